What follows belongs to an exercise in optimizing a design on an open flow for small area and a short achievable clock period; a production flow would make more cautious choices.
RTL that was checked went through simulation tests only; none was proved equivalent to the original.
Order is by start time. A run may have started before the one above it ended, and the first run may already hold edits.
Not every run is shown, and edits may drop behaviour that the tests do not exercise.
Function not checked in runs 2 to 4, 7 and 8: the RTL went through the layout flow alone.

===== flow/config.mk =====
export PLATFORM = sky130hd
export DESIGN_NAME = DCT_Custom_Instruction
export DESIGN_NICKNAME = DCT_Custom_Instruction
export VERILOG_FILES = /design/flow/design.v
export SDC_FILE = /design/flow/constraint.sdc
export NUM_CORES = 4
export LEC_CHECK = 0
export CAP_MARGIN = 20
export CORE_MARGIN = 2
export CORE_UTILIZATION = 40
export SLEW_MARGIN = 20

===== flow/constraint.sdc =====
create_clock -name core_clock -period 16.0 [get_ports {clk}]
set_input_delay 3.2000 -clock core_clock [delete_from_list [all_inputs] [get_ports {clk}]]
set_output_delay 3.2000 -clock core_clock [all_outputs]
set_load 0.01 [all_outputs]

===== flow/design.v =====
module DCT_Component (
    input clk,
    input reset,
    input [3:0] address,
    input signed [31:0] writedata,
    input write,
    input read,
    input chipselect,
    output reg signed [31:0] readdata
);
    parameter signed [31:0] c1 = 1420;
    parameter signed [31:0] c2 = 1338;
    parameter signed [31:0] c3 = 1204;
    parameter signed [31:0] c5 = 805;
    parameter signed [31:0] c6 = 554;
    parameter signed [31:0] c7 = 283;
    parameter s1 = 3;
    parameter s2 = 10;
    parameter s3 = 13; 
    reg signed [31:0] data1, data2, data3, data4, data5, data6, data7, data8;
    wire signed [31:0] result1, result2, result3, result4, result5, result6, result7, result8;
    wire signed [31:0] result1_, result2_, result3_, result4_, result5_, result6_, result7_, result8_;
    wire signed [31:0] x0, x1, x2, x3, x4, x5, x6, x7, x8;
    wire signed [31:0] x5_out, x8_out, x7_out;
    DCT_Stage1 stage1(
        .data1(data1), .data2(data2), .data3(data3), .data4(data4),
        .data5(data5), .data6(data6), .data7(data7), .data8(data8),
        .x0(x0), .x1(x1), .x2(x2), .x3(x3), .x5(x5), .x6(x6), .x7(x7), .x8(x8)
    );
    DCT_Stage2 stage2(
        .x8(x8), .x5(x5), .x7(x7), .x6(x6),
        .x4(x4), .x5_out(x5_out), .x8_out(x8_out), .x7_out(x7_out)
    );
    DCT_Stage3 stage3(
        .x4(x4), .x5_out(x5_out),
        .result1(result1), .result5(result5)
    );
    DCT_Stage3Col stage3col(
        .x4(x4), .x5_out(x5_out),
        .result1_(result1_), .result5_(result5_)
    );
    DCT_Stage4 stage4(
        .x0(x0), .x1(x1), .x2(x2), .x3(x3), .x8_out(x8_out), .x7_out(x7_out),
        .result3(result3), .result7(result7), .result8(result8), .result6(result6), .result4(result4), .result2(result2)
    );
    DCT_Stage4Col stage4col(
        .x0(x0), .x1(x1), .x2(x2), .x3(x3), .x8_out(x8_out), .x7_out(x7_out),
        .result3_(result3_), .result7_(result7_), .result8_(result8_), .result6_(result6_), .result4_(result4_), .result2_(result2_)
    );
    always @(posedge clk or posedge reset) begin
        if (reset) begin
            data1 <= 0;
            data2 <= 0;
            data3 <= 0;
            data4 <= 0;
            data5 <= 0;
            data6 <= 0;
            data7 <= 0;
            data8 <= 0;
            readdata <= 0;
        end else begin
            if (write && chipselect) begin
                case (address)
                    4'b0000: data1 <= writedata;
                    4'b0001: data2 <= writedata;
                    4'b0010: data3 <= writedata;
                    4'b0011: data4 <= writedata;
                    4'b0100: data5 <= writedata;
                    4'b0101: data6 <= writedata;
                    4'b0110: data7 <= writedata;
                    4'b0111: data8 <= writedata;
                endcase
            end
            if (read && chipselect) begin
                case (address)
                    4'b0000: readdata <= result1;
                    4'b0001: readdata <= result2;
                    4'b0010: readdata <= result3;
                    4'b0011: readdata <= result4;
                    4'b0100: readdata <= result5;
                    4'b0101: readdata <= result6;
                    4'b0110: readdata <= result7;
                    4'b0111: readdata <= result8;
                    4'b1000: readdata <= result1_;
                    4'b1001: readdata <= result2_;
                    4'b1010: readdata <= result3_;
                    4'b1011: readdata <= result4_;
                    4'b1100: readdata <= result5_;
                    4'b1101: readdata <= result6_;
                    4'b1110: readdata <= result7_;
                    4'b1111: readdata <= result8_;
                endcase
            end
        end
    end
defparam stage4.c1 = c1;
defparam stage4.c2 = c2;
defparam stage4.c3 = c3;
defparam stage4.c5 = c5;
defparam stage4.c6 = c6;
defparam stage4.c7 = c7;
defparam stage4.s1 = s1;
defparam stage4.s2 = s2;
defparam stage4.s3 = s3;
defparam stage4col.c1 = c1;
defparam stage4col.c2 = c2;
defparam stage4col.c3 = c3;
defparam stage4col.c5 = c5;
defparam stage4col.c6 = c6;
defparam stage4col.c7 = c7;
defparam stage4col.s1 = s1;
defparam stage4col.s2 = s2;
defparam stage4col.s3 = s3;
defparam stage3col.s1 = s1;
defparam stage3col.s2 = s2;
defparam stage3col.s3 = s3;
endmodule
module DCT_Stage1(
    input signed [31:0] data1, data2, data3, data4, data5, data6, data7, data8,
    output reg signed [31:0] x0, x1, x2, x3, x5, x6, x7, x8
);
    always @(*) begin
        x8 = data1 + data8;
        x0 = data1 - data8;
        x7 = data2 + data7;
        x1 = data2 - data7;
        x6 = data3 + data6;
        x2 = data3 - data6;
        x5 = data4 + data5;
        x3 = data4 - data5;
    end
endmodule
module DCT_Stage2(
    input signed [31:0] x8, x5, x7, x6,
    output reg signed [31:0] x4, x5_out, x8_out, x7_out
);
    always @(*) begin
        x4 = x8 + x5;
        x8_out = x8 - x5;
        x5_out = x7 + x6;
        x7_out = x7 - x6;
    end
endmodule
module DCT_Stage3(
    input signed [31:0] x4, x5_out,
    output reg signed [31:0] result1, result5
);
    always @(*) begin
        result1 = x4 + x5_out;
        result5 = x4 - x5_out;
    end
endmodule
module DCT_Stage3Col(
    input signed [31:0] x4, x5_out,
    output reg signed [31:0] result1_, result5_
);
    parameter s1 = 3;
    parameter s2 = 10;
    parameter s3 = 13; 
    always @(*) begin
        result1_ = (x4 + x5_out) >>> s1;
        result5_ = (x4 - x5_out) >>> s1;
    end
endmodule
module DCT_Stage4(
    input signed [31:0] x0, x1, x2, x3, x8_out, x7_out,
    output reg signed [31:0] result3, result7, result8, result6, result4, result2
);
    parameter signed [31:0] c1 = 1420;
    parameter signed [31:0] c2 = 1338;
    parameter signed [31:0] c3 = 1204;
    parameter signed [31:0] c5 = 805;
    parameter signed [31:0] c6 = 554;
    parameter signed [31:0] c7 = 283;
    parameter s1 = 3;
    parameter s2 = 10;
    parameter s3 = 13; 
    always @(*) begin
        result3 = (x8_out * c2 + x7_out * c6) >>> s2;
        result7 = (x8_out * c6 - x7_out * c2) >>> s2;
        result8 = (x0 * c7 - x1 * c5 + x2 * c3 - x3 * c1) >>> s2;
        result6 = (x0 * c5 - x1 * c1 + x2 * c7 + x3 * c3) >>> s2;
        result4 = (x0 * c3 - x1 * c7 - x2 * c1 - x3 * c5) >>> s2;
        result2 = (x0 * c1 + x1 * c3 + x2 * c5 + x3 * c7) >>> s2;
    end
endmodule
module DCT_Stage4Col(
    input signed [31:0] x0, x1, x2, x3, x8_out, x7_out,
    output reg signed [31:0] result3_, result7_, result8_, result6_, result4_, result2_
);
    parameter signed [31:0] c1 = 1420;
    parameter signed [31:0] c2 = 1338;
    parameter signed [31:0] c3 = 1204;
    parameter signed [31:0] c5 = 805;
    parameter signed [31:0] c6 = 554;
    parameter signed [31:0] c7 = 283;
    parameter s1 = 3;
    parameter s2 = 10;
    parameter s3 = 13; 
    always @(*) begin
        result3_ = (x8_out * c2 + x7_out * c6) >>> s3;
        result7_ = (x8_out * c6 - x7_out * c2) >>> s3;
        result8_ = (x0 * c7 - x1 * c5 + x2 * c3 - x3 * c1) >>> s3;
        result6_ = (x0 * c5 - x1 * c1 + x2 * c7 + x3 * c3) >>> s3;
        result4_ = (x0 * c3 - x1 * c7 - x2 * c1 - x3 * c5) >>> s3;
        result2_ = (x0 * c1 + x1 * c3 + x2 * c5 + x3 * c7) >>> s3;
    end
endmodule
module DCT_Custom_Instruction(clk,
                              reset,
                              dataa,
                              n,
                              clk_en,
                              start,
							                done,
                              result);
parameter c1 = 1420;
parameter c2 = 1338;
parameter c3 = 1204;
parameter c5 = 805;
parameter c6 = 554;
parameter c7 = 283;
parameter s1 = 3;
parameter s2 = 10;
parameter s3 = 13;   
  input clk;
  input reset;
  input signed [31:0] dataa;  
  input [4:0] n;
  input clk_en;
  input start;
  output done;
  output signed [31:0] result;
  wire [3:0] address;
  wire write;
  wire read;
  reg done_delay;
  assign write = (n<8);
  assign read = (n>7);
 assign address = (n == 1) ? 4'b0001 :
                   (n == 2) ? 4'b0010 :
                   (n == 3) ? 4'b0011 :
                   (n == 4) ? 4'b0100 :
                   (n == 5) ? 4'b0101 :
                   (n == 6) ? 4'b0110 :
                   (n == 7) ? 4'b0111 :
                   (n == 8) ? 4'b0000 :
                   (n == 9) ? 4'b0001 :
                   (n == 10) ? 4'b0010 :
                   (n == 11) ? 4'b0011 :
                   (n == 12) ? 4'b0100 :
                   (n == 13) ? 4'b0101 :
                   (n == 14) ? 4'b0110 :
                   (n == 15) ? 4'b0111 :
                   (n == 16) ? 4'b1000 :
                   (n == 17) ? 4'b1001 :
                   (n == 18) ? 4'b1010 :
                   (n == 19) ? 4'b1011 :
                   (n == 20) ? 4'b1100 :
                   (n == 21) ? 4'b1101 :
                   (n == 22) ? 4'b1110 :
                   (n == 23) ? 4'b1111 : 4'b0000;
  assign done = (n>7)? done_delay : start;
  always @ (posedge clk or posedge reset)
  begin
  if (reset)
		done_delay <= 0;
  else
		done_delay <= start & read;
  end
  DCT_Component wrapper_wiring(.clk(clk),
                               .reset(reset),
                               .address(address),
                               .writedata(dataa),
                               .write(write & start),
                               .read(read),
                               .chipselect(clk_en),
                               .readdata(result));
defparam wrapper_wiring.c1 = c1;
defparam wrapper_wiring.c2 = c2;
defparam wrapper_wiring.c3 = c3;
defparam wrapper_wiring.c5 = c5;
defparam wrapper_wiring.c6 = c6;
defparam wrapper_wiring.c7 = c7;
defparam wrapper_wiring.s1 = s1;
defparam wrapper_wiring.s2 = s2;
defparam wrapper_wiring.s3 = s3;
endmodule

===== flow/run.sh =====
#!/bin/bash
# synth_recipe.tcl (not shown) runs the flow's synth.tcl, then flattens the netlist and writes it again
# the make line also repeats each setting of config.mk as NAME=value (left out here)
make -C /OpenROAD-flow-scripts/flow DESIGN_CONFIG=/design/flow/config.mk WORK_HOME=/design/flow/orfs CLKGATE_MAP_FILE= SYNTH_SCRIPT=/design/flow/synth_recipe.tcl finish

==> flow_metrics.py, run 1 <==
metrics = {
    "timing": {
        "slew_violations": 0,
        "fin_tns_setup_ps": 0,
        "rsz0062_at_grt": "false",
        "tightest_slew_ps": 1278,
        "slew_headroom_pct": 14.38,
        "finalCritPeriodShare_pct": 96.73,
        "finalSetupViolCount": 0,
        "hold_viol_final": 0,
        "skew_ps": 26.64,
        "fmax_mhz": 64.61,
        "post-route-min-period_ps": 15480,
    },
    "synth": {
        "netlist.area_leader.share_pct": 31.82,
        "synth_most_common_cell": "inv_1",
        "synthTopCellsByArea": "fa_1, ha_1, inv_1",
        "synth_seq_cells": 289,
        "syn_area_mm2": 0.1176,
        "synth_edf_count": 0,
        "synth_common_cells": "inv_1, ha_1, fa_1",
        "synth-main-ff-cell": "dfrtp_1",
        "yosysSeqAreaShare_pct": 6.147,
        "avgSynthCellArea_um2": 9.311,
        "yosys.area.top_type": "fa_1",
        "syn_inst": 12640,
        "synth.distinct_cells": 101,
        "synthArstFlopShare_pct": 100.0,
        "yosys_warnings": 8,
    },
    "min_path": {
        "hp-class": "reg2reg",
    },
    "placement": {
        "portBuffers": 73,
        "dp_cells": 16710,
        "hpwlAfterDp_mm": 379.7,
        "gp_congestion": 1.032,
    },
    "cells_and_area": {
        "area_delta_synth_final_pct": 7.595,
        "fill_cells": 29370,
        "fin_nets": 16950,
        "fin_cells": 16780,
        "multiInputGateArea_mm2": 0.09871,
        "fin_util_pct": 43.16,
        "seqCellArea_mm2": 0.007232,
        "drive_above_1_share_pct": 6.005,
    },
    "job": {
        "drv_cap": 0,
    },
    "drt": {
        "drt_iter0_drc": 7443,
        "drc": 0,
        "via_per_inst": 5.472,
        "detail-route-antenna-nets": 0,
        "wl_per_cell_um": 25.83,
        "wirelength_mm": 433.5,
        "vias": 91820,
        "drt_first_pass_iters": 7,
    },
    "worst_setup_path": {
        "critPathRequiredTime_ps": 16430,
        "path_class": "reg2reg",
        "rrSetupSlack_ps": 520,
        "worst_path_most_repeated_cell": "fa_1",
        "critPathMaxStageDelay_ps": 560,
        "cp-endpoint": "wrapper_wiring.readdata[23]",
        "critPathMaxFanout": 10,
        "start_kind": "flop",
        "crit_slowest_cell": "fa_1",
        "end_kind": "flop",
        "startpoint": "wrapper_wiring.data6[2]",
        "r2r_start": "wrapper_wiring.data6[2]",
        "reg2reg_depth": 56,
        "rr_endpoint": "wrapper_wiring.readdata[23]",
        "critPathArrivalTime_ps": 15910,
    },
    "floorplanning": {
        "die_y_um": 546.3,
        "fp.dieW_um": 546.3,
        "start_util_pct": 40.11,
        "fp.coreArea_mm2": 0.2933,
        "die-area_mm2": 0.2985,
        "boundaryPins": 74,
        "placementRows": 199,
    },
    "global_route": {
        "grt_pass1_wl_mm": 630.6,
        "grt_pass1_vias": 94960,
        "grt_max_degree": 132,
        "grt_overflow": 0,
        "track_usage_pct": 28.87,
        "grt_antenna_before_repair": 36,
    },
    "clock_network": {
        "clockBufferDepth": 3,
        "tritoncts": "yes",
        "clock_latency_ps": 610,
        "cts_root_buffer": "clkbuf_16",
        "htree_levels": 2,
        "clkTransAtPathRegs_ps": 70,
        "cts_buffers": 35,
        "cts.sinks": 289,
        "hold_buffers": 0,
    },
    "status": {
        "status": "complete, no violations",
    },
}
-- stage by stage --
| stage | hold slack [ps] | worst slack (ps) | cell area [um2] |
|---|---|---|---|
| after detailed placement | 465.5 | 721.0 | 125200 |
| after global placement | 469.1 | 713.6 | 125200 |
| after floorplan | 499.4 | 2793 | 117600 |
| after global routing | 520.0 | 56.38 | 126600 |
| final | 481.9 | 522.7 | 126600 |
| after CTS | 490.3 | 614.5 | 126500 |
-- placed cells by master, fill, tap and decap left out, types with 44 or more instances in the layout --
cell                n
a211oi_1           62
a21o_1            157
a21oi_1           594
a221oi_1           44
a31oi_1            59
and3_1             54
buf_4             271
clkdlybuf4s50_1    73
dfrtp_1           289
fa_1             1870
ha_1             2205
inv_1            3092
mux2_2            258
nand2_1           323
nand2b_1          121
nand3_1           135
nor2_1            663
nor2b_1           115
nor3_1            156
o211ai_1           47
o21a_1             86
o21ai_0           345
o21bai_1          142
or3_1              48
xnor2_1           646
xnor2_2            58
xor2_1            216
-- sequential cells by signal, indices dropped and copies added (netlist names) --
signal	flops
wrapper_wiring.data7	32
wrapper_wiring.readdata	32
wrapper_wiring.data3	32
wrapper_wiring.data8	32
wrapper_wiring.data2	32
wrapper_wiring.data6	32
wrapper_wiring.data5	32
done_delay	1
wrapper_wiring.data1	32
wrapper_wiring.data4	32
-- cell families after synthesis --
| group | synth area share (%) |
|---|---|
| AO/OA/AOI/OAI | 10.81 |
| AND/OR/NAND/NOR | 7.312 |
| buffers and inverters | 10.52 |
| adder cells (fa/ha/maj) | 55.27 |
| flip-flops | 6.147 |
| multiplexers | 2.522 |
| XOR/XNOR | 7.422 |
-- worst min path at each step --
| stage | to | cells after the start | slack [ps] | startpoint |
|---|---|---|---|---|
| final | wrapper_wiring.readdata[5] | 1 | 480 | wrapper_wiring.readdata[5] |
| after global routing | wrapper_wiring.readdata[3] | 2 | 520 | wrapper_wiring.readdata[3] |
| after CTS | wrapper_wiring.readdata[5] | 1 | 490 | wrapper_wiring.readdata[5] |
| after global placement | wrapper_wiring.readdata[25] | 1 | 470 | wrapper_wiring.readdata[25] |
| after detailed placement | wrapper_wiring.readdata[5] | 1 | 470 | wrapper_wiring.readdata[5] |
| after floorplan | wrapper_wiring.data2[31] | 1 | 500 | wrapper_wiring.data2[31] |
-- worst max-delay path, delay by kind of cell (launching register included) --
kind,cells,cell delay [ps]
adders and majority gates,14,6200
AOI/OAI and AO/OA,15,3890
DFF,1,360
and+or+nand+nor,6,1020
xor gates and xnor gates,11,2680
buffers and inverters,10,1130
-- repair_timing --
item                                    4_1_cts  5_1_grt
gates resized for setup                       0        2
endpoints found under the setup margin        0        5
setup buffers                                 0        0
-- layer usage --
layer  up-vias  wire length, um  GRT usage (%)
met3       946            35590          5.165
met2      3438           198900          47.29
li1      40880                -              -
met5         -              183              0
met4        26            21600          11.90
met1     46530           177200          37.48
-- area by class of cell --
type	count	share of cell area (%)
antenna	6	0.01186
clock buffer	42	0.7611
clock inverter	21	0.2560
inverter	3098	9.195
multi-input combinational	9059	77.98
sequential	289	5.713
tap	3919	3.874
timing repair buffer	346	2.212
Power of run 1 is not shown: default switching activity piles up to over one toggle a cycle in this logic, so the estimate is an artifact.
## Run 2: large edit since run 1, in outline
flow/design.v: 288 -> 1768 lines; modules unchanged: 0
  DCT_Tree: new, 1695 lines, shown in part
  DCT_Custom_Instruction: edited, 80 -> 73 lines
  removed: DCT_Component, DCT_Stage1, DCT_Stage2, DCT_Stage3, DCT_Stage3Col, DCT_Stage4, DCT_Stage4Col
==> module DCT_Tree as of run 2, first 27 of 1695 lines <==
module DCT_Tree (
    input  [31:0] x0, x1, x2, x3, x8, x7, x6, x5, e8, e7,
    input  t1, t2, t3, t4, t5, t6, t7, t8,
    output [31:0] sa, sb
);
  wire uA_2_4_6_8 = t2 | t4 | t6 | t8;
  wire uB_2_4_6_8 = t2 | t4 | t6 | t8;
  wire uC_2_3_4_6_7_8 = t2 | t3 | t4 | t6 | t7 | t8;
  wire uD_2_3_4_6_7_8 = t2 | t3 | t4 | t6 | t7 | t8;
  wire [31:0] mA;
  assign mA[0] = (t2 & x0[0]) | (t4 & ~x2[0]) | (t6 & ~x1[0]) | (t8 & ~x3[0]);
  assign mA[1] = (t2 & x0[1]) | (t4 & ~x2[1]) | (t6 & ~x1[1]) | (t8 & ~x3[1]);
  assign mA[2] = (t2 & x0[2]) | (t4 & ~x2[2]) | (t6 & ~x1[2]) | (t8 & ~x3[2]);
  assign mA[3] = (t2 & x0[3]) | (t4 & ~x2[3]) | (t6 & ~x1[3]) | (t8 & ~x3[3]);
  assign mA[4] = (t2 & x0[4]) | (t4 & ~x2[4]) | (t6 & ~x1[4]) | (t8 & ~x3[4]);
  assign mA[5] = (t2 & x0[5]) | (t4 & ~x2[5]) | (t6 & ~x1[5]) | (t8 & ~x3[5]);
  assign mA[6] = (t2 & x0[6]) | (t4 & ~x2[6]) | (t6 & ~x1[6]) | (t8 & ~x3[6]);
  assign mA[7] = (t2 & x0[7]) | (t4 & ~x2[7]) | (t6 & ~x1[7]) | (t8 & ~x3[7]);
  assign mA[8] = (t2 & x0[8]) | (t4 & ~x2[8]) | (t6 & ~x1[8]) | (t8 & ~x3[8]);
  assign mA[9] = (t2 & x0[9]) | (t4 & ~x2[9]) | (t6 & ~x1[9]) | (t8 & ~x3[9]);
  assign mA[10] = (t2 & x0[10]) | (t4 & ~x2[10]) | (t6 & ~x1[10]) | (t8 & ~x3[10]);
  assign mA[11] = (t2 & x0[11]) | (t4 & ~x2[11]) | (t6 & ~x1[11]) | (t8 & ~x3[11]);
  assign mA[12] = (t2 & x0[12]) | (t4 & ~x2[12]) | (t6 & ~x1[12]) | (t8 & ~x3[12]);
  assign mA[13] = (t2 & x0[13]) | (t4 & ~x2[13]) | (t6 & ~x1[13]) | (t8 & ~x3[13]);
  assign mA[14] = (t2 & x0[14]) | (t4 & ~x2[14]) | (t6 & ~x1[14]) | (t8 & ~x3[14]);
  assign mA[15] = (t2 & x0[15]) | (t4 & ~x2[15]) | (t6 & ~x1[15]) | (t8 & ~x3[15]);
  assign mA[16] = (t2 & x0[16]) | (t4 & ~x2[16]) | (t6 & ~x1[16]) | (t8 & ~x3[16]);
==> module DCT_Custom_Instruction as of run 2 <==
module DCT_Custom_Instruction(clk,
                              reset,
                              dataa,
                              n,
                              clk_en,
                              start,
                              done,
                              result);
  input clk;
  input reset;
  input signed [31:0] dataa;
  input [4:0] n;
  input clk_en;
  input start;
  output done;
  output signed [31:0] result;
  reg [31:0] d1, d2, d3, d4, d5, d6, d7, d8;
  reg done_delay;
  wire read = n[4] | n[3];
  assign done = read ? done_delay : start;
  always @(posedge clk or posedge reset) begin
    if (reset)
      done_delay <= 1'b0;
    else
      done_delay <= start & read;
  end
  wire we = start & clk_en & ~read;
  always @(posedge clk or posedge reset) begin
    if (reset) begin
      d1 <= 32'd0; d2 <= 32'd0; d3 <= 32'd0; d4 <= 32'd0;
      d5 <= 32'd0; d6 <= 32'd0; d7 <= 32'd0; d8 <= 32'd0;
    end else if (we) begin
      case (n[2:0])
        3'd0: d1 <= dataa;
        3'd1: d2 <= dataa;
        3'd2: d3 <= dataa;
        3'd3: d4 <= dataa;
        3'd4: d5 <= dataa;
        3'd5: d6 <= dataa;
        3'd6: d7 <= dataa;
        default: d8 <= dataa;
      endcase
    end
  end
  wire [31:0] x8 = d1 + d8, x0 = d1 - d8;
  wire [31:0] x7 = d2 + d7, x1 = d2 - d7;
  wire [31:0] x6 = d3 + d6, x2 = d3 - d6;
  wire [31:0] x5 = d4 + d5, x3 = d4 - d5;
  wire [31:0] e8 = x8 - x5, e7 = x7 - x6;
  wire hi = n[4] & n[3];
  wire t1 = hi | (n[2:0] == 3'd0);
  wire t2 = ~hi & (n[2:0] == 3'd1);
  wire t3 = ~hi & (n[2:0] == 3'd2);
  wire t4 = ~hi & (n[2:0] == 3'd3);
  wire t5 = ~hi & (n[2:0] == 3'd4);
  wire t6 = ~hi & (n[2:0] == 3'd5);
  wire t7 = ~hi & (n[2:0] == 3'd6);
  wire t8 = ~hi & (n[2:0] == 3'd7);
  wire [31:0] sa, sb;
  DCT_Tree tree(.x0(x0), .x1(x1), .x2(x2), .x3(x3), .x8(x8), .x7(x7), .x6(x6), .x5(x5),
                .e8(e8), .e7(e7), .t1(t1), .t2(t2), .t3(t3), .t4(t4), .t5(t5), .t6(t6),
                .t7(t7), .t8(t8), .sa(sa), .sb(sb));
  reg [31:0] pa, pb;
  reg col, even;
  always @(posedge clk) begin
    pa <= sa;
    pb <= sb;
    col <= n[4] & ~n[3];
    even <= t1 | t5;
  end
  wire signed [31:0] s = pa + pb;
  assign result = even ? (col ? (s >>> 3) : s) : (col ? (s >>> 13) : (s >>> 10));
endmodule
==> run 2 against run 1 <==
Compared with the run above: final area is 61% lower; via count is 57% lower; register-to-register slack better by 4100 ps; utilization is 0.33 points higher; count of clock-buffer cells in the layout rose by 16; sequential cell count is 34 higher; die area decreased by 61%; critical path type unchanged; largest cell class unchanged; highest routed layer unchanged.
==> flow_metrics.py, run 2 <==
metrics = {
    "status": {
        "status": "complete, no violations",
    },
    "cells_and_area": {
        "fin_nets": 5953,
        "fill_cells": 11310,
        "drive_above_1_share_pct": 9.814,
        "final_cell_mix": "inv_1, fa_1, nor2_1",
        "mostFrequentLayoutCell": "inv_1",
        "area_delta_synth_final_pct": 8.201,
    },
    "global_route": {
        "track_usage_pct": 27.82,
        "grt_pass1_wl_mm": 244.3,
        "grt_pass1_vias": 38090,
        "grt_max_degree": 88,
        "grt_overflow": 0,
        "grt_antenna_before_repair": 2,
    },
    "worst_setup_path": {
        "path_class": "reg2reg",
        "critPathArrivalTime_ps": 11910,
        "critPathRequiredTime_ps": 16540,
        "reg2reg_depth": 44,
        "rr_endpoint": "pa[31]",
        "startpoint": "d5[1]",
        "rrSetupSlack_ps": 4630,
        "crit_slowest_cell": "o41ai_1",
        "critPathMaxFanout": 6,
        "r2r_start": "d5[1]",
        "worst_path_most_repeated_cell": "xnor2_1",
        "end_kind": "flop",
        "start_kind": "flop",
        "critPathMaxStageDelay_ps": 720,
    },
    "clock_network": {
        "clock_latency_ps": 640,
        "cts_buffers": 39,
        "clockBufferDepth": 3,
        "tritoncts": "yes",
        "clkTransAtPathRegs_ps": 90,
        "hold_buffers": 0,
        "cts.sinks": 323,
        "ctsResizeCount": 0,
        "cts_setup_buffers": 0,
        "htree_levels": 2,
        "cts_root_buffer": "clkbuf_16",
    },
    "drt": {
        "vias": 39220,
        "drc": 0,
        "wl_met3_mm": 19.14,
        "detail-route-antenna-nets": 0,
        "wl_per_cell_um": 25.03,
        "wl_met1_mm": 73.71,
        "dr.max_layer_used": "met5",
        "met2WireLength_mm": 68.54,
        "drt_iter0_drc": 4835,
        "drt_first_pass_iters": 8,
        "wirelength_mm": 165.7,
        "via_per_inst": 5.924,
    },
    "min_path": {
        "whs_path_depth": 1,
        "hp-class": "reg2reg",
        "holdPathEnd": "d7[31]",
        "min-delay-start": "d7[31]",
    },
    "floorplanning": {
        "start_util_pct": 40.19,
        "die-area_mm2": 0.1171,
        "die_y_um": 342.3,
        "boundaryPins": 74,
        "fp.dieW_um": 342.3,
        "placementRows": 124,
        "fp.coreArea_mm2": 0.1139,
    },
    "synth": {
        "synth.distinct_cells": 114,
        "syn_inst": 5126,
        "synth-main-ff-cell": "dfrtp_1",
        "yosys.area.top_type": "fa_1",
        "yosys_warnings": 1,
        "synthArstFlopShare_pct": 79.57,
        "synth_edf_count": 0,
        "synth_most_common_cell": "inv_1",
        "syn_area_mm2": 0.04577,
        "netlist.area_leader.share_pct": 20.47,
        "avgSynthCellArea_um2": 8.929,
        "synth_seq_cells": 323,
        "synth_common_cells": "inv_1, fa_1, nor2_1",
        "yosysSeqAreaShare_pct": 16.94,
        "synthTopCellsByArea": "fa_1, dfrtp_1, ha_1",
    },
    "timing": {
        "fin_tns_setup_ps": 0,
        "slew_violations": 0,
        "hold_viol_final": 0,
        "skew_ps": 43.90,
        "post-route-min-period_ps": 11370,
        "finalCritPeriodShare_pct": 71.06,
        "fmax_mhz": 87.96,
        "slew_headroom_pct": 12.24,
        "rsz0062_at_grt": "false",
        "finalSetupViolCount": 0,
        "tightest_slew_ps": 1316,
    },
    "placement": {
        "portBuffers": 73,
        "gp_congestion": 1.053,
        "hpwlAfterDp_mm": 136.5,
    },
    "job": {
        "drv_cap": 0,
    },
}
## run 2: layout make-up
type / instances / area (um2) / share of cell area (%)
Antenna cell: 3 / 7.507 / 0.01516
Clock buffer: 58 / 1210 / 2.443
Clock inverter: 13 / 216.5 / 0.4371
Inverter: 630 / 2374 / 4.793
Multi-Input combinational cell: 3937 / 34790 / 70.26
Sequential cell: 323 / 7754 / 15.66
Tap cell: 1512 / 1892 / 3.820
Timing Repair Buffer: 144 / 1276 / 2.577
## run 2: metal layers
layer  vias to the layer above  track usage [%]
met5                         -                0
met4                         2            6.597
met3                       260            7.218
met2                      2074            40.92
met1                     19300            40.57
li1                      17580                -
## run 2: critical path, delay by kind of cell, from the launching register on
kind | cells | cell delay (ps)
AOI/OAI and AO/OA | 12 | 3560
xor gates and xnor gates | 13 | 2950
adders and majority gates | 8 | 3400
buffers and inverters | 4 | 290
DFF | 1 | 390
and+or+nand+nor | 7 | 700
## run 2: worst max-delay path by stage
stage                         to  slack (ps)  depth (start not counted)
final                     pa[31]        4630                         44
after global routing      pa[31]        3780                         42
after CTS                 pa[31]        4600                         44
after detailed placement  pa[31]        4370                         25
after global placement    pa[31]        4440                         25
after floorplan           pa[31]        5720                         25
## run 2: cells by family (layout without fill, tap and decap cells)
logic type                 after synthesis  in the layout  share of synthesized area, %
and+or+nand+nor                       1090           1090                         10.92
AOI/OAI and AO/OA                     1371           1371                         20.36
other                                    0              3                             0
adders and majority gates              837            837                         30.56
DFF                                    323            323                         16.94
buffers and inverters                  866            845                         7.288
xor gates and xnor gates               351            351                         6.927
muxes                                  288            288                         7.017
## run 2: through the flow
step	cells	cell area (um2)	hold WS [ps]	util [%]	setup WS, ps
2_1_floorplan	5126	45770	499.9	-	5718
3_5_place_dp	6544	48060	515.7	42.20	4374
3_3_place_gp	6543	48040	508.7	42.19	4445
4_1_cts	6615	49480	529.4	43.45	4596
6_report	6620	49520	530.8	43.49	4631
5_1_grt	6618	49520	544.8	43.48	3779
Power of run 2 is left out for the same reason.
## Run 3: large edit since run 2, in outline
flow/design.v: 1768 -> 1585 lines; modules unchanged: 0
  DCT_Tree: edited, 1695 -> 1470 lines, shown in part
  DCT_FA: new, 4 lines
  DCT_HA: new, 4 lines
  DCT_Final: new, 19 lines
  DCT_Custom_Instruction: edited, 73 -> 88 lines
==> module DCT_Tree as of run 3, first 26 of 1470 lines <==
module DCT_Tree (
    input  [31:0] x0, x1, x2, x3, x8, x7, x6, x5, e8, e7,
    input  t1, t2, t3, t4, t5, t6, t7, t8,
    output [4*32-1:0] rows
);
  wire [31:0] mA;
  assign mA[0] = (t2 & x0[0]) | (t4 & ~x2[0]) | (t6 & ~x1[0]) | (t8 & ~x3[0]);
  assign mA[1] = (t2 & x0[1]) | (t4 & ~x2[1]) | (t6 & ~x1[1]) | (t8 & ~x3[1]);
  assign mA[2] = (t2 & x0[2]) | (t4 & ~x2[2]) | (t6 & ~x1[2]) | (t8 & ~x3[2]);
  assign mA[3] = (t2 & x0[3]) | (t4 & ~x2[3]) | (t6 & ~x1[3]) | (t8 & ~x3[3]);
  assign mA[4] = (t2 & x0[4]) | (t4 & ~x2[4]) | (t6 & ~x1[4]) | (t8 & ~x3[4]);
  assign mA[5] = (t2 & x0[5]) | (t4 & ~x2[5]) | (t6 & ~x1[5]) | (t8 & ~x3[5]);
  assign mA[6] = (t2 & x0[6]) | (t4 & ~x2[6]) | (t6 & ~x1[6]) | (t8 & ~x3[6]);
  assign mA[7] = (t2 & x0[7]) | (t4 & ~x2[7]) | (t6 & ~x1[7]) | (t8 & ~x3[7]);
  assign mA[8] = (t2 & x0[8]) | (t4 & ~x2[8]) | (t6 & ~x1[8]) | (t8 & ~x3[8]);
  assign mA[9] = (t2 & x0[9]) | (t4 & ~x2[9]) | (t6 & ~x1[9]) | (t8 & ~x3[9]);
  assign mA[10] = (t2 & x0[10]) | (t4 & ~x2[10]) | (t6 & ~x1[10]) | (t8 & ~x3[10]);
  assign mA[11] = (t2 & x0[11]) | (t4 & ~x2[11]) | (t6 & ~x1[11]) | (t8 & ~x3[11]);
  assign mA[12] = (t2 & x0[12]) | (t4 & ~x2[12]) | (t6 & ~x1[12]) | (t8 & ~x3[12]);
  assign mA[13] = (t2 & x0[13]) | (t4 & ~x2[13]) | (t6 & ~x1[13]) | (t8 & ~x3[13]);
  assign mA[14] = (t2 & x0[14]) | (t4 & ~x2[14]) | (t6 & ~x1[14]) | (t8 & ~x3[14]);
  assign mA[15] = (t2 & x0[15]) | (t4 & ~x2[15]) | (t6 & ~x1[15]) | (t8 & ~x3[15]);
  assign mA[16] = (t2 & x0[16]) | (t4 & ~x2[16]) | (t6 & ~x1[16]) | (t8 & ~x3[16]);
  assign mA[17] = (t2 & x0[17]) | (t4 & ~x2[17]) | (t6 & ~x1[17]) | (t8 & ~x3[17]);
  assign mA[18] = (t2 & x0[18]) | (t4 & ~x2[18]) | (t6 & ~x1[18]) | (t8 & ~x3[18]);
  assign mA[19] = (t2 & x0[19]) | (t4 & ~x2[19]) | (t6 & ~x1[19]) | (t8 & ~x3[19]);
==> module DCT_FA as of run 3 <==
module DCT_FA (input a, b, c, output s, co);
  assign s = a ^ b ^ c;
  assign co = (a & b) | (a & c) | (b & c);
endmodule
==> module DCT_HA as of run 3 <==
module DCT_HA (input a, b, output s, co);
  assign s = a ^ b;
  assign co = a & b;
endmodule
==> module DCT_Final as of run 3 <==
module DCT_Final (
    input  [4*32-1:0] rows,
    output [31:0] a, b
);
  wire [31:0] fs1, fc1;
  genvar g1;
  generate for (g1 = 0; g1 < 32; g1 = g1 + 1) begin : l1
    wire [31:0] x = rows[31:0], y = rows[63:32], z = rows[95:64];
    DCT_FA u (.a(x[g1]), .b(y[g1]), .c(z[g1]), .s(fs1[g1]), .co(fc1[g1]));
  end endgenerate
  wire [31:0] fs2, fc2;
  genvar g2;
  generate for (g2 = 0; g2 < 32; g2 = g2 + 1) begin : l2
    wire [31:0] x = rows[127:96], y = fs1, z = {fc1[30:0], 1'b0};
    DCT_FA u (.a(x[g2]), .b(y[g2]), .c(z[g2]), .s(fs2[g2]), .co(fc2[g2]));
  end endgenerate
  assign a = fs2;
  assign b = {fc2[30:0], 1'b0};
endmodule
==> module DCT_Custom_Instruction as of run 3 <==
module DCT_Custom_Instruction(clk,
                              reset,
                              dataa,
                              n,
                              clk_en,
                              start,
                              done,
                              result);
  input clk;
  input reset;
  input signed [31:0] dataa;
  input [4:0] n;
  input clk_en;
  input start;
  output done;
  output signed [31:0] result;
  reg [32:0] y8, y7, y6, y5, x0, x1, x2, x3;
  reg done_delay;
  localparam NR = 4;
  wire read = n[4] | n[3];
  assign done = read ? done_delay : start;
  always @(posedge clk or posedge reset) begin
    if (reset)
      done_delay <= 1'b0;
    else
      done_delay <= start & read;
  end
  wire we = start & clk_en & ~read;
  wire first = ~n[2];
  wire [1:0] pair = n[2] ? ~n[1:0] : n[1:0];
  reg [32:0] ys, xs;
  always @(*) begin
    case (pair)
      2'd0: begin ys = y8; xs = x0; end
      2'd1: begin ys = y7; xs = x1; end
      2'd2: begin ys = y6; xs = x2; end
      default: begin ys = y5; xs = x3; end
    endcase
  end
  wire [33:0] v2 = {dataa[31], dataa, 1'b0};
  wire [33:0] ye = {ys[32], ys};
  wire [33:0] xe = {xs[32], xs};
  wire [33:0] fm = {34{first}};
  wire [33:0] ysum = v2 + ye + (xe ^ fm) + {33'd0, first};
  wire [33:0] xsum = xe + (ye ^ fm) + (v2 ^ ~fm) + 34'd1;
  wire [32:0] ynew = ysum[33:1];
  wire [32:0] xnew = xsum[33:1];
  always @(posedge clk or posedge reset) begin
    if (reset) begin
      y8 <= 33'd0; y7 <= 33'd0; y6 <= 33'd0; y5 <= 33'd0;
      x0 <= 33'd0; x1 <= 33'd0; x2 <= 33'd0; x3 <= 33'd0;
    end else if (we) begin
      case (pair)
        2'd0: begin y8 <= ynew; x0 <= xnew; end
        2'd1: begin y7 <= ynew; x1 <= xnew; end
        2'd2: begin y6 <= ynew; x2 <= xnew; end
        default: begin y5 <= ynew; x3 <= xnew; end
      endcase
    end
  end
  wire [31:0] e8 = y8[31:0] - y5[31:0];
  wire [31:0] e7 = y7[31:0] - y6[31:0];
  wire hi = n[4] & n[3];
  wire t1 = hi | (n[2:0] == 3'd0);
  wire t2 = ~hi & (n[2:0] == 3'd1);
  wire t3 = ~hi & (n[2:0] == 3'd2);
  wire t4 = ~hi & (n[2:0] == 3'd3);
  wire t5 = ~hi & (n[2:0] == 3'd4);
  wire t6 = ~hi & (n[2:0] == 3'd5);
  wire t7 = ~hi & (n[2:0] == 3'd6);
  wire t8 = ~hi & (n[2:0] == 3'd7);
  wire [NR*32-1:0] rows;
  DCT_Tree tree(.x0(x0[31:0]), .x1(x1[31:0]), .x2(x2[31:0]), .x3(x3[31:0]),
                .x8(y8[31:0]), .x7(y7[31:0]), .x6(y6[31:0]), .x5(y5[31:0]),
                .e8(e8), .e7(e7), .t1(t1), .t2(t2), .t3(t3), .t4(t4), .t5(t5), .t6(t6),
                .t7(t7), .t8(t8), .rows(rows));
  reg [NR*32-1:0] pr;
  reg col, even;
  always @(posedge clk) begin
    pr <= rows;
    col <= n[4] & ~n[3];
    even <= t1 | t5;
  end
  wire [31:0] fa_, fb_;
  DCT_Final fin(.rows(pr), .a(fa_), .b(fb_));
  wire signed [31:0] s = fa_ + fb_;
  assign result = even ? (col ? (s >>> 3) : s) : (col ? (s >>> 13) : (s >>> 10));
endmodule
==> run 3 against run 2 <==
Compared with the run above: first-iteration DRC count decreased by 10%; still clean on timing, DRC and antenna; sequential share of layout area increased by 4.5 points; final cell count decreased by 8.9%; die area decreased by 8.2%; fmax increased by 19%; hold slack got worse by 48 ps; utilization increased by 0.64 points; largest cell class unchanged; sequential cell count increased by 72; routed wire length decreased by 11%; synthesized area decreased by 8.3%.
==> flow_metrics.py, run 3 <==
metrics = {
    "synth": {
        "synth-main-ff-cell": "dfrtp_1",
        "netlist.area_leader.share_pct": 23.60,
        "synth_most_common_cell": "nand2_1",
        "yosys_warnings": 1,
        "synthTopCellsByArea": "fa_1, dfrtp_1, nand2_1",
        "syn_area_mm2": 0.04199,
        "synth_edf_count": 0,
        "synthArstFlopShare_pct": 67.09,
        "yosysSeqAreaShare_pct": 21.99,
        "synth_seq_cells": 395,
        "syn_inst": 4648,
        "avgSynthCellArea_um2": 9.033,
        "yosys.area.top_type": "fa_1",
        "synth.distinct_cells": 95,
        "synth_common_cells": "nand2_1, inv_1, fa_1",
    },
    "global_route": {
        "grt_antenna_before_repair": 2,
        "track_usage_pct": 27.24,
        "grt_max_degree": 167,
        "grt_overflow": 0,
        "grt_pass1_vias": 33780,
        "grt_pass1_wl_mm": 219.9,
    },
    "worst_setup_path": {
        "reg2reg_depth": 18,
        "critPathRequiredTime_ps": 16500,
        "worst_path_most_repeated_cell": "buf_4",
        "start_kind": "input pin",
        "critPathMaxFanout": 40,
        "end_kind": "flop",
        "critPathMaxStageDelay_ps": 700,
        "critPathArrivalTime_ps": 10070,
        "crit_slowest_cell": "buf_4",
        "path_class": "in2reg",
        "rrSetupSlack_ps": 9290,
        "crit_chain": "buf_4 -> buf_4 -> xnor2_2 -> buf_4 -> mux4_2 -> xnor2_1 -> fa_1 -> inv_1 -> ha_1 -> nor2b_1 -> o21ai_0 -> a21boi_1 -> o21ai_0 -> a21oi_1 -> a311o_1 -> a31o_2 -> a31oi_1 -> o21ai_1 -> a2111oi_4 -> or4_1 -> nand3_1",
        "rr_endpoint": "pr[28]",
        "r2r_start": "y6[3]",
        "critPathBufInv": 4,
        "cp_top_family": "compound AO/OA/AOI/OAI gates",
    },
    "timing": {
        "skew_ps": 20.80,
        "hold_viol_final": 0,
        "finalSetupViolCount": 0,
        "fin_tns_setup_ps": 0,
        "slew_headroom_pct": 15.59,
        "fmax_mhz": 104.5,
        "tightest_slew_ps": 1253,
        "post-route-min-period_ps": 9573,
        "slew_violations": 0,
        "rsz0062_at_grt": "false",
        "finalCritPeriodShare_pct": 59.83,
    },
    "floorplanning": {
        "die-area_mm2": 0.1076,
        "placementRows": 118,
        "fp.dieW_um": 328.0,
        "fp.coreArea_mm2": 0.1038,
        "start_util_pct": 40.45,
        "die_y_um": 328.0,
        "boundaryPins": 74,
    },
    "drt": {
        "drt_iter0_drc": 4328,
        "detail-route-antenna-nets": 0,
        "vias": 35050,
        "wl_per_cell_um": 24.52,
        "drc": 0,
        "via_per_inst": 5.813,
        "drt_first_pass_iters": 7,
        "wirelength_mm": 147.9,
    },
    "clock_network": {
        "hold_buffers": 0,
        "ctsResizeCount": 0,
        "cts_buffers": 47,
        "htree_levels": 2,
        "cts_setup_buffers": 0,
        "clock_latency_ps": 640,
        "clkTransAtPathRegs_ps": 60,
        "clockBufferDepth": 3,
        "cts_root_buffer": "clkbuf_16",
        "cts.sinks": 395,
        "tritoncts": "yes",
    },
    "cells_and_area": {
        "area_delta_synth_final_pct": 9.074,
        "fin_nets": 5322,
        "mostFrequentLayoutCell": "nand2_1",
        "drive_above_1_share_pct": 7.141,
        "top_register": "pr",
        "largest_reg_flops": 128,
        "final_cell_mix": "nand2_1, inv_1, fa_1",
        "diodes": 0,
    },
    "min_path": {
        "whs_path_depth": 2,
        "holdPathEnd": "x3[32]",
        "min-delay-start": "x3[32]",
        "hp-class": "reg2reg",
    },
    "placement": {
        "gp_congestion": 0.9859,
        "portBuffers": 73,
        "hpwlAfterDp_mm": 117.0,
    },
    "job": {
        "drv_cap": 0,
    },
    "status": {
        "status": "complete, no violations",
    },
}
-- run 3: cell types whose count changed after synthesis, sizes merged, moves of 32 or more --
cell / before / now
mux2: 253 / 44
nand2: 311 / 725
o21bai: 83 / 18
o21ai: 215 / 249
buf: 82 / 45
mux4: 1 / 73
xnor2: 278 / 187
a21oi: 399 / 235
dfxtp: 66 / 130
o21a: 58 / 26
nor2: 419 / 273
ha: 369 / 173
-- run 3: how the worst max path moves through the flow --
stage	from	end	slack [ps]	cells after the start
after global routing	n[0]	y7[32]	6040	21
after detailed placement	n[0]	y7[32]	5860	21
after floorplan	reset	done_delay	5500	1
final	n[0]	y7[32]	6430	21
after CTS	n[0]	y7[32]	6490	20
after global placement	n[0]	y7[32]	5990	21
-- run 3: worst min-delay path, delay by kind of cell, from the launching register on --
kind	cells	cell delay, ps
compound gates	1	60
simple gates	1	50
flops	1	340
-- run 3: metal layers --
layer | global-route usage [%] | wire (um) | up-vias
li1 | - | - | 15570
met1 | 40.75 | 65360 | 17490
met2 | 39.02 | 60810 | 1823
met3 | 7.252 | 18230 | 165
met4 | 6.372 | 3424 | 4
met5 | 0 | 32 | -
-- run 3: final cells by class --
class | instances | area, um2
fill | 10110 | 58000
multi-input combinational | 3396 | 29640
sequential | 395 | 9235
inverter | 651 | 2451
tap | 1380 | 1727
clock buffer | 60 | 1285
timing repair buffer | 122 | 1110
clock inverter | 25 | 346.6
-- run 3: stage by stage --
| step | hold WS [ps] | area, um2 | std cells | setup slack (ps) | utilization, % |
|---|---|---|---|---|---|
| after global routing | 509.8 | 45800 | 6029 | 6037 | 44.12 |
| after global placement | 460.1 | 44160 | 5944 | 5986 | 42.55 |
| after detailed placement | 470.3 | 44160 | 5944 | 5859 | 42.55 |
| final | 482.8 | 45800 | 6029 | 6427 | 44.12 |
| after CTS | 483.0 | 45800 | 6029 | 6492 | 44.12 |
| after floorplan | 444.6 | 41990 | 4648 | 5503 | - |
-- run 3: cells by family (layout without fill, tap and decap cells) --
kind of cell	Yosys count	after routing	share of synthesized area (%)
adder cells (fa/ha/maj)	668	668	28.76
AND/OR/NAND/NOR	1237	1237	12.41
AO/OA/AOI/OAI	1069	1069	17.40
XOR/XNOR	274	274	5.817
multiplexers	148	148	5.874
buffers and inverters	857	858	7.748
flip-flops	395	395	21.99
Power of run 3 is left out for the same reason.
==> run 4, diff against run 3 <==
--- a/flow/config.mk
+++ b/flow/config.mk
@@ -9,3 +9,5 @@
 export CORE_MARGIN = 2
 export CORE_UTILIZATION = 40
 export SLEW_MARGIN = 20
+export SYNTH_HIERARCHICAL = 1
+export SYNTH_MINIMUM_KEEP_SIZE = 0
==> run 4 against run 3 <==
Compared with the run above: critical endpoint is now x0[30]; clock skew is 11 ps higher; synthesized area is 0.84% higher; critical path type unchanged; setup slack worse by 70 ps; fmax is 0.73% lower; highest routed layer unchanged; non-clock buffer count is 20 lower.
==> flow_metrics.py, run 4 <==
metrics = {
    "timing": {
        "slew_violations": 0,
        "rsz0062_at_grt": "false",
        "finalCritPeriodShare_pct": 60.27,
        "tightest_slew_ps": 968.6,
        "fmax_mhz": 103.7,
        "hold_viol_final": 0,
        "skew_ps": 31.53,
        "fin_tns_setup_ps": 0,
        "slew_headroom_pct": 35.42,
        "post-route-min-period_ps": 9643,
        "finalSetupViolCount": 0,
    },
    "worst_setup_path": {
        "worst_path_most_repeated_cell": "buf_4",
        "critPathMaxStageDelay_ps": 730,
        "crit_chain": "buf_6 -> buf_4 -> xnor2_2 -> buf_4 -> buf_4 -> mux4_2 -> xnor2_1 -> fa_1 -> ha_1 -> a21oi_1 -> a21oi_1 -> or4_1 -> nor3_2 -> nor3_1 -> nor2_1 -> o21ai_1 -> a311oi_1 -> nor2_1 -> mux2_2",
        "critPathRequiredTime_ps": 16500,
        "crit_slowest_cell": "buf_4",
        "cp_top_family": "buffers and inverters",
        "start_kind": "input pin",
        "path_class": "in2reg",
        "end_kind": "flop",
        "critPathArrivalTime_ps": 10140,
        "critPathMaxFanout": 57,
        "critPathBufInv": 4,
    },
    "clock_network": {
        "clkTransAtPathRegs_ps": 60,
        "cts_setup_buffers": 0,
        "clockBufferDepth": 3,
        "cts_root_buffer": "clkbuf_16",
        "hold_buffers": 0,
        "cts.sinks": 395,
        "htree_levels": 2,
        "clock_latency_ps": 620,
        "tritoncts": "yes",
        "cts_buffers": 42,
        "ctsResizeCount": 0,
    },
    "cells_and_area": {
        "top_register": "pr",
        "final_cell_mix": "fa_1, nand2_1, inv_1",
        "mostFrequentLayoutCell": "fa_1",
        "fill_cells": 10160,
        "area_delta_synth_final_pct": 5.503,
        "largest_reg_flops": 128,
        "fin_nets": 4591,
        "drive_above_1_share_pct": 12.04,
        "diodes": 0,
    },
    "floorplanning": {
        "die-area_mm2": 0.1085,
        "boundaryPins": 74,
        "placementRows": 119,
        "fp.coreArea_mm2": 0.1051,
        "die_y_um": 329.3,
        "start_util_pct": 40.28,
        "fp.dieW_um": 329.3,
    },
    "drt": {
        "wl_per_cell_um": 24.67,
        "detail-route-antenna-nets": 0,
        "drt_iter0_drc": 3195,
        "wirelength_mm": 130.4,
        "drt_first_pass_iters": 9,
        "vias": 31080,
        "drc": 0,
        "via_per_inst": 5.880,
    },
    "synth": {
        "syn_area_mm2": 0.04234,
        "avgSynthCellArea_um2": 10.40,
        "syn_inst": 4071,
        "yosys_warnings": 7,
    },
    "global_route": {
        "track_usage_pct": 23.96,
        "grt_antenna_before_repair": 3,
        "grt_max_degree": 116,
        "grt_pass1_vias": 31300,
        "grt_overflow": 0,
        "grt_pass1_wl_mm": 197.0,
    },
    "placement": {
        "gp_congestion": 0.9376,
        "portBuffers": 73,
        "hpwlAfterDp_mm": 104.3,
    },
    "job": {
        "drv_cap": 0,
    },
    "status": {
        "status": "complete, no violations",
    },
    "min_path": {
        "hp-class": "reg2reg",
    },
}
[run 4: metrics by stage]
| stage | std cells | util, % | hold WS, ps | worst slack [ps] | area [um2] |
|---|---|---|---|---|---|
| global route | 5285 | 42.49 | 512.0 | 5963 | 44670 |
| finish | 5285 | 42.49 | 486.8 | 6357 | 44670 |
| floorplan | 4072 | - | 444.6 | 5503 | 42340 |
| global placement | 5206 | 40.98 | 461.4 | 5815 | 43080 |
| detailed placement | 5206 | 40.98 | 474.5 | 5742 | 43080 |
| CTS | 5284 | 42.47 | 488.7 | 6386 | 44640 |
[run 4: final cells by class]
cell class | count | area (um2) | share of cell area, %
Clock buffer | 51 | 1145 | 2.563
Timing Repair Buffer | 102 | 969.7 | 2.171
Clock inverter | 27 | 412.9 | 0.9244
Inverter | 344 | 1299 | 2.908
Sequential cell | 395 | 9236 | 20.68
Multi-Input combinational cell | 2975 | 29860 | 66.86
Tap cell | 1391 | 1740 | 3.896
[run 4: worst min-delay path, cell delays in order, from the launching register on]
cell and delay [ps]:
dfrtp_1 340, nand2_1 50, o21ai_1 60
[run 4: worst paths after layout]
| path | from | slack [ps] | endpoint | depth (start not counted) |
|---|---|---|---|---|
| setup / recovery | n[2] | 6360 | x0[30] | 19 |
| hold / removal | x1[32] | 490 | x1[32] | 2 |
| setup reg to reg | y5[2] | 9170 | pr[29] | 18 |
| hold reg to reg | x1[32] | 490 | x1[32] | 2 |
| max in group asynchronous | reset | 10690 | x2[25] | 5 |
| min in group asynchronous | reset | 3140 | y7[1] | 2 |
[run 4: layer usage]
layer | part of all wire [%] | up-vias | track usage [%]
li1 | - | 13670 | -
met1 | 46 | 15800 | 36.42
met2 | 41 | 1455 | 34.30
met3 | 11 | 147 | 5.901
met4 | 2.0 | 4 | 5.059
met5 | 0.018 | - | 0
Power of run 4 is left out for the same reason.
==> run 5, diff against run 4 <==
--- a/flow/design.v
+++ b/flow/design.v
@@ -1,140 +1,218 @@
-module DCT_Tree (
-    input  [31:0] x0, x1, x2, x3, x8, x7, x6, x5, e8, e7,
-    input  t1, t2, t3, t4, t5, t6, t7, t8,
-    output [4*32-1:0] rows
-);
+module DCT_FA (input a, b, c, output s, co);
+  assign s = a ^ b ^ c;
+  assign co = (a & b) | (a & c) | (b & c);
+endmodule
+module DCT_HA (input a, b, output s, co);
+  assign s = a ^ b;
+  assign co = a & b;
+endmodule
+module DCT_Custom_Instruction(clk,
+                              reset,
+                              dataa,
+                              n,
+                              clk_en,
+                              start,
+                              done,
+                              result);
+  input clk;
+  input reset;
+  input signed [31:0] dataa;
+  input [4:0] n;
+  input clk_en;
+  input start;
+  output done;
+  output signed [31:0] result;
+  reg [32:0] y8, y7, y6, y5, x0, x1, x2, x3;
+  reg done_delay;
+  localparam NR = 4;
+  wire read = n[4] | n[3];
+  assign done = read ? done_delay : start;
+  always @(posedge clk or posedge reset) begin
+    if (reset)
+      done_delay <= 1'b0;
+    else
+      done_delay <= start & read;
+  end
+  wire we = start & clk_en & ~read;
+  wire first = ~n[2];
+  wire [1:0] pair = n[2] ? ~n[1:0] : n[1:0];
+  reg [32:0] ys, xs;
+  always @(*) begin
+    case (pair)
+      2'd0: begin ys = y8; xs = x0; end
+      2'd1: begin ys = y7; xs = x1; end
+      2'd2: begin ys = y6; xs = x2; end
+      default: begin ys = y5; xs = x3; end
+    endcase
+  end
+  wire [33:0] v2 = {dataa[31], dataa, 1'b0};
+  wire [33:0] ye = {ys[32], ys};
+  wire [33:0] xe = {xs[32], xs};
+  wire [33:0] fm = {34{first}};
+  wire [33:0] ysum = v2 + ye + (xe ^ fm) + {33'd0, first};
+  wire [33:0] xsum = xe + (ye ^ fm) + (v2 ^ ~fm) + 34'd1;
+  wire [32:0] ynew = ysum[33:1];
+  wire [32:0] xnew = xsum[33:1];
+  always @(posedge clk or posedge reset) begin
+    if (reset) begin
+      y8 <= 33'd0; y7 <= 33'd0; y6 <= 33'd0; y5 <= 33'd0;
+      x0 <= 33'd0; x1 <= 33'd0; x2 <= 33'd0; x3 <= 33'd0;
+    end else if (we) begin
+      case (pair)
+        2'd0: begin y8 <= ynew; x0 <= xnew; end
+        2'd1: begin y7 <= ynew; x1 <= xnew; end
+        2'd2: begin y6 <= ynew; x2 <= xnew; end
+        default: begin y5 <= ynew; x3 <= xnew; end
+      endcase
+    end
+  end
+  wire [31:0] e8 = y8[31:0] - y5[31:0];
+  wire [31:0] e7 = y7[31:0] - y6[31:0];
+  wire hi = n[4] & n[3];
+  wire t1 = hi | (n[2:0] == 3'd0);
+  wire t2 = ~hi & (n[2:0] == 3'd1);
+  wire t3 = ~hi & (n[2:0] == 3'd2);
+  wire t4 = ~hi & (n[2:0] == 3'd3);
+  wire t5 = ~hi & (n[2:0] == 3'd4);
+  wire t6 = ~hi & (n[2:0] == 3'd5);
+  wire t7 = ~hi & (n[2:0] == 3'd6);
+  wire t8 = ~hi & (n[2:0] == 3'd7);
+  wire [31:0] qx0 = x0[31:0], qx1 = x1[31:0], qx2 = x2[31:0], qx3 = x3[31:0];
+  wire [31:0] qx8 = y8[31:0], qx7 = y7[31:0], qx6 = y6[31:0], qx5 = y5[31:0];
+  wire [31:0] qe8 = e8, qe7 = e7;
+  wire [NR*32-1:0] rows;
   wire [31:0] mA;
-  assign mA[0] = (t2 & x0[0]) | (t4 & ~x2[0]) | (t6 & ~x1[0]) | (t8 & ~x3[0]);
-  assign mA[1] = (t2 & x0[1]) | (t4 & ~x2[1]) | (t6 & ~x1[1]) | (t8 & ~x3[1]);
-  assign mA[2] = (t2 & x0[2]) | (t4 & ~x2[2]) | (t6 & ~x1[2]) | (t8 & ~x3[2]);
-  assign mA[3] = (t2 & x0[3]) | (t4 & ~x2[3]) | (t6 & ~x1[3]) | (t8 & ~x3[3]);
-  assign mA[4] = (t2 & x0[4]) | (t4 & ~x2[4]) | (t6 & ~x1[4]) | (t8 & ~x3[4]);
-  assign mA[5] = (t2 & x0[5]) | (t4 & ~x2[5]) | (t6 & ~x1[5]) | (t8 & ~x3[5]);
-  assign mA[6] = (t2 & x0[6]) | (t4 & ~x2[6]) | (t6 & ~x1[6]) | (t8 & ~x3[6]);
-  assign mA[7] = (t2 & x0[7]) | (t4 & ~x2[7]) | (t6 & ~x1[7]) | (t8 & ~x3[7]);
-  assign mA[8] = (t2 & x0[8]) | (t4 & ~x2[8]) | (t6 & ~x1[8]) | (t8 & ~x3[8]);
-  assign mA[9] = (t2 & x0[9]) | (t4 & ~x2[9]) | (t6 & ~x1[9]) | (t8 & ~x3[9]);
-  assign mA[10] = (t2 & x0[10]) | (t4 & ~x2[10]) | (t6 & ~x1[10]) | (t8 & ~x3[10]);
-  assign mA[11] = (t2 & x0[11]) | (t4 & ~x2[11]) | (t6 & ~x1[11]) | (t8 & ~x3[11]);
-  assign mA[12] = (t2 & x0[12]) | (t4 & ~x2[12]) | (t6 & ~x1[12]) | (t8 & ~x3[12]);
-  assign mA[13] = (t2 & x0[13]) | (t4 & ~x2[13]) | (t6 & ~x1[13]) | (t8 & ~x3[13]);
-  assign mA[14] = (t2 & x0[14]) | (t4 & ~x2[14]) | (t6 & ~x1[14]) | (t8 & ~x3[14]);
-  assign mA[15] = (t2 & x0[15]) | (t4 & ~x2[15]) | (t6 & ~x1[15]) | (t8 & ~x3[15]);
-  assign mA[16] = (t2 & x0[16]) | (t4 & ~x2[16]) | (t6 & ~x1[16]) | (t8 & ~x3[16]);
-  assign mA[17] = (t2 & x0[17]) | (t4 & ~x2[17]) | (t6 & ~x1[17]) | (t8 & ~x3[17]);
-  assign mA[18] = (t2 & x0[18]) | (t4 & ~x2[18]) | (t6 & ~x1[18]) | (t8 & ~x3[18]);
-  assign mA[19] = (t2 & x0[19]) | (t4 & ~x2[19]) | (t6 & ~x1[19]) | (t8 & ~x3[19]);
-  assign mA[20] = (t2 & x0[20]) | (t4 & ~x2[20]) | (t6 & ~x1[20]) | (t8 & ~x3[20]);
-  assign mA[21] = (t2 & x0[21]) | (t4 & ~x2[21]) | (t6 & ~x1[21]) | (t8 & ~x3[21]);
-  assign mA[22] = (t2 & x0[22]) | (t4 & ~x2[22]) | (t6 & ~x1[22]) | (t8 & ~x3[22]);
-  assign mA[23] = (t2 & x0[23]) | (t4 & ~x2[23]) | (t6 & ~x1[23]) | (t8 & ~x3[23]);
-  assign mA[24] = (t2 & x0[24]) | (t4 & ~x2[24]) | (t6 & ~x1[24]) | (t8 & ~x3[24]);
-  assign mA[25] = (t2 & x0[25]) | (t4 & ~x2[25]) | (t6 & ~x1[25]) | (t8 & ~x3[25]);
-  assign mA[26] = (t2 & x0[26]) | (t4 & ~x2[26]) | (t6 & ~x1[26]) | (t8 & ~x3[26]);
-  assign mA[27] = (t2 & x0[27]) | (t4 & ~x2[27]) | (t6 & ~x1[27]) | (t8 & ~x3[27]);
-  assign mA[28] = (t2 & x0[28]) | (t4 & ~x2[28]) | (t6 & ~x1[28]) | (t8 & ~x3[28]);
-  assign mA[29] = (t2 & x0[29]) | (t4 & ~x2[29]) | (t6 & ~x1[29]) | (t8 & ~x3[29]);
-  assign mA[30] = (t2 & x0[30]) | (t4 & ~x2[30]) | (t6 & ~x1[30]) | (t8 & ~x3[30]);
-  assign mA[31] = (t2 & x0[31]) | (t4 & ~x2[31]) | (t6 & ~x1[31]) | (t8 & ~x3[31]);
+  assign mA[0] = (t2 & qx0[0]) | (t4 & ~qx2[0]) | (t6 & ~qx1[0]) | (t8 & ~qx3[0]);
+  assign mA[1] = (t2 & qx0[1]) | (t4 & ~qx2[1]) | (t6 & ~qx1[1]) | (t8 & ~qx3[1]);
+  assign mA[2] = (t2 & qx0[2]) | (t4 & ~qx2[2]) | (t6 & ~qx1[2]) | (t8 & ~qx3[2]);
+  assign mA[3] = (t2 & qx0[3]) | (t4 & ~qx2[3]) | (t6 & ~qx1[3]) | (t8 & ~qx3[3]);
+  assign mA[4] = (t2 & qx0[4]) | (t4 & ~qx2[4]) | (t6 & ~qx1[4]) | (t8 & ~qx3[4]);
+  assign mA[5] = (t2 & qx0[5]) | (t4 & ~qx2[5]) | (t6 & ~qx1[5]) | (t8 & ~qx3[5]);
+  assign mA[6] = (t2 & qx0[6]) | (t4 & ~qx2[6]) | (t6 & ~qx1[6]) | (t8 & ~qx3[6]);
+  assign mA[7] = (t2 & qx0[7]) | (t4 & ~qx2[7]) | (t6 & ~qx1[7]) | (t8 & ~qx3[7]);
+  assign mA[8] = (t2 & qx0[8]) | (t4 & ~qx2[8]) | (t6 & ~qx1[8]) | (t8 & ~qx3[8]);
+  assign mA[9] = (t2 & qx0[9]) | (t4 & ~qx2[9]) | (t6 & ~qx1[9]) | (t8 & ~qx3[9]);
+  assign mA[10] = (t2 & qx0[10]) | (t4 & ~qx2[10]) | (t6 & ~qx1[10]) | (t8 & ~qx3[10]);
+  assign mA[11] = (t2 & qx0[11]) | (t4 & ~qx2[11]) | (t6 & ~qx1[11]) | (t8 & ~qx3[11]);
+  assign mA[12] = (t2 & qx0[12]) | (t4 & ~qx2[12]) | (t6 & ~qx1[12]) | (t8 & ~qx3[12]);
+  assign mA[13] = (t2 & qx0[13]) | (t4 & ~qx2[13]) | (t6 & ~qx1[13]) | (t8 & ~qx3[13]);
+  assign mA[14] = (t2 & qx0[14]) | (t4 & ~qx2[14]) | (t6 & ~qx1[14]) | (t8 & ~qx3[14]);
+  assign mA[15] = (t2 & qx0[15]) | (t4 & ~qx2[15]) | (t6 & ~qx1[15]) | (t8 & ~qx3[15]);
+  assign mA[16] = (t2 & qx0[16]) | (t4 & ~qx2[16]) | (t6 & ~qx1[16]) | (t8 & ~qx3[16]);
+  assign mA[17] = (t2 & qx0[17]) | (t4 & ~qx2[17]) | (t6 & ~qx1[17]) | (t8 & ~qx3[17]);
+  assign mA[18] = (t2 & qx0[18]) | (t4 & ~qx2[18]) | (t6 & ~qx1[18]) | (t8 & ~qx3[18]);
+  assign mA[19] = (t2 & qx0[19]) | (t4 & ~qx2[19]) | (t6 & ~qx1[19]) | (t8 & ~qx3[19]);
+  assign mA[20] = (t2 & qx0[20]) | (t4 & ~qx2[20]) | (t6 & ~qx1[20]) | (t8 & ~qx3[20]);
+  assign mA[21] = (t2 & qx0[21]) | (t4 & ~qx2[21]) | (t6 & ~qx1[21]) | (t8 & ~qx3[21]);
+  assign mA[22] = (t2 & qx0[22]) | (t4 & ~qx2[22]) | (t6 & ~qx1[22]) | (t8 & ~qx3[22]);
+  assign mA[23] = (t2 & qx0[23]) | (t4 & ~qx2[23]) | (t6 & ~qx1[23]) | (t8 & ~qx3[23]);
+  assign mA[24] = (t2 & qx0[24]) | (t4 & ~qx2[24]) | (t6 & ~qx1[24]) | (t8 & ~qx3[24]);
+  assign mA[25] = (t2 & qx0[25]) | (t4 & ~qx2[25]) | (t6 & ~qx1[25]) | (t8 & ~qx3[25]);
+  assign mA[26] = (t2 & qx0[26]) | (t4 & ~qx2[26]) | (t6 & ~qx1[26]) | (t8 & ~qx3[26]);
+  assign mA[27] = (t2 & qx0[27]) | (t4 & ~qx2[27]) | (t6 & ~qx1[27]) | (t8 & ~qx3[27]);
+  assign mA[28] = (t2 & qx0[28]) | (t4 & ~qx2[28]) | (t6 & ~qx1[28]) | (t8 & ~qx3[28]);
+  assign mA[29] = (t2 & qx0[29]) | (t4 & ~qx2[29]) | (t6 & ~qx1[29]) | (t8 & ~qx3[29]);
+  assign mA[30] = (t2 & qx0[30]) | (t4 & ~qx2[30]) | (t6 & ~qx1[30]) | (t8 & ~qx3[30]);
+  assign mA[31] = (t2 & qx0[31]) | (t4 & ~qx2[31]) | (t6 & ~qx1[31]) | (t8 & ~qx3[31]);
   wire [31:0] mB;
-  assign mB[0] = (t2 & x1[0]) | (t4 & x0[0]) | (t6 & x3[0]) | (t8 & x2[0]);
-  assign mB[1] = (t2 & x1[1]) | (t4 & x0[1]) | (t6 & x3[1]) | (t8 & x2[1]);
-  assign mB[2] = (t2 & x1[2]) | (t4 & x0[2]) | (t6 & x3[2]) | (t8 & x2[2]);
-  assign mB[3] = (t2 & x1[3]) | (t4 & x0[3]) | (t6 & x3[3]) | (t8 & x2[3]);
-  assign mB[4] = (t2 & x1[4]) | (t4 & x0[4]) | (t6 & x3[4]) | (t8 & x2[4]);
-  assign mB[5] = (t2 & x1[5]) | (t4 & x0[5]) | (t6 & x3[5]) | (t8 & x2[5]);
-  assign mB[6] = (t2 & x1[6]) | (t4 & x0[6]) | (t6 & x3[6]) | (t8 & x2[6]);
-  assign mB[7] = (t2 & x1[7]) | (t4 & x0[7]) | (t6 & x3[7]) | (t8 & x2[7]);
-  assign mB[8] = (t2 & x1[8]) | (t4 & x0[8]) | (t6 & x3[8]) | (t8 & x2[8]);
-  assign mB[9] = (t2 & x1[9]) | (t4 & x0[9]) | (t6 & x3[9]) | (t8 & x2[9]);
-  assign mB[10] = (t2 & x1[10]) | (t4 & x0[10]) | (t6 & x3[10]) | (t8 & x2[10]);
-  assign mB[11] = (t2 & x1[11]) | (t4 & x0[11]) | (t6 & x3[11]) | (t8 & x2[11]);
-  assign mB[12] = (t2 & x1[12]) | (t4 & x0[12]) | (t6 & x3[12]) | (t8 & x2[12]);
-  assign mB[13] = (t2 & x1[13]) | (t4 & x0[13]) | (t6 & x3[13]) | (t8 & x2[13]);
-  assign mB[14] = (t2 & x1[14]) | (t4 & x0[14]) | (t6 & x3[14]) | (t8 & x2[14]);
-  assign mB[15] = (t2 & x1[15]) | (t4 & x0[15]) | (t6 & x3[15]) | (t8 & x2[15]);
-  assign mB[16] = (t2 & x1[16]) | (t4 & x0[16]) | (t6 & x3[16]) | (t8 & x2[16]);
-  assign mB[17] = (t2 & x1[17]) | (t4 & x0[17]) | (t6 & x3[17]) | (t8 & x2[17]);
-  assign mB[18] = (t2 & x1[18]) | (t4 & x0[18]) | (t6 & x3[18]) | (t8 & x2[18]);
-  assign mB[19] = (t2 & x1[19]) | (t4 & x0[19]) | (t6 & x3[19]) | (t8 & x2[19]);
-  assign mB[20] = (t2 & x1[20]) | (t4 & x0[20]) | (t6 & x3[20]) | (t8 & x2[20]);
-  assign mB[21] = (t2 & x1[21]) | (t4 & x0[21]) | (t6 & x3[21]) | (t8 & x2[21]);
-  assign mB[22] = (t2 & x1[22]) | (t4 & x0[22]) | (t6 & x3[22]) | (t8 & x2[22]);
-  assign mB[23] = (t2 & x1[23]) | (t4 & x0[23]) | (t6 & x3[23]) | (t8 & x2[23]);
-  assign mB[24] = (t2 & x1[24]) | (t4 & x0[24]) | (t6 & x3[24]) | (t8 & x2[24]);
-  assign mB[25] = (t2 & x1[25]) | (t4 & x0[25]) | (t6 & x3[25]) | (t8 & x2[25]);
-  assign mB[26] = (t2 & x1[26]) | (t4 & x0[26]) | (t6 & x3[26]) | (t8 & x2[26]);
-  assign mB[27] = (t2 & x1[27]) | (t4 & x0[27]) | (t6 & x3[27]) | (t8 & x2[27]);
-  assign mB[28] = (t2 & x1[28]) | (t4 & x0[28]) | (t6 & x3[28]) | (t8 & x2[28]);
-  assign mB[29] = (t2 & x1[29]) | (t4 & x0[29]) | (t6 & x3[29]) | (t8 & x2[29]);
-  assign mB[30] = (t2 & x1[30]) | (t4 & x0[30]) | (t6 & x3[30]) | (t8 & x2[30]);
-  assign mB[31] = (t2 & x1[31]) | (t4 & x0[31]) | (t6 & x3[31]) | (t8 & x2[31]);
+  assign mB[0] = (t2 & qx1[0]) | (t4 & qx0[0]) | (t6 & qx3[0]) | (t8 & qx2[0]);
+  assign mB[1] = (t2 & qx1[1]) | (t4 & qx0[1]) | (t6 & qx3[1]) | (t8 & qx2[1]);
+  assign mB[2] = (t2 & qx1[2]) | (t4 & qx0[2]) | (t6 & qx3[2]) | (t8 & qx2[2]);
+  assign mB[3] = (t2 & qx1[3]) | (t4 & qx0[3]) | (t6 & qx3[3]) | (t8 & qx2[3]);
+  assign mB[4] = (t2 & qx1[4]) | (t4 & qx0[4]) | (t6 & qx3[4]) | (t8 & qx2[4]);
+  assign mB[5] = (t2 & qx1[5]) | (t4 & qx0[5]) | (t6 & qx3[5]) | (t8 & qx2[5]);
+  assign mB[6] = (t2 & qx1[6]) | (t4 & qx0[6]) | (t6 & qx3[6]) | (t8 & qx2[6]);
+  assign mB[7] = (t2 & qx1[7]) | (t4 & qx0[7]) | (t6 & qx3[7]) | (t8 & qx2[7]);
+  assign mB[8] = (t2 & qx1[8]) | (t4 & qx0[8]) | (t6 & qx3[8]) | (t8 & qx2[8]);
+  assign mB[9] = (t2 & qx1[9]) | (t4 & qx0[9]) | (t6 & qx3[9]) | (t8 & qx2[9]);
+  assign mB[10] = (t2 & qx1[10]) | (t4 & qx0[10]) | (t6 & qx3[10]) | (t8 & qx2[10]);
+  assign mB[11] = (t2 & qx1[11]) | (t4 & qx0[11]) | (t6 & qx3[11]) | (t8 & qx2[11]);
+  assign mB[12] = (t2 & qx1[12]) | (t4 & qx0[12]) | (t6 & qx3[12]) | (t8 & qx2[12]);
+  assign mB[13] = (t2 & qx1[13]) | (t4 & qx0[13]) | (t6 & qx3[13]) | (t8 & qx2[13]);
+  assign mB[14] = (t2 & qx1[14]) | (t4 & qx0[14]) | (t6 & qx3[14]) | (t8 & qx2[14]);
+  assign mB[15] = (t2 & qx1[15]) | (t4 & qx0[15]) | (t6 & qx3[15]) | (t8 & qx2[15]);
+  assign mB[16] = (t2 & qx1[16]) | (t4 & qx0[16]) | (t6 & qx3[16]) | (t8 & qx2[16]);
+  assign mB[17] = (t2 & qx1[17]) | (t4 & qx0[17]) | (t6 & qx3[17]) | (t8 & qx2[17]);
+  assign mB[18] = (t2 & qx1[18]) | (t4 & qx0[18]) | (t6 & qx3[18]) | (t8 & qx2[18]);
+  assign mB[19] = (t2 & qx1[19]) | (t4 & qx0[19]) | (t6 & qx3[19]) | (t8 & qx2[19]);
+  assign mB[20] = (t2 & qx1[20]) | (t4 & qx0[20]) | (t6 & qx3[20]) | (t8 & qx2[20]);
+  assign mB[21] = (t2 & qx1[21]) | (t4 & qx0[21]) | (t6 & qx3[21]) | (t8 & qx2[21]);
+  assign mB[22] = (t2 & qx1[22]) | (t4 & qx0[22]) | (t6 & qx3[22]) | (t8 & qx2[22]);
+  assign mB[23] = (t2 & qx1[23]) | (t4 & qx0[23]) | (t6 & qx3[23]) | (t8 & qx2[23]);
+  assign mB[24] = (t2 & qx1[24]) | (t4 & qx0[24]) | (t6 & qx3[24]) | (t8 & qx2[24]);
+  assign mB[25] = (t2 & qx1[25]) | (t4 & qx0[25]) | (t6 & qx3[25]) | (t8 & qx2[25]);
+  assign mB[26] = (t2 & qx1[26]) | (t4 & qx0[26]) | (t6 & qx3[26]) | (t8 & qx2[26]);
+  assign mB[27] = (t2 & qx1[27]) | (t4 & qx0[27]) | (t6 & qx3[27]) | (t8 & qx2[27]);
+  assign mB[28] = (t2 & qx1[28]) | (t4 & qx0[28]) | (t6 & qx3[28]) | (t8 & qx2[28]);
+  assign mB[29] = (t2 & qx1[29]) | (t4 & qx0[29]) | (t6 & qx3[29]) | (t8 & qx2[29]);
+  assign mB[30] = (t2 & qx1[30]) | (t4 & qx0[30]) | (t6 & qx3[30]) | (t8 & qx2[30]);
+  assign mB[31] = (t2 & qx1[31]) | (t4 & qx0[31]) | (t6 & qx3[31]) | (t8 & qx2[31]);
   wire [31:0] mC;
-  assign mC[0] = (t2 & x2[0]) | (t4 & ~x3[0]) | (t6 & x0[0]) | (t7 & 1'b1) | (t8 & ~x1[0]);
-  assign mC[1] = (t2 & x2[1]) | (t3 & e8[0]) | (t4 & ~x3[1]) | (t6 & x0[1]) | (t7 & ~e7[0]) | (t8 & ~x1[1]);
-  assign mC[2] = (t2 & x2[2]) | (t3 & e8[1]) | (t4 & ~x3[2]) | (t6 & x0[2]) | (t7 & ~e7[1]) | (t8 & ~x1[2]);
-  assign mC[3] = (t2 & x2[3]) | (t3 & e8[2]) | (t4 & ~x3[3]) | (t6 & x0[3]) | (t7 & ~e7[2]) | (t8 & ~x1[3]);
-  assign mC[4] = (t2 & x2[4]) | (t3 & e8[3]) | (t4 & ~x3[4]) | (t6 & x0[4]) | (t7 & ~e7[3]) | (t8 & ~x1[4]);
-  assign mC[5] = (t2 & x2[5]) | (t3 & e8[4]) | (t4 & ~x3[5]) | (t6 & x0[5]) | (t7 & ~e7[4]) | (t8 & ~x1[5]);
-  assign mC[6] = (t2 & x2[6]) | (t3 & e8[5]) | (t4 & ~x3[6]) | (t6 & x0[6]) | (t7 & ~e7[5]) | (t8 & ~x1[6]);
-  assign mC[7] = (t2 & x2[7]) | (t3 & e8[6]) | (t4 & ~x3[7]) | (t6 & x0[7]) | (t7 & ~e7[6]) | (t8 & ~x1[7]);
-  assign mC[8] = (t2 & x2[8]) | (t3 & e8[7]) | (t4 & ~x3[8]) | (t6 & x0[8]) | (t7 & ~e7[7]) | (t8 & ~x1[8]);
-  assign mC[9] = (t2 & x2[9]) | (t3 & e8[8]) | (t4 & ~x3[9]) | (t6 & x0[9]) | (t7 & ~e7[8]) | (t8 & ~x1[9]);
-  assign mC[10] = (t2 & x2[10]) | (t3 & e8[9]) | (t4 & ~x3[10]) | (t6 & x0[10]) | (t7 & ~e7[9]) | (t8 & ~x1[10]);
-  assign mC[11] = (t2 & x2[11]) | (t3 & e8[10]) | (t4 & ~x3[11]) | (t6 & x0[11]) | (t7 & ~e7[10]) | (t8 & ~x1[11]);
-  assign mC[12] = (t2 & x2[12]) | (t3 & e8[11]) | (t4 & ~x3[12]) | (t6 & x0[12]) | (t7 & ~e7[11]) | (t8 & ~x1[12]);
-  assign mC[13] = (t2 & x2[13]) | (t3 & e8[12]) | (t4 & ~x3[13]) | (t6 & x0[13]) | (t7 & ~e7[12]) | (t8 & ~x1[13]);
-  assign mC[14] = (t2 & x2[14]) | (t3 & e8[13]) | (t4 & ~x3[14]) | (t6 & x0[14]) | (t7 & ~e7[13]) | (t8 & ~x1[14]);
-  assign mC[15] = (t2 & x2[15]) | (t3 & e8[14]) | (t4 & ~x3[15]) | (t6 & x0[15]) | (t7 & ~e7[14]) | (t8 & ~x1[15]);
-  assign mC[16] = (t2 & x2[16]) | (t3 & e8[15]) | (t4 & ~x3[16]) | (t6 & x0[16]) | (t7 & ~e7[15]) | (t8 & ~x1[16]);
-  assign mC[17] = (t2 & x2[17]) | (t3 & e8[16]) | (t4 & ~x3[17]) | (t6 & x0[17]) | (t7 & ~e7[16]) | (t8 & ~x1[17]);
-  assign mC[18] = (t2 & x2[18]) | (t3 & e8[17]) | (t4 & ~x3[18]) | (t6 & x0[18]) | (t7 & ~e7[17]) | (t8 & ~x1[18]);
-  assign mC[19] = (t2 & x2[19]) | (t3 & e8[18]) | (t4 & ~x3[19]) | (t6 & x0[19]) | (t7 & ~e7[18]) | (t8 & ~x1[19]);
-  assign mC[20] = (t2 & x2[20]) | (t3 & e8[19]) | (t4 & ~x3[20]) | (t6 & x0[20]) | (t7 & ~e7[19]) | (t8 & ~x1[20]);
-  assign mC[21] = (t2 & x2[21]) | (t3 & e8[20]) | (t4 & ~x3[21]) | (t6 & x0[21]) | (t7 & ~e7[20]) | (t8 & ~x1[21]);
-  assign mC[22] = (t2 & x2[22]) | (t3 & e8[21]) | (t4 & ~x3[22]) | (t6 & x0[22]) | (t7 & ~e7[21]) | (t8 & ~x1[22]);
-  assign mC[23] = (t2 & x2[23]) | (t3 & e8[22]) | (t4 & ~x3[23]) | (t6 & x0[23]) | (t7 & ~e7[22]) | (t8 & ~x1[23]);
-  assign mC[24] = (t2 & x2[24]) | (t3 & e8[23]) | (t4 & ~x3[24]) | (t6 & x0[24]) | (t7 & ~e7[23]) | (t8 & ~x1[24]);
-  assign mC[25] = (t2 & x2[25]) | (t3 & e8[24]) | (t4 & ~x3[25]) | (t6 & x0[25]) | (t7 & ~e7[24]) | (t8 & ~x1[25]);
-  assign mC[26] = (t2 & x2[26]) | (t3 & e8[25]) | (t4 & ~x3[26]) | (t6 & x0[26]) | (t7 & ~e7[25]) | (t8 & ~x1[26]);
-  assign mC[27] = (t2 & x2[27]) | (t3 & e8[26]) | (t4 & ~x3[27]) | (t6 & x0[27]) | (t7 & ~e7[26]) | (t8 & ~x1[27]);
-  assign mC[28] = (t2 & x2[28]) | (t3 & e8[27]) | (t4 & ~x3[28]) | (t6 & x0[28]) | (t7 & ~e7[27]) | (t8 & ~x1[28]);
-  assign mC[29] = (t2 & x2[29]) | (t3 & e8[28]) | (t4 & ~x3[29]) | (t6 & x0[29]) | (t7 & ~e7[28]) | (t8 & ~x1[29]);
-  assign mC[30] = (t2 & x2[30]) | (t3 & e8[29]) | (t4 & ~x3[30]) | (t6 & x0[30]) | (t7 & ~e7[29]) | (t8 & ~x1[30]);
-  assign mC[31] = (t2 & x2[31]) | (t3 & e8[30]) | (t4 & ~x3[31]) | (t6 & x0[31]) | (t7 & ~e7[30]) | (t8 & ~x1[31]);
+  assign mC[0] = (t2 & qx2[0]) | (t4 & ~qx3[0]) | (t6 & qx0[0]) | (t7 & 1'b1) | (t8 & ~qx1[0]);
+  assign mC[1] = (t2 & qx2[1]) | (t3 & qe8[0]) | (t4 & ~qx3[1]) | (t6 & qx0[1]) | (t7 & ~qe7[0]) | (t8 & ~qx1[1]);
+  assign mC[2] = (t2 & qx2[2]) | (t3 & qe8[1]) | (t4 & ~qx3[2]) | (t6 & qx0[2]) | (t7 & ~qe7[1]) | (t8 & ~qx1[2]);
+  assign mC[3] = (t2 & qx2[3]) | (t3 & qe8[2]) | (t4 & ~qx3[3]) | (t6 & qx0[3]) | (t7 & ~qe7[2]) | (t8 & ~qx1[3]);
+  assign mC[4] = (t2 & qx2[4]) | (t3 & qe8[3]) | (t4 & ~qx3[4]) | (t6 & qx0[4]) | (t7 & ~qe7[3]) | (t8 & ~qx1[4]);
+  assign mC[5] = (t2 & qx2[5]) | (t3 & qe8[4]) | (t4 & ~qx3[5]) | (t6 & qx0[5]) | (t7 & ~qe7[4]) | (t8 & ~qx1[5]);
+  assign mC[6] = (t2 & qx2[6]) | (t3 & qe8[5]) | (t4 & ~qx3[6]) | (t6 & qx0[6]) | (t7 & ~qe7[5]) | (t8 & ~qx1[6]);
+  assign mC[7] = (t2 & qx2[7]) | (t3 & qe8[6]) | (t4 & ~qx3[7]) | (t6 & qx0[7]) | (t7 & ~qe7[6]) | (t8 & ~qx1[7]);
+  assign mC[8] = (t2 & qx2[8]) | (t3 & qe8[7]) | (t4 & ~qx3[8]) | (t6 & qx0[8]) | (t7 & ~qe7[7]) | (t8 & ~qx1[8]);
+  assign mC[9] = (t2 & qx2[9]) | (t3 & qe8[8]) | (t4 & ~qx3[9]) | (t6 & qx0[9]) | (t7 & ~qe7[8]) | (t8 & ~qx1[9]);
+  assign mC[10] = (t2 & qx2[10]) | (t3 & qe8[9]) | (t4 & ~qx3[10]) | (t6 & qx0[10]) | (t7 & ~qe7[9]) | (t8 & ~qx1[10]);
+  assign mC[11] = (t2 & qx2[11]) | (t3 & qe8[10]) | (t4 & ~qx3[11]) | (t6 & qx0[11]) | (t7 & ~qe7[10]) | (t8 & ~qx1[11]);
+  assign mC[12] = (t2 & qx2[12]) | (t3 & qe8[11]) | (t4 & ~qx3[12]) | (t6 & qx0[12]) | (t7 & ~qe7[11]) | (t8 & ~qx1[12]);
+  assign mC[13] = (t2 & qx2[13]) | (t3 & qe8[12]) | (t4 & ~qx3[13]) | (t6 & qx0[13]) | (t7 & ~qe7[12]) | (t8 & ~qx1[13]);
+  assign mC[14] = (t2 & qx2[14]) | (t3 & qe8[13]) | (t4 & ~qx3[14]) | (t6 & qx0[14]) | (t7 & ~qe7[13]) | (t8 & ~qx1[14]);
+  assign mC[15] = (t2 & qx2[15]) | (t3 & qe8[14]) | (t4 & ~qx3[15]) | (t6 & qx0[15]) | (t7 & ~qe7[14]) | (t8 & ~qx1[15]);
+  assign mC[16] = (t2 & qx2[16]) | (t3 & qe8[15]) | (t4 & ~qx3[16]) | (t6 & qx0[16]) | (t7 & ~qe7[15]) | (t8 & ~qx1[16]);
+  assign mC[17] = (t2 & qx2[17]) | (t3 & qe8[16]) | (t4 & ~qx3[17]) | (t6 & qx0[17]) | (t7 & ~qe7[16]) | (t8 & ~qx1[17]);
+  assign mC[18] = (t2 & qx2[18]) | (t3 & qe8[17]) | (t4 & ~qx3[18]) | (t6 & qx0[18]) | (t7 & ~qe7[17]) | (t8 & ~qx1[18]);
+  assign mC[19] = (t2 & qx2[19]) | (t3 & qe8[18]) | (t4 & ~qx3[19]) | (t6 & qx0[19]) | (t7 & ~qe7[18]) | (t8 & ~qx1[19]);
+  assign mC[20] = (t2 & qx2[20]) | (t3 & qe8[19]) | (t4 & ~qx3[20]) | (t6 & qx0[20]) | (t7 & ~qe7[19]) | (t8 & ~qx1[20]);
+  assign mC[21] = (t2 & qx2[21]) | (t3 & qe8[20]) | (t4 & ~qx3[21]) | (t6 & qx0[21]) | (t7 & ~qe7[20]) | (t8 & ~qx1[21]);
+  assign mC[22] = (t2 & qx2[22]) | (t3 & qe8[21]) | (t4 & ~qx3[22]) | (t6 & qx0[22]) | (t7 & ~qe7[21]) | (t8 & ~qx1[22]);
+  assign mC[23] = (t2 & qx2[23]) | (t3 & qe8[22]) | (t4 & ~qx3[23]) | (t6 & qx0[23]) | (t7 & ~qe7[22]) | (t8 & ~qx1[23]);
+  assign mC[24] = (t2 & qx2[24]) | (t3 & qe8[23]) | (t4 & ~qx3[24]) | (t6 & qx0[24]) | (t7 & ~qe7[23]) | (t8 & ~qx1[24]);
+  assign mC[25] = (t2 & qx2[25]) | (t3 & qe8[24]) | (t4 & ~qx3[25]) | (t6 & qx0[25]) | (t7 & ~qe7[24]) | (t8 & ~qx1[25]);
+  assign mC[26] = (t2 & qx2[26]) | (t3 & qe8[25]) | (t4 & ~qx3[26]) | (t6 & qx0[26]) | (t7 & ~qe7[25]) | (t8 & ~qx1[26]);
+  assign mC[27] = (t2 & qx2[27]) | (t3 & qe8[26]) | (t4 & ~qx3[27]) | (t6 & qx0[27]) | (t7 & ~qe7[26]) | (t8 & ~qx1[27]);
+  assign mC[28] = (t2 & qx2[28]) | (t3 & qe8[27]) | (t4 & ~qx3[28]) | (t6 & qx0[28]) | (t7 & ~qe7[27]) | (t8 & ~qx1[28]);
+  assign mC[29] = (t2 & qx2[29]) | (t3 & qe8[28]) | (t4 & ~qx3[29]) | (t6 & qx0[29]) | (t7 & ~qe7[28]) | (t8 & ~qx1[29]);
+  assign mC[30] = (t2 & qx2[30]) | (t3 & qe8[29]) | (t4 & ~qx3[30]) | (t6 & qx0[30]) | (t7 & ~qe7[29]) | (t8 & ~qx1[30]);
+  assign mC[31] = (t2 & qx2[31]) | (t3 & qe8[30]) | (t4 & ~qx3[31]) | (t6 & qx0[31]) | (t7 & ~qe7[30]) | (t8 & ~qx1[31]);
   wire [31:0] mD;
-  assign mD[0] = (t2 & x3[0]) | (t4 & ~x1[0]) | (t6 & x2[0]) | (t8 & x0[0]);
-  assign mD[1] = (t2 & x3[1]) | (t3 & e7[0]) | (t4 & ~x1[1]) | (t6 & x2[1]) | (t7 & e8[0]) | (t8 & x0[1]);
-  assign mD[2] = (t2 & x3[2]) | (t3 & e7[1]) | (t4 & ~x1[2]) | (t6 & x2[2]) | (t7 & e8[1]) | (t8 & x0[2]);
-  assign mD[3] = (t2 & x3[3]) | (t3 & e7[2]) | (t4 & ~x1[3]) | (t6 & x2[3]) | (t7 & e8[2]) | (t8 & x0[3]);
-  assign mD[4] = (t2 & x3[4]) | (t3 & e7[3]) | (t4 & ~x1[4]) | (t6 & x2[4]) | (t7 & e8[3]) | (t8 & x0[4]);
-  assign mD[5] = (t2 & x3[5]) | (t3 & e7[4]) | (t4 & ~x1[5]) | (t6 & x2[5]) | (t7 & e8[4]) | (t8 & x0[5]);
-  assign mD[6] = (t2 & x3[6]) | (t3 & e7[5]) | (t4 & ~x1[6]) | (t6 & x2[6]) | (t7 & e8[5]) | (t8 & x0[6]);
-  assign mD[7] = (t2 & x3[7]) | (t3 & e7[6]) | (t4 & ~x1[7]) | (t6 & x2[7]) | (t7 & e8[6]) | (t8 & x0[7]);
-  assign mD[8] = (t2 & x3[8]) | (t3 & e7[7]) | (t4 & ~x1[8]) | (t6 & x2[8]) | (t7 & e8[7]) | (t8 & x0[8]);
-  assign mD[9] = (t2 & x3[9]) | (t3 & e7[8]) | (t4 & ~x1[9]) | (t6 & x2[9]) | (t7 & e8[8]) | (t8 & x0[9]);
-  assign mD[10] = (t2 & x3[10]) | (t3 & e7[9]) | (t4 & ~x1[10]) | (t6 & x2[10]) | (t7 & e8[9]) | (t8 & x0[10]);
-  assign mD[11] = (t2 & x3[11]) | (t3 & e7[10]) | (t4 & ~x1[11]) | (t6 & x2[11]) | (t7 & e8[10]) | (t8 & x0[11]);
-  assign mD[12] = (t2 & x3[12]) | (t3 & e7[11]) | (t4 & ~x1[12]) | (t6 & x2[12]) | (t7 & e8[11]) | (t8 & x0[12]);
-  assign mD[13] = (t2 & x3[13]) | (t3 & e7[12]) | (t4 & ~x1[13]) | (t6 & x2[13]) | (t7 & e8[12]) | (t8 & x0[13]);
-  assign mD[14] = (t2 & x3[14]) | (t3 & e7[13]) | (t4 & ~x1[14]) | (t6 & x2[14]) | (t7 & e8[13]) | (t8 & x0[14]);
-  assign mD[15] = (t2 & x3[15]) | (t3 & e7[14]) | (t4 & ~x1[15]) | (t6 & x2[15]) | (t7 & e8[14]) | (t8 & x0[15]);
-  assign mD[16] = (t2 & x3[16]) | (t3 & e7[15]) | (t4 & ~x1[16]) | (t6 & x2[16]) | (t7 & e8[15]) | (t8 & x0[16]);
-  assign mD[17] = (t2 & x3[17]) | (t3 & e7[16]) | (t4 & ~x1[17]) | (t6 & x2[17]) | (t7 & e8[16]) | (t8 & x0[17]);
-  assign mD[18] = (t2 & x3[18]) | (t3 & e7[17]) | (t4 & ~x1[18]) | (t6 & x2[18]) | (t7 & e8[17]) | (t8 & x0[18]);
-  assign mD[19] = (t2 & x3[19]) | (t3 & e7[18]) | (t4 & ~x1[19]) | (t6 & x2[19]) | (t7 & e8[18]) | (t8 & x0[19]);
-  assign mD[20] = (t2 & x3[20]) | (t3 & e7[19]) | (t4 & ~x1[20]) | (t6 & x2[20]) | (t7 & e8[19]) | (t8 & x0[20]);
-  assign mD[21] = (t2 & x3[21]) | (t3 & e7[20]) | (t4 & ~x1[21]) | (t6 & x2[21]) | (t7 & e8[20]) | (t8 & x0[21]);
-  assign mD[22] = (t2 & x3[22]) | (t3 & e7[21]) | (t4 & ~x1[22]) | (t6 & x2[22]) | (t7 & e8[21]) | (t8 & x0[22]);
-  assign mD[23] = (t2 & x3[23]) | (t3 & e7[22]) | (t4 & ~x1[23]) | (t6 & x2[23]) | (t7 & e8[22]) | (t8 & x0[23]);
-  assign mD[24] = (t2 & x3[24]) | (t3 & e7[23]) | (t4 & ~x1[24]) | (t6 & x2[24]) | (t7 & e8[23]) | (t8 & x0[24]);
-  assign mD[25] = (t2 & x3[25]) | (t3 & e7[24]) | (t4 & ~x1[25]) | (t6 & x2[25]) | (t7 & e8[24]) | (t8 & x0[25]);
-  assign mD[26] = (t2 & x3[26]) | (t3 & e7[25]) | (t4 & ~x1[26]) | (t6 & x2[26]) | (t7 & e8[25]) | (t8 & x0[26]);
-  assign mD[27] = (t2 & x3[27]) | (t3 & e7[26]) | (t4 & ~x1[27]) | (t6 & x2[27]) | (t7 & e8[26]) | (t8 & x0[27]);
-  assign mD[28] = (t2 & x3[28]) | (t3 & e7[27]) | (t4 & ~x1[28]) | (t6 & x2[28]) | (t7 & e8[27]) | (t8 & x0[28]);
-  assign mD[29] = (t2 & x3[29]) | (t3 & e7[28]) | (t4 & ~x1[29]) | (t6 & x2[29]) | (t7 & e8[28]) | (t8 & x0[29]);
-  assign mD[30] = (t2 & x3[30]) | (t3 & e7[29]) | (t4 & ~x1[30]) | (t6 & x2[30]) | (t7 & e8[29]) | (t8 & x0[30]);
-  assign mD[31] = (t2 & x3[31]) | (t3 & e7[30]) | (t4 & ~x1[31]) | (t6 & x2[31]) | (t7 & e8[30]) | (t8 & x0[31]);
+  assign mD[0] = (t2 & qx3[0]) | (t4 & ~qx1[0]) | (t6 & qx2[0]) | (t8 & qx0[0]);
+  assign mD[1] = (t2 & qx3[1]) | (t3 & qe7[0]) | (t4 & ~qx1[1]) | (t6 & qx2[1]) | (t7 & qe8[0]) | (t8 & qx0[1]);
+  assign mD[2] = (t2 & qx3[2]) | (t3 & qe7[1]) | (t4 & ~qx1[2]) | (t6 & qx2[2]) | (t7 & qe8[1]) | (t8 & qx0[2]);
+  assign mD[3] = (t2 & qx3[3]) | (t3 & qe7[2]) | (t4 & ~qx1[3]) | (t6 & qx2[3]) | (t7 & qe8[2]) | (t8 & qx0[3]);
+  assign mD[4] = (t2 & qx3[4]) | (t3 & qe7[3]) | (t4 & ~qx1[4]) | (t6 & qx2[4]) | (t7 & qe8[3]) | (t8 & qx0[4]);
+  assign mD[5] = (t2 & qx3[5]) | (t3 & qe7[4]) | (t4 & ~qx1[5]) | (t6 & qx2[5]) | (t7 & qe8[4]) | (t8 & qx0[5]);
+  assign mD[6] = (t2 & qx3[6]) | (t3 & qe7[5]) | (t4 & ~qx1[6]) | (t6 & qx2[6]) | (t7 & qe8[5]) | (t8 & qx0[6]);
+  assign mD[7] = (t2 & qx3[7]) | (t3 & qe7[6]) | (t4 & ~qx1[7]) | (t6 & qx2[7]) | (t7 & qe8[6]) | (t8 & qx0[7]);
+  assign mD[8] = (t2 & qx3[8]) | (t3 & qe7[7]) | (t4 & ~qx1[8]) | (t6 & qx2[8]) | (t7 & qe8[7]) | (t8 & qx0[8]);
+  assign mD[9] = (t2 & qx3[9]) | (t3 & qe7[8]) | (t4 & ~qx1[9]) | (t6 & qx2[9]) | (t7 & qe8[8]) | (t8 & qx0[9]);
+  assign mD[10] = (t2 & qx3[10]) | (t3 & qe7[9]) | (t4 & ~qx1[10]) | (t6 & qx2[10]) | (t7 & qe8[9]) | (t8 & qx0[10]);
+  assign mD[11] = (t2 & qx3[11]) | (t3 & qe7[10]) | (t4 & ~qx1[11]) | (t6 & qx2[11]) | (t7 & qe8[10]) | (t8 & qx0[11]);
+  assign mD[12] = (t2 & qx3[12]) | (t3 & qe7[11]) | (t4 & ~qx1[12]) | (t6 & qx2[12]) | (t7 & qe8[11]) | (t8 & qx0[12]);
+  assign mD[13] = (t2 & qx3[13]) | (t3 & qe7[12]) | (t4 & ~qx1[13]) | (t6 & qx2[13]) | (t7 & qe8[12]) | (t8 & qx0[13]);
+  assign mD[14] = (t2 & qx3[14]) | (t3 & qe7[13]) | (t4 & ~qx1[14]) | (t6 & qx2[14]) | (t7 & qe8[13]) | (t8 & qx0[14]);
+  assign mD[15] = (t2 & qx3[15]) | (t3 & qe7[14]) | (t4 & ~qx1[15]) | (t6 & qx2[15]) | (t7 & qe8[14]) | (t8 & qx0[15]);
+  assign mD[16] = (t2 & qx3[16]) | (t3 & qe7[15]) | (t4 & ~qx1[16]) | (t6 & qx2[16]) | (t7 & qe8[15]) | (t8 & qx0[16]);
+  assign mD[17] = (t2 & qx3[17]) | (t3 & qe7[16]) | (t4 & ~qx1[17]) | (t6 & qx2[17]) | (t7 & qe8[16]) | (t8 & qx0[17]);
+  assign mD[18] = (t2 & qx3[18]) | (t3 & qe7[17]) | (t4 & ~qx1[18]) | (t6 & qx2[18]) | (t7 & qe8[17]) | (t8 & qx0[18]);
+  assign mD[19] = (t2 & qx3[19]) | (t3 & qe7[18]) | (t4 & ~qx1[19]) | (t6 & qx2[19]) | (t7 & qe8[18]) | (t8 & qx0[19]);
+  assign mD[20] = (t2 & qx3[20]) | (t3 & qe7[19]) | (t4 & ~qx1[20]) | (t6 & qx2[20]) | (t7 & qe8[19]) | (t8 & qx0[20]);
+  assign mD[21] = (t2 & qx3[21]) | (t3 & qe7[20]) | (t4 & ~qx1[21]) | (t6 & qx2[21]) | (t7 & qe8[20]) | (t8 & qx0[21]);
+  assign mD[22] = (t2 & qx3[22]) | (t3 & qe7[21]) | (t4 & ~qx1[22]) | (t6 & qx2[22]) | (t7 & qe8[21]) | (t8 & qx0[22]);
+  assign mD[23] = (t2 & qx3[23]) | (t3 & qe7[22]) | (t4 & ~qx1[23]) | (t6 & qx2[23]) | (t7 & qe8[22]) | (t8 & qx0[23]);
+  assign mD[24] = (t2 & qx3[24]) | (t3 & qe7[23]) | (t4 & ~qx1[24]) | (t6 & qx2[24]) | (t7 & qe8[23]) | (t8 & qx0[24]);
+  assign mD[25] = (t2 & qx3[25]) | (t3 & qe7[24]) | (t4 & ~qx1[25]) | (t6 & qx2[25]) | (t7 & qe8[24]) | (t8 & qx0[25]);
+  assign mD[26] = (t2 & qx3[26]) | (t3 & qe7[25]) | (t4 & ~qx1[26]) | (t6 & qx2[26]) | (t7 & qe8[25]) | (t8 & qx0[26]);
+  assign mD[27] = (t2 & qx3[27]) | (t3 & qe7[26]) | (t4 & ~qx1[27]) | (t6 & qx2[27]) | (t7 & qe8[26]) | (t8 & qx0[27]);
+  assign mD[28] = (t2 & qx3[28]) | (t3 & qe7[27]) | (t4 & ~qx1[28]) | (t6 & qx2[28]) | (t7 & qe8[27]) | (t8 & qx0[28]);
+  assign mD[29] = (t2 & qx3[29]) | (t3 & qe7[28]) | (t4 & ~qx1[29]) | (t6 & qx2[29]) | (t7 & qe8[28]) | (t8 & qx0[29]);
+  assign mD[30] = (t2 & qx3[30]) | (t3 & qe7[29]) | (t4 & ~qx1[30]) | (t6 & qx2[30]) | (t7 & qe8[29]) | (t8 & qx0[30]);
+  assign mD[31] = (t2 & qx3[31]) | (t3 & qe7[30]) | (t4 & ~qx1[31]) | (t6 & qx2[31]) | (t7 & qe8[30]) | (t8 & qx0[31]);
   wire r_A10_10 = mA[0];
   wire r_A10_11 = mA[1];
   wire r_A10_12 = mA[2];
@@ -157,30 +235,30 @@
   wire r_A10_29 = mA[19];
   wire r_A10_30 = mA[20];
   wire r_A10_31 = mA[21];
-  wire r_A8_8 = (t3 & ~e8[0]) | (t7 & e7[0]) | mA[0];
-  wire r_A8_9 = (t3 & ~e8[1]) | (t7 & e7[1]) | mA[1];
-  wire r_A8_10 = (t3 & ~e8[2]) | (t7 & e7[2]) | mA[2];
-  wire r_A8_11 = (t3 & ~e8[3]) | (t7 & e7[3]) | mA[3];
-  wire r_A8_12 = (t3 & ~e8[4]) | (t7 & e7[4]) | mA[4];
-  wire r_A8_13 = (t3 & ~e8[5]) | (t7 & e7[5]) | mA[5];
-  wire r_A8_14 = (t3 & ~e8[6]) | (t7 & e7[6]) | mA[6];
-  wire r_A8_15 = (t3 & ~e8[7]) | (t7 & e7[7]) | mA[7];
-  wire r_A8_16 = (t3 & ~e8[8]) | (t7 & e7[8]) | mA[8];
-  wire r_A8_17 = (t3 & ~e8[9]) | (t7 & e7[9]) | mA[9];
-  wire r_A8_18 = (t3 & ~e8[10]) | (t7 & e7[10]) | mA[10];
-  wire r_A8_19 = (t3 & ~e8[11]) | (t7 & e7[11]) | mA[11];
-  wire r_A8_20 = (t3 & ~e8[12]) | (t7 & e7[12]) | mA[12];
-  wire r_A8_21 = (t3 & ~e8[13]) | (t7 & e7[13]) | mA[13];
-  wire r_A8_22 = (t3 & ~e8[14]) | (t7 & e7[14]) | mA[14];
-  wire r_A8_23 = (t3 & ~e8[15]) | (t7 & e7[15]) | mA[15];
-  wire r_A8_24 = (t3 & ~e8[16]) | (t7 & e7[16]) | mA[16];
-  wire r_A8_25 = (t3 & ~e8[17]) | (t7 & e7[17]) | mA[17];
-  wire r_A8_26 = (t3 & ~e8[18]) | (t7 & e7[18]) | mA[18];
-  wire r_A8_27 = (t3 & ~e8[19]) | (t7 & e7[19]) | mA[19];
-  wire r_A8_28 = (t3 & ~e8[20]) | (t7 & e7[20]) | mA[20];
-  wire r_A8_29 = (t3 & ~e8[21]) | (t7 & e7[21]) | mA[21];
-  wire r_A8_30 = (t3 & ~e8[22]) | (t7 & e7[22]) | mA[22];
-  wire r_A8_31 = (t3 & ~e8[23]) | (t7 & e7[23]) | mA[23];
+  wire r_A8_8 = (t3 & ~qe8[0]) | (t7 & qe7[0]) | mA[0];
+  wire r_A8_9 = (t3 & ~qe8[1]) | (t7 & qe7[1]) | mA[1];
+  wire r_A8_10 = (t3 & ~qe8[2]) | (t7 & qe7[2]) | mA[2];
+  wire r_A8_11 = (t3 & ~qe8[3]) | (t7 & qe7[3]) | mA[3];
+  wire r_A8_12 = (t3 & ~qe8[4]) | (t7 & qe7[4]) | mA[4];
+  wire r_A8_13 = (t3 & ~qe8[5]) | (t7 & qe7[5]) | mA[5];
+  wire r_A8_14 = (t3 & ~qe8[6]) | (t7 & qe7[6]) | mA[6];
+  wire r_A8_15 = (t3 & ~qe8[7]) | (t7 & qe7[7]) | mA[7];
+  wire r_A8_16 = (t3 & ~qe8[8]) | (t7 & qe7[8]) | mA[8];
+  wire r_A8_17 = (t3 & ~qe8[9]) | (t7 & qe7[9]) | mA[9];
+  wire r_A8_18 = (t3 & ~qe8[10]) | (t7 & qe7[10]) | mA[10];
+  wire r_A8_19 = (t3 & ~qe8[11]) | (t7 & qe7[11]) | mA[11];
+  wire r_A8_20 = (t3 & ~qe8[12]) | (t7 & qe7[12]) | mA[12];
+  wire r_A8_21 = (t3 & ~qe8[13]) | (t7 & qe7[13]) | mA[13];
+  wire r_A8_22 = (t3 & ~qe8[14]) | (t7 & qe7[14]) | mA[14];
+  wire r_A8_23 = (t3 & ~qe8[15]) | (t7 & qe7[15]) | mA[15];
+  wire r_A8_24 = (t3 & ~qe8[16]) | (t7 & qe7[16]) | mA[16];
+  wire r_A8_25 = (t3 & ~qe8[17]) | (t7 & qe7[17]) | mA[17];
+  wire r_A8_26 = (t3 & ~qe8[18]) | (t7 & qe7[18]) | mA[18];
+  wire r_A8_27 = (t3 & ~qe8[19]) | (t7 & qe7[19]) | mA[19];
+  wire r_A8_28 = (t3 & ~qe8[20]) | (t7 & qe7[20]) | mA[20];
+  wire r_A8_29 = (t3 & ~qe8[21]) | (t7 & qe7[21]) | mA[21];
+  wire r_A8_30 = (t3 & ~qe8[22]) | (t7 & qe7[22]) | mA[22];
+  wire r_A8_31 = (t3 & ~qe8[23]) | (t7 & qe7[23]) | mA[23];
   wire r_A7_7 = mA[0];
   wire r_A7_8 = mA[1];
   wire r_A7_9 = mA[2];
@@ -206,67 +284,67 @@
   wire r_A7_29 = mA[22];
   wire r_A7_30 = mA[23];
   wire r_A7_31 = mA[24];
-  wire r_A3_3 = (t3 & ~e7[0]) | (t7 & ~e8[0]) | mA[0];
-  wire r_A3_4 = (t3 & ~e7[1]) | (t7 & ~e8[1]) | mA[1];
-  wire r_A3_5 = (t3 & ~e7[2]) | (t7 & ~e8[2]) | mA[2];
-  wire r_A3_6 = (t3 & ~e7[3]) | (t7 & ~e8[3]) | mA[3];
-  wire r_A3_7 = (t3 & ~e7[4]) | (t7 & ~e8[4]) | mA[4];
-  wire r_A3_8 = (t3 & ~e7[5]) | (t7 & ~e8[5]) | mA[5];
-  wire r_A3_9 = (t3 & ~e7[6]) | (t7 & ~e8[6]) | mA[6];
-  wire r_A3_10 = (t3 & ~e7[7]) | (t7 & ~e8[7]) | mA[7];
-  wire r_A3_11 = (t3 & ~e7[8]) | (t7 & ~e8[8]) | mA[8];
-  wire r_A3_12 = (t3 & ~e7[9]) | (t7 & ~e8[9]) | mA[9];
-  wire r_A3_13 = (t3 & ~e7[10]) | (t7 & ~e8[10]) | mA[10];
-  wire r_A3_14 = (t3 & ~e7[11]) | (t7 & ~e8[11]) | mA[11];
-  wire r_A3_15 = (t3 & ~e7[12]) | (t7 & ~e8[12]) | mA[12];
-  wire r_A3_16 = (t3 & ~e7[13]) | (t7 & ~e8[13]) | mA[13];
-  wire r_A3_17 = (t3 & ~e7[14]) | (t7 & ~e8[14]) | mA[14];
-  wire r_A3_18 = (t3 & ~e7[15]) | (t7 & ~e8[15]) | mA[15];
-  wire r_A3_19 = (t3 & ~e7[16]) | (t7 & ~e8[16]) | mA[16];
-  wire r_A3_20 = (t3 & ~e7[17]) | (t7 & ~e8[17]) | mA[17];
-  wire r_A3_21 = (t3 & ~e7[18]) | (t7 & ~e8[18]) | mA[18];
-  wire r_A3_22 = (t3 & ~e7[19]) | (t7 & ~e8[19]) | mA[19];
-  wire r_A3_23 = (t3 & ~e7[20]) | (t7 & ~e8[20]) | mA[20];
-  wire r_A3_24 = (t3 & ~e7[21]) | (t7 & ~e8[21]) | mA[21];
-  wire r_A3_25 = (t3 & ~e7[22]) | (t7 & ~e8[22]) | mA[22];
-  wire r_A3_26 = (t3 & ~e7[23]) | (t7 & ~e8[23]) | mA[23];
-  wire r_A3_27 = (t3 & ~e7[24]) | (t7 & ~e8[24]) | mA[24];
-  wire r_A3_28 = (t3 & ~e7[25]) | (t7 & ~e8[25]) | mA[25];
-  wire r_A3_29 = (t3 & ~e7[26]) | (t7 & ~e8[26]) | mA[26];
-  wire r_A3_30 = (t3 & ~e7[27]) | (t7 & ~e8[27]) | mA[27];
-  wire r_A3_31 = (t3 & ~e7[28]) | (t7 & ~e8[28]) | mA[28];
-  wire r_A2_0 = (t1 & x5[0]) | (t5 & x5[0]);
-  wire r_A2_1 = (t1 & x5[1]) | (t5 & x5[1]);
-  wire r_A2_2 = (t1 & x5[2]) | (t3 & ~e7[0]) | (t5 & x5[2]) | (t7 & ~e8[0]) | mA[0];
-  wire r_A2_3 = (t1 & x5[3]) | (t3 & ~e7[1]) | (t5 & x5[3]) | (t7 & ~e8[1]) | mA[1];
-  wire r_A2_4 = (t1 & x5[4]) | (t3 & ~e7[2]) | (t5 & x5[4]) | (t7 & ~e8[2]) | mA[2];
-  wire r_A2_5 = (t1 & x5[5]) | (t3 & ~e7[3]) | (t5 & x5[5]) | (t7 & ~e8[3]) | mA[3];
-  wire r_A2_6 = (t1 & x5[6]) | (t3 & ~e7[4]) | (t5 & x5[6]) | (t7 & ~e8[4]) | mA[4];
-  wire r_A2_7 = (t1 & x5[7]) | (t3 & ~e7[5]) | (t5 & x5[7]) | (t7 & ~e8[5]) | mA[5];
-  wire r_A2_8 = (t1 & x5[8]) | (t3 & ~e7[6]) | (t5 & x5[8]) | (t7 & ~e8[6]) | mA[6];
-  wire r_A2_9 = (t1 & x5[9]) | (t3 & ~e7[7]) | (t5 & x5[9]) | (t7 & ~e8[7]) | mA[7];
-  wire r_A2_10 = (t1 & x5[10]) | (t3 & ~e7[8]) | (t5 & x5[10]) | (t7 & ~e8[8]) | mA[8];
-  wire r_A2_11 = (t1 & x5[11]) | (t3 & ~e7[9]) | (t5 & x5[11]) | (t7 & ~e8[9]) | mA[9];
-  wire r_A2_12 = (t1 & x5[12]) | (t3 & ~e7[10]) | (t5 & x5[12]) | (t7 & ~e8[10]) | mA[10];
-  wire r_A2_13 = (t1 & x5[13]) | (t3 & ~e7[11]) | (t5 & x5[13]) | (t7 & ~e8[11]) | mA[11];
-  wire r_A2_14 = (t1 & x5[14]) | (t3 & ~e7[12]) | (t5 & x5[14]) | (t7 & ~e8[12]) | mA[12];
-  wire r_A2_15 = (t1 & x5[15]) | (t3 & ~e7[13]) | (t5 & x5[15]) | (t7 & ~e8[13]) | mA[13];
-  wire r_A2_16 = (t1 & x5[16]) | (t3 & ~e7[14]) | (t5 & x5[16]) | (t7 & ~e8[14]) | mA[14];
-  wire r_A2_17 = (t1 & x5[17]) | (t3 & ~e7[15]) | (t5 & x5[17]) | (t7 & ~e8[15]) | mA[15];
-  wire r_A2_18 = (t1 & x5[18]) | (t3 & ~e7[16]) | (t5 & x5[18]) | (t7 & ~e8[16]) | mA[16];
-  wire r_A2_19 = (t1 & x5[19]) | (t3 & ~e7[17]) | (t5 & x5[19]) | (t7 & ~e8[17]) | mA[17];
-  wire r_A2_20 = (t1 & x5[20]) | (t3 & ~e7[18]) | (t5 & x5[20]) | (t7 & ~e8[18]) | mA[18];
-  wire r_A2_21 = (t1 & x5[21]) | (t3 & ~e7[19]) | (t5 & x5[21]) | (t7 & ~e8[19]) | mA[19];
-  wire r_A2_22 = (t1 & x5[22]) | (t3 & ~e7[20]) | (t5 & x5[22]) | (t7 & ~e8[20]) | mA[20];
-  wire r_A2_23 = (t1 & x5[23]) | (t3 & ~e7[21]) | (t5 & x5[23]) | (t7 & ~e8[21]) | mA[21];
-  wire r_A2_24 = (t1 & x5[24]) | (t3 & ~e7[22]) | (t5 & x5[24]) | (t7 & ~e8[22]) | mA[22];
-  wire r_A2_25 = (t1 & x5[25]) | (t3 & ~e7[23]) | (t5 & x5[25]) | (t7 & ~e8[23]) | mA[23];
-  wire r_A2_26 = (t1 & x5[26]) | (t3 & ~e7[24]) | (t5 & x5[26]) | (t7 & ~e8[24]) | mA[24];
-  wire r_A2_27 = (t1 & x5[27]) | (t3 & ~e7[25]) | (t5 & x5[27]) | (t7 & ~e8[25]) | mA[25];
-  wire r_A2_28 = (t1 & x5[28]) | (t3 & ~e7[26]) | (t5 & x5[28]) | (t7 & ~e8[26]) | mA[26];
-  wire r_A2_29 = (t1 & x5[29]) | (t3 & ~e7[27]) | (t5 & x5[29]) | (t7 & ~e8[27]) | mA[27];
-  wire r_A2_30 = (t1 & x5[30]) | (t3 & ~e7[28]) | (t5 & x5[30]) | (t7 & ~e8[28]) | mA[28];
-  wire r_A2_31 = (t1 & x5[31]) | (t3 & ~e7[29]) | (t5 & x5[31]) | (t7 & ~e8[29]) | mA[29];
+  wire r_A3_3 = (t3 & ~qe7[0]) | (t7 & ~qe8[0]) | mA[0];
+  wire r_A3_4 = (t3 & ~qe7[1]) | (t7 & ~qe8[1]) | mA[1];
+  wire r_A3_5 = (t3 & ~qe7[2]) | (t7 & ~qe8[2]) | mA[2];
+  wire r_A3_6 = (t3 & ~qe7[3]) | (t7 & ~qe8[3]) | mA[3];
+  wire r_A3_7 = (t3 & ~qe7[4]) | (t7 & ~qe8[4]) | mA[4];
+  wire r_A3_8 = (t3 & ~qe7[5]) | (t7 & ~qe8[5]) | mA[5];
+  wire r_A3_9 = (t3 & ~qe7[6]) | (t7 & ~qe8[6]) | mA[6];
+  wire r_A3_10 = (t3 & ~qe7[7]) | (t7 & ~qe8[7]) | mA[7];
+  wire r_A3_11 = (t3 & ~qe7[8]) | (t7 & ~qe8[8]) | mA[8];
+  wire r_A3_12 = (t3 & ~qe7[9]) | (t7 & ~qe8[9]) | mA[9];
+  wire r_A3_13 = (t3 & ~qe7[10]) | (t7 & ~qe8[10]) | mA[10];
+  wire r_A3_14 = (t3 & ~qe7[11]) | (t7 & ~qe8[11]) | mA[11];
+  wire r_A3_15 = (t3 & ~qe7[12]) | (t7 & ~qe8[12]) | mA[12];
+  wire r_A3_16 = (t3 & ~qe7[13]) | (t7 & ~qe8[13]) | mA[13];
+  wire r_A3_17 = (t3 & ~qe7[14]) | (t7 & ~qe8[14]) | mA[14];
+  wire r_A3_18 = (t3 & ~qe7[15]) | (t7 & ~qe8[15]) | mA[15];
+  wire r_A3_19 = (t3 & ~qe7[16]) | (t7 & ~qe8[16]) | mA[16];
+  wire r_A3_20 = (t3 & ~qe7[17]) | (t7 & ~qe8[17]) | mA[17];
+  wire r_A3_21 = (t3 & ~qe7[18]) | (t7 & ~qe8[18]) | mA[18];
+  wire r_A3_22 = (t3 & ~qe7[19]) | (t7 & ~qe8[19]) | mA[19];
+  wire r_A3_23 = (t3 & ~qe7[20]) | (t7 & ~qe8[20]) | mA[20];
+  wire r_A3_24 = (t3 & ~qe7[21]) | (t7 & ~qe8[21]) | mA[21];
+  wire r_A3_25 = (t3 & ~qe7[22]) | (t7 & ~qe8[22]) | mA[22];
+  wire r_A3_26 = (t3 & ~qe7[23]) | (t7 & ~qe8[23]) | mA[23];
+  wire r_A3_27 = (t3 & ~qe7[24]) | (t7 & ~qe8[24]) | mA[24];
+  wire r_A3_28 = (t3 & ~qe7[25]) | (t7 & ~qe8[25]) | mA[25];
+  wire r_A3_29 = (t3 & ~qe7[26]) | (t7 & ~qe8[26]) | mA[26];
+  wire r_A3_30 = (t3 & ~qe7[27]) | (t7 & ~qe8[27]) | mA[27];
+  wire r_A3_31 = (t3 & ~qe7[28]) | (t7 & ~qe8[28]) | mA[28];
+  wire r_A2_0 = (t1 & qx5[0]) | (t5 & qx5[0]);
+  wire r_A2_1 = (t1 & qx5[1]) | (t5 & qx5[1]);
+  wire r_A2_2 = (t1 & qx5[2]) | (t3 & ~qe7[0]) | (t5 & qx5[2]) | (t7 & ~qe8[0]) | mA[0];
+  wire r_A2_3 = (t1 & qx5[3]) | (t3 & ~qe7[1]) | (t5 & qx5[3]) | (t7 & ~qe8[1]) | mA[1];
+  wire r_A2_4 = (t1 & qx5[4]) | (t3 & ~qe7[2]) | (t5 & qx5[4]) | (t7 & ~qe8[2]) | mA[2];
+  wire r_A2_5 = (t1 & qx5[5]) | (t3 & ~qe7[3]) | (t5 & qx5[5]) | (t7 & ~qe8[3]) | mA[3];
+  wire r_A2_6 = (t1 & qx5[6]) | (t3 & ~qe7[4]) | (t5 & qx5[6]) | (t7 & ~qe8[4]) | mA[4];
+  wire r_A2_7 = (t1 & qx5[7]) | (t3 & ~qe7[5]) | (t5 & qx5[7]) | (t7 & ~qe8[5]) | mA[5];
+  wire r_A2_8 = (t1 & qx5[8]) | (t3 & ~qe7[6]) | (t5 & qx5[8]) | (t7 & ~qe8[6]) | mA[6];
+  wire r_A2_9 = (t1 & qx5[9]) | (t3 & ~qe7[7]) | (t5 & qx5[9]) | (t7 & ~qe8[7]) | mA[7];
+  wire r_A2_10 = (t1 & qx5[10]) | (t3 & ~qe7[8]) | (t5 & qx5[10]) | (t7 & ~qe8[8]) | mA[8];
+  wire r_A2_11 = (t1 & qx5[11]) | (t3 & ~qe7[9]) | (t5 & qx5[11]) | (t7 & ~qe8[9]) | mA[9];
+  wire r_A2_12 = (t1 & qx5[12]) | (t3 & ~qe7[10]) | (t5 & qx5[12]) | (t7 & ~qe8[10]) | mA[10];
+  wire r_A2_13 = (t1 & qx5[13]) | (t3 & ~qe7[11]) | (t5 & qx5[13]) | (t7 & ~qe8[11]) | mA[11];
+  wire r_A2_14 = (t1 & qx5[14]) | (t3 & ~qe7[12]) | (t5 & qx5[14]) | (t7 & ~qe8[12]) | mA[12];
+  wire r_A2_15 = (t1 & qx5[15]) | (t3 & ~qe7[13]) | (t5 & qx5[15]) | (t7 & ~qe8[13]) | mA[13];
+  wire r_A2_16 = (t1 & qx5[16]) | (t3 & ~qe7[14]) | (t5 & qx5[16]) | (t7 & ~qe8[14]) | mA[14];
+  wire r_A2_17 = (t1 & qx5[17]) | (t3 & ~qe7[15]) | (t5 & qx5[17]) | (t7 & ~qe8[15]) | mA[15];
+  wire r_A2_18 = (t1 & qx5[18]) | (t3 & ~qe7[16]) | (t5 & qx5[18]) | (t7 & ~qe8[16]) | mA[16];
+  wire r_A2_19 = (t1 & qx5[19]) | (t3 & ~qe7[17]) | (t5 & qx5[19]) | (t7 & ~qe8[17]) | mA[17];
+  wire r_A2_20 = (t1 & qx5[20]) | (t3 & ~qe7[18]) | (t5 & qx5[20]) | (t7 & ~qe8[18]) | mA[18];
+  wire r_A2_21 = (t1 & qx5[21]) | (t3 & ~qe7[19]) | (t5 & qx5[21]) | (t7 & ~qe8[19]) | mA[19];
+  wire r_A2_22 = (t1 & qx5[22]) | (t3 & ~qe7[20]) | (t5 & qx5[22]) | (t7 & ~qe8[20]) | mA[20];
+  wire r_A2_23 = (t1 & qx5[23]) | (t3 & ~qe7[21]) | (t5 & qx5[23]) | (t7 & ~qe8[21]) | mA[21];
+  wire r_A2_24 = (t1 & qx5[24]) | (t3 & ~qe7[22]) | (t5 & qx5[24]) | (t7 & ~qe8[22]) | mA[22];
+  wire r_A2_25 = (t1 & qx5[25]) | (t3 & ~qe7[23]) | (t5 & qx5[25]) | (t7 & ~qe8[23]) | mA[23];
+  wire r_A2_26 = (t1 & qx5[26]) | (t3 & ~qe7[24]) | (t5 & qx5[26]) | (t7 & ~qe8[24]) | mA[24];
+  wire r_A2_27 = (t1 & qx5[27]) | (t3 & ~qe7[25]) | (t5 & qx5[27]) | (t7 & ~qe8[25]) | mA[25];
+  wire r_A2_28 = (t1 & qx5[28]) | (t3 & ~qe7[26]) | (t5 & qx5[28]) | (t7 & ~qe8[26]) | mA[26];
+  wire r_A2_29 = (t1 & qx5[29]) | (t3 & ~qe7[27]) | (t5 & qx5[29]) | (t7 & ~qe8[27]) | mA[27];
+  wire r_A2_30 = (t1 & qx5[30]) | (t3 & ~qe7[28]) | (t5 & qx5[30]) | (t7 & ~qe8[28]) | mA[28];
+  wire r_A2_31 = (t1 & qx5[31]) | (t3 & ~qe7[29]) | (t5 & qx5[31]) | (t7 & ~qe8[29]) | mA[29];
   wire r_B10_10 = mB[0];
   wire r_B10_11 = mB[1];
   wire r_B10_12 = mB[2];
@@ -341,66 +419,66 @@
   wire r_B5_29 = mB[24];
   wire r_B5_30 = mB[25];
   wire r_B5_31 = mB[26];
-  wire r_B4_4 = (t3 & ~e8[0]) | (t7 & e7[0]) | mB[0];
-  wire r_B4_5 = (t3 & ~e8[1]) | (t7 & e7[1]) | mB[1];
-  wire r_B4_6 = (t3 & ~e8[2]) | (t7 & e7[2]) | mB[2];
-  wire r_B4_7 = (t3 & ~e8[3]) | (t7 & e7[3]) | mB[3];
-  wire r_B4_8 = (t3 & ~e8[4]) | (t7 & e7[4]) | mB[4];
-  wire r_B4_9 = (t3 & ~e8[5]) | (t7 & e7[5]) | mB[5];
-  wire r_B4_10 = (t3 & ~e8[6]) | (t7 & e7[6]) | mB[6];
-  wire r_B4_11 = (t3 & ~e8[7]) | (t7 & e7[7]) | mB[7];
-  wire r_B4_12 = (t3 & ~e8[8]) | (t7 & e7[8]) | mB[8];
-  wire r_B4_13 = (t3 & ~e8[9]) | (t7 & e7[9]) | mB[9];
-  wire r_B4_14 = (t3 & ~e8[10]) | (t7 & e7[10]) | mB[10];
-  wire r_B4_15 = (t3 & ~e8[11]) | (t7 & e7[11]) | mB[11];
-  wire r_B4_16 = (t3 & ~e8[12]) | (t7 & e7[12]) | mB[12];
-  wire r_B4_17 = (t3 & ~e8[13]) | (t7 & e7[13]) | mB[13];
-  wire r_B4_18 = (t3 & ~e8[14]) | (t7 & e7[14]) | mB[14];
-  wire r_B4_19 = (t3 & ~e8[15]) | (t7 & e7[15]) | mB[15];
-  wire r_B4_20 = (t3 & ~e8[16]) | (t7 & e7[16]) | mB[16];
-  wire r_B4_21 = (t3 & ~e8[17]) | (t7 & e7[17]) | mB[17];
-  wire r_B4_22 = (t3 & ~e8[18]) | (t7 & e7[18]) | mB[18];
-  wire r_B4_23 = (t3 & ~e8[19]) | (t7 & e7[19]) | mB[19];
-  wire r_B4_24 = (t3 & ~e8[20]) | (t7 & e7[20]) | mB[20];
-  wire r_B4_25 = (t3 & ~e8[21]) | (t7 & e7[21]) | mB[21];
-  wire r_B4_26 = (t3 & ~e8[22]) | (t7 & e7[22]) | mB[22];
-  wire r_B4_27 = (t3 & ~e8[23]) | (t7 & e7[23]) | mB[23];
-  wire r_B4_28 = (t3 & ~e8[24]) | (t7 & e7[24]) | mB[24];
-  wire r_B4_29 = (t3 & ~e8[25]) | (t7 & e7[25]) | mB[25];
-  wire r_B4_30 = (t3 & ~e8[26]) | (t7 & e7[26]) | mB[26];
-  wire r_B4_31 = (t3 & ~e8[27]) | (t7 & e7[27]) | mB[27];
-  wire r_B2_0 = (t1 & x7[0]) | (t5 & ~x7[0]);
-  wire r_B2_1 = (t1 & x7[1]) | (t5 & ~x7[1]);
-  wire r_B2_2 = (t1 & x7[2]) | (t5 & ~x7[2]) | mB[0];
-  wire r_B2_3 = (t1 & x7[3]) | (t5 & ~x7[3]) | mB[1];
-  wire r_B2_4 = (t1 & x7[4]) | (t5 & ~x7[4]) | mB[2];
-  wire r_B2_5 = (t1 & x7[5]) | (t5 & ~x7[5]) | mB[3];
-  wire r_B2_6 = (t1 & x7[6]) | (t5 & ~x7[6]) | mB[4];
-  wire r_B2_7 = (t1 & x7[7]) | (t5 & ~x7[7]) | mB[5];
-  wire r_B2_8 = (t1 & x7[8]) | (t5 & ~x7[8]) | mB[6];
-  wire r_B2_9 = (t1 & x7[9]) | (t5 & ~x7[9]) | mB[7];
-  wire r_B2_10 = (t1 & x7[10]) | (t5 & ~x7[10]) | mB[8];
-  wire r_B2_11 = (t1 & x7[11]) | (t5 & ~x7[11]) | mB[9];
-  wire r_B2_12 = (t1 & x7[12]) | (t5 & ~x7[12]) | mB[10];
-  wire r_B2_13 = (t1 & x7[13]) | (t5 & ~x7[13]) | mB[11];
-  wire r_B2_14 = (t1 & x7[14]) | (t5 & ~x7[14]) | mB[12];
-  wire r_B2_15 = (t1 & x7[15]) | (t5 & ~x7[15]) | mB[13];
-  wire r_B2_16 = (t1 & x7[16]) | (t5 & ~x7[16]) | mB[14];
-  wire r_B2_17 = (t1 & x7[17]) | (t5 & ~x7[17]) | mB[15];
-  wire r_B2_18 = (t1 & x7[18]) | (t5 & ~x7[18]) | mB[16];
-  wire r_B2_19 = (t1 & x7[19]) | (t5 & ~x7[19]) | mB[17];
-  wire r_B2_20 = (t1 & x7[20]) | (t5 & ~x7[20]) | mB[18];
-  wire r_B2_21 = (t1 & x7[21]) | (t5 & ~x7[21]) | mB[19];
-  wire r_B2_22 = (t1 & x7[22]) | (t5 & ~x7[22]) | mB[20];
-  wire r_B2_23 = (t1 & x7[23]) | (t5 & ~x7[23]) | mB[21];
-  wire r_B2_24 = (t1 & x7[24]) | (t5 & ~x7[24]) | mB[22];
-  wire r_B2_25 = (t1 & x7[25]) | (t5 & ~x7[25]) | mB[23];
-  wire r_B2_26 = (t1 & x7[26]) | (t5 & ~x7[26]) | mB[24];
-  wire r_B2_27 = (t1 & x7[27]) | (t5 & ~x7[27]) | mB[25];
-  wire r_B2_28 = (t1 & x7[28]) | (t5 & ~x7[28]) | mB[26];
-  wire r_B2_29 = (t1 & x7[29]) | (t5 & ~x7[29]) | mB[27];
-  wire r_B2_30 = (t1 & x7[30]) | (t5 & ~x7[30]) | mB[28];
-  wire r_B2_31 = (t1 & x7[31]) | (t5 & ~x7[31]) | mB[29];
+  wire r_B4_4 = (t3 & ~qe8[0]) | (t7 & qe7[0]) | mB[0];
+  wire r_B4_5 = (t3 & ~qe8[1]) | (t7 & qe7[1]) | mB[1];
+  wire r_B4_6 = (t3 & ~qe8[2]) | (t7 & qe7[2]) | mB[2];
+  wire r_B4_7 = (t3 & ~qe8[3]) | (t7 & qe7[3]) | mB[3];
+  wire r_B4_8 = (t3 & ~qe8[4]) | (t7 & qe7[4]) | mB[4];
+  wire r_B4_9 = (t3 & ~qe8[5]) | (t7 & qe7[5]) | mB[5];
+  wire r_B4_10 = (t3 & ~qe8[6]) | (t7 & qe7[6]) | mB[6];
+  wire r_B4_11 = (t3 & ~qe8[7]) | (t7 & qe7[7]) | mB[7];
+  wire r_B4_12 = (t3 & ~qe8[8]) | (t7 & qe7[8]) | mB[8];
+  wire r_B4_13 = (t3 & ~qe8[9]) | (t7 & qe7[9]) | mB[9];
+  wire r_B4_14 = (t3 & ~qe8[10]) | (t7 & qe7[10]) | mB[10];
+  wire r_B4_15 = (t3 & ~qe8[11]) | (t7 & qe7[11]) | mB[11];
+  wire r_B4_16 = (t3 & ~qe8[12]) | (t7 & qe7[12]) | mB[12];
+  wire r_B4_17 = (t3 & ~qe8[13]) | (t7 & qe7[13]) | mB[13];
+  wire r_B4_18 = (t3 & ~qe8[14]) | (t7 & qe7[14]) | mB[14];
+  wire r_B4_19 = (t3 & ~qe8[15]) | (t7 & qe7[15]) | mB[15];
+  wire r_B4_20 = (t3 & ~qe8[16]) | (t7 & qe7[16]) | mB[16];
+  wire r_B4_21 = (t3 & ~qe8[17]) | (t7 & qe7[17]) | mB[17];
+  wire r_B4_22 = (t3 & ~qe8[18]) | (t7 & qe7[18]) | mB[18];
+  wire r_B4_23 = (t3 & ~qe8[19]) | (t7 & qe7[19]) | mB[19];
+  wire r_B4_24 = (t3 & ~qe8[20]) | (t7 & qe7[20]) | mB[20];
+  wire r_B4_25 = (t3 & ~qe8[21]) | (t7 & qe7[21]) | mB[21];
+  wire r_B4_26 = (t3 & ~qe8[22]) | (t7 & qe7[22]) | mB[22];
+  wire r_B4_27 = (t3 & ~qe8[23]) | (t7 & qe7[23]) | mB[23];
+  wire r_B4_28 = (t3 & ~qe8[24]) | (t7 & qe7[24]) | mB[24];
+  wire r_B4_29 = (t3 & ~qe8[25]) | (t7 & qe7[25]) | mB[25];
+  wire r_B4_30 = (t3 & ~qe8[26]) | (t7 & qe7[26]) | mB[26];
+  wire r_B4_31 = (t3 & ~qe8[27]) | (t7 & qe7[27]) | mB[27];
+  wire r_B2_0 = (t1 & qx7[0]) | (t5 & ~qx7[0]);
+  wire r_B2_1 = (t1 & qx7[1]) | (t5 & ~qx7[1]);
+  wire r_B2_2 = (t1 & qx7[2]) | (t5 & ~qx7[2]) | mB[0];
+  wire r_B2_3 = (t1 & qx7[3]) | (t5 & ~qx7[3]) | mB[1];
+  wire r_B2_4 = (t1 & qx7[4]) | (t5 & ~qx7[4]) | mB[2];
+  wire r_B2_5 = (t1 & qx7[5]) | (t5 & ~qx7[5]) | mB[3];
+  wire r_B2_6 = (t1 & qx7[6]) | (t5 & ~qx7[6]) | mB[4];
+  wire r_B2_7 = (t1 & qx7[7]) | (t5 & ~qx7[7]) | mB[5];
+  wire r_B2_8 = (t1 & qx7[8]) | (t5 & ~qx7[8]) | mB[6];
+  wire r_B2_9 = (t1 & qx7[9]) | (t5 & ~qx7[9]) | mB[7];
+  wire r_B2_10 = (t1 & qx7[10]) | (t5 & ~qx7[10]) | mB[8];
+  wire r_B2_11 = (t1 & qx7[11]) | (t5 & ~qx7[11]) | mB[9];
+  wire r_B2_12 = (t1 & qx7[12]) | (t5 & ~qx7[12]) | mB[10];
+  wire r_B2_13 = (t1 & qx7[13]) | (t5 & ~qx7[13]) | mB[11];
+  wire r_B2_14 = (t1 & qx7[14]) | (t5 & ~qx7[14]) | mB[12];
+  wire r_B2_15 = (t1 & qx7[15]) | (t5 & ~qx7[15]) | mB[13];
+  wire r_B2_16 = (t1 & qx7[16]) | (t5 & ~qx7[16]) | mB[14];
+  wire r_B2_17 = (t1 & qx7[17]) | (t5 & ~qx7[17]) | mB[15];
+  wire r_B2_18 = (t1 & qx7[18]) | (t5 & ~qx7[18]) | mB[16];
+  wire r_B2_19 = (t1 & qx7[19]) | (t5 & ~qx7[19]) | mB[17];
+  wire r_B2_20 = (t1 & qx7[20]) | (t5 & ~qx7[20]) | mB[18];
+  wire r_B2_21 = (t1 & qx7[21]) | (t5 & ~qx7[21]) | mB[19];
+  wire r_B2_22 = (t1 & qx7[22]) | (t5 & ~qx7[22]) | mB[20];
+  wire r_B2_23 = (t1 & qx7[23]) | (t5 & ~qx7[23]) | mB[21];
+  wire r_B2_24 = (t1 & qx7[24]) | (t5 & ~qx7[24]) | mB[22];
+  wire r_B2_25 = (t1 & qx7[25]) | (t5 & ~qx7[25]) | mB[23];
+  wire r_B2_26 = (t1 & qx7[26]) | (t5 & ~qx7[26]) | mB[24];
+  wire r_B2_27 = (t1 & qx7[27]) | (t5 & ~qx7[27]) | mB[25];
+  wire r_B2_28 = (t1 & qx7[28]) | (t5 & ~qx7[28]) | mB[26];
+  wire r_B2_29 = (t1 & qx7[29]) | (t5 & ~qx7[29]) | mB[27];
+  wire r_B2_30 = (t1 & qx7[30]) | (t5 & ~qx7[30]) | mB[28];
+  wire r_B2_31 = (t1 & qx7[31]) | (t5 & ~qx7[31]) | mB[29];
   wire r_C9_9 = mC[0];
   wire r_C9_10 = mC[1];
   wire r_C9_11 = mC[2];
@@ -475,70 +553,70 @@
   wire r_C5_29 = mC[24];
   wire r_C5_30 = mC[25];
   wire r_C5_31 = mC[26];
-  wire r_C2_0 = (t1 & x6[0]) | (t5 & ~x6[0]);
-  wire r_C2_1 = (t1 & x6[1]) | (t5 & ~x6[1]);
-  wire r_C2_2 = (t1 & x6[2]) | (t5 & ~x6[2]) | mC[0];
-  wire r_C2_3 = (t1 & x6[3]) | (t5 & ~x6[3]) | mC[1];
-  wire r_C2_4 = (t1 & x6[4]) | (t5 & ~x6[4]) | mC[2];
-  wire r_C2_5 = (t1 & x6[5]) | (t5 & ~x6[5]) | mC[3];
-  wire r_C2_6 = (t1 & x6[6]) | (t5 & ~x6[6]) | mC[4];
-  wire r_C2_7 = (t1 & x6[7]) | (t5 & ~x6[7]) | mC[5];
-  wire r_C2_8 = (t1 & x6[8]) | (t5 & ~x6[8]) | mC[6];
-  wire r_C2_9 = (t1 & x6[9]) | (t5 & ~x6[9]) | mC[7];
-  wire r_C2_10 = (t1 & x6[10]) | (t5 & ~x6[10]) | mC[8];
-  wire r_C2_11 = (t1 & x6[11]) | (t5 & ~x6[11]) | mC[9];
-  wire r_C2_12 = (t1 & x6[12]) | (t5 & ~x6[12]) | mC[10];
-  wire r_C2_13 = (t1 & x6[13]) | (t5 & ~x6[13]) | mC[11];
-  wire r_C2_14 = (t1 & x6[14]) | (t5 & ~x6[14]) | mC[12];
-  wire r_C2_15 = (t1 & x6[15]) | (t5 & ~x6[15]) | mC[13];
-  wire r_C2_16 = (t1 & x6[16]) | (t5 & ~x6[16]) | mC[14];
-  wire r_C2_17 = (t1 & x6[17]) | (t5 & ~x6[17]) | mC[15];
-  wire r_C2_18 = (t1 & x6[18]) | (t5 & ~x6[18]) | mC[16];
-  wire r_C2_19 = (t1 & x6[19]) | (t5 & ~x6[19]) | mC[17];
-  wire r_C2_20 = (t1 & x6[20]) | (t5 & ~x6[20]) | mC[18];
-  wire r_C2_21 = (t1 & x6[21]) | (t5 & ~x6[21]) | mC[19];
-  wire r_C2_22 = (t1 & x6[22]) | (t5 & ~x6[22]) | mC[20];
-  wire r_C2_23 = (t1 & x6[23]) | (t5 & ~x6[23]) | mC[21];
-  wire r_C2_24 = (t1 & x6[24]) | (t5 & ~x6[24]) | mC[22];
-  wire r_C2_25 = (t1 & x6[25]) | (t5 & ~x6[25]) | mC[23];
-  wire r_C2_26 = (t1 & x6[26]) | (t5 & ~x6[26]) | mC[24];
-  wire r_C2_27 = (t1 & x6[27]) | (t5 & ~x6[27]) | mC[25];
-  wire r_C2_28 = (t1 & x6[28]) | (t5 & ~x6[28]) | mC[26];
-  wire r_C2_29 = (t1 & x6[29]) | (t5 & ~x6[29]) | mC[27];
-  wire r_C2_30 = (t1 & x6[30]) | (t5 & ~x6[30]) | mC[28];
-  wire r_C2_31 = (t1 & x6[31]) | (t5 & ~x6[31]) | mC[29];
-  wire r_C0_0 = (t1 & x8[0]) | (t5 & x8[0]) | mC[0];
-  wire r_C0_1 = (t1 & x8[1]) | (t5 & x8[1]) | mC[1];
-  wire r_C0_2 = (t1 & x8[2]) | (t5 & x8[2]) | mC[2];
-  wire r_C0_3 = (t1 & x8[3]) | (t5 & x8[3]) | mC[3];
-  wire r_C0_4 = (t1 & x8[4]) | (t5 & x8[4]) | mC[4];
-  wire r_C0_5 = (t1 & x8[5]) | (t5 & x8[5]) | mC[5];
-  wire r_C0_6 = (t1 & x8[6]) | (t5 & x8[6]) | mC[6];
-  wire r_C0_7 = (t1 & x8[7]) | (t5 & x8[7]) | mC[7];
-  wire r_C0_8 = (t1 & x8[8]) | (t5 & x8[8]) | mC[8];
-  wire r_C0_9 = (t1 & x8[9]) | (t5 & x8[9]) | mC[9];
-  wire r_C0_10 = (t1 & x8[10]) | (t5 & x8[10]) | mC[10];
-  wire r_C0_11 = (t1 & x8[11]) | (t5 & x8[11]) | mC[11];
-  wire r_C0_12 = (t1 & x8[12]) | (t5 & x8[12]) | mC[12];
-  wire r_C0_13 = (t1 & x8[13]) | (t5 & x8[13]) | mC[13];
-  wire r_C0_14 = (t1 & x8[14]) | (t5 & x8[14]) | mC[14];
-  wire r_C0_15 = (t1 & x8[15]) | (t5 & x8[15]) | mC[15];
-  wire r_C0_16 = (t1 & x8[16]) | (t5 & x8[16]) | mC[16];
-  wire r_C0_17 = (t1 & x8[17]) | (t5 & x8[17]) | mC[17];
-  wire r_C0_18 = (t1 & x8[18]) | (t5 & x8[18]) | mC[18];
-  wire r_C0_19 = (t1 & x8[19]) | (t5 & x8[19]) | mC[19];
-  wire r_C0_20 = (t1 & x8[20]) | (t5 & x8[20]) | mC[20];
-  wire r_C0_21 = (t1 & x8[21]) | (t5 & x8[21]) | mC[21];
-  wire r_C0_22 = (t1 & x8[22]) | (t5 & x8[22]) | mC[22];
-  wire r_C0_23 = (t1 & x8[23]) | (t5 & x8[23]) | mC[23];
-  wire r_C0_24 = (t1 & x8[24]) | (t5 & x8[24]) | mC[24];
-  wire r_C0_25 = (t1 & x8[25]) | (t5 & x8[25]) | mC[25];
-  wire r_C0_26 = (t1 & x8[26]) | (t5 & x8[26]) | mC[26];
-  wire r_C0_27 = (t1 & x8[27]) | (t5 & x8[27]) | mC[27];
-  wire r_C0_28 = (t1 & x8[28]) | (t5 & x8[28]) | mC[28];
-  wire r_C0_29 = (t1 & x8[29]) | (t5 & x8[29]) | mC[29];
-  wire r_C0_30 = (t1 & x8[30]) | (t5 & x8[30]) | mC[30];
-  wire r_C0_31 = (t1 & x8[31]) | (t5 & x8[31]) | mC[31];
+  wire r_C2_0 = (t1 & qx6[0]) | (t5 & ~qx6[0]);
+  wire r_C2_1 = (t1 & qx6[1]) | (t5 & ~qx6[1]);
+  wire r_C2_2 = (t1 & qx6[2]) | (t5 & ~qx6[2]) | mC[0];
+  wire r_C2_3 = (t1 & qx6[3]) | (t5 & ~qx6[3]) | mC[1];
+  wire r_C2_4 = (t1 & qx6[4]) | (t5 & ~qx6[4]) | mC[2];
+  wire r_C2_5 = (t1 & qx6[5]) | (t5 & ~qx6[5]) | mC[3];
+  wire r_C2_6 = (t1 & qx6[6]) | (t5 & ~qx6[6]) | mC[4];
+  wire r_C2_7 = (t1 & qx6[7]) | (t5 & ~qx6[7]) | mC[5];
+  wire r_C2_8 = (t1 & qx6[8]) | (t5 & ~qx6[8]) | mC[6];
+  wire r_C2_9 = (t1 & qx6[9]) | (t5 & ~qx6[9]) | mC[7];
+  wire r_C2_10 = (t1 & qx6[10]) | (t5 & ~qx6[10]) | mC[8];
+  wire r_C2_11 = (t1 & qx6[11]) | (t5 & ~qx6[11]) | mC[9];
+  wire r_C2_12 = (t1 & qx6[12]) | (t5 & ~qx6[12]) | mC[10];
+  wire r_C2_13 = (t1 & qx6[13]) | (t5 & ~qx6[13]) | mC[11];
+  wire r_C2_14 = (t1 & qx6[14]) | (t5 & ~qx6[14]) | mC[12];
+  wire r_C2_15 = (t1 & qx6[15]) | (t5 & ~qx6[15]) | mC[13];
+  wire r_C2_16 = (t1 & qx6[16]) | (t5 & ~qx6[16]) | mC[14];
+  wire r_C2_17 = (t1 & qx6[17]) | (t5 & ~qx6[17]) | mC[15];
+  wire r_C2_18 = (t1 & qx6[18]) | (t5 & ~qx6[18]) | mC[16];
+  wire r_C2_19 = (t1 & qx6[19]) | (t5 & ~qx6[19]) | mC[17];
+  wire r_C2_20 = (t1 & qx6[20]) | (t5 & ~qx6[20]) | mC[18];
+  wire r_C2_21 = (t1 & qx6[21]) | (t5 & ~qx6[21]) | mC[19];
+  wire r_C2_22 = (t1 & qx6[22]) | (t5 & ~qx6[22]) | mC[20];
+  wire r_C2_23 = (t1 & qx6[23]) | (t5 & ~qx6[23]) | mC[21];
+  wire r_C2_24 = (t1 & qx6[24]) | (t5 & ~qx6[24]) | mC[22];
+  wire r_C2_25 = (t1 & qx6[25]) | (t5 & ~qx6[25]) | mC[23];
+  wire r_C2_26 = (t1 & qx6[26]) | (t5 & ~qx6[26]) | mC[24];
+  wire r_C2_27 = (t1 & qx6[27]) | (t5 & ~qx6[27]) | mC[25];
+  wire r_C2_28 = (t1 & qx6[28]) | (t5 & ~qx6[28]) | mC[26];
+  wire r_C2_29 = (t1 & qx6[29]) | (t5 & ~qx6[29]) | mC[27];
+  wire r_C2_30 = (t1 & qx6[30]) | (t5 & ~qx6[30]) | mC[28];
+  wire r_C2_31 = (t1 & qx6[31]) | (t5 & ~qx6[31]) | mC[29];
+  wire r_C0_0 = (t1 & qx8[0]) | (t5 & qx8[0]) | mC[0];
+  wire r_C0_1 = (t1 & qx8[1]) | (t5 & qx8[1]) | mC[1];
+  wire r_C0_2 = (t1 & qx8[2]) | (t5 & qx8[2]) | mC[2];
+  wire r_C0_3 = (t1 & qx8[3]) | (t5 & qx8[3]) | mC[3];
+  wire r_C0_4 = (t1 & qx8[4]) | (t5 & qx8[4]) | mC[4];
+  wire r_C0_5 = (t1 & qx8[5]) | (t5 & qx8[5]) | mC[5];
+  wire r_C0_6 = (t1 & qx8[6]) | (t5 & qx8[6]) | mC[6];
+  wire r_C0_7 = (t1 & qx8[7]) | (t5 & qx8[7]) | mC[7];
+  wire r_C0_8 = (t1 & qx8[8]) | (t5 & qx8[8]) | mC[8];
+  wire r_C0_9 = (t1 & qx8[9]) | (t5 & qx8[9]) | mC[9];
+  wire r_C0_10 = (t1 & qx8[10]) | (t5 & qx8[10]) | mC[10];
+  wire r_C0_11 = (t1 & qx8[11]) | (t5 & qx8[11]) | mC[11];
+  wire r_C0_12 = (t1 & qx8[12]) | (t5 & qx8[12]) | mC[12];
+  wire r_C0_13 = (t1 & qx8[13]) | (t5 & qx8[13]) | mC[13];
+  wire r_C0_14 = (t1 & qx8[14]) | (t5 & qx8[14]) | mC[14];
+  wire r_C0_15 = (t1 & qx8[15]) | (t5 & qx8[15]) | mC[15];
+  wire r_C0_16 = (t1 & qx8[16]) | (t5 & qx8[16]) | mC[16];
+  wire r_C0_17 = (t1 & qx8[17]) | (t5 & qx8[17]) | mC[17];
+  wire r_C0_18 = (t1 & qx8[18]) | (t5 & qx8[18]) | mC[18];
+  wire r_C0_19 = (t1 & qx8[19]) | (t5 & qx8[19]) | mC[19];
+  wire r_C0_20 = (t1 & qx8[20]) | (t5 & qx8[20]) | mC[20];
+  wire r_C0_21 = (t1 & qx8[21]) | (t5 & qx8[21]) | mC[21];
+  wire r_C0_22 = (t1 & qx8[22]) | (t5 & qx8[22]) | mC[22];
+  wire r_C0_23 = (t1 & qx8[23]) | (t5 & qx8[23]) | mC[23];
+  wire r_C0_24 = (t1 & qx8[24]) | (t5 & qx8[24]) | mC[24];
+  wire r_C0_25 = (t1 & qx8[25]) | (t5 & qx8[25]) | mC[25];
+  wire r_C0_26 = (t1 & qx8[26]) | (t5 & qx8[26]) | mC[26];
+  wire r_C0_27 = (t1 & qx8[27]) | (t5 & qx8[27]) | mC[27];
+  wire r_C0_28 = (t1 & qx8[28]) | (t5 & qx8[28]) | mC[28];
+  wire r_C0_29 = (t1 & qx8[29]) | (t5 & qx8[29]) | mC[29];
+  wire r_C0_30 = (t1 & qx8[30]) | (t5 & qx8[30]) | mC[30];
+  wire r_C0_31 = (t1 & qx8[31]) | (t5 & qx8[31]) | mC[31];
   wire r_D8_8 = mD[0];
   wire r_D8_9 = mD[1];
   wire r_D8_10 = mD[2];
@@ -1467,119 +1545,28 @@
   wire s797, c798;
   DCT_FA f399 (.a(c662), .b(c664), .c(c666), .s(s797), .co(c798));
   assign rows = {c794, c790, c786, c782, c778, c774, c770, c766, c762, c758, c754, c750, c746, c742, c738, c734, c730, c726, c722, c718, c714, c710, c706, c702, s701, c694, s693, c686, c682, s681, c674, s673, c792, c788, c784, c780, c776, c772, c768, c764, c760, c756, c752, c748, c744, c740, c736, c732, c728, c724, c720, c716, c712, c708, s709, s705, c698, s697, c690, s689, s685, c678, s677, k_0_0, s797, s793, s789, s785, s781, s777, s773, s769, s765, s761, s757, s753, s749, s745, s741, s737, s733, s729, s725, s721, s717, s713, s707, c700, s699, c692, s691, c684, c680, c676, s675, r_D0_0, s795, s791, s787, s783, s779, s775, s771, s767, s763, s759, s755, s751, s747, s743, s739, s735, s731, s727, s723, s719, s715, s711, c704, s703, c696, s695, c688, s687, s683, s679, k_1_0, r_C0_0};
-endmodule
-module DCT_FA (input a, b, c, output s, co);
-  assign s = a ^ b ^ c;
-  assign co = (a & b) | (a & c) | (b & c);
-endmodule
-module DCT_HA (input a, b, output s, co);
-  assign s = a ^ b;
-  assign co = a & b;
-endmodule
-module DCT_Final (
-    input  [4*32-1:0] rows,
-    output [31:0] a, b
-);
+  reg [NR*32-1:0] pr;
+  reg col, even;
+  always @(posedge clk) begin
+    pr <= rows;
+    col <= n[4] & ~n[3];
+    even <= t1 | t5;
+  end
+  wire [31:0] fa_, fb_;
   wire [31:0] fs1, fc1;
   genvar g1;
   generate for (g1 = 0; g1 < 32; g1 = g1 + 1) begin : l1
-    wire [31:0] x = rows[31:0], y = rows[63:32], z = rows[95:64];
+    wire [31:0] x = pr[31:0], y = pr[63:32], z = pr[95:64];
     DCT_FA u (.a(x[g1]), .b(y[g1]), .c(z[g1]), .s(fs1[g1]), .co(fc1[g1]));
   end endgenerate
   wire [31:0] fs2, fc2;
   genvar g2;
   generate for (g2 = 0; g2 < 32; g2 = g2 + 1) begin : l2
-    wire [31:0] x = rows[127:96], y = fs1, z = {fc1[30:0], 1'b0};
+    wire [31:0] x = pr[127:96], y = fs1, z = {fc1[30:0], 1'b0};
     DCT_FA u (.a(x[g2]), .b(y[g2]), .c(z[g2]), .s(fs2[g2]), .co(fc2[g2]));
   end endgenerate
-  assign a = fs2;
-  assign b = {fc2[30:0], 1'b0};
-endmodule
-module DCT_Custom_Instruction(clk,
-                              reset,
-                              dataa,
-                              n,
-                              clk_en,
-                              start,
-                              done,
-                              result);
-  input clk;
-  input reset;
-  input signed [31:0] dataa;
-  input [4:0] n;
-  input clk_en;
-  input start;
-  output done;
-  output signed [31:0] result;
-  reg [32:0] y8, y7, y6, y5, x0, x1, x2, x3;
-  reg done_delay;
-  localparam NR = 4;
-  wire read = n[4] | n[3];
-  assign done = read ? done_delay : start;
-  always @(posedge clk or posedge reset) begin
-    if (reset)
-      done_delay <= 1'b0;
-    else
-      done_delay <= start & read;
-  end
-  wire we = start & clk_en & ~read;
-  wire first = ~n[2];
-  wire [1:0] pair = n[2] ? ~n[1:0] : n[1:0];
-  reg [32:0] ys, xs;
-  always @(*) begin
-    case (pair)
-      2'd0: begin ys = y8; xs = x0; end
-      2'd1: begin ys = y7; xs = x1; end
-      2'd2: begin ys = y6; xs = x2; end
-      default: begin ys = y5; xs = x3; end
-    endcase
-  end
-  wire [33:0] v2 = {dataa[31], dataa, 1'b0};
-  wire [33:0] ye = {ys[32], ys};
-  wire [33:0] xe = {xs[32], xs};
-  wire [33:0] fm = {34{first}};
-  wire [33:0] ysum = v2 + ye + (xe ^ fm) + {33'd0, first};
-  wire [33:0] xsum = xe + (ye ^ fm) + (v2 ^ ~fm) + 34'd1;
-  wire [32:0] ynew = ysum[33:1];
-  wire [32:0] xnew = xsum[33:1];
-  always @(posedge clk or posedge reset) begin
-    if (reset) begin
-      y8 <= 33'd0; y7 <= 33'd0; y6 <= 33'd0; y5 <= 33'd0;
-      x0 <= 33'd0; x1 <= 33'd0; x2 <= 33'd0; x3 <= 33'd0;
-    end else if (we) begin
-      case (pair)
-        2'd0: begin y8 <= ynew; x0 <= xnew; end
-        2'd1: begin y7 <= ynew; x1 <= xnew; end
-        2'd2: begin y6 <= ynew; x2 <= xnew; end
-        default: begin y5 <= ynew; x3 <= xnew; end
-      endcase
-    end
-  end
-  wire [31:0] e8 = y8[31:0] - y5[31:0];
-  wire [31:0] e7 = y7[31:0] - y6[31:0];
-  wire hi = n[4] & n[3];
-  wire t1 = hi | (n[2:0] == 3'd0);
-  wire t2 = ~hi & (n[2:0] == 3'd1);
-  wire t3 = ~hi & (n[2:0] == 3'd2);
-  wire t4 = ~hi & (n[2:0] == 3'd3);
-  wire t5 = ~hi & (n[2:0] == 3'd4);
-  wire t6 = ~hi & (n[2:0] == 3'd5);
-  wire t7 = ~hi & (n[2:0] == 3'd6);
-  wire t8 = ~hi & (n[2:0] == 3'd7);
-  wire [NR*32-1:0] rows;
-  DCT_Tree tree(.x0(x0[31:0]), .x1(x1[31:0]), .x2(x2[31:0]), .x3(x3[31:0]),
-                .x8(y8[31:0]), .x7(y7[31:0]), .x6(y6[31:0]), .x5(y5[31:0]),
-                .e8(e8), .e7(e7), .t1(t1), .t2(t2), .t3(t3), .t4(t4), .t5(t5), .t6(t6),
-                .t7(t7), .t8(t8), .rows(rows));
-  reg [NR*32-1:0] pr;
-  reg col, even;
-  always @(posedge clk) begin
-    pr <= rows;
-    col <= n[4] & ~n[3];
-    even <= t1 | t5;
-  end
-  wire [31:0] fa_, fb_;
-  DCT_Final fin(.rows(pr), .a(fa_), .b(fb_));
+  assign fa_ = fs2;
+  assign fb_ = {fc2[30:0], 1'b0};
   wire signed [31:0] s = fa_ + fb_;
   assign result = even ? (col ? (s >>> 3) : s) : (col ? (s >>> 13) : (s >>> 10));
 endmodule
==> flow/flow/run.sh (new file) <==
#!/bin/bash
set -o pipefail
export SETUP_SLACK_MARGIN=8
bash standard.sh finish > standard.log 2>&1
==> flow/standard.sh (new file) <==
#!/bin/bash
# synth_recipe.tcl (not shown) runs the flow's synth.tcl, then flattens the netlist and writes it again
# the make line also repeats each setting of config.mk as NAME=value (left out here)
make -C /OpenROAD-flow-scripts/flow DESIGN_CONFIG=/design/flow/config.mk WORK_HOME=/design/flow/orfs CLKGATE_MAP_FILE= SYNTH_SCRIPT=/design/flow/synth_recipe.tcl "${@:-finish}"
removed: flow/run.sh
==> run 5 against run 4 <==
Compared with the run above: still clean on timing, DRC and antenna; critical path depth fell by 2; final cell count increased by 4.3%; hold slack better by 28 ps; fmax is 16% higher; global-route usage increased by 3.1 points.
==> flow_metrics.py, run 5 <==
metrics = {
    "status": {
        "status": "complete, no violations",
    },
    "cells_and_area": {
        "drive_above_1_share_pct": 10.79,
        "mostFrequentLayoutCell": "fa_1",
        "fin_nets": 4909,
        "top_register": "pr",
        "largest_reg_flops": 128,
        "final_cell_mix": "fa_1, nand2_1, o21ai_0",
        "diodes": 0,
        "area_delta_synth_final_pct": 12.20,
    },
    "floorplanning": {
        "placementRows": 116,
        "start_util_pct": 40.22,
        "fp.dieW_um": 320.6,
        "die-area_mm2": 0.1028,
        "die_y_um": 320.6,
        "boundaryPins": 74,
        "fp.coreArea_mm2": 0.09971,
    },
    "timing": {
        "finalSetupViolCount": 0,
        "finalCritPeriodShare_pct": 52.05,
        "fmax_mhz": 120.1,
        "rsz0062_at_grt": "true",
        "post-route-min-period_ps": 8328,
        "hold_viol_final": 0,
        "skew_ps": 34.60,
        "fin_tns_setup_ps": 0,
        "tightest_slew_ps": 1245,
        "slew_violations": 0,
        "slew_headroom_pct": 16.67,
    },
    "clock_network": {
        "clkTransAtPathRegs_ps": 70,
        "tritoncts": "yes",
        "cts_root_buffer": "clkbuf_16",
        "clockBufferDepth": 3,
        "hold_buffers": 0,
        "clock_latency_ps": 630,
        "htree_levels": 2,
        "cts.sinks": 395,
        "cts_buffers": 44,
    },
    "worst_setup_path": {
        "end_kind": "primary output",
        "path_class": "reg2out",
        "critPathMaxFanout": 4,
        "critPathMaxStageDelay_ps": 590,
        "crit_chain": "fa_1 -> fa_1 -> ha_2 -> inv_2 -> fa_2 -> nor2b_2 -> o31a_1 -> o211ai_1 -> a311oi_2 -> o211ai_1 -> a21oi_2 -> a31oi_2 -> xnor2_2 -> buf_6 -> buf_6 -> mux4_2 -> buf_6",
        "critPathRequiredTime_ps": 12800,
        "crit_slowest_cell": "fa_1",
        "critPathArrivalTime_ps": 5130,
        "worst_path_most_repeated_cell": "buf_6",
        "start_kind": "flop",
    },
    "global_route": {
        "grt_max_degree": 102,
        "grt_antenna_before_repair": 1,
        "grt_pass1_vias": 32330,
        "grt_overflow": 0,
        "track_usage_pct": 27.08,
        "grt_pass1_wl_mm": 209.3,
    },
    "synth": {
        "muxShareOfSynthArea_pct": 4.836,
        "yosys_warnings": 7,
        "synth_compound_area_share_pct": 20.53,
        "avgSynthCellArea_um2": 9.600,
        "synth_most_common_cell": "fa_1",
        "syn_area_mm2": 0.04010,
        "yosysSeqAreaShare_pct": 23.03,
        "synthArstFlopShare_pct": 67.09,
        "synth-xor-area-share_pct": 5.239,
        "synthTopCellsByArea": "fa_1, dfrtp_1, dfxtp_1",
        "synth_top_family_by_area": "adder cells",
        "synth_edf_count": 0,
        "synthSimpleGateAreaFrac_pct": 10.19,
        "synth_common_cells": "fa_1, nand2_1, o21ai_0",
        "synth.distinct_cells": 80,
        "synthAdderAreaFrac_pct": 31.23,
        "netlist.area_leader.share_pct": 26.11,
        "syn_inst": 4177,
        "yosys.area.top_type": "fa_1",
        "synth-main-ff-cell": "dfrtp_1",
        "synth_seq_cells": 395,
    },
    "job": {
        "drv_cap": 0,
    },
    "drt": {
        "vias": 33140,
        "wl_per_cell_um": 25.66,
        "detail-route-antenna-nets": 0,
        "drt_iter0_drc": 3667,
        "drc": 0,
        "via_per_inst": 6.011,
        "drt_first_pass_iters": 6,
        "wirelength_mm": 141.4,
    },
    "placement": {
        "hpwlAfterDp_mm": 110.9,
        "gp_congestion": 0.9678,
        "portBuffers": 73,
    },
    "min_path": {
        "hp-class": "reg2reg",
    },
}
[run 5: logic make-up (layout without fill, tap and decap cells)]
| group | after synthesis | count (layout) |
|---|---|---|
| AO/OA/AOI/OAI | 1258 | 1258 |
| XOR/XNOR | 239 | 239 |
| adder cells (fa/ha/maj) | 687 | 687 |
| buffers and inverters | 525 | 563 |
| flip-flops | 395 | 395 |
| multiplexers | 111 | 111 |
| other | 1 | 1 |
| AND/OR/NAND/NOR | 961 | 961 |
[run 5: per-module statistics from Yosys, one instance, submodules excluded]
module                  times used  cells inside  flip-flops and latches  cell area, um2
DCT_Custom_Instruction           1          3714                     395           30900
DCT_FA                         454             1                       0           20.02
DCT_HA                           9             1                       0           12.51
[run 5: layout make-up]
type	count	area, um2
well taps	1298	1624
inverters	316	1195
clock inverters	26	319.1
fillers	9358	54720
clock buffers	54	1200
repair buffers	167	1620
flip-flops and latches	395	9238
multi-input cells	3257	29800
[run 5: repair_timing]
action,4_1_cts,5_1_grt
resized for setup,236,109
cloned,2,3
setup endpoints to repair,331,189
buffers inserted,28,21
pin swaps,29,34
[run 5: per-stage QoR]
| step | std cells | cell area (um2) | hold slack [ps] | util [%] | setup slack [ps] |
|---|---|---|---|---|---|
| global route | 5513 | 44990 | 545.4 | 45.12 | 7550 |
| floorplan | 4177 | 40110 | 460.8 | - | 8021 |
| CTS | 5489 | 44390 | 513.2 | 44.52 | 7641 |
| detailed placement | 5379 | 42070 | 505.8 | 42.19 | 5867 |
| finish | 5513 | 44990 | 514.9 | 45.12 | 7672 |
| global placement | 5379 | 42070 | 499.8 | 42.19 | 5954 |
[run 5: worst max-delay path, delay by kind of cell (launching register included)]
kind | cells | cell delay (ps)
adders and majority gates | 4 | 1640
AOI/OAI and AO/OA | 6 | 1290
muxes | 1 | 490
buffers and inverters | 4 | 440
DFF | 1 | 320
and+or+nand+nor | 1 | 160
xor gates and xnor gates | 1 | 160
[run 5: per-layer routing]
layer  wire [um]  track usage (%)  vias up
met5          18                0        -
met4        3829            7.084        2
met3       16040            6.415      227
met2       59670            39.64     1757
met1       61890            40.01    16540
li1            -                -    14610
[run 5: path summary, 6_finish.rpt]
path	start	depth (start not counted)	to	slack [ps]
max	pr[1]	17	result[20]	7670
min	x2[32]	2	x2[32]	510
max reg2reg	y6[3]	14	pr[30]	9370
min reg2reg	x2[32]	2	x2[32]	510
max in group asynchronous	reset	4	y8[27]	11330
min in group asynchronous	reset	3	x1[2]	3190
Power of run 5 is left out for the same reason.
==> run 6, diff against run 5 <==
==> flow/run.sh (new file) <==
#!/bin/bash
# synth_recipe.tcl (not shown) runs the flow's synth.tcl, then flattens the netlist and writes it again
# the make line also repeats each setting of config.mk as NAME=value (left out here)
make -C /OpenROAD-flow-scripts/flow DESIGN_CONFIG=/design/flow/config.mk WORK_HOME=/design/flow/orfs CLKGATE_MAP_FILE= SYNTH_SCRIPT=/design/flow/synth_recipe.tcl finish
removed: flow/flow/run.sh
removed: flow/standard.sh
==> run 6 against run 5 <==
Compared with the run above: synthesized area unchanged; clock skew fell by 6.8 ps; non-clock buffer count is 56 lower; sequential cell count is the same; critical path type is now in2reg; largest cell class unchanged.
==> flow_metrics.py, run 6 <==
metrics = {
    "clock_network": {
        "clkTransAtPathRegs_ps": 60,
        "cts_setup_buffers": 0,
        "ctsResizeCount": 0,
        "cts_root_buffer": "clkbuf_16",
        "tritoncts": "yes",
        "cts_buffers": 44,
        "htree_levels": 2,
        "clock_latency_ps": 630,
        "cts.sinks": 395,
        "clockBufferDepth": 3,
        "hold_buffers": 0,
    },
    "min_path": {
        "min-delay-start": "y5[31]",
        "hp-class": "reg2reg",
    },
    "drt": {
        "via_per_inst": 6.002,
        "drt_iter0_drc": 3509,
        "vias": 32740,
        "drc": 0,
        "drt_first_pass_iters": 8,
        "wirelength_mm": 139.5,
        "met2WireLength_mm": 58.64,
        "wl_met1_mm": 62.49,
        "wl_per_cell_um": 25.58,
        "dr.max_layer_used": "met5",
        "wl_met3_mm": 15.36,
        "detail-route-antenna-nets": 0,
    },
    "timing": {
        "slew_violations": 0,
        "slew_headroom_pct": 20.45,
        "finalSetupViolCount": 0,
        "hold_viol_final": 0,
        "tightest_slew_ps": 1163,
        "setup_slack_ps": 6219,
        "post-route-min-period_ps": 9781,
        "rsz0062_at_grt": "false",
        "holdWs_ps": 520.9,
        "skew_ps": 27.84,
        "finalCritPeriodShare_pct": 61.13,
        "fin_tns_setup_ps": 0,
        "fmax_mhz": 102.2,
    },
    "floorplanning": {
        "die-area_mm2": 0.1028,
        "placementRows": 116,
        "start_util_pct": 40.22,
        "die_y_um": 320.6,
        "boundaryPins": 74,
        "fp.coreArea_mm2": 0.09971,
        "fp.dieW_um": 320.6,
    },
    "cells_and_area": {
        "multiInputGateArea_mm2": 0.02899,
        "area_delta_synth_final_pct": 8.546,
        "top_register": "pr",
        "drive_above_1_share_pct": 5.942,
        "seqCellArea_mm2": 0.009235,
        "fill_cells": 9563,
        "final_cell_mix": "fa_1, nand2_1, o21ai_0",
        "fin_util_pct": 43.65,
        "diodes": 0,
        "mostFrequentLayoutCell": "fa_1",
        "fin_nets": 4853,
        "largest_reg_flops": 128,
    },
    "worst_setup_path": {
        "end_kind": "flop",
        "critPathMaxFanout": 68,
        "critPathRequiredTime_ps": 16510,
        "crit_slowest_cell": "buf_4",
        "start_kind": "input pin",
        "crit_chain": "buf_6 -> buf_4 -> xor2_4 -> buf_4 -> buf_4 -> mux4_2 -> xor2_1 -> fa_1 -> inv_1 -> ha_1 -> and3_1 -> a221oi_1 -> nor2b_1 -> a311oi_1 -> o21a_1 -> o21ai_1 -> a221oi_1 -> mux2i_1 -> nand2_1",
        "startpoint": "n[2]",
        "cp_top_family": "buffers and inverters",
        "worst_path_most_repeated_cell": "buf_4",
        "path_class": "in2reg",
        "critPathArrivalTime_ps": 10290,
        "critPathMaxStageDelay_ps": 830,
        "critPathBufInv": 5,
        "r2r_start": "y6[1]",
    },
    "synth": {
        "syn_area_mm2": 0.04010,
        "netlist.area_leader.share_pct": 26.11,
        "syn_inst": 4177,
        "yosys_warnings": 7,
        "synthTopCellsByArea": "fa_1, dfrtp_1, dfxtp_1",
        "yosysSeqAreaShare_pct": 23.03,
        "synth_common_cells": "fa_1, nand2_1, o21ai_0",
        "synthArstFlopShare_pct": 67.09,
        "yosys.area.top_type": "fa_1",
        "synth.distinct_cells": 80,
        "synth_most_common_cell": "fa_1",
        "synth_seq_cells": 395,
        "synth-main-ff-cell": "dfrtp_1",
        "avgSynthCellArea_um2": 9.600,
        "synth_edf_count": 0,
    },
    "placement": {
        "gp_congestion": 0.9453,
        "portBuffers": 73,
        "hpwlAfterDp_mm": 111.6,
        "pre_cts_ws_ps": 5463,
    },
    "job": {
        "drv_cap": 0,
    },
    "global_route": {
        "track_usage_pct": 27.16,
        "grt_pass1_wl_mm": 209.7,
        "grt_antenna_before_repair": 2,
        "grt_pass1_vias": 31860,
        "grt_max_degree": 120,
        "grt_overflow": 0,
    },
    "status": {
        "status": "complete, no violations",
    },
}
==> run 6: cell counts after synthesis <==
Identical to the previous run, type by type.
==> run 6: through the flow <==
| step | std cells | cell area [um2] |
|---|---|---|
| floorplan | 4177 | 40100 |
| global placement | 5377 | 42050 |
| detailed placement | 5377 | 42050 |
| CTS | 5455 | 43520 |
| global route | 5455 | 43530 |
| finish | 5455 | 43530 |
==> run 6: layout make-up <==
type,instances,area share [%]
clock buffer,58,2.886
clock inverter,20,0.4829
inverter,316,2.742
multi-input combinational,3257,66.60
sequential,395,21.22
tap,1298,3.731
timing repair buffer,111,2.346
==> run 6: per-layer routing <==
metal / GRT usage, % / vias to the layer above
met5: 0 / -
met2: 39.49 / 1641
met4: 6.082 / 2
met3: 6.131 / 174
met1: 40.95 / 16440
li1: - / 14480
==> run 6: kinds of logic after synthesis <==
logic type	Yosys count	synth area share, %
xor+xnor	239	5.239
compound gates	1258	20.53
mux	111	4.836
other cells	1	0.009351
simple gates	961	10.19
buf+inv	525	4.942
fa+ha+maj	687	31.23
flops	395	23.03
==> run 6: path summary, 6_finish.rpt <==
kind,depth (start not counted),end,slack (ps)
max,19,x3[32],6220
min,2,y5[31],520
max reg2reg,16,pr[28],9270
min reg2reg,2,y5[31],520
max in group asynchronous,3,y8[28],11410
min in group asynchronous,2,x0[4],3170
==> run 6: modules after synthesis, one instance, submodules excluded <==
module | flops+latches | cells inside | times used
DCT_Custom_Instruction | 395 | 3714 | 1
DCT_FA | 0 | 1 | 454
DCT_HA | 0 | 1 | 9
==> run 6: worst register-to-register path, cell delays in order, from the launching register on <==
cell	delay, ps
dfrtp_1	430
inv_1	200
ha_1	260
nor2b_1	140
o31ai_1	490
a21oi_1	310
a211oi_1	560
o31a_1	360
o21ai_0	210
a211oi_1	360
xor2_1	440
nor2_1	110
a211oi_1	690
fa_1	570
fa_1	510
fa_1	570
fa_1	410
Power of run 6 is left out for the same reason.
==> run 7: too many edits to list; what changed since run 6 <==
flow/design.v: 1572 -> 1862 lines; modules unchanged: 2
  DCT_Custom_Instruction: edited, 1564 -> 1854 lines, shown in part
==> module DCT_Custom_Instruction, changes in run 7, first 48 of 1874 lines <==
@@ -14,7 +14,9 @@
   input start;
   output done;
   output signed [31:0] result;
-  reg [32:0] y8, y7, y6, y5, x0, x1, x2, x3;
+  reg [32:0] y8, y7, y6, y5;
+  reg [32:1] xh0, xh1, xh2, xh3;
+  wire [32:0] x0 = {xh0, y8[0]}, x1 = {xh1, y7[0]}, x2 = {xh2, y6[0]}, x3 = {xh3, y5[0]};
   reg done_delay;
   localparam NR = 4;
   wire read = n[4] | n[3];
@@ -26,40 +28,339 @@
       done_delay <= start & read;
   end
   wire we = start & clk_en & ~read;
-  wire first = ~n[2];
-  wire [1:0] pair = n[2] ? ~n[1:0] : n[1:0];
-  reg [32:0] ys, xs;
-  always @(*) begin
-    case (pair)
-      2'd0: begin ys = y8; xs = x0; end
-      2'd1: begin ys = y7; xs = x1; end
-      2'd2: begin ys = y6; xs = x2; end
-      default: begin ys = y5; xs = x3; end
-    endcase
-  end
-  wire [33:0] v2 = {dataa[31], dataa, 1'b0};
-  wire [33:0] ye = {ys[32], ys};
-  wire [33:0] xe = {xs[32], xs};
-  wire [33:0] fm = {34{first}};
-  wire [33:0] ysum = v2 + ye + (xe ^ fm) + {33'd0, first};
-  wire [33:0] xsum = xe + (ye ^ fm) + (v2 ^ ~fm) + 34'd1;
-  wire [32:0] ynew = ysum[33:1];
+  wire first = ~n[0];
+  wire p0 = (n[2:0] == 3'd0) | (n[2:0] == 3'd7);
+  wire p1 = (n[2:0] == 3'd1) | (n[2:0] == 3'd6);
+  wire p2 = (n[2:0] == 3'd2) | (n[2:0] == 3'd5);
+  wire p3 = (n[2:0] == 3'd3) | (n[2:0] == 3'd4);
+  wire [32:0] ys = ({33{p0}} & y8) | ({33{p1}} & y7) | ({33{p2}} & y6) | ({33{p3}} & y5);
+  wire [32:0] xs = ({33{p0}} & x0) | ({33{p1}} & x1) | ({33{p2}} & x2) | ({33{p3}} & x3);
+  wire second = n[0];
+  wire [32:0] fm = {33{first}};
+  wire [32:0] vx = {dataa[31], dataa};
+  wire [32:0] yh = {ys[32], ys[32:1]};
+  wire [32:0] xh = {xs[32], xs[32:1]};
+  wire par = ys[0];
+  wire [32:0] ya = vx, yb = yh, yc = xh ^ fm;
+  wire [32:0] xa = vx ^ ~fm, xb = yh ^ fm, xc = xh;
removed: flow/run.sh
==> flow/flow/run.sh (new file) <==
#!/bin/bash
set -o pipefail
export SETUP_SLACK_MARGIN=8
bash standard.sh finish > standard.log 2>&1
==> flow/standard.sh (new file) <==
#!/bin/bash
# synth_recipe.tcl (not shown) runs the flow's synth.tcl, then flattens the netlist and writes it again
# the make line also repeats each setting of config.mk as NAME=value (left out here)
make -C /OpenROAD-flow-scripts/flow DESIGN_CONFIG=/design/flow/config.mk WORK_HOME=/design/flow/orfs CLKGATE_MAP_FILE= SYNTH_SCRIPT=/design/flow/synth_recipe.tcl "${@:-finish}"
--- a/flow/config.mk
+++ b/flow/config.mk
@@ -7,7 +7,8 @@
 export LEC_CHECK = 0
 export CAP_MARGIN = 20
 export CORE_MARGIN = 2
-export CORE_UTILIZATION = 40
+export CORE_UTILIZATION = 55
+export PLACE_DENSITY = 0.65
 export SLEW_MARGIN = 20
 export SYNTH_HIERARCHICAL = 1
 export SYNTH_MINIMUM_KEEP_SIZE = 0
==> run 7 against run 6 <==
Compared with the run above: hold slack got worse by 41 ps; final area decreased by 5.2%; utilization increased by 17 points.
==> flow_metrics.py, run 7 <==
metrics = {
    "timing": {
        "finalCritPeriodShare_pct": 49.73,
        "holdWs_ps": 480.3,
        "hold_viol_final": 0,
        "finalSetupViolCount": 0,
        "slew_violations": 0,
        "fmax_mhz": 125.7,
        "skew_ps": 37.05,
        "fin_tns_setup_ps": 0,
        "tightest_slew_ps": 1090,
        "slew_headroom_pct": 27.36,
        "post-route-min-period_ps": 7956,
        "rsz0062_at_grt": "true",
    },
    "floorplanning": {
        "die-area_mm2": 0.07116,
        "placementRows": 96,
        "fp.dieW_um": 266.8,
        "start_util_pct": 55.46,
        "fp.coreArea_mm2": 0.06847,
        "die_y_um": 266.8,
        "boundaryPins": 74,
    },
    "cells_and_area": {
        "largest_reg_flops": 128,
        "diodes": 0,
        "area_delta_synth_final_pct": 8.725,
        "postLayoutCellArea_mm2": 0.04129,
        "seqCellArea_mm2": 0.009136,
        "mostFrequentLayoutCell": "nand2_1",
        "fill_cells": 5895,
        "drive_above_1_share_pct": 6.303,
        "multiInputGateArea_mm2": 0.02773,
        "top_register": "pr",
        "fin_nets": 4605,
        "final_cell_mix": "nand2_1, fa_1, o21ai_0",
    },
    "drt": {
        "drc": 0,
        "drt_first_pass_iters": 6,
        "wirelength_mm": 120.7,
        "via_per_inst": 6.407,
        "vias": 30560,
        "drt_iter0_drc": 3898,
        "detail-route-antenna-nets": 0,
        "wl_per_cell_um": 25.31,
    },
    "synth": {
        "avgSynthCellArea_um2": 9.722,
        "synthTopCellsByArea": "fa_1, dfrtp_1, dfxtp_1",
        "yosys_warnings": 7,
        "synth_most_common_cell": "nand2_1",
        "yosysSeqAreaShare_pct": 24.05,
        "yosys.area.top_type": "fa_1",
        "synthArstFlopShare_pct": 66.75,
        "synth.distinct_cells": 84,
        "syn_area_mm2": 0.03797,
        "synth_common_cells": "nand2_1, fa_1, o21ai_0",
        "synth_edf_count": 0,
        "synth_seq_cells": 391,
        "syn_inst": 3906,
        "netlist.area_leader.share_pct": 28.84,
        "synth-main-ff-cell": "dfrtp_1",
    },
    "status": {
        "status": "complete, no violations",
    },
    "clock_network": {
        "clockBufferDepth": 3,
        "cts_buffers": 42,
        "cts_root_buffer": "clkbuf_16",
        "htree_levels": 2,
        "tritoncts": "yes",
        "clkTransAtPathRegs_ps": 60,
        "clock_latency_ps": 600,
        "hold_buffers": 0,
        "cts.sinks": 391,
    },
    "min_path": {
        "hp-class": "reg2reg",
        "holdPathEnd": "xh3[32]",
        "whs_path_depth": 2,
        "min-delay-start": "xh3[32]",
    },
    "placement": {
        "portBuffers": 73,
        "gp_congestion": 0.9871,
        "hpwlAfterDp_mm": 94.38,
        "post_dp_cell_area_mm2": 0.03933,
    },
    "worst_setup_path": {
        "end_kind": "primary output",
        "rrSetupSlack_ps": 8730,
        "r2r_start": "y8[0]",
        "start_kind": "flop",
        "critPathArrivalTime_ps": 4760,
        "path_class": "reg2out",
        "reg2reg_depth": 23,
        "rr_endpoint": "pr[29]",
        "critPathMaxFanout": 3,
        "critPathRequiredTime_ps": 12800,
    },
    "job": {
        "drv_cap": 0,
    },
    "global_route": {
        "grt_pass1_vias": 29650,
        "grt_antenna_before_repair": 0,
        "grt_pass1_wl_mm": 184.0,
        "track_usage_pct": 34.44,
        "grt_overflow": 0,
        "grt_max_degree": 175,
    },
}
==> run 7: cell count changes after synthesis, sizes merged, moves of 62 or more <==
cell,change
mux4,-62
a21oi,-74
nand2,+115
a22oi,+127
inv,-127
nor2,-93
==> run 7: cell type report <==
type                    count  area share, %
multi-input cells        3114          67.16
clock inverters            14         0.5061
flip-flops and latches    391          22.13
well taps                 882          2.673
clock buffers              62          3.097
repair buffers            116          2.682
inverters                 190          1.752
==> run 7: through the flow <==
| stage | cells | utilization, % | setup WS [ps] |
|---|---|---|---|
| after global routing | 4769 | 60.30 | 7892 |
| after global placement | 4676 | 57.45 | 6823 |
| after floorplan | 3906 | - | 8150 |
| after detailed placement | 4676 | 57.45 | 6778 |
| after CTS | 4759 | 59.91 | 7799 |
| final | 4769 | 60.30 | 8044 |
==> run 7: Yosys stat by module (local to each module, per instance) <==
module	cell area, um2	cells	copies in the design	flops+latches
DCT_FA	20.02	1	515	0
DCT_Custom_Instruction	27530	3380	1	391
DCT_HA	12.51	1	11	0
==> run 7: worst max-delay path by stage <==
stage | startpoint | end | slack, ps | cells past startpoint
2_1_floorplan | n[2] | y5[18] | 8150 | 22
3_3_place_gp | n[1] | y7[32] | 6820 | 20
3_5_place_dp | n[1] | y7[32] | 6780 | 20
4_1_cts | pr[65] | result[15] | 7800 | 16
5_1_grt | pr[65] | result[26] | 7890 | 20
6_report | pr[66] | result[27] | 8040 | 14
==> run 7: timing repair <==
action,CTS,global route
endpoints found under the hold margin,0,0
setup endpoints to repair,255,207
cloned,0,2
gates resized for setup,79,84
setup buffers,7,8
pin swaps,16,28
==> run 7: cell families after synthesis <==
kind of cell	count (synthesis)	synth area share, %
other	1	0.009876
AO/OA/AOI/OAI	1205	21.04
flip-flops	391	24.05
XOR/XNOR	204	4.705
AND/OR/NAND/NOR	934	10.24
buffers and inverters	401	3.997
adder cells (fa/ha/maj)	709	34.18
multiplexers	61	1.783
==> run 7: worst max-delay path, stage by stage (launching register included) <==
cell and delay (ps):
dfxtp_2 330, fa_1 510, fa_2 620, ha_4 210
a211oi_2 200, nor2_2 80, o31a_1 280, a311o_2 490
o2111ai_4 260, a21boi_2 100, o311a_1 370, o21ai_2 190
nand2_4 90, a221oi_1 260, buf_2 180
==> run 7: per-layer routing <==
layer	up-vias	track usage, %	routed length (um)
met1	15160	54.96	55250
met3	137	10.24	15390
met2	1772	45.84	47570
met5	-	0.6237	64
met4	2	6.726	2442
li1	13490	-	-
Power of run 7 is left out for the same reason.
==> run 8, diff against run 7 <==
--- a/flow/config.mk
+++ b/flow/config.mk
@@ -7,8 +7,7 @@
 export LEC_CHECK = 0
 export CAP_MARGIN = 20
 export CORE_MARGIN = 2
-export CORE_UTILIZATION = 55
-export PLACE_DENSITY = 0.65
+export CORE_UTILIZATION = 40
 export SLEW_MARGIN = 20
 export SYNTH_HIERARCHICAL = 1
 export SYNTH_MINIMUM_KEEP_SIZE = 0
==> run 8 against run 7 <==
Compared with the run above: sequential share of layout area shrank 0.42 points; count of clock-buffer cells in the layout did not move; setup slack worse by 100 ps; routed wire length rose by 1.9%; global-route usage is 9.4 points lower.
==> flow_metrics.py, run 8 <==
metrics = {
    "timing": {
        "slew_headroom_pct": 27.56,
        "tightest_slew_ps": 1087,
        "slew_violations": 0,
        "finalSetupViolCount": 0,
        "skew_ps": 35.03,
        "finalCritPeriodShare_pct": 50.36,
        "fin_tns_setup_ps": 0,
        "rsz0062_at_grt": "true",
        "hold_viol_final": 0,
        "fmax_mhz": 124.1,
        "post-route-min-period_ps": 8057,
    },
    "clock_network": {
        "cts.sinks": 391,
        "hold_buffers": 0,
        "clkTransAtPathRegs_ps": 70,
        "cts_root_buffer": "clkbuf_16",
        "tritoncts": "yes",
        "cts_buffers": 43,
        "htree_levels": 2,
        "clockBufferDepth": 3,
        "clock_latency_ps": 620,
    },
    "cells_and_area": {
        "mostFrequentLayoutCell": "nand2_1",
        "diodes": 0,
        "area_delta_synth_final_pct": 10.82,
        "postLayoutCellArea_mm2": 0.04208,
        "largest_reg_flops": 128,
        "fin_cells": 5169,
        "top_register": "pr",
        "drive_above_1_share_pct": 7.403,
        "fin_nets": 4620,
        "final_cell_mix": "nand2_1, fa_1, o21ai_0",
    },
    "worst_setup_path": {
        "crit_slowest_cell": "fa_2",
        "critPathMaxFanout": 3,
        "rrSetupSlack_ps": 8720,
        "crit_chain": "fa_1 -> fa_2 -> ha_4 -> a211oi_2 -> nor2_2 -> o31a_1 -> a311o_2 -> o2111ai_4 -> a21boi_2 -> o311a_1 -> o21ai_2 -> nand2_4 -> buf_6 -> o31ai_4 -> buf_2",
        "critPathMaxStageDelay_ps": 650,
        "critPathArrivalTime_ps": 4860,
        "end_kind": "primary output",
        "critPathRequiredTime_ps": 12800,
        "path_class": "reg2out",
        "start_kind": "flop",
    },
    "placement": {
        "hpwlAfterDp_mm": 95.87,
        "dp_cells": 5062,
        "gp_congestion": 0.9379,
        "portBuffers": 73,
        "post_dp_cell_area_mm2": 0.03983,
    },
    "synth": {
        "synth.distinct_cells": 84,
        "synthArstFlopShare_pct": 66.75,
        "synth_edf_count": 0,
        "netlist.area_leader.share_pct": 28.84,
        "synth_common_cells": "nand2_1, fa_1, o21ai_0",
        "avgSynthCellArea_um2": 9.722,
        "yosysSeqAreaShare_pct": 24.05,
        "syn_inst": 3906,
        "syn_area_mm2": 0.03797,
        "yosys.area.top_type": "fa_1",
        "synthTopCellsByArea": "fa_1, dfrtp_1, dfxtp_1",
        "synth_seq_cells": 391,
        "synth_most_common_cell": "nand2_1",
        "synth-main-ff-cell": "dfrtp_1",
        "yosys_warnings": 7,
    },
    "global_route": {
        "grt_antenna_before_repair": 0,
        "grt_pass1_wl_mm": 186.7,
        "grt_overflow": 0,
        "track_usage_pct": 25.04,
        "grt_max_degree": 157,
        "grt_pass1_vias": 29680,
    },
    "drt": {
        "vias": 29920,
        "detail-route-antenna-nets": 0,
        "drc": 0,
        "drt_iter0_drc": 3482,
        "via_per_inst": 5.789,
        "wl_per_cell_um": 23.81,
        "wirelength_mm": 123.1,
        "drt_first_pass_iters": 6,
    },
    "floorplanning": {
        "die-area_mm2": 0.09741,
        "boundaryPins": 74,
        "fp.coreArea_mm2": 0.09459,
        "die_y_um": 312.1,
        "fp.dieW_um": 312.1,
        "placementRows": 113,
        "start_util_pct": 40.15,
    },
    "min_path": {
        "hp-class": "reg2reg",
    },
    "job": {
        "drv_cap": 0,
    },
    "status": {
        "status": "complete, no violations",
    },
}
-- run 8: cell count changes in the layout (fill, tap and decap cells not counted), moves of 3 or more --
cell	change
a21oi_1	-3
a221oi_1	-5
a221oi_2	+4
buf_2	+4
buf_4	+9
buf_6	+5
clkbuf_8	+3
clkdlybuf4s15_2	+3
clkinv_4	+3
dlygate4sd2_1	-3
xnor2_1	-3
xnor2_2	+3
-- run 8: area by class of cell --
class                      instances  area (um2)
fill                            9002       52500
multi-input combinational       3114       27880
sequential                       391        9136
tap                             1265        1583
clock buffer                      62        1287
timing repair buffer             130        1211
inverter                         190       723.2
clock inverter                    17       257.7
-- run 8: worst paths after layout --
kind | start | endpoint | depth (start not counted)
max | pr[66] | result[20] | 15
min | y5[32] | y5[32] | 2
max reg2reg | y8[0] | pr[29] | 23
min reg2reg | y5[32] | y5[32] | 2
max in group asynchronous | reset | xh1[32] | 4
min in group asynchronous | reset | y5[3] | 2
-- run 8: kinds of logic after synthesis --
group / after synthesis / share of synthesized area, %
compound gates: 1205 / 21.04
fa+ha+maj: 709 / 34.18
xor+xnor: 204 / 4.705
mux: 61 / 1.783
buf+inv: 401 / 3.997
flops: 391 / 24.05
simple gates: 934 / 10.24
other cells: 1 / 0.009876
-- run 8: repair_timing --
| item | in CTS | in global routing |
|---|---|---|
| cloned | 0 | 2 |
| setup buffers | 16 | 10 |
| setup endpoints to repair | 238 | 113 |
| gates resized for setup | 145 | 68 |
| pin swaps | 29 | 23 |
-- run 8: per-stage QoR --
stage	hold slack, ps	utilization [%]	setup slack (ps)
floorplan	450.2	-	8150
global placement	469.0	42.11	6722
detailed placement	471.3	42.11	6645
CTS	484.3	44.19	7845
global route	533.8	44.49	7829
finish	478.7	44.49	7943
-- run 8: critical path: cells and delay by family, from the launching register on --
| kind | cells | cell delay (ps) |
|---|---|---|
| adder cells (fa/ha/maj) | 3 | 1380 |
| buffers and inverters | 2 | 310 |
| AND/OR/NAND/NOR | 2 | 180 |
| AO/OA/AOI/OAI | 8 | 2090 |
| flip-flops | 1 | 320 |
-- run 8: routing by layer --
layer,GRT usage [%],share of wire (%),vias to the layer above
li1,-,-,13530
met1,38.53,47,14890
met2,34.94,41,1373
met3,7.147,11,132
met4,4.666,1.7,0
met5,0,0,-
-- run 8: per-module statistics from Yosys, one instance, submodules excluded --
module | flops+latches | area (um2)
DCT_Custom_Instruction | 391 | 27530
DCT_FA | 0 | 20.02
DCT_HA | 0 | 12.51
Power of run 8 is left out for the same reason.
==> run 9, diff against run 8 <==
--- a/flow/design.v
+++ b/flow/design.v
@@ -1836,11 +1836,15 @@
   DCT_FA f396 (.a(c656), .b(c658), .c(c660), .s(s791), .co(c792));
   assign rows = {c788, c784, c780, c776, c772, c768, c764, c760, c756, c752, c748, c744, c740, c736, c732, c728, c724, c720, c716, c712, c708, c704, c700, s699, c692, c688, s687, c680, c676, s675, c668, s667, c786, c782, c778, c774, c770, c766, c762, c758, c754, c750, c746, c742, c738, c734, c730, c726, c722, c718, c714, c710, c706, s707, s703, c696, s695, s691, c684, s683, s679, c672, s671, k_0_0, s791, s787, s783, s779, s775, s771, s767, s763, s759, s755, s751, s747, s743, s739, s735, s731, s727, s723, s719, s715, s711, s705, c698, c694, s693, c686, c682, s681, c674, c670, s669, r_D0_0, s789, s785, s781, s777, s773, s769, s765, s761, s757, s753, s749, s745, s741, s737, s733, s729, s725, s721, s717, s713, s709, c702, s701, s697, c690, s689, s685, c678, s677, s673, k_1_0, r_C0_0};
   reg [NR*32-1:0] pr;
-  reg col, even;
+  reg sh0, sh3, sh10, sh13;
+  wire col = n[4] & ~n[3];
+  wire even = t1 | t5;
   always @(posedge clk) begin
     pr <= rows;
-    col <= n[4] & ~n[3];
-    even <= t1 | t5;
+    sh0 <= even & ~col;
+    sh3 <= even & col;
+    sh10 <= ~even & ~col;
+    sh13 <= ~even & col;
   end
   wire [31:0] fa_, fb_;
   wire [31:0] fs1, fc1;
@@ -1858,5 +1862,6 @@
   assign fa_ = fs2;
   assign fb_ = {fc2[30:0], 1'b0};
   wire signed [31:0] s = fa_ + fb_;
-  assign result = even ? (col ? (s >>> 3) : s) : (col ? (s >>> 13) : (s >>> 10));
+  wire [31:0] q3 = s >>> 3, q10 = s >>> 10, q13 = s >>> 13;
+  assign result = ({32{sh0}} & s) | ({32{sh3}} & q3) | ({32{sh10}} & q10) | ({32{sh13}} & q13);
 endmodule
==> flow/flow/run.sh (replaced) <==
#!/bin/bash
set -o pipefail
export SETUP_SLACK_MARGIN=8
bash standard.sh REMOVE_ABC_BUFFERS=1 finish > standard.log 2>&1
--- a/flow/config.mk
+++ b/flow/config.mk
@@ -7,7 +7,8 @@
 export LEC_CHECK = 0
 export CAP_MARGIN = 20
 export CORE_MARGIN = 2
-export CORE_UTILIZATION = 40
+export CORE_UTILIZATION = 55
+export PLACE_DENSITY = 0.65
 export SLEW_MARGIN = 20
 export SYNTH_HIERARCHICAL = 1
 export SYNTH_MINIMUM_KEEP_SIZE = 0
==> run 9 against run 8 <==
Compared with the run above: still clean on timing, DRC and antenna; die area shrank 28%; sequential cell count grew 2; final area down 0.75%; largest cell class unchanged; highest routed layer unchanged.
==> flow_metrics.py, run 9 <==
metrics = {
    "status": {
        "status": "complete, no violations",
    },
    "timing": {
        "tightest_slew_ps": 1234,
        "slew_headroom_pct": 17.64,
        "fmax_mhz": 123.8,
        "slew_violations": 0,
        "finalCritPeriodShare_pct": 50.47,
        "skew_ps": 28.84,
        "hold_viol_final": 0,
        "finalSetupViolCount": 0,
        "fin_tns_setup_ps": 0,
        "rsz0062_at_grt": "true",
        "post-route-min-period_ps": 8075,
    },
    "drt": {
        "wl_met3_mm": 16.22,
        "via_per_inst": 6.782,
        "detail-route-antenna-nets": 0,
        "dr.max_layer_used": "met4",
        "wirelength_mm": 143.8,
        "vias": 31880,
        "met2WireLength_mm": 64.35,
        "wl_met1_mm": 54.15,
        "drt_iter0_drc": 4415,
        "drt_first_pass_iters": 7,
        "drc": 0,
        "wl_per_cell_um": 30.58,
    },
    "worst_setup_path": {
        "critPathMaxStageDelay_ps": 590,
        "critPathArrivalTime_ps": 4880,
        "start_kind": "flop",
        "path_class": "reg2out",
        "cp_top_family": "compound AO/OA/AOI/OAI gates",
        "crit_slowest_cell": "fa_1",
        "critPathMaxFanout": 4,
        "crit_chain": "fa_1 -> fa_1 -> ha_2 -> fa_2 -> a21o_1 -> a21oi_2 -> o21ai_2 -> a31oi_4 -> o21ai_4 -> a311o_1 -> a21oi_2 -> xnor2_2 -> buf_4 -> a22o_1 -> a221o_1 -> buf_2",
        "critPathRequiredTime_ps": 12800,
        "end_kind": "primary output",
        "critPathBufInv": 2,
    },
    "cells_and_area": {
        "top_register": "pr",
        "seqCellArea_mm2": 0.009176,
        "multiInputGateArea_mm2": 0.02782,
        "postLayoutCellArea_mm2": 0.04177,
        "largest_reg_flops": 128,
        "fin_nets": 4540,
        "mostFrequentLayoutCell": "nand2_1",
        "final_cell_mix": "nand2_1, fa_1, o21ai_0",
        "fill_cells": 5553,
        "diodes": 0,
        "drive_above_1_share_pct": 8.255,
        "area_delta_synth_final_pct": 10.94,
    },
    "synth": {
        "syn_inst": 3799,
        "synthTopCellsByArea": "fa_1, dfrtp_1, dfxtp_1",
        "avgSynthCellArea_um2": 9.910,
        "synth.distinct_cells": 70,
        "yosys_warnings": 7,
        "synthArstFlopShare_pct": 66.41,
        "synth_common_cells": "nand2_1, fa_1, o21ai_0",
        "synth_seq_cells": 393,
        "yosys.area.top_type": "fa_1",
        "yosysSeqAreaShare_pct": 24.37,
        "syn_area_mm2": 0.03765,
        "synth_edf_count": 0,
        "synth-main-ff-cell": "dfrtp_1",
        "netlist.area_leader.share_pct": 29.09,
        "synth_most_common_cell": "nand2_1",
    },
    "floorplanning": {
        "die-area_mm2": 0.07056,
        "boundaryPins": 74,
        "placementRows": 95,
        "start_util_pct": 55.77,
        "die_y_um": 265.6,
        "fp.dieW_um": 265.6,
        "fp.coreArea_mm2": 0.06751,
    },
    "clock_network": {
        "htree_levels": 2,
        "cts_root_buffer": "clkbuf_16",
        "clkTransAtPathRegs_ps": 60,
        "tritoncts": "yes",
        "cts.sinks": 393,
        "clock_latency_ps": 620,
        "clockBufferDepth": 3,
        "cts_buffers": 48,
    },
    "placement": {
        "gp_congestion": 0.9982,
        "portBuffers": 73,
        "post_dp_cell_area_mm2": 0.03913,
        "hpwlAfterDp_mm": 109.4,
    },
    "global_route": {
        "grt_overflow": 0,
        "grt_antenna_before_repair": 0,
        "grt_pass1_wl_mm": 212.2,
        "grt_max_degree": 132,
        "grt_pass1_vias": 33000,
        "track_usage_pct": 40.99,
    },
    "min_path": {
        "hp-class": "reg2reg",
    },
    "job": {
        "drv_cap": 0,
    },
}
-- run 9: worst register-to-register path, cell delays in order (launching register included) --
cell	delay [ps]
dfrtp_1	560
ha_1	230
inv_1	60
fa_1	440
a211oi_1	240
o21bai_1	200
or4_1	550
a31oi_1	340
o31a_1	430
inv_1	140
a21o_1	200
a21o_1	250
fa_1	470
o21ai_0	530
o21ai_0	180
a221oi_2	490
o211ai_1	440
fa_1	660
fa_1	460
fa_1	490
fa_1	490
-- run 9: worst paths after layout --
kind / from / to / slack, ps / cells after the start
worst max-delay path: pr[1] / result[15] / 7920 / 16
worst min-delay path: y7[32] / y7[32] / 490 / 2
worst max register to register: y5[0] / pr[23] / 8040 / 20
worst min register to register: y7[32] / y7[32] / 490 / 2
max in group asynchronous: reset / y5[30] / 11210 / 3
min in group asynchronous: reset / xh3[31] / 3220 / 2
-- run 9: Yosys stat by module (local to each module, per instance) --
module                  flops+latches  cells  cell area, um2
DCT_Custom_Instruction            393   3273           27200
DCT_FA                              0      1           20.02
DCT_HA                              0      1           12.51
-- run 9: per-layer routing --
layer  track usage [%]  vias to the layer above
met1             52.19                    15900
li1                  -                    13340
met2             64.52                     2143
met5                 0                        -
met3             11.43                      494
met4             20.57                        0
-- run 9: final cells by class --
type	instances	area share, %
flip-flops and latches	393	21.97
clock buffers	67	3.238
inverters	184	1.696
clock inverters	21	0.5332
well taps	873	2.615
multi-input cells	3017	66.60
repair buffers	146	3.343
-- run 9: per-stage QoR --
step | std cells | setup slack (ps) | util, % | hold slack, ps
after global placement | 4575 | 6066 | 57.93 | 469.7
after detailed placement | 4576 | 6064 | 57.95 | 471.8
after CTS | 4683 | 7817 | 61.11 | 485.0
after floorplan | 3593 | 4631 | - | 448.9
final | 4701 | 7925 | 61.86 | 488.1
after global routing | 4701 | 7826 | 61.86 | 515.8
-- run 9: kinds of logic after synthesis --
logic type                 count (synthesis)  synth area share (%)
xor gates and xnor gates                 213                 4.975
DFF                                      393                 24.37
muxes                                     39                 1.087
adders and majority gates                709                 34.47
and+or+nand+nor                          887                 9.810
AOI/OAI and AO/OA                       1167                 21.37
buffers and inverters                    390                 3.911
other                                      1              0.009960
-- run 9: what timing repair did --
action                     CTS  global route
cloned                       1             2
hold buffers                 0             0
buffers inserted            18            16
setup endpoints to repair  345           244
pin swaps                   33            57
gates resized for setup    125           111
Power of run 9 is left out for the same reason.
==> run 10, diff against run 9 <==
==> flow/flow/run.sh (replaced) <==
#!/bin/bash
set -o pipefail
export SETUP_SLACK_MARGIN=8
bash standard.sh "BUFFER_PORTS_ARGS=-buffer_cell sky130_fd_sc_hd__buf_4" finish > standard.log 2>&1
==> run 10 against run 9 <==
Compared with the run above: die area is the same; hold slack lost 11 ps; synthesized area is the same; register-to-register slack gained 410 ps; critical path type unchanged.
==> flow_metrics.py, run 10 <==
metrics = {
    "floorplanning": {
        "boundaryPins": 74,
        "start_util_pct": 55.77,
        "fp.coreArea_mm2": 0.06751,
        "die-area_mm2": 0.07056,
        "die_y_um": 265.6,
        "fp.dieW_um": 265.6,
        "placementRows": 95,
    },
    "synth": {
        "synthTopCellsByArea": "fa_1, dfrtp_1, dfxtp_1",
        "yosysSeqAreaShare_pct": 24.37,
        "syn_inst": 3799,
        "netlist.area_leader.share_pct": 29.09,
        "yosys_warnings": 7,
        "synth.distinct_cells": 70,
        "synth_seq_cells": 393,
        "synth-main-ff-cell": "dfrtp_1",
        "avgSynthCellArea_um2": 9.910,
        "synth_most_common_cell": "nand2_1",
        "synth_edf_count": 0,
        "yosys.area.top_type": "fa_1",
        "synth_common_cells": "nand2_1, fa_1, o21ai_0",
        "syn_area_mm2": 0.03765,
        "synthArstFlopShare_pct": 66.41,
    },
    "clock_network": {
        "clockBufferDepth": 3,
        "tritoncts": "yes",
        "htree_levels": 2,
        "hold_buffers": 0,
        "clock_latency_ps": 610,
        "cts.sinks": 393,
        "cts_root_buffer": "clkbuf_16",
        "cts_buffers": 42,
        "clkTransAtPathRegs_ps": 60,
    },
    "placement": {
        "gp_congestion": 0.9868,
        "hpwlAfterDp_mm": 105.0,
        "portBuffers": 73,
    },
    "worst_setup_path": {
        "crit_chain": "fa_1 -> fa_1 -> ha_1 -> fa_2 -> a21o_1 -> a21oi_2 -> o21ai_2 -> a31oi_4 -> o21ai_4 -> a311o_1 -> a21oi_2 -> xnor2_2 -> a22o_1 -> a221o_1 -> buf_4",
        "crit_slowest_cell": "fa_1",
        "critPathMaxStageDelay_ps": 600,
        "r2r_start": "y7[0]",
        "path_class": "reg2out",
        "rrSetupSlack_ps": 8450,
        "critPathRequiredTime_ps": 12800,
        "cp_top_family": "compound AO/OA/AOI/OAI gates",
        "critPathArrivalTime_ps": 4720,
        "start_kind": "flop",
        "reg2reg_depth": 23,
        "rr_endpoint": "pr[29]",
        "critPathBufInv": 1,
        "end_kind": "primary output",
        "critPathMaxFanout": 3,
    },
    "min_path": {
        "holdPathEnd": "y8[32]",
        "whs_path_depth": 2,
        "hp-class": "reg2reg",
        "min-delay-start": "y8[32]",
    },
    "cells_and_area": {
        "top_register": "pr",
        "multiInputGateArea_mm2": 0.02740,
        "area_delta_synth_final_pct": 8.421,
        "fin_nets": 4513,
        "mostFrequentLayoutCell": "nand2_1",
        "largest_reg_flops": 128,
        "diodes": 0,
        "drive_above_1_share_pct": 7.536,
        "final_cell_mix": "nand2_1, fa_1, o21ai_0",
        "fill_cells": 5609,
        "seqCellArea_mm2": 0.009174,
    },
    "drt": {
        "drc": 0,
        "via_per_inst": 6.720,
        "drt_iter0_drc": 4022,
        "wirelength_mm": 133.0,
        "wl_per_cell_um": 28.50,
        "vias": 31370,
        "drt_first_pass_iters": 8,
        "detail-route-antenna-nets": 0,
    },
    "timing": {
        "fin_tns_setup_ps": 0,
        "slew_headroom_pct": 20.37,
        "tightest_slew_ps": 1194,
        "finalCritPeriodShare_pct": 49.51,
        "rsz0062_at_grt": "true",
        "hold_viol_final": 0,
        "fmax_mhz": 126.2,
        "skew_ps": 41.16,
        "finalSetupViolCount": 0,
        "slew_violations": 0,
        "post-route-min-period_ps": 7921,
    },
    "global_route": {
        "grt_overflow": 0,
        "track_usage_pct": 38.12,
        "grt_antenna_before_repair": 3,
        "grt_max_degree": 179,
        "grt_pass1_vias": 31050,
        "grt_pass1_wl_mm": 199.2,
    },
    "job": {
        "drv_cap": 0,
    },
    "status": {
        "status": "complete, no violations",
    },
}
==> run 10: routing by layer <==
layer | GRT usage [%] | vias up | wire length (um)
li1 | - | 13280 | -
met1 | 58.70 | 15840 | 58700
met2 | 51.70 | 2038 | 52770
met3 | 12.91 | 213 | 18770
met4 | 8.305 | 6 | 2727
met5 | 0 | - | 41
==> run 10: cells by family (layout without fill, tap and decap cells) <==
| kind of cell | after synthesis | in the layout | share of synthesized area, % |
|---|---|---|---|
| AO/OA/AOI/OAI | 1167 | 1167 | 21.37 |
| AND/OR/NAND/NOR | 887 | 888 | 9.810 |
| adder cells (fa/ha/maj) | 709 | 709 | 34.47 |
| flip-flops | 393 | 393 | 24.37 |
| buffers and inverters | 390 | 385 | 3.911 |
| XOR/XNOR | 213 | 213 | 4.975 |
| multiplexers | 39 | 39 | 1.087 |
| other | 1 | 1 | 0.009960 |
==> run 10: Yosys stat by module, one instance, submodules excluded <==
module                  cell area, um2  cells  flip-flops and latches
DCT_Custom_Instruction           27200   3273                     393
DCT_FA                           20.02      1                       0
DCT_HA                           12.51      1                       0
==> run 10: worst max path at each step <==
stage | to | startpoint | cells past startpoint
finish | result[15] | pr[65] | 15
global route | xh0[32] | n[0] | 20
CTS | result[16] | pr[2] | 13
detailed placement | xh0[32] | n[2] | 20
global placement | xh1[32] | n[2] | 20
floorplan | y7[32] | n[0] | 22
==> run 10: worst reg2reg max path: stages (launching register included) <==
cell	delay, ps
dfrtp_1	530
inv_1	270
ha_1	190
inv_1	50
fa_1	410
a21o_1	170
a21oi_1	430
nor4_1	190
o311ai_1	570
and2_1	360
o21bai_1	150
a21o_1	190
a21o_1	180
fa_1	370
xor2_1	160
o21ai_0	400
nor2_1	130
a2111oi_2	400
buf_4	230
inv_1	60
fa_1	480
fa_1	510
fa_1	570
fa_1	410
==> run 10: final cells by class <==
class	instances	area share [%]
Clock buffer	61	3.071
Clock inverter	15	0.4291
Tap cell	873	2.676
Multi-Input combinational cell	3017	67.11
Inverter	184	1.720
Timing Repair Buffer	125	2.516
Sequential cell	393	22.47
==> run 10: timing repair <==
action | CTS | global route
cloned | 1 | 0
pin swaps | 8 | 13
setup buffers | 7 | 10
endpoints found under the setup margin | 242 | 152
gates resized for setup | 38 | 36
==> run 10: stage by stage <==
| step | area, um2 | utilization [%] | instances | setup WS [ps] | hold slack, ps |
|---|---|---|---|---|---|
| 2_1_floorplan | 37650 | - | 3799 | 8091 | 448.9 |
| 3_3_place_gp | 38920 | 57.65 | 4573 | 6531 | 462.3 |
| 3_5_place_dp | 38930 | 57.66 | 4574 | 6506 | 469.8 |
| 4_1_cts | 40580 | 60.11 | 4658 | 8001 | 482.8 |
| 5_1_grt | 40820 | 60.46 | 4668 | 7943 | 525.4 |
| 6_report | 40820 | 60.46 | 4668 | 8079 | 477.5 |
Power of run 10 is left out for the same reason.
==> run 11, diff against run 10 <==
==> flow/flow/run.sh (replaced) <==
#!/bin/bash
set -o pipefail
export SETUP_SLACK_MARGIN=8.5
bash standard.sh "BUFFER_PORTS_ARGS=-buffer_cell sky130_fd_sc_hd__buf_4" finish > standard.log 2>&1
==> run 11 against run 10 <==
Compared with the run above: sequential share of layout area shrank 0.77 points; register-to-register slack gained 250 ps; largest cell class unchanged; synthesized cell count is the same; global-route usage grew 0.056 points; utilization grew 2.2 points; synthesized area is the same; critical path type unchanged; critical path depth is the same; still clean on timing, DRC and antenna; setup slack gained 130 ps; clock skew grew 25 ps; final cell count grew 1.1%; critical endpoint unchanged; sequential cell count is the same; fmax grew 1.7%.
==> flow_metrics.py, run 11 <==
metrics = {
    "timing": {
        "skew_ps": 66.17,
        "holdWs_ps": 485.0,
        "hold_viol_final": 0,
        "post-route-min-period_ps": 7789,
        "rsz0062_at_grt": "true",
        "finalCritPeriodShare_pct": 48.68,
        "tightest_slew_ps": 1157,
        "slew_violations": 0,
        "slew_headroom_pct": 22.85,
        "fin_tns_setup_ps": 0,
        "finalSetupViolCount": 0,
        "fmax_mhz": 128.4,
    },
    "synth": {
        "yosys.area.top_type": "fa_1",
        "synthArstFlopShare_pct": 66.41,
        "synth_seq_cells": 393,
        "syn_area_mm2": 0.03765,
        "syn_inst": 3799,
        "synth_edf_count": 0,
        "synth-main-ff-cell": "dfrtp_1",
        "avgSynthCellArea_um2": 9.910,
        "netlist.area_leader.share_pct": 29.09,
        "synth.distinct_cells": 70,
        "synth_most_common_cell": "nand2_1",
        "synthTopCellsByArea": "fa_1, dfrtp_1, dfxtp_1",
        "synth_common_cells": "nand2_1, fa_1, o21ai_0",
        "yosysSeqAreaShare_pct": 24.37,
        "yosys_warnings": 7,
    },
    "drt": {
        "detail-route-antenna-nets": 0,
        "vias": 31970,
        "drt_first_pass_iters": 8,
        "via_per_inst": 6.772,
        "drt_iter0_drc": 4040,
        "wirelength_mm": 138.0,
        "wl_per_cell_um": 29.23,
        "drc": 0,
    },
    "worst_setup_path": {
        "crit_chain": "fa_1 -> fa_1 -> ha_2 -> fa_2 -> a21o_1 -> a21oi_2 -> o21ai_2 -> a31oi_4 -> o21ai_4 -> a311o_1 -> a21oi_2 -> xnor2_2 -> a22o_1 -> a221o_1 -> buf_6",
        "critPathArrivalTime_ps": 4590,
        "cp_top_family": "compound AO/OA/AOI/OAI gates",
        "crit_slowest_cell": "fa_1",
        "start_kind": "flop",
        "critPathRequiredTime_ps": 12800,
        "critPathBufInv": 1,
        "critPathMaxFanout": 3,
        "path_class": "reg2out",
        "critPathMaxStageDelay_ps": 580,
        "end_kind": "primary output",
    },
    "cells_and_area": {
        "postLayoutCellArea_mm2": 0.04229,
        "final_cell_mix": "nand2_1, fa_1, o21ai_0",
        "drive_above_1_share_pct": 11.54,
        "area_delta_synth_final_pct": 12.33,
        "top_register": "pr",
        "fin_nets": 4564,
        "mostFrequentLayoutCell": "nand2_1",
        "largest_reg_flops": 128,
        "fin_cells": 4720,
        "diodes": 0,
    },
    "clock_network": {
        "cts_buffers": 44,
        "clkTransAtPathRegs_ps": 60,
        "clock_latency_ps": 630,
        "cts.sinks": 393,
        "cts_root_buffer": "clkbuf_16",
        "htree_levels": 2,
        "tritoncts": "yes",
        "hold_buffers": 0,
        "clockBufferDepth": 3,
    },
    "placement": {
        "gp_congestion": 1.008,
        "post_dp_cell_area_mm2": 0.03893,
        "hpwlAfterDp_mm": 104.3,
        "dp_cells": 4573,
        "portBuffers": 73,
    },
    "global_route": {
        "track_usage_pct": 38.17,
        "grt_max_degree": 178,
        "grt_overflow": 0,
        "grt_antenna_before_repair": 4,
        "grt_pass1_wl_mm": 199.9,
        "grt_pass1_vias": 31330,
    },
    "min_path": {
        "hp-class": "reg2reg",
    },
    "floorplanning": {
        "boundaryPins": 74,
        "die_y_um": 265.6,
        "start_util_pct": 55.77,
        "die-area_mm2": 0.07056,
        "fp.dieW_um": 265.6,
        "fp.coreArea_mm2": 0.06751,
        "placementRows": 95,
    },
    "status": {
        "status": "complete, no violations",
    },
    "job": {
        "drv_cap": 0,
    },
}
run 11: cell counts after synthesis:
Identical to the previous run, type by type.
run 11: worst paths after layout:
check                            start          to  slack, ps  cells past startpoint
max in group asynchronous        reset      y5[21]      12090                      3
worst min register to register  y5[32]      y5[32]        480                      2
min in group asynchronous        reset  done_delay       2590                      2
worst max register to register   y7[0]      pr[30]       8700                     21
worst min-delay path            y5[32]      y5[32]        480                      2
worst max-delay path            pr[65]  result[15]       8210                     15
run 11: per-layer routing:
metal | part of all wire, % | track usage (%) | vias up | routed length [um]
met1 | 43 | 58.55 | 16170 | 59130
met5 | 0.067 | 0.8316 | - | 92
met2 | 40 | 52.07 | 2182 | 55110
li1 | - | - | 13350 | -
met4 | 2.4 | 7.911 | 4 | 3245
met3 | 15 | 13.09 | 261 | 20390
run 11: worst min-delay path: cells and delay by family, from the launching register on:
| kind | cells | cell delay (ps) |
|---|---|---|
| simple gates | 1 | 50 |
| compound gates | 1 | 50 |
| flops | 1 | 340 |
run 11: metrics by stage:
step           setup slack, ps  utilization [%]
2_1_floorplan             8506                -
3_3_place_gp              6666            57.66
3_5_place_dp              6481            57.66
4_1_cts                   8216            61.24
5_1_grt                   8100            62.64
6_report                  8211            62.64
run 11: layout make-up:
cell class | count | area (um2)
Clock buffer | 55 | 1192
Clock inverter | 24 | 270.3
Fill cell | 5508 | 25220
Inverter | 184 | 705.7
Multi-Input combinational cell | 3016 | 28130
Sequential cell | 393 | 9179
Tap cell | 873 | 1092
Timing Repair Buffer | 175 | 1724
run 11: cell families after synthesis:
group / share of synthesized area (%)
adder cells (fa/ha/maj): 34.47
AO/OA/AOI/OAI: 21.37
AND/OR/NAND/NOR: 9.810
other: 0.009960
buffers and inverters: 3.911
XOR/XNOR: 4.975
multiplexers: 1.087
flip-flops: 24.37
run 11: what timing repair did:
action / CTS / global route
buffers inserted: 31 / 26
endpoints found under the setup margin: 349 / 242
cloned: 3 / 8
pin swaps: 61 / 43
resized for setup: 131 / 119
run 11: per-module statistics from Yosys, one instance, submodules excluded:
module	area, um2	flip-flops and latches	cells
DCT_HA	12.51	0	1
DCT_FA	20.02	0	1
DCT_Custom_Instruction	27200	393	3273
Power of run 11 is left out for the same reason.
==> run 12, diff against run 11 <==
==> flow/flow/run.sh (replaced) <==
#!/bin/bash
set -o pipefail
export SETUP_SLACK_MARGIN=8
bash standard.sh "BUFFER_PORTS_ARGS=-buffer_cell sky130_fd_sc_hd__buf_4" finish > standard.log 2>&1
--- a/flow/config.mk
+++ b/flow/config.mk
@@ -5,6 +5,7 @@
 export SDC_FILE = /design/flow/constraint.sdc
 export NUM_CORES = 4
 export LEC_CHECK = 0
+export ABC_AREA = 1
 export CAP_MARGIN = 20
 export CORE_MARGIN = 2
 export CORE_UTILIZATION = 55
==> run 12 against run 11 <==
Compared with the run above: final cell count grew 18%; synthesized area grew 5.3%; via count grew 11%; critical path depth shrank 2; critical endpoint is now pr[15]; largest cell class unchanged; hold slack lost 1.3 ps; count of clock-buffer cells in the layout grew 6; synthesized cell count grew 21%.
==> flow_metrics.py, run 12 <==
metrics = {
    "min_path": {
        "hp-class": "reg2reg",
        "whs_path_depth": 2,
        "holdPathEnd": "xh1[31]",
        "min-delay-start": "xh1[31]",
    },
    "timing": {
        "slew_headroom_pct": 20.42,
        "hold_viol_final": 0,
        "fin_tns_setup_ps": 0,
        "tightest_slew_ps": 1183,
        "rsz0062_at_grt": "true",
        "skew_ps": 42.11,
        "post-route-min-period_ps": 8020,
        "slew_violations": 0,
        "finalCritPeriodShare_pct": 50.13,
        "fmax_mhz": 124.7,
        "finalSetupViolCount": 0,
    },
    "worst_setup_path": {
        "critPathMaxFanout": 57,
        "r2r_start": "y8[0]",
        "rr_endpoint": "pr[16]",
        "reg2reg_depth": 24,
        "start_kind": "input pin",
        "path_class": "in2reg",
        "end_kind": "flop",
        "rrSetupSlack_ps": 8900,
        "critPathArrivalTime_ps": 8490,
        "critPathRequiredTime_ps": 16470,
    },
    "cells_and_area": {
        "mostFrequentLayoutCell": "nand2_1",
        "diodes": 0,
        "area_delta_synth_final_pct": 9.367,
        "drive_above_1_share_pct": 7.443,
        "final_cell_mix": "nand2_1, fa_1, inv_1",
        "largest_reg_flops": 128,
        "fin_nets": 5350,
        "fill_cells": 6435,
        "fin_cells": 5585,
        "top_register": "pr",
    },
    "global_route": {
        "grt_pass1_wl_mm": 225.5,
        "grt_antenna_before_repair": 1,
        "track_usage_pct": 41.15,
        "grt_pass1_vias": 34520,
        "grt_max_degree": 95,
        "grt_overflow": 0,
    },
    "job": {
        "drv_cap": 0,
    },
    "floorplanning": {
        "start_util_pct": 55.54,
        "fp.dieW_um": 272.4,
        "die_y_um": 272.4,
        "die-area_mm2": 0.07422,
        "boundaryPins": 74,
        "placementRows": 98,
        "fp.coreArea_mm2": 0.07136,
    },
    "drt": {
        "via_per_inst": 6.382,
        "drt_iter0_drc": 4955,
        "wl_per_cell_um": 27.36,
        "detail-route-antenna-nets": 0,
        "wirelength_mm": 152.8,
        "vias": 35640,
        "drt_first_pass_iters": 6,
        "drc": 0,
    },
    "clock_network": {
        "cts.sinks": 393,
        "hold_buffers": 0,
        "cts_root_buffer": "clkbuf_16",
        "clock_latency_ps": 630,
        "clockBufferDepth": 3,
        "tritoncts": "yes",
        "cts_buffers": 46,
        "htree_levels": 2,
        "clkTransAtPathRegs_ps": 70,
    },
    "placement": {
        "dp_cells": 5494,
        "portBuffers": 73,
        "gp_congestion": 1.006,
        "hpwlAfterDp_mm": 118.0,
    },
    "synth": {
        "synth_edf_count": 0,
        "yosysSeqAreaShare_pct": 23.15,
        "netlist.area_leader.share_pct": 27.63,
        "synth_seq_cells": 393,
        "synth-main-ff-cell": "dfrtp_1",
        "syn_inst": 4612,
        "yosys.area.top_type": "fa_1",
        "synthArstFlopShare_pct": 66.41,
        "synth_most_common_cell": "nand2_1",
        "synthTopCellsByArea": "fa_1, dfrtp_1, dfxtp_1",
        "avgSynthCellArea_um2": 8.593,
        "synth_common_cells": "nand2_1, fa_1, inv_1",
        "syn_area_mm2": 0.03963,
        "synth.distinct_cells": 59,
        "yosys_warnings": 7,
    },
    "status": {
        "status": "complete, no violations",
    },
}
run 12: cell count changes after synthesis, sizes merged, moves of 49 or more:
cell	before	now
a21oi	123	196
a221o	119	10
nand3	22	208
inv	184	549
nor4	3	66
o22ai	14	216
a22oi	50	1
a22o	82	0
xnor2	120	49
nand2	608	716
a21o	124	25
nor2	122	396
run 12: per-layer routing:
layer  track usage, %  part of all wire, %  vias up
met2            57.27                   40     2536
li1                 -                    -    15410
met1            59.85                   41    17410
met3            15.92                   16      277
met5           0.9628                0.079        -
met4            10.53                  2.9        4
run 12: cell families after synthesis:
| group | count (synthesis) | synth area share (%) |
|---|---|---|
| muxes | 1 | 0.02841 |
| xor gates and xnor gates | 185 | 4.107 |
| and+or+nand+nor | 1497 | 16.27 |
| buffers and inverters | 746 | 7.264 |
| other | 1 | 0.009462 |
| AOI/OAI and AO/OA | 1080 | 16.43 |
| DFF | 393 | 23.15 |
| adders and majority gates | 709 | 32.75 |
run 12: worst max path at each step:
stage,from,to,slack (ps),cells past startpoint
floorplan,n[0],pr[16],8880,14
global placement,n[0],xh1[24],6170,23
detailed placement,n[0],xh0[24],6060,23
CTS,n[0],xh0[28],8000,24
global route,n[0],pr[12],8000,18
finish,n[4],pr[15],7980,13
run 12: critical path, stage by stage:
cell and delay [ps]:
buf_4 100, nand2_1 340, clkinv_4 290, nor3_4 60
inv_4 440, buf_6 520, nor2_1 90, nor4_1 910
inv_1 380, fa_1 630, fa_1 460, fa_1 520
fa_1 490
run 12: what timing repair did:
item / 4_1_cts / 5_1_grt
setup buffers: 0 / 4
setup endpoints to repair: 340 / 257
gates cloned: 0 / 4
gates resized for setup: 74 / 58
pin swaps: 0 / 4
run 12: stage by stage:
stage | hold WS, ps | setup WS, ps | area (um2) | utilization, %
detailed placement | 465.6 | 6059 | 41070 | 57.54
CTS | 481.5 | 8003 | 43010 | 60.27
floorplan | 448.9 | 8878 | 39640 | -
global placement | 464.2 | 6170 | 41060 | 57.54
finish | 483.7 | 7980 | 43340 | 60.74
global route | 503.6 | 7997 | 43340 | 60.74
run 12: final cells by class:
class	instances	area, um2	share of cell area [%]
multi-input combinational	3474	28050	64.72
sequential	393	9174	21.17
inverter	551	2135	4.925
clock buffer	61	1350	3.115
timing repair buffer	134	1199	2.765
tap	950	1189	2.742
clock inverter	22	244.0	0.5629
run 12: Yosys stat by module, one instance, submodules excluded:
module | area [um2] | cells inside | flip-flops and latches
DCT_FA | 20.02 | 1 | 0
DCT_HA | 12.51 | 1 | 0
DCT_Custom_Instruction | 29180 | 4086 | 393
Power of run 12 is left out for the same reason.
==> run 13, diff against run 12 <==
--- a/flow/config.mk
+++ b/flow/config.mk
@@ -5,11 +5,10 @@
 export SDC_FILE = /design/flow/constraint.sdc
 export NUM_CORES = 4
 export LEC_CHECK = 0
-export ABC_AREA = 1
 export CAP_MARGIN = 20
 export CORE_MARGIN = 2
-export CORE_UTILIZATION = 55
-export PLACE_DENSITY = 0.65
+export CORE_UTILIZATION = 65
+export PLACE_DENSITY = 0.75
 export SLEW_MARGIN = 20
 export SYNTH_HIERARCHICAL = 1
 export SYNTH_MINIMUM_KEEP_SIZE = 0
==> run 13 against run 12 <==
Compared with the run above: still clean on timing, DRC and antenna; first-iteration DRC count down 6.3%; sequential cell count did not move; routed wire length down 9.6%; non-clock buffer count fell by 13; sequential share of layout area is 1.4 points higher; synthesized area shrank 5.0%; clock skew decreased by 0.59 ps; setup slack got worse by 83 ps; critical endpoint is now result[25]; highest routed layer unchanged.
==> flow_metrics.py, run 13 <==
metrics = {
    "cells_and_area": {
        "drive_above_1_share_pct": 7.499,
        "top_register": "pr",
        "fin_nets": 4508,
        "largest_reg_flops": 128,
        "postLayoutCellArea_mm2": 0.04071,
        "final_cell_mix": "nand2_1, fa_1, o21ai_0",
        "fin_util_pct": 70.83,
        "area_delta_synth_final_pct": 8.129,
        "mostFrequentLayoutCell": "nand2_1",
    },
    "floorplanning": {
        "boundaryPins": 74,
        "die-area_mm2": 0.05986,
        "placementRows": 88,
        "start_util_pct": 65.51,
        "fp.dieW_um": 244.7,
        "fp.coreArea_mm2": 0.05748,
        "die_y_um": 244.7,
    },
    "worst_setup_path": {
        "reg2reg_depth": 23,
        "crit_slowest_cell": "fa_1",
        "cp_top_family": "compound AO/OA/AOI/OAI gates",
        "path_class": "reg2out",
        "end_kind": "primary output",
        "critPathMaxFanout": 5,
        "critPathRequiredTime_ps": 12800,
        "critPathMaxStageDelay_ps": 580,
        "critical_path_cell_count": 14,
        "critPathArrivalTime_ps": 4900,
        "crit_chain": "fa_1 -> fa_1 -> ha_1 -> a21o_1 -> a21oi_2 -> o21ai_1 -> a41oi_4 -> a211oi_2 -> and3b_2 -> o21bai_1 -> a21oi_2 -> xnor2_2 -> a221o_1 -> buf_4",
        "start_kind": "flop",
        "critPathBufInv": 1,
    },
    "timing": {
        "slew_violations": 0,
        "skew_ps": 41.52,
        "fin_tns_setup_ps": 0,
        "post-route-min-period_ps": 8103,
        "slew_headroom_pct": 15.92,
        "fmax_mhz": 123.4,
        "finalCritPeriodShare_pct": 50.64,
        "rsz0062_at_grt": "true",
        "finalSetupViolCount": 0,
        "tightest_slew_ps": 1261,
        "hold_viol_final": 0,
    },
    "drt": {
        "detail-route-antenna-nets": 0,
        "vias": 32740,
        "via_per_inst": 7.188,
        "drc": 0,
        "drt_iter0_drc": 4644,
        "wl_per_cell_um": 30.35,
        "drt_first_pass_iters": 13,
        "wirelength_mm": 138.2,
    },
    "status": {
        "status": "complete, no violations",
    },
    "synth": {
        "synthTopCellsByArea": "fa_1, dfrtp_1, dfxtp_1",
        "netlist.area_leader.share_pct": 29.09,
        "synth-main-ff-cell": "dfrtp_1",
        "avgSynthCellArea_um2": 9.910,
        "syn_area_mm2": 0.03765,
        "yosysSeqAreaShare_pct": 24.37,
        "synth_seq_cells": 393,
        "synth_common_cells": "nand2_1, fa_1, o21ai_0",
        "syn_inst": 3799,
        "yosys.area.top_type": "fa_1",
        "synth.distinct_cells": 70,
        "synth_most_common_cell": "nand2_1",
        "synth_edf_count": 0,
        "yosys_warnings": 7,
        "synthArstFlopShare_pct": 66.41,
    },
    "clock_network": {
        "htree_levels": 2,
        "clockBufferDepth": 3,
        "cts_buffers": 42,
        "cts.sinks": 393,
        "cts_root_buffer": "clkbuf_16",
        "tritoncts": "yes",
        "clock_latency_ps": 610,
        "clkTransAtPathRegs_ps": 70,
    },
    "min_path": {
        "whs_path_depth": 2,
        "hp-class": "reg2reg",
    },
    "global_route": {
        "grt_max_degree": 110,
        "grt_pass1_vias": 32700,
        "grt_antenna_before_repair": 2,
        "grt_overflow": 0,
        "track_usage_pct": 46.22,
        "grt_pass1_wl_mm": 205.0,
    },
    "placement": {
        "gp_congestion": 1.032,
        "hpwlAfterDp_mm": 104.3,
        "post_dp_cell_area_mm2": 0.03877,
        "portBuffers": 73,
    },
    "job": {
        "drv_cap": 0,
    },
}
[run 13: repair_timing]
item	CTS	global route
gates resized for setup	30	51
endpoints found under the setup margin	193	155
pin swaps	6	7
buffers inserted	5	7
hold buffers	0	0
cloned	0	1
[run 13: area by class of cell]
| type | instances | area, um2 |
|---|---|---|
| Fill cell | 4041 | 16760 |
| Clock buffer | 56 | 1165 |
| Timing Repair Buffer | 121 | 1003 |
| Inverter | 184 | 701.9 |
| Sequential cell | 393 | 9175 |
| Antenna cell | 2 | 5.005 |
| Tap cell | 765 | 957.2 |
| Multi-Input combinational cell | 3016 | 27460 |
| Clock inverter | 17 | 244.0 |
[run 13: worst min-delay path, cell delays in order (launching register included)]
cell and delay (ps):
dfrtp_1 350, nand2_1 50, o31ai_1 60
[run 13: kinds of logic (layout without fill, tap and decap cells)]
logic type                 count (synthesis)  after routing  share of synthesized area (%)
other                                      1              3                       0.009960
DFF                                      393            393                          24.37
AOI/OAI and AO/OA                       1167           1167                          21.37
adders and majority gates                709            709                          34.47
muxes                                     39             39                          1.087
xor gates and xnor gates                 213            213                          4.975
and+or+nand+nor                          887            887                          9.810
buffers and inverters                    390            378                          3.911
[run 13: metal layers]
layer | wire, um | share of wire, % | global-route usage [%] | up-vias
met3 | 23920 | 17 | 20.02 | 493
met5 | 43 | 0.031 | 0 | -
met1 | 52770 | 38 | 65.65 | 16190
met4 | 5694 | 4.1 | 14.54 | 6
met2 | 55770 | 40 | 64.01 | 2796
li1 | - | - | - | 13250
[run 13: path summary, 6_finish.rpt]
kind | start | to | slack [ps]
min in group asynchronous | reset | xh3[1] | 2710
max | pr[2] | result[25] | 7900
min reg2reg | y5[32] | y5[32] | 490
max in group asynchronous | reset | y7[13] | 11000
min | y5[32] | y5[32] | 490
max reg2reg | y8[0] | pr[25] | 8160
[run 13: through the flow]
step / setup slack, ps / hold slack (ps) / instances
after global placement: 6671 / 459.5 / 4465
after floorplan: 8091 / 448.9 / 3799
after global routing: 7704 / 516.0 / 4552
after CTS: 7962 / 492.8 / 4543
final: 7897 / 493.4 / 4554
after detailed placement: 6513 / 477.6 / 4465
[run 13: modules after synthesis (local to each module, per instance)]
module                  cells inside  area (um2)  copies in the design  flip-flops and latches
DCT_Custom_Instruction          3273       27200                     1                     393
DCT_FA                             1       20.02                   515                       0
DCT_HA                             1       12.51                    11                       0
Power of run 13 is left out for the same reason.

-- static timing again, ports no longer ideal --
How much do the figures lean on ideal ports? The routed layouts below were timed once more, with nothing changed but the port constraints. Step 1 (the two cells are an assumption about what drives the block):
set clk [get_ports {clk}]
set_driving_cell -lib_cell sky130_fd_sc_hd__clkbuf_16 $clk
set_driving_cell -lib_cell sky130_fd_sc_hd__buf_2 [delete_from_list [all_inputs] $clk]
Step 2 adds t to the input delays and takes it off the output delays; t is the mean of the earliest and latest rising clock arrival at the registers after step 1. Input paths then give back, and output paths get back, about the clock's delay inside the block. Three values: ideal ports, drivers, drivers and shift; two values: the first two.
| run | shift t [ns] | slack for setup (ns) | worst setup path after step 2 | clock arrival spread, ns | cell pins on the clock port's net |
|---|---|---|---|---|---|
| run 1 | 0.673 | 0.523 / 0.523 / 0.523 | register to register | 0.027 / 0.027 | 1 |
| run 2 | 0.692 | 4.631 / 4.631 / 4.250 | input to register | 0.050 / 0.050 | 1 |
| run 3 | 0.687 | 6.427 / 6.459 / 5.772 | input to register | 0.021 / 0.020 | 1 |
| run 4 | 0.663 | 6.357 / 6.378 / 5.714 | input to register | 0.032 / 0.031 | 1 |
| run 5 | 0.687 | 7.672 / 7.603 / 7.418 | input to register | 0.036 / 0.036 | 1 |
| run 6 | 0.678 | 6.219 / 6.238 / 5.560 | input to register | 0.033 / 0.032 | 1 |
| run 7 | 0.642 | 8.044 / 7.985 / 7.492 | input to register | 0.037 / 0.038 | 1 |
| run 8 | 0.672 | 7.943 / 7.874 / 7.545 | input to register | 0.040 / 0.040 | 1 |
| run 9 | 0.673 | 7.925 / 7.861 / 7.315 | input to register | 0.029 / 0.029 | 1 |
| run 10 | 0.649 | 8.079 / 8.022 / 7.538 | input to register | 0.044 / 0.044 | 1 |
| run 11 | 0.658 | 8.211 / 8.152 / 7.652 | input to register | 0.067 / 0.066 | 1 |
| run 12 | 0.669 | 7.980 / 7.993 / 7.324 | input to register | 0.042 / 0.042 | 1 |
| run 13 | 0.645 | 7.897 / 7.837 / 7.420 | input to register | 0.043 / 0.043 | 1 |
After both steps setup and hold are still met in every run listed. The setup slack of run 6, which loses most, moves by +0.019 ns with the drivers and by -0.659 ns with both steps.
